This is an optimization exercise on Yosys and OpenROAD, whose aim is small area, not a production implementation. At most, simulation tests tie the RTL to the original design; equivalence was not proved. Runs are listed by start time; runs that overlapped did not see each other's results, and the first one shown may already differ from the original design. The series may have gaps, and a smaller design here may also do less where the tests do not look. Only the layout flow was run in run 2; the RTL was not checked for function there. Power is estimated from default activity; no workload was simulated.

===== flow/config.mk =====
export PLATFORM = sky130hd
export DESIGN_NAME = conv_top
export DESIGN_NICKNAME = conv_top
export VERILOG_FILES = /design/flow/design.v
export SDC_FILE = /design/flow/constraint.sdc
export NUM_CORES = 4
export LEC_CHECK = 0
export CAP_MARGIN = 20
export CORE_MARGIN = 2
export CORE_UTILIZATION = 40
export PLACE_DENSITY = 0.6
export SLEW_MARGIN = 20

===== flow/constraint.sdc =====
create_clock -name core_clock -period 11.0 [get_ports {clk}]
set_input_delay 2.2000 -clock core_clock [delete_from_list [all_inputs] [get_ports {clk}]]
set_output_delay 2.2000 -clock core_clock [all_outputs]
set_load 0.01 [all_outputs]

===== flow/design.v =====
module convolve #(parameter KERNEL_SIZE = 9,
                  parameter DATA_WIDTH  = 8,
                  parameter KDATA_WIDTH = 8,
                  parameter ACTIVATION  = "RELU")
(
   input  logic                   clk,
   input  logic                   rst,
   input  logic                   en_convolve,
   input  logic [0:KERNEL_SIZE-1] [DATA_WIDTH-1:0] image,
   input  logic [0:KERNEL_SIZE-1][KDATA_WIDTH-1:0] kernel,  
   output logic  [DATA_WIDTH-1:0] feature_map,
   output logic                   feature_out
);
function [DATA_WIDTH-1:0] activation;
   input [DATA_WIDTH+KDATA_WIDTH+$clog2(KERNEL_SIZE)-1:0] weighted_inputs;
   begin
      case(ACTIVATION)
         "RELU": begin
            if (weighted_inputs[DATA_WIDTH+KDATA_WIDTH+$clog2(KERNEL_SIZE)-1]) activation = 0;  
            else activation = weighted_inputs[DATA_WIDTH+KDATA_WIDTH-2-1:KDATA_WIDTH-2];      
         end
         "SIGNUM": begin
            if (weighted_inputs[DATA_WIDTH+KDATA_WIDTH+$clog2(KERNEL_SIZE)-1]) activation = 0;  
            else activation = {DATA_WIDTH{1'b1}};
         end
         default: activation = 'h0;
      endcase
   end
endfunction
function [KDATA_WIDTH-1:0] twos_compl;
   input [KDATA_WIDTH-1:0] kernel;
   twos_compl = (~kernel) + 1;
endfunction
logic en_convolve_q;
logic [0:KERNEL_SIZE-1][DATA_WIDTH+KDATA_WIDTH-1:0] feat_mult_c;
logic [0:KERNEL_SIZE-1][DATA_WIDTH+KDATA_WIDTH-1:0] feat_mult_q;
logic [DATA_WIDTH+KDATA_WIDTH+$clog2(KERNEL_SIZE)-1:0] feature_map_c;
logic [0:KERNEL_SIZE-1][KDATA_WIDTH-1:0] kernel_abs;
always_comb begin
   for (int i=0;i<KERNEL_SIZE; i=i+1) begin
      kernel_abs[i] = kernel[i][KDATA_WIDTH-1] ? twos_compl(kernel[i]) : kernel[i];  
   end
end
always_comb begin
   feat_mult_c = 'h0;
   for (int i=0; i<KERNEL_SIZE; i=i+1) begin
      feat_mult_c[i][DATA_WIDTH+KDATA_WIDTH-1]     = kernel[i][KDATA_WIDTH-1];                 
      feat_mult_c[i][DATA_WIDTH+KDATA_WIDTH-2:0]   = image[i]*kernel_abs[i][KDATA_WIDTH-2:0];  
   end
end
always_comb begin
   feature_map_c = 'h0;
   for (int i=0; i<KERNEL_SIZE; i=i+1) begin
      feature_map_c = feat_mult_q[i][DATA_WIDTH+KDATA_WIDTH-1] ? feature_map_c - feat_mult_q[i][DATA_WIDTH+KDATA_WIDTH-2:0]:  
                                                                 feature_map_c + feat_mult_q[i][DATA_WIDTH+KDATA_WIDTH-2:0];   
   end
end
always_ff@(posedge clk) begin
   en_convolve_q <= en_convolve;
end
always_ff@(posedge clk, negedge rst) begin
   if (~rst) begin
      feat_mult_q <= 'h0;
      feature_map <= 'h0;
      feature_out <= 1'b0;
   end
   else begin
      if (en_convolve) begin
         feat_mult_q <= feat_mult_c;
      end
      if (en_convolve_q) begin
         feature_map <= activation(feature_map_c);  
         feature_out <= 1'b1;
      end else begin
         feature_map <= 'h0;
         feature_out <= 1'b0;
      end
   end
end
endmodule
module conv_layer # (parameter KERNEL_SIZE = 3,
                     parameter IMGCOL      = 8,
                     parameter IMGROW      = 8,
                     parameter DATA_WIDTH  = 8,
                     parameter KDATA_WIDTH = 8,
                     parameter ACTIVATION  = "RELU")
(
   input  logic                   clk,
   input  logic                   rst,
   input  logic [0:IMGROW-1][0:IMGCOL-1][DATA_WIDTH-1:0]  image,
   input  logic [0:KERNEL_SIZE-1][0:KERNEL_SIZE-1][KDATA_WIDTH-1:0] kernel,   
   output logic [0:IMGROW-KERNEL_SIZE][0:IMGCOL-KERNEL_SIZE][DATA_WIDTH-1:0]  conv_out,
   output logic                   layer_done_out
);
localparam PAD_SIZE = (KERNEL_SIZE-1)/2;
logic [0:KERNEL_SIZE*KERNEL_SIZE-1][DATA_WIDTH-1:0]  img_window;
logic [0:KERNEL_SIZE*KERNEL_SIZE-1][KDATA_WIDTH-1:0] ker_window;
logic [$clog2(IMGCOL)-1:0] col;
logic [$clog2(IMGROW+1)-1:0] row;
logic [$clog2(IMGCOL-KERNEL_SIZE):0] out_col;
logic [$clog2(IMGROW-KERNEL_SIZE):0] out_row;
logic en_convolve, layer_conv_done, feature_out;
logic [DATA_WIDTH-1:0]  activated_feature;
always_ff@(posedge clk or negedge rst) begin
   if (~rst) begin
      row <= 'h0;
      col <= 'h0;
      layer_conv_done <= 1'b0;
   end
   else begin
      if (row == IMGROW) begin
         row <= 'h0;
         col <= 'h0;
         layer_conv_done <= 1'b1;
      end else if (col==IMGCOL-1) begin
         row <= row+'h1;
         col <= 'h0;
      end else begin
         col <= col+'h1;
         layer_conv_done <= 1'b0;
      end
   end
end
assign layer_done_out = layer_conv_done;
always_comb begin
   for (int i=0; i<KERNEL_SIZE; i=i+1) begin  
      for (int j=0; j<KERNEL_SIZE; j=j+1) begin   
         ker_window[i*KERNEL_SIZE+j] = kernel[i][j];
      end
   end
end
always_ff@(posedge clk or negedge rst) begin
   if (~rst) begin
      img_window  <= 'h0;
      en_convolve <= 1'b0;
   end else begin
      if (row>PAD_SIZE-1 && row<IMGROW-PAD_SIZE &&   
          col>PAD_SIZE-1 && col<IMGCOL-PAD_SIZE)    
      begin
         en_convolve <= 1'b1;
         for (int i=0; i<KERNEL_SIZE; i=i+1) begin  
            for (int j=0; j<KERNEL_SIZE; j=j+1) begin   
               img_window[i*KERNEL_SIZE+j] <= image[row-PAD_SIZE+i][col-PAD_SIZE+j];
            end
         end
      end else begin
         en_convolve <= 1'b0;
         img_window  <= 'h0;
      end
   end
end
convolve #(
   .KERNEL_SIZE (KERNEL_SIZE*KERNEL_SIZE),
   .DATA_WIDTH  (DATA_WIDTH),
   .KDATA_WIDTH (KDATA_WIDTH),
   .ACTIVATION  (ACTIVATION)
) u_convolve (
   .clk          (clk),
   .rst          (rst),
   .en_convolve  (en_convolve),
   .image        (img_window),
   .kernel       (ker_window),
   .feature_map  (activated_feature),
   .feature_out  (feature_out)
);
always_ff@(posedge clk or negedge rst) begin
   if (~rst) begin
      out_row <= 'h0;
      out_col <= 'h0;
   end
   else if (feature_out || layer_conv_done) begin
      if (out_row == IMGROW-KERNEL_SIZE+1 || layer_conv_done) begin
         out_row <= 'h0;
         out_col <= 'h0;
      end else if (out_col==IMGCOL-KERNEL_SIZE) begin
         out_row <= out_row+'h1;
         out_col <= 'h0;
      end else begin
         out_col <= out_col+'h1;
      end
   end
end
always_ff@(posedge clk or negedge rst) begin
   if (~rst) begin
      conv_out <= 'h0;
   end else if (out_row <= IMGROW-KERNEL_SIZE && out_col <= IMGCOL-KERNEL_SIZE) begin
      conv_out[out_row][out_col] <= activated_feature;
   end
end
endmodule
module conv_top (
   input  logic         clk,
   input  logic         rst,
   input  logic [511:0] image,
   input  logic [71:0]  kernel,
   output logic [287:0] conv_out,
   output logic         layer_done_out
);
logic [0:7][0:7][7:0] image_a;
logic [0:2][0:2][7:0] kernel_a;
logic [0:5][0:5][7:0] conv_out_a;
always_comb begin
   for (int r=0; r<8; r++)
      for (int c=0; c<8; c++)
         image_a[r][c] = image[(r*8+c)*8 +: 8];
   for (int i=0; i<3; i++)
      for (int j=0; j<3; j++)
         kernel_a[i][j] = kernel[(i*3+j)*8 +: 8];
   for (int r=0; r<6; r++)
      for (int c=0; c<6; c++)
         conv_out[(r*6+c)*8 +: 8] = conv_out_a[r][c];
end
conv_layer #(
   .KERNEL_SIZE (3),
   .IMGCOL      (8),
   .IMGROW      (8),
   .DATA_WIDTH  (8),
   .KDATA_WIDTH (8),
   .ACTIVATION  ("RELU")
) u_conv_layer (
   .clk            (clk),
   .rst            (rst),
   .image          (image_a),
   .kernel         (kernel_a),
   .conv_out       (conv_out_a),
   .layer_done_out (layer_done_out)
);
endmodule

===== flow/run.sh =====
#!/bin/bash
# synth_recipe.tcl (not shown) runs the flow's synth.tcl, then flattens the netlist and writes it again
# the make line also repeats each setting of config.mk as NAME=value (left out here)
make -C /OpenROAD-flow-scripts/flow DESIGN_CONFIG=/design/flow/config.mk WORK_HOME=/design/flow/orfs CLKGATE_MAP_FILE= SYNTH_SCRIPT=/design/flow/synth_recipe.tcl finish

==> summary.md, run 1 <==
| Metric | Value |
|---|---|
| Total Routing Usage GR | 0.2805 |
| Max incr delay on CP | 0.40 ns |
| Fillcell total | 14,260 |
| Synth Area in XOR/XNOR | 0.06702 |
| RR Startpoint | u_conv_layer.u_convolve.feat_mult_q[113] |
| Commonest non-fill, non-tap cell in the layout | clkdlybuf4s50_1 |
| Status | timing/DRC/antenna clean |
| WL final | 221,700 um |
| Setup slack at placement | -0.04664 ns |
| Largest net degree at the start of global routing | 161 |
| Initial Utilization | 0.4022 |
| Slack of the critical path | 0.7493 ns |
| GPL Wtd Cong | 0.9748 |
| Crit. End Element | register |
| CP startpoint | u_conv_layer.u_convolve.feat_mult_q[113] |
| Fmax achieved | 0.09755 GHz |
| Area grow syn2layout | 22.18% |
| Max-slew violations | 0 |
| Vias/cell | 5.609 |
| H-Tree Level Count | 3 |
| CTS tree | yes |
| Least-Margin Pin Slew | 1.210 ns |
| Worst relative slew slack | 0.1700 |
| Global-route wire length before repair | 331,000 um |
| Post-synthesis mux area share | 0.2427 |
| Core box area | 0.1517 mm^2 |
| Distinct cells, synth | 78 |
| DRT iter0 DRCs | 3,602 |
| Gr ovfl total | 0 |
| Final Non-Filler Cells | 9,080 |
| Inserted Clock Buffers | 66 |
| CTS sink cnt | 531 |
| PortBufs | 874 |
| Crit path time final | 10.25 ns |
| Longest Clk Path Bufs | 3 |
| Most used DFF post-synth | dfrtp_1 |
| Synth Area in Adders | 0.2006 |
| Die Height | 394.6 um |
| Syn avg cell area | 9.808 um^2 |
| Hold Startpoint | u_conv_layer.u_convolve.en_convolve_q |
| Via count | 50,930 |
| Die area | 0.1557 mm^2 |
| Crit Path Max Fanout | 8 |
| Final ANT Viol Nets | 0 |
| Critical path type | reg -> reg |
| Worst-Skew Late Latency | 0.65 ns |
| Hold WC Path Type | reg -> reg |
| Max-Cap Viols | 0 |
| Num rows | 143 |
| Skew final | 0.03040 ns |
| Finished Cell Area | 0.07456 mm^2 |
| Flops & latches, synth | 531 |
| Fraction of layout cells with a size suffix above 1 | 0.1603 |
| RSZ-0062 raised after global routing | false |
| Placed inst area | 0.07201 mm^2 |
| Final hold slack | 0.4685 ns |
| Reg clk slew, reported paths | 0.06 ns |
| Final setup viols | 0 |
| Post-Syn Instances | 6,222 |
| Asr flop ratio synth | 0.9981 |
| Number of flops mapped to enable cells by yosys | 0 |
| Placed Instances | 8,925 |
| Critical path startpoint category | register |
| Io pins | 875 |
| Most used cell, CP | ha_1 |
| Worst EP required | 11.51 ns |
| Antenna violations before repair | 45 |
| Synth warnings | 3 |
| Final Hold Vio Count | 0 |
| Clk root buf | clkbuf_16 |
| Syn_nets | 7,618 |
| Final Cycle Share | 0.9319 |
| Pre-antenna DRT Iters | 6 |
| Hpwl dp | 182,900 um |
| Sequential fraction of the synthesis area | 0.2177 |
| Synth Area in Compound Gates | 0.09521 |
| Crit path arrival time | 10.76 ns |
| Slowest CP cell | dfrtp_1 |
| Simple-gate area share of the yosys netlist | 0.1292 |
| Die width | 394.6 um |
| # nets final | 8,371 |
| Vias in the first global route | 50,950 |
| Most frequent cells in the layout | 873 x clkdlybuf4s50_1, 705 x nand2_1, 523 x ha_1 |
| Synth Cell Area | 0.06103 mm^2 |
| Drc violations | 0 |
| Largest family of logic cells by synthesized area | multiplexers |
| Wire per inst | 24.42 um |
## synthesized netlist by cell type (25+ instances only)
cell | instances | area share
and2_1 | 224 | 0.023
a21o_1 | 66 | 0.0081
a211oi_1 | 78 | 0.0096
or3_1 | 26 | 0.0027
nand3_1 | 55 | 0.0045
mux4_2 | 302 | 0.11
inv_1 | 494 | 0.030
dfrtp_1 | 530 | 0.22
a21oi_1 | 338 | 0.028
o21a_1 | 26 | 0.0032
nor2b_1 | 35 | 0.0036
fa_1 | 281 | 0.092
nor4_1 | 27 | 0.0028
o21ai_0 | 167 | 0.014
clkbuf_1 | 196 | 0.012
nand2b_1 | 46 | 0.0047
nor2_1 | 388 | 0.024
xnor2_1 | 368 | 0.053
nand2_1 | 705 | 0.043
o31ai_1 | 30 | 0.0037
mux2i_1 | 214 | 0.035
o21bai_1 | 91 | 0.011
mux2_2 | 515 | 0.095
and3_1 | 25 | 0.0026
xor2_1 | 85 | 0.012
ha_1 | 529 | 0.11
buf_1 | 66 | 0.0041
nor3_1 | 85 | 0.0070
## worst paths after layout
path | endpoint | slack (ns) | cells after the start
worst max-delay path | u_conv_layer.u_convolve.feature_map[0] | 0.75 | 53
worst min-delay path | u_conv_layer.u_convolve.feature_out | 0.47 | 0
worst max register to register | u_conv_layer.u_convolve.feature_map[0] | 0.75 | 53
worst min register to register | u_conv_layer.u_convolve.feature_out | 0.47 | 0
max in group asynchronous | u_conv_layer.conv_out[165] | 7.53 | 3
min in group asynchronous | u_conv_layer.img_window[54] | 1.48 | 1
## worst max-delay path: cells and delay by family (launching register included)
kind,cells,cell delay (ns)
xor gates and xnor gates,9,1.68
DFF,1,0.40
and+or+nand+nor,7,0.57
muxes,1,0.30
adders and majority gates,9,2.73
AOI/OAI and AO/OA,25,4.20
buffers and inverters,2,0.18
## kinds of logic after synthesis
group / count (synthesis)
and+or+nand+nor: 1685
muxes: 1037
AOI/OAI and AO/OA: 933
adders and majority gates: 810
buffers and inverters: 767
DFF: 531
xor gates and xnor gates: 459
## stage by stage
step,util,setup TNS (ns)
after floorplan,-,0
after global placement,0.4745,0
after detailed placement,0.4746,-0.2821
after CTS,0.4889,0
after global routing,0.4913,0
final,0.4914,0
## cell type report
type | instances | area, um^2 | area share
multi-input cells | 4924 | 45240 | 0.6067
flip-flops and latches | 531 | 13300 | 0.1784
repair buffers | 953 | 9375 | 0.1257
well taps | 2030 | 2540 | 0.03406
inverters | 499 | 1878 | 0.02519
clock buffers | 89 | 1818 | 0.02438
clock inverters | 24 | 336.6 | 0.004514
diodes | 30 | 75.07 | 0.001007
## metal layers
metal / up-vias / part of all wire / global-route usage
li1: 23400 / - / -
met2: 1553 / 0.48 / 0.4701
met4: 12 / 0.053 / 0.1349
met1: 25610 / 0.41 / 0.3532
met3: 362 / 0.056 / 0.04339
met5: - / 0.00040 / 0
## sequential cells by signal (all words and copies together) (netlist names), 3 cells and up
signal,count
u_conv_layer.conv_out,288
u_conv_layer.out_col,4
u_conv_layer.u_convolve.feat_mult_q,144
u_conv_layer.u_convolve.feature_map,8
u_conv_layer.col,3
u_conv_layer.img_window,72
u_conv_layer.row,4
u_conv_layer.out_row,4
## repair_timing
| item | CTS | global route |
|---|---|---|
| endpoints found under the setup margin | 8 | 8 |
| gates resized for setup | 3 | 60 |
| pin swaps | 1 | 26 |
| hold buffers | 0 | 0 |
| buffers inserted | 0 | 12 |
Power of run 1 is not shown: default switching activity piles up to over one toggle a cycle in this logic, so the estimate is an artifact.
==> run 2: changes to the inputs <==
==> flow/design.v (replaced) <==
module conv_top (
   input  logic         clk,
   input  logic         rst,
   input  logic [511:0] image,
   input  logic [71:0]  kernel,
   output logic [287:0] conv_out,
   output logic         layer_done_out
);
logic [6:0] q;
always_ff @(posedge clk or negedge rst) begin
   if (~rst)          q <= 7'd111;
   else if (q == 7'd48) q <= 7'd112;
   else               q <= q + 7'd1;
end
assign layer_done_out = (q == 7'd48);
wire [2:0] r = q[5:3];
wire [2:0] t = q[2:0];
logic [7:0][7:0] colv;
always_comb
   for (int x = 0; x < 8; x++)
      colv[x] = image[(x*8 + t)*8 +: 8];
logic [2:0][7:0] px;
always_comb
   for (int i = 0; i < 3; i++)
      px[i] = colv[r + i];
logic [71:0] w;
always_comb
   for (int n = 0; n < 9; n++)
      w[n*8 +: 8] = {kernel[n*8+7] & (|kernel[n*8 +: 7]), kernel[n*8 +: 7]};
logic signed [19:0] a [3];
always_comb
   for (int j = 0; j < 3; j++) begin
      a[j] = 20'sd0;
      for (int i = 0; i < 3; i++)
         a[j] = a[j] + $signed({1'b0, px[i]}) * $signed(w[(i*3+j)*8 +: 8]);
   end
logic signed [19:0] s0, s1;
wire  signed [19:0] acc = a[2] + s1;
wire  [7:0] res = acc[19] ? 8'd0 : acc[13:6];
logic [45:0][7:0] chain;
always_ff @(posedge clk) begin
   s0    <= a[0];
   s1    <= a[1] + s0;
   chain <= {chain[44:0], res};
end
always_comb
   for (int rr = 0; rr < 6; rr++)
      for (int c = 0; c < 6; c++)
         conv_out[(rr*6+c)*8 +: 8] = chain[45 - 8*rr - c];
endmodule
==> summary.md, run 2 <==
| Metric | Value |
|---|---|
| Status | timing/DRC/antenna clean |
| Area leader, netlist | fa_1 |
| Final Hold Vio Count | 0 |
| Biggest regs | chain x368, s1 x20, s0 x19 |
| Initial Utilization | 0.4029 |
| DRT iter0 DRCs | 1,618 |
| Final ANT Viol Nets | 0 |
| Leading cell types by count after synthesis | 796 x inv_1, 539 x fa_1, 407 x dfxtp_1, 364 x ha_1, 310 x and2_1 |
| Synth warnings | 2 |
| Reg2Reg Depth | 27 |
| Asr flop ratio synth | 0.01691 |
| Leak | 22.32 nW |
| Clock network power share | 0.104 |
| Simple-gate area share of the yosys netlist | 0.09504 |
| Max-Cap Viols | 0 |
| Die area | 0.09963 mm^2 |
| Gr ovfl total | 0 |
| Worst-Skew Late Latency | 0.59 ns |
| Io pins | 875 |
| Most frequent cells in the layout | 874 x clkdlybuf4s50_1, 796 x inv_1, 539 x fa_1 |
| Worst EP required | 11.53 ns |
| Seq. cell area | 0.008343 mm^2 |
| Synth Area in Adders | 0.3950 |
| Hpwl dp | 118,400 um |
| Distinct cells, synth | 61 |
| RR Startpoint | q[0] |
| Area of the multi-input gates | 0.02487 mm^2 |
| Max FFs per register | 368 |
| Switch Pwr | 6.368 mW |
| Area grow syn2layout | 25.37% |
| Clk root buf | clkbuf_16 |
| Most used DFF post-synth | dfxtp_1 |
| Critical path type | in -> reg |
| Fmax achieved | 0.09896 GHz |
| PortBufs | 874 |
| GPL Wtd Cong | 0.9368 |
| Crit path arrival time | 10.63 ns |
| Largest cells by area after synthesis | fa_1 28%, dfxtp_1 21%, ha_1 12% |
| Fraction of layout cells with a size suffix above 1 | 0.08396 |
| Sequential Power Share | 0.181 |
| Max rail drop VDD | 0.0005430 V |
| Vias/cell | 4.935 |
| Comb power frac | 0.715 |
| Num rows | 114 |
| Synth Cell Area | 0.03885 mm^2 |
| CTS tree | yes |
| Worst hold path depth | 0 |
| CTS sink cnt | 414 |
| Post-synth top area share | 0.2777 |
| Number of flops mapped to enable cells by yosys | 0 |
| Highest routed layer | met5 |
| WL final | 136,800 um |
| Commonest non-fill, non-tap cell in the layout | clkdlybuf4s50_1 |
| Worst hold endpoint | chain[253] |
| Switching Fraction | 0.4542 |
| R2R setup slack | 1.47 ns |
| Syn_nets | 5,161 |
| Final Cycle Share | 0.9186 |
| Syn avg cell area | 10.58 um^2 |
| Synth Area in Compound Gates | 0.02895 |
| Core box area | 0.09642 mm^2 |
| Pre-antenna DRT Iters | 5 |
| Max-slew violations | 0 |
| Die width | 315.7 um |
| Wire per inst | 24.52 um |
| RSZ-0062 raised after global routing | false |
| Hold Startpoint | chain[245] |
| Final setup TNS | 0 ns |
| Crit Path Max Fanout | 16 |
| Reg clk slew, reported paths | 0.07 ns |
| H-Tree Level Count | 2 |
| Setup repair bufs after CTS | 0 |
| Synth Area in XOR/XNOR | 0.01127 |
| Post-Syn Instances | 3,672 |
| Largest net degree at the start of global routing | 56 |
| Crit. End Element | register |
| Inserted Clock Buffers | 43 |
| Met2 wire length | 68,470 um |
| Fillcell total | 8,922 |
| Least-Margin Pin Slew | 1.098 ns |
| Vias in the first global route | 29,360 |
| Hold buffer count at cts | 0 |
| Post-CTS sizing | 0 |
| Internal power | 7.651 mW |
| Critical path startpoint category | input pin |
| Most flops, register | chain |
| # nets final | 5,744 |
| Die Height | 315.7 um |
| Hold WC Path Type | reg -> reg |
| Largest family of logic cells by synthesized area | adder cells |
| Total Routing Usage GR | 0.2769 |
| Longest Clk Path Bufs | 3 |
| Worst relative slew slack | 0.2677 |
| Top-count cell post-synth | inv_1 |
| Met3 WL post-DR | 8884 um |
| Sequential fraction of the synthesis area | 0.2144 |
| Final setup viols | 0 |
| Antenna violations before repair | 30 |
| Post-synthesis mux area share | 0.1075 |
| M1 wire length | 51,790 um |
| Flops & latches, synth | 414 |
| Global-route wire length before repair | 198,500 um |
| Skew final | 0.02653 ns |
| Worst r2r dst | s1[19] |
| Pwr/cell area | 287.8 mW/mm^2 |
| Drc violations | 0 |
| Final hold slack | 0.3151 ns |
| Via count | 27,550 |
| Crit path time final | 10.11 ns |
==> run 2: cell count changes after synthesis, sizes merged, moves of 258 or more <==
cell   before  now
xnor2     370   35
mux2      521    5
nor2      388   74
inv       495  796
buf        72  351
a21oi     340   43
dfxtp       1  407
nand2     705  269
fa        281  539
dfrtp     530    1
==> run 2: per-stage QoR <==
step	worst slack (ns)	area (um^2)	power, mW	utilization	instances
floorplan	1.898	38850	9.741	-	3672
global placement	0.3979	47220	12.53	0.4897	5486
detailed placement	0.2590	47220	12.63	0.4897	5486
CTS	0.8892	48660	14.17	0.5047	5564
global route	0.4433	48700	15.57	0.5050	5578
finish	0.8950	48710	14.02	0.5052	5582
==> run 2: worst max-delay path: stages <==
cell	delay (ns)
clkdlybuf4s50_1	0.64
mux4_2	0.38
mux4_2	0.28
and2_1	0.15
o31a_1	0.87
nand2_1	0.18
fa_1	0.54
inv_1	0.05
fa_1	0.54
inv_1	0.06
fa_1	0.52
inv_1	0.05
fa_1	0.48
fa_1	0.55
inv_1	0.05
fa_1	0.47
inv_1	0.05
fa_1	0.43
ha_1	0.34
nor2b_1	0.17
o31ai_1	0.33
a21oi_1	0.25
o2111ai_1	0.34
nand3b_1	0.18
a311oi_1	0.36
xnor2_1	0.15
==> run 2: worst max path at each step <==
stage / from / to / slack [ns] / cells after the start
after CTS: image[108] / s0[17] / 0.89 / 26
after detailed placement: image[108] / s0[17] / 0.26 / 26
after global placement: image[108] / s0[17] / 0.40 / 26
after floorplan: kernel[65] / chain[0] / 1.90 / 22
after global routing: image[28] / s0[17] / 0.44 / 27
final: image[108] / s0[17] / 0.89 / 26
==> run 2: cell families after synthesis <==
logic type               Yosys count
AND/OR/NAND/NOR                  728
XOR/XNOR                          50
flip-flops                       414
multiplexers                     198
adder cells (fa/ha/maj)          903
AO/OA/AOI/OAI                    166
buffers and inverters           1213
==> run 2: layer usage <==
layer / GRT usage / vias to the layer above
met3: 0.04775 / 233
met1: 0.3303 / 13860
li1: - / 12310
met4: 0.1429 / 6
met5: 0 / -
met2: 0.4795 / 1145
==> run 2: power groups by stage <==
stage	Combinational [mW]	Clock (mW)	Sequential, mW
global placement	9.96	0	2.57
floorplan	7.29	0	2.45
finish	10.0	1.45	2.54
global route	11.4	1.56	2.61
CTS	10.1	1.50	2.56
detailed placement	10.0	0	2.58
==> run 2: cell type report <==
class	count	share of cell area
Clock inverter	19	0.004187
Multi-Input combinational cell	2045	0.5106
Tap cell	1276	0.03278
Timing Repair Buffer	953	0.1933
Sequential cell	414	0.1713
Clock buffer	59	0.02538
Antenna cell	18	0.0009248
Inverter	798	0.06150
--- run 3: outline of the changes from run 2 ---
flow/design.v: 50 -> 1809 lines; modules unchanged: 0
  conv_top: edited, 50 -> 1791 lines, shown in part
  cv_fa: new, 4 lines
  cv_sel: new, 4 lines
  cv_sel21: new, 3 lines
  cv_sel2: new, 3 lines
  cv_ha: new, 4 lines
==> module conv_top, changes in run 3, first 49 of 1809 lines <==
@@ -9,39 +9,1780 @@
 logic [6:0] q;
 always_ff @(posedge clk or negedge rst) begin
-   if (~rst)          q <= 7'd111;
-   else if (q == 7'd48) q <= 7'd112;
-   else               q <= q + 7'd1;
+   if (~rst)            q <= 7'd112;
+   else if (q == 7'd49) q <= 7'd113;
+   else                 q <= q + 7'd1;
 end
-assign layer_done_out = (q == 7'd48);
+assign layer_done_out = (q == 7'd49);
 wire [2:0] r = q[5:3];
 wire [2:0] t = q[2:0];
+wire [7:0] ct;
+wire [5:0] rt;
+for (genvar k = 0; k < 8; k++) begin : g_ct
+   assign ct[k] = (t == k);
+end
+for (genvar k = 0; k < 6; k++) begin : g_rt
+   assign rt[k] = (r == k);
+end
 logic [7:0][7:0] colv;
-always_comb
-   for (int x = 0; x < 8; x++)
-      colv[x] = image[(x*8 + t)*8 +: 8];
-logic [2:0][7:0] px;
-always_comb
-   for (int i = 0; i < 3; i++)
-      px[i] = colv[r + i];
-logic [71:0] w;
-always_comb
-   for (int n = 0; n < 9; n++)
-      w[n*8 +: 8] = {kernel[n*8+7] & (|kernel[n*8 +: 7]), kernel[n*8 +: 7]};
-logic signed [19:0] a [3];
-always_comb
-   for (int j = 0; j < 3; j++) begin
-      a[j] = 20'sd0;
-      for (int i = 0; i < 3; i++)
-         a[j] = a[j] + $signed({1'b0, px[i]}) * $signed(w[(i*3+j)*8 +: 8]);
+for (genvar x = 0; x < 8; x++) begin : g_colx
+   for (genvar b = 0; b < 8; b++) begin : g_colb
+      wire n0, n1, n2;
+      cv_sel u_m0 (.e0(ct[0]), .x0(image[(x*8+0)*8+b]), .e1(ct[1]), .x1(image[(x*8+1)*8+b]),
+                   .e2(ct[2]), .x2(image[(x*8+2)*8+b]), .y(n0));
+      cv_sel u_m1 (.e0(ct[3]), .x0(image[(x*8+3)*8+b]), .e1(ct[4]), .x1(image[(x*8+4)*8+b]),
+                   .e2(ct[5]), .x2(image[(x*8+5)*8+b]), .y(n1));
+      cv_sel2 u_m2 (.e0(ct[6]), .x0(image[(x*8+6)*8+b]), .e1(ct[7]), .x1(image[(x*8+7)*8+b]),
+                   .y(n2));
==> module cv_fa as of run 3 <==
module cv_fa (input logic a, input logic b, input logic c, output logic s, output logic co);
assign s  = a ^ b ^ c;
assign co = (a & b) | (a & c) | (b & c);
endmodule
==> module cv_sel as of run 3 <==
module cv_sel (input logic e0, input logic x0, input logic e1, input logic x1,
               input logic e2, input logic x2, output logic y);
assign y = ~((e0 & x0) | (e1 & x1) | (e2 & x2));
endmodule
==> module cv_sel21 as of run 3 <==
module cv_sel21 (input logic e0, input logic x0, input logic e1, input logic x1, input logic c, output logic y);
assign y = ~((e0 & x0) | (e1 & x1) | c);
endmodule
==> module cv_sel2 as of run 3 <==
module cv_sel2 (input logic e0, input logic x0, input logic e1, input logic x1, output logic y);
assign y = ~((e0 & x0) | (e1 & x1));
endmodule
==> module cv_ha as of run 3 <==
module cv_ha (input logic a, input logic b, output logic s, output logic co);
assign s  = a ^ b;
assign co = a & b;
endmodule
removed: flow/run.sh
==> flow/flow/run.sh (new file) <==
#!/bin/bash
# The standard layout (standard.sh, unchanged synthesis), except that
# the port buffers that global placement inserts use the smallest buffer cell.
export BUFFER_PORTS_ARGS="-buffer_cell sky130_fd_sc_hd__buf_1"
bash standard.sh > standard.log 2>&1
==> flow/standard.sh (new file) <==
#!/bin/bash
# synth_recipe.tcl (not shown) runs the flow's synth.tcl, then flattens the netlist and writes it again
# the make line also repeats each setting of config.mk as NAME=value (left out here)
make -C /OpenROAD-flow-scripts/flow DESIGN_CONFIG=/design/flow/config.mk WORK_HOME=/design/flow/orfs CLKGATE_MAP_FILE= SYNTH_SCRIPT=/design/flow/synth_recipe.tcl "${@:-finish}"
--- a/flow/config.mk
+++ b/flow/config.mk
@@ -8,5 +8,8 @@
 export CAP_MARGIN = 20
 export CORE_MARGIN = 2
-export CORE_UTILIZATION = 40
-export PLACE_DENSITY = 0.6
+export CORE_UTILIZATION = 60
+export CTS_BUF_LIST = sky130_fd_sc_hd__clkbuf_4 sky130_fd_sc_hd__clkbuf_8
+export PLACE_DENSITY = 0.75
 export SLEW_MARGIN = 20
+export SYNTH_HIERARCHICAL = 1
+export SYNTH_MINIMUM_KEEP_SIZE = 0
==> summary.md, run 3 <==
| Metric | Value |
|---|---|
| Post-Syn Instances | 2,274 |
| Initial Utilization | 0.6045 |
| Status | did not finish |
| Top-count cell post-synth | dfxtp_1 |
| Area leader, netlist | dfxtp_1 |
| Syn_nets | 3,310 |
| Die Height | 219.9 um |
| Leading cell types by count after synthesis | 431 x dfxtp_1, 429 x a222oi_1, 349 x fa_1, 288 x buf_4, 118 x a22oi_2 |
| Last stage reached | I/O pin placement (3_2_place_iop) |
| Synth warnings | 7 |
| Sequential fraction of the synthesis area | 0.3150 |
| Most used DFF post-synth | dfxtp_1 |
| Flops & latches, synth | 438 |
| Num rows | 79 |
| Asr flop ratio synth | 0.01598 |
| Number of flops mapped to enable cells by yosys | 0 |
| Err | [ERROR PPL-0024] Number of IO pins (875) exceeds maximum number of available positions (790). Increase the die perimeter from 879.52um to 1190.00um. |
| Die width | 219.9 um |
| Synth Cell Area | 0.02796 mm^2 |
| Distinct cells, synth | 46 |
| Post-synth top area share | 0.3086 |
| Syn avg cell area | 12.30 um^2 |
| Largest cells by area after synthesis | dfxtp_1 31%, fa_1 25%, a222oi_1 15% |
## run 3: cell count changes after synthesis, sizes merged, moves of 62 or more
cell | before | now
a222oi | 0 | 429
a22oi | 8 | 119
and2 | 310 | 39
buf | 351 | 289
fa | 539 | 349
ha | 364 | 101
inv | 796 | 116
mux4 | 175 | 0
nand2 | 269 | 61
nor2b | 13 | 76
## run 3: modules after synthesis, one instance, submodules excluded
module / flops+latches / cells inside
cv_ha: 0 / 1
cv_sel: 0 / 1
cv_fa: 0 / 1
cv_sel2: 0 / 1
conv_top: 438 / 1325
cv_sel21: 0 / 1
## run 3: cells by family after synthesis
group           after synthesis  synth area share
flops                       438            0.3150
compound gates              615            0.2240
simple gates                344           0.06654
fa+ha+maj                   451            0.2954
xor+xnor                     18          0.005638
buf+inv                     408           0.09347
==> run 4: changes to the inputs <==
--- a/flow/config.mk
+++ b/flow/config.mk
@@ -8,7 +8,6 @@
 export CAP_MARGIN = 20
 export CORE_MARGIN = 2
-export CORE_UTILIZATION = 60
-export CTS_BUF_LIST = sky130_fd_sc_hd__clkbuf_4 sky130_fd_sc_hd__clkbuf_8
-export PLACE_DENSITY = 0.75
+export CORE_UTILIZATION = 40
+export PLACE_DENSITY = 0.6
 export SLEW_MARGIN = 20
 export SYNTH_HIERARCHICAL = 1
==> summary.md, run 4 <==
| Metric | Value |
|---|---|
| Area grow syn2layout | 16.86% |
| Asr flop ratio synth | 0.01598 |
| Sequential fraction of the synthesis area | 0.3150 |
| CTS sink cnt | 438 |
| Clk root buf | clkbuf_16 |
| Via count | 24,960 |
| Inserted Clock Buffers | 45 |
| Final Cycle Share | 0.9146 |
| Synth warnings | 7 |
| Worst EP required | 11.46 ns |
| Leak | 11.16 nW |
| Largest net degree at the start of global routing | 43 |
| Slowest CP cell | fa_1 |
| Hpwl dp | 113,800 um |
| Worst-Skew Late Latency | 0.59 ns |
| Vias in the first global route | 26,280 |
| WL final | 138,900 um |
| Post-CTS sizing | 0 |
| Skew final | 0.03030 ns |
| Io pins | 875 |
| Die area | 0.07204 mm^2 |
| Global-route wire length before repair | 188,800 um |
| Worst relative slew slack | 0.1410 |
| Most flops, register | chain |
| Final ANT Viol Nets | 0 |
| Total Routing Usage GR | 0.3742 |
| Max FFs per register | 368 |
| DRT iter0 DRCs | 4,721 |
| Largest cells by area after synthesis | dfxtp_1 31%, fa_1 25%, a222oi_1 15% |
| Core box area | 0.06895 mm^2 |
| Crit path time final | 10.06 ns |
| GPL Wtd Cong | 1.134 |
| Crit path arrival time | 10.52 ns |
| Number of flops mapped to enable cells by yosys | 0 |
| Most frequent cells in the layout | 874 x buf_1, 429 x a222oi_1, 429 x dfxtp_1 |
| Flops & latches, synth | 438 |
| Final setup TNS | 0 ns |
| Final setup viols | 0 |
| Reg2Reg Depth | 30 |
| Crit Path Max Fanout | 8 |
| Die Height | 268.4 um |
| Area leader, netlist | dfxtp_1 |
| R2R setup slack | 1.39 ns |
| Max-Cap Viols | 0 |
| Initial Utilization | 0.4056 |
| Max-slew violations | 0 |
| Syn avg cell area | 12.30 um^2 |
| Distinct cells, synth | 46 |
| Top-count cell post-synth | dfxtp_1 |
| Status | timing/DRC/antenna clean |
| Worst hold path depth | 0 |
| Crit. End Element | register |
| Num rows | 96 |
| Pre-antenna DRT Iters | 11 |
| CTS tree | yes |
| Hold buffer count at cts | 0 |
| # nets final | 4,044 |
| Syn_nets | 3,310 |
| Antenna violations before repair | 19 |
| Reg clk slew, reported paths | 0.06 ns |
| Hold WC Path Type | reg -> reg |
| Die width | 268.4 um |
| Commonest non-fill, non-tap cell in the layout | buf_1 |
| Least-Margin Pin Slew | 1.286 ns |
| Gr ovfl total | 0 |
| Leading cell types by count after synthesis | 431 x dfxtp_1, 429 x a222oi_1, 349 x fa_1, 288 x buf_4, 118 x a22oi_2 |
| Pwr/cell area | 209.7 mW/mm^2 |
| Max incr delay on CP | 0.55 ns |
| RSZ-0062 raised after global routing | false |
| Fraction of layout cells with a size suffix above 1 | 0.1135 |
| Drc violations | 0 |
| PortBufs | 874 |
| H-Tree Level Count | 2 |
| Critical path startpoint category | input pin |
| Post-Syn Instances | 2,274 |
| Biggest regs | chain x368, s1 x19, s0 x18 |
| Critical path type | in -> reg |
| Synth Cell Area | 0.02796 mm^2 |
| Most used cell, CP | fa_1 |
| Power consumption | 6.853 mW |
| Final Hold Vio Count | 0 |
| Post-synth top area share | 0.3086 |
| Most used DFF post-synth | dfxtp_1 |
| Fmax achieved | 0.09940 GHz |
| Max rail drop VDD | 0.0001842 V |
| Longest Clk Path Bufs | 3 |
| Setup repair bufs after CTS | 0 |
| Vias/cell | 6.262 |
| Wire per inst | 34.84 um |
-- run 4: cell counts after synthesis --
Identical to the previous run, type by type.
-- run 4: worst paths after layout --
check / start / end
worst max-delay path: kernel[18] / chain[2]
worst min-delay path: chain[55] / chain[63]
worst max register to register: p2[1] / chain[2]
worst min register to register: chain[55] / chain[63]
max in group asynchronous: rst / q[6]
min in group asynchronous: rst / q[1]
-- run 4: Yosys stat by module, one instance, submodules excluded --
| module | flops+latches | cells |
|---|---|---|
| cv_sel21 | 0 | 1 |
| cv_sel2 | 0 | 1 |
| cv_ha | 0 | 1 |
| conv_top | 438 | 1325 |
| cv_fa | 0 | 1 |
| cv_sel | 0 | 1 |
-- run 4: stage by stage --
step | hold WS, ns | cell area [um^2] | utilization | worst slack (ns) | instances
global route | 0.3238 | 32680 | 0.4739 | 0.5443 | 3985
global placement | 0.3104 | 31150 | 0.4517 | 0.3351 | 3890
finish | 0.3078 | 32680 | 0.4740 | 0.9393 | 3986
CTS | 0.3240 | 32620 | 0.4731 | 0.9028 | 3969
floorplan | 0.3096 | 27960 | - | 1.009 | 2274
detailed placement | 0.3121 | 31150 | 0.4517 | 0.3118 | 3890
-- run 4: routing by layer --
metal / up-vias / global-route usage / wire [um]
li1: 10240 / - / -
met1: 12260 / 0.3844 / 44070
met2: 1975 / 0.6155 / 65630
met3: 481 / 0.09310 / 13680
met4: 6 / 0.3731 / 15480
met5: - / 0 / 37
-- run 4: worst max-delay path: cells and delay by family --
kind,cells,cell delay (ns)
AOI/OAI and AO/OA,1,0.43
buffers and inverters,2,0.29
and+or+nand+nor,8,1.55
xor gates and xnor gates,1,0.13
adders and majority gates,14,5.89
-- run 4: final cells by class --
| cell class | count | area [um^2] |
|---|---|---|
| Inverter | 116 | 435.4 |
| Sequential cell | 438 | 8810 |
| Fill cell | 6367 | 36270 |
| Tap cell | 931 | 1165 |
| Antenna cell | 15 | 37.54 |
| Clock inverter | 18 | 197.7 |
| Clock buffer | 61 | 1277 |
| Timing Repair Buffer | 979 | 4064 |
| Multi-Input combinational cell | 1428 | 16690 |
-- run 4: cell families after synthesis --
kind of cell             Yosys count  synth area share
AND/OR/NAND/NOR                  344           0.06654
adder cells (fa/ha/maj)          451            0.2954
buffers and inverters            408           0.09347
XOR/XNOR                          18          0.005638
AO/OA/AOI/OAI                    615            0.2240
flip-flops                       438            0.3150
-- run 4: power breakdown --
group | switching [mW] | internal (mW) | leakage (nW)
registers | 0.298 | 2.21 | 3.67
clock network | 0.647 | 0.871 | 0.728
logic | 1.64 | 1.19 | 6.77
==> run 5: changes to the inputs <==
==> flow/flow/run.sh (replaced) <==
#!/bin/bash
# The standard layout (standard.sh: the standard synthesis, unchanged),
# with three changes that only affect cell sizes:
#  - after synthesis, combinational cells that abc upsized are set back to
#    drive strength 1 (flow/downsize.tcl); later repair steps upsize again
#    where timing, slew or load need it;
#  - the port buffers that global placement inserts use buf_1;
#  - the power recovery step of global routing is on (RECOVER_POWER).
set -e
export BUFFER_PORTS_ARGS="-buffer_cell sky130_fd_sc_hd__buf_1"
export RECOVER_POWER=100
bash standard.sh synth > synth.log 2>&1
openroad -no_init -exit flow/downsize.tcl > downsize.log 2>&1
bash standard.sh > layout.log 2>&1
==> flow/flow/downsize.tcl (new file) <==
# Set combinational cells of the synthesized netlist to drive strength 1.
set odb orfs/results/sky130hd/conv_top/base/1_synth.odb
read_db $odb
set db [ord::get_db]
set block [ord::get_db_block]
set n 0
foreach inst [$block getInsts] {
   set m [$inst getMaster]
   set name [$m getName]
   if {[regexp {^(sky130_fd_sc_hd__([a-z0-9]+))_([0-9]+)$} $name -> base kind drive]} {
      if {$drive <= 1} continue
      if {[regexp {^(df|edf|sdf|dl|sdl|clk|conb|tap|fill|decap|diode|lpflow|probe)} $kind]} continue
      set new [$db findMaster ${base}_1]
      if {$new == "NULL" || $new == ""} continue
      $inst swapMaster $new
      incr n
   }
}
puts "downsized $n instances"
write_db $odb
==> summary.md, run 5 <==
| Metric | Value |
|---|---|
| Status | complete, but fails checks |
| Failed Checks | max-capacitance violations, max-slew violations |
| Post-CTS sizing | 0 |
| Gr ovfl total | 0 |
| Biggest regs | chain x368, s1 x19, s0 x18 |
| Vias in the first global route | 26,640 |
| Crit path time final | 10.27 ns |
| H-Tree Level Count | 2 |
| Final hold slack | 0.3078 ns |
| Worst EP required | 11.46 ns |
| Final setup viols | 0 |
| Final ANT Viol Nets | 0 |
| RSZ-0062 raised after global routing | false |
| Core box area | 0.06458 mm^2 |
| Hpwl dp | 117,100 um |
| Worst-Skew Late Latency | 0.63 ns |
| Pwr/cell area | 220.8 mW/mm^2 |
| Buf/Inv on CP | 2 |
| Max rail drop VDD | 0.0002184 V |
| Fmax achieved | 0.09734 GHz |
| CTS tree | yes |
| Via count | 25,870 |
| Slack of the critical path | 0.7264 ns |
| Most used cell, CP | fa_1 |
| Synth Cell Area | 0.02618 mm^2 |
| Hold WC Path Type | reg -> reg |
| Final Cycle Share | 0.9340 |
| Worst relative slew slack | -0.2716 |
| Fraction of layout cells with a size suffix above 1 | 0.06434 |
| Final Core Density | 0.4938 |
| Setup repair bufs after CTS | 0 |
| Clk root buf | clkbuf_16 |
| Power consumption | 7.041 mW |
| Crit. End Element | register |
| Antenna violations before repair | 27 |
| Max incr delay on CP | 0.60 ns |
| Skew final | 0.05344 ns |
| Comb power frac | 0.415 |
| Largest net degree at the start of global routing | 46 |
| Area grow syn2layout | 21.82% |
| GPL Wtd Cong | 1.116 |
| Clock network power share | 0.225 |
| Die width | 259.8 um |
| Internal power | 4.330 mW |
| Setup slack at placement | 0.2922 ns |
| Crit-path leading delay family | adder cells |
| Switching Fraction | 0.3851 |
| Wire per inst | 36.87 um |
| Most frequent cells in the layout | 867 x buf_1, 430 x dfxtp_1, 429 x a222oi_1 |
| Die Height | 259.8 um |
| Total Routing Usage GR | 0.4157 |
| Final Hold Vio Count | 0 |
| WL final | 144,100 um |
| Sequential Power Share | 0.359 |
| Commonest non-fill, non-tap cell in the layout | buf_1 |
| Slowest CP cell | a222oi_1 |
| PortBufs | 874 |
| Leak | 11.06 nW |
| Longest Clk Path Bufs | 3 |
| Least-Margin Pin Slew | 1.907 ns |
| Most flops, register | chain |
| Max FFs per register | 368 |
| Post-Syn Instances | 2,274 |
| # nets final | 4,033 |
| CTS sink cnt | 438 |
| Pre-antenna DRT Iters | 17 |
| Die area | 0.06751 mm^2 |
| Reg clk slew, reported paths | 0.06 ns |
| Global-route wire length before repair | 196,900 um |
| Hold buffer count at cts | 0 |
| DRT iter0 DRCs | 5,228 |
| Max-Cap Viols | 2 |
| Inserted Clock Buffers | 42 |
| Final setup TNS | 0 ns |
| Crit Path Max Fanout | 8 |
| Drc violations | 0 |
| Synth warnings | 7 |
| Crit path arrival time | 10.73 ns |
| Critical path startpoint category | input pin |
| Max-slew violations | 67 |
| Io pins | 875 |
| Syn_nets | 3,310 |
| Num rows | 93 |
| Syn avg cell area | 11.51 um^2 |
| Switch Pwr | 2.711 mW |
| Initial Utilization | 0.4053 |
| Vias/cell | 6.622 |
| Critical path type | in -> reg |
## run 5: per-stage QoR
stage	cell area, um^2	std cells
6_report	31890	3907
5_1_grt	31860	3895
4_1_cts	31830	3884
3_5_place_dp	30300	3806
3_3_place_gp	30300	3806
2_1_floorplan	26180	2274
## run 5: final timing paths
kind                            start    endpoint  slack [ns]  depth (start not counted)
max                        kernel[18]    chain[5]        0.73                         26
min                        chain[243]  chain[251]        0.31                          0
max reg2reg                     p1[1]    chain[5]        1.07                         30
min reg2reg                chain[243]  chain[251]        0.31                          0
max in group asynchronous         rst        q[5]        9.19                          1
min in group asynchronous         rst        q[1]        1.48                          1
## run 5: final cells by class
type,instances,area (um^2)
clock inverters,21,340.3
diodes,21,52.55
flip-flops and latches,438,8808
clock buffers,57,1189
repair buffers,971,4009
fillers,6003,32690
inverters,116,435.4
well taps,855,1070
multi-input cells,1428,15990
## run 5: power by group through the flow
stage	combinational [mW]	sequential [mW]	clock [mW]
6_report	2.92	2.53	1.59
5_1_grt	3.23	2.58	1.67
4_1_cts	2.90	2.54	1.61
3_5_place_dp	2.88	2.56	0
3_3_place_gp	2.82	2.53	0
2_1_floorplan	1.94	2.39	0
## run 5: routing by layer
| layer | GRT usage | up-vias | share of wire |
|---|---|---|---|
| li1 | - | 10260 | - |
| met1 | 0.4286 | 12640 | 0.32 |
| met2 | 0.6646 | 2382 | 0.46 |
| met3 | 0.1431 | 587 | 0.12 |
| met4 | 0.3841 | 12 | 0.11 |
| met5 | 0.001425 | - | 0.00048 |
## run 5: worst reg2reg max path, delay by kind of cell (launching register included)
kind,cells,cell delay (ns)
flops,1,0.41
compound gates,4,1.26
xor+xnor,1,0.13
buf+inv,3,0.66
simple gates,6,0.76
fa+ha+maj,16,6.54
==> run 6: too many edits to list; what changed since run 5 <==
flow/design.v: 1809 -> 1777 lines; modules unchanged: 5
  conv_top: edited, 1791 -> 1759 lines, shown in part
==> module conv_top, changes in run 6, first 90 of 2323 lines <==
@@ -7,13 +7,23 @@
    output logic         layer_done_out
 );
-logic [6:0] q;
+logic [2:0] rq;
+logic [3:0] tq;
 always_ff @(posedge clk or negedge rst) begin
-   if (~rst)            q <= 7'd112;
-   else if (q == 7'd49) q <= 7'd113;
-   else                 q <= q + 7'd1;
+   if (~rst) begin
+      rq <= 3'd7;
+      tq <= 4'd0;
+   end else if (rq == 3'd7) begin
+      rq <= 3'd6;
+      tq <= 4'd0;
+   end else if ((rq == 3'd6 && tq == 4'd4) || tq == 4'd9) begin
+      rq <= (rq == 3'd6) ? 3'd0 : rq + 3'd1;
+      tq <= 4'd0;
+   end else begin
+      tq <= tq + 4'd1;
+   end
 end
-assign layer_done_out = (q == 7'd49);
-wire [2:0] r = q[5:3];
-wire [2:0] t = q[2:0];
+assign layer_done_out = (rq == 3'd5) && (tq == 4'd9);
+wire [2:0] r = rq;
+wire [2:0] t = tq[2:0];
 wire [7:0] ct;
 wire [5:0] rt;
@@ -229,28 +239,29 @@
 wire k124;
 wire k125;
-wire s126, c127;
-wire s128, c129;
-wire s130, c131;
-wire s132, c133;
-wire s134, c135;
-wire s136, c137;
-wire s138, c139;
-wire s140, c141;
-wire s142, c143;
-wire s144, c145;
-wire s146, c147;
-wire s148, c149;
-wire s150, c151;
-wire s152, c153;
-wire s154, c155;
-wire k156;
-wire k157;
-wire s158, c159;
-wire s160, c161;
-wire s162, c163;
-wire s164, c165;
-wire k166;
-wire k167;
-wire k168;
+wire k126;
+wire s127, c128;
+wire k129;
+wire k130;
+wire s131, c132;
+wire k133;
+wire k134;
+wire s135, c136;
+wire s137, c138;
+wire k139;
+wire k140;
+wire s141, c142;
+wire s143, c144;
+wire s145, c146;
+wire s147, c148;
+wire s149, c150;
+wire s151, c152;
+wire s153, c154;
+wire s155, c156;
+wire s157, c158;
+wire s159, c160;
+wire s161, c162;
+wire s163, c164;
+wire s165, c166;
+wire s167, c168;
 wire s169, c170;
 wire s171, c172;
@@ -258,5 +269,6 @@
 wire s175, c176;
 wire s177, c178;
-wire s179, c180;
+wire k179;
==> flow/flow/run.sh (replaced) <==
#!/bin/bash
# The standard layout (standard.sh, with the standard synthesis unchanged),
# with changes that only affect cell sizes:
#  - after synthesis, combinational cells that abc upsized are set back to
#    drive strength 1 (flow/downsize.tcl); the repair steps of the layout
#    upsize again where timing, slew or load need it;
#  - the port buffers that global placement inserts use buf_1;
#  - clock tree synthesis uses clkbuf_4/clkbuf_8 and adds no dummy loads.
# Each step's full output is in synth.log, downsize.log and layout.log here
# (and ORFS's per-step logs under orfs/logs).
set -e
export CTS_ARGS="-sink_clustering_enable -repair_clock_nets -dont_use_dummy_load -buf_list {sky130_fd_sc_hd__clkbuf_4 sky130_fd_sc_hd__clkbuf_8}"
export BUFFER_PORTS_ARGS="-buffer_cell sky130_fd_sc_hd__buf_1"
bash standard.sh synth > synth.log 2>&1
openroad -no_init -exit flow/downsize.tcl > downsize.log 2>&1
bash standard.sh > layout.log 2>&1
==> summary.md, run 6 <==
| Metric | Value |
|---|---|
| Slowest CP cell | or4_1 |
| Biggest regs | ring x288, s1 x19, s0 x18 |
| WL final | 145,700 um |
| Crit. End Element | register |
| Least-Margin Pin Slew | 1.329 ns |
| H-Tree Level Count | 2 |
| Total Routing Usage GR | 0.4726 |
| Leak | 11.33 nW |
| Largest net degree at the start of global routing | 53 |
| Pre-antenna DRT Iters | 17 |
| Worst EP required | 11.55 ns |
| Syn_nets | 2,885 |
| Area grow syn2layout | 31.02% |
| Max incr delay on CP | 0.54 ns |
| Max-slew violations | 0 |
| Reg clk slew, reported paths | 0.06 ns |
| Synth warnings | 7 |
| Crit Path Max Fanout | 8 |
| # nets final | 4,066 |
| Commonest non-fill, non-tap cell in the layout | buf_1 |
| Crit path arrival time | 11.29 ns |
| Clk root buf | clkbuf_8 |
| Fraction of layout cells with a size suffix above 1 | 0.1178 |
| Most flops, register | ring |
| Skew final | 0.06574 ns |
| Setup repair bufs after CTS | 0 |
| Worst-Skew Late Latency | 0.68 ns |
| Vias in the first global route | 26,030 |
| Initial Utilization | 0.4032 |
| Gr ovfl total | 0 |
| Critical path startpoint category | input pin |
| Final setup viols | 0 |
| Antenna violations before repair | 41 |
| Buf/Inv on CP | 3 |
| Io pins | 875 |
| Status | timing/DRC/antenna clean |
| PortBufs | 874 |
| Final hold slack | 0.3102 ns |
| Post-Syn Instances | 1,886 |
| Setup slack at placement | -0.6965 ns |
| RSZ-0062 raised after global routing | true |
| Vias/cell | 6.750 |
| Inserted Clock Buffers | 57 |
| Die width | 244.9 um |
| Drc violations | 0 |
| Num rows | 88 |
| Final Cycle Share | 0.9760 |
| Most frequent cells in the layout | 874 x buf_1, 428 x a222oi_1, 347 x fa_1 |
| Hold WC Path Type | reg -> reg |
| Final Hold Vio Count | 0 |
| Die area | 0.05999 mm^2 |
| Via count | 26,020 |
| Fmax achieved | 0.09314 GHz |
| Crit path time final | 10.74 ns |
| Max-Cap Viols | 0 |
| Most used cell, CP | fa_1 |
| Longest Clk Path Bufs | 3 |
| Slack of the critical path | 0.2635 ns |
| CTS sink cnt | 356 |
| Synth Cell Area | 0.02322 mm^2 |
| Syn avg cell area | 12.31 um^2 |
| Worst relative slew slack | 0.1137 |
| Pwr/cell area | 320.9 mW/mm^2 |
| Global-route wire length before repair | 197,100 um |
| Max FFs per register | 288 |
| Final ANT Viol Nets | 0 |
| Hpwl dp | 121,700 um |
| Critical path type | in -> reg |
| CTS tree | yes |
| Fillcell total | 5,342 |
| GPL Wtd Cong | 1.102 |
| Hold buffer count at cts | 0 |
| Wire per inst | 37.80 um |
| Finished Cell Area | 0.03042 mm^2 |
| Die Height | 244.9 um |
| Placed inst area | 0.02952 mm^2 |
| DRT iter0 DRCs | 5,956 |
| Core box area | 0.05759 mm^2 |
| Crit-path leading delay family | adder cells |
| Max rail drop VDD | 0.0004971 V |
==> run 6: path summary, 6_finish.rpt <==
| kind | startpoint | endpoint | slack [ns] | depth (start not counted) |
|---|---|---|---|---|
| setup / recovery | kernel[18] | ring[18] | 0.26 | 27 |
| hold / removal | ring[263] | ring[271] | 0.31 | 0 |
| setup reg to reg | p0[4] | ring[18] | 0.74 | 26 |
| hold reg to reg | ring[263] | ring[271] | 0.31 | 0 |
| max in group asynchronous | rst | rq[0] | 9.18 | 1 |
| min in group asynchronous | rst | tq[2] | 1.44 | 1 |
==> run 6: repair_timing <==
item / CTS / global route
setup endpoints to repair: 5 / 25
pin swaps: 0 / 9
gates cloned: 0 / 0
gates resized for setup: 1 / 14
endpoints found under the hold margin: 0 / 0
==> run 6: power breakdown <==
part           internal, mW  switching, mW  total (mW)
Clock                 0.453          0.486       0.940
Sequential             1.80          0.263        2.06
Combinational          2.91           3.85        6.76
Total                  5.16           4.60        9.76
==> run 6: cell type report <==
type	count	area (um^2)	area share
Inverter	133	499.2	0.01641
Antenna cell	24	60.06	0.001974
Sequential cell	356	7169	0.2357
Timing Repair Buffer	1129	5187	0.1705
Tap cell	765	957.2	0.03146
Clock buffer	57	784.5	0.02579
Multi-Input combinational cell	1390	15760	0.5182
==> run 6: per-stage QoR <==
step           setup TNS (ns)    util  total power [mW]  instances
2_1_floorplan               0       -             5.733       1886
5_1_grt               -0.2848  0.5279             10.48       3844
3_5_place_dp           -16.38  0.5127             8.491       3773
4_1_cts                     0  0.5263             9.509       3830
6_report                    0  0.5283             9.763       3854
3_3_place_gp           -11.75  0.5124             8.420       3770
==> run 6: worst register-to-register path, delay by kind of cell, from the launching register on <==
kind	cells	cell delay [ns]
fa+ha+maj	19	7.72
xor+xnor	1	0.83
compound gates	4	0.82
flops	1	0.42
simple gates	1	0.21
mux	1	0.17
==> run 6: layer usage <==
layer | GRT usage | up-vias | part of all wire
met2 | 0.6698 | 2327 | 0.41
met4 | 0.3113 | 30 | 0.079
li1 | - | 10190 | -
met3 | 0.2069 | 489 | 0.15
met1 | 0.5810 | 12980 | 0.36
met5 | 0.008170 | - | 0.0017
==> run 7: changes to the inputs <==
--- a/flow/config.mk
+++ b/flow/config.mk
@@ -8,5 +8,6 @@
 export CAP_MARGIN = 20
 export CORE_MARGIN = 2
-export CORE_UTILIZATION = 40
+export CORE_UTILIZATION = 30
+export GPL_TIMING_DRIVEN = 0
 export PLACE_DENSITY = 0.6
 export SLEW_MARGIN = 20
==> summary.md, run 7 <==
| Metric | Value |
|---|---|
| Placed Instances | 3,837 |
| PortBufs | 874 |
| GPL Wtd Cong | 1.009 |
| Final Cycle Share | 0.9868 |
| Crit. End Element | register |
| Biggest regs | ring x288, s1 x19, s0 x18 |
| Clk root buf | clkbuf_8 |
| M1 wire length | 45,920 um |
| Syn_nets | 2,885 |
| Synth Cell Area | 0.02322 mm^2 |
| Vias/cell | 6.103 |
| Leak | 10.40 nW |
| Hold WC Path Type | reg -> reg |
| Slack of the critical path | 0.1448 ns |
| Final Non-Filler Cells | 3,915 |
| Setup slack at placement | -1.644 ns |
| Power consumption | 9.198 mW |
| Largest net degree at the start of global routing | 48 |
| Commonest non-fill, non-tap cell in the layout | buf_1 |
| Global-route wire length before repair | 169,800 um |
| Num rows | 102 |
| Inserted Clock Buffers | 57 |
| Core box area | 0.07708 mm^2 |
| Pwr/cell area | 310.8 mW/mm^2 |
| Gr ovfl total | 0 |
| Fmax achieved | 0.09212 GHz |
| Total Routing Usage GR | 0.2996 |
| Initial Utilization | 0.3012 |
| Area grow syn2layout | 27.46% |
| Die width | 282.2 um |
| # nets final | 3,859 |
| Fraction of layout cells with a size suffix above 1 | 0.06788 |
| Final hold slack | 0.2881 ns |
| Crit Path Max Fanout | 8 |
| Vias in the first global route | 23,450 |
| Final Core Density | 0.3839 |
| Hpwl dp | 100,900 um |
| Placed inst area | 0.02852 mm^2 |
| Die area | 0.07964 mm^2 |
| Max-slew violations | 0 |
| RSZ-0062 raised after global routing | false |
| H-Tree Level Count | 2 |
| Pre-antenna DRT Iters | 14 |
| Least-Margin Pin Slew | 1.173 ns |
| Max rail drop VDD | 0.0004571 V |
| Syn avg cell area | 12.31 um^2 |
| Worst-Skew Late Latency | 0.66 ns |
| Highest routed layer | met5 |
| WL final | 124,500 um |
| CTS sink cnt | 356 |
| Final setup viols | 0 |
| Most frequent cells in the layout | 877 x buf_1, 428 x a222oi_1, 343 x fa_1 |
| Worst relative slew slack | 0.2182 |
| DRT iter0 DRCs | 5,816 |
| Critical path startpoint category | input pin |
| Synth warnings | 7 |
| Reg clk slew, reported paths | 0.06 ns |
| Status | timing/DRC/antenna clean |
| CTS tree | yes |
| Max FFs per register | 288 |
| Met3 WL post-DR | 17,480 um |
| Die Height | 282.2 um |
| Antenna violations before repair | 34 |
| Via count | 23,890 |
| Final Hold Vio Count | 0 |
| Crit path arrival time | 11.29 ns |
| Max-Cap Viols | 0 |
| Crit path time final | 10.86 ns |
| Finished Cell Area | 0.02960 mm^2 |
| Worst EP required | 11.44 ns |
| Skew final | 0.1172 ns |
| Most flops, register | ring |
| Fillcell total | 7,830 |
| Longest Clk Path Bufs | 3 |
| Final setup TNS | 0 ns |
| Hold buffer count at cts | 0 |
| Post-Syn Instances | 1,886 |
| Drc violations | 0 |
| Final ANT Viol Nets | 0 |
| Critical path type | in -> reg |
| Wire per inst | 31.79 um |
| Met2 wire length | 55,180 um |
| Io pins | 875 |
==> run 7: power by group <==
group          leakage, nW  internal (mW)  switching (mW)
Combinational         7.02           2.76            3.42
Sequential            2.97           1.80           0.293
Clock                0.410          0.453           0.466
==> run 7: worst max-delay path, stage by stage <==
cell	delay (ns)
buf_1	0.10
or4_1	0.58
nor4_4	0.33
nand2b_1	0.23
nor2_1	0.18
a221oi_2	0.35
fa_1	0.50
fa_1	0.57
fa_1	0.44
fa_1	0.51
fa_1	0.43
fa_1	0.41
fa_1	0.38
fa_1	0.40
fa_1	0.40
fa_1	0.42
fa_1	0.41
fa_1	0.40
fa_1	0.40
fa_1	0.38
ha_1	0.20
fa_1	0.38
fa_1	0.37
ha_1	0.30
==> run 7: area by class of cell <==
| cell class | instances | area [um^2] | area share |
|---|---|---|---|
| inverters | 133 | 499.2 | 0.01687 |
| clock buffers | 57 | 784.5 | 0.02651 |
| plain buffers | 6 | 32.53 | 0.001099 |
| multi-input cells | 1390 | 15930 | 0.5382 |
| well taps | 1040 | 1301 | 0.04397 |
| flip-flops and latches | 356 | 7196 | 0.2431 |
| diodes | 17 | 42.54 | 0.001437 |
| repair buffers | 916 | 3812 | 0.1288 |
==> run 7: what timing repair did <==
action	4_1_cts	5_1_grt
buffers inserted	3	0
pin swaps	8	5
hold endpoints to repair	0	0
setup endpoints to repair	25	25
gates resized for setup	31	11
==> run 7: worst paths after layout <==
| path | start | end | slack, ns | depth (start not counted) |
|---|---|---|---|---|
| max in group asynchronous | rst | rq[0] | 9.10 | 1 |
| hold reg to reg | ring[229] | ring[237] | 0.29 | 0 |
| hold / removal | ring[229] | ring[237] | 0.29 | 0 |
| setup / recovery | kernel[34] | s1[18] | 0.14 | 24 |
| min in group asynchronous | rst | tq[2] | 1.56 | 1 |
| setup reg to reg | p2[1] | ring[39] | 0.37 | 26 |
==> run 7: per-layer routing <==
layer,GRT usage,vias to the layer above
li1,-,9757
met1,0.3771,11680
met2,0.4559,2127
met3,0.1165,297
met4,0.1247,32
met5,0.02137,-
==> run 8: changes to the inputs <==
--- a/flow/design.v
+++ b/flow/design.v
@@ -64,45 +64,48 @@
    p2 <= pn[2];
 end
-wire [7:0] w0 = {kernel[7] & (|kernel[0 +: 7]), kernel[0 +: 7]};
+logic [8:0] nz;
+always_ff @(posedge clk)
+   for (int n = 0; n < 9; n++) nz[n] <= |kernel[n*8 +: 6];
+wire [7:0] w0 = {kernel[7] & (kernel[6] | nz[0]), kernel[0 +: 7]};
 wire [2:0] e0_0 = {w0[1] & w0[0], w0[1] & ~w0[0], ~w0[1] & w0[0]};
 wire [2:0] e0_1 = {w0[3] & w0[2], w0[3] & ~w0[2], ~w0[3] & w0[2]};
 wire [2:0] e0_2 = {w0[5] & w0[4], w0[5] & ~w0[4], ~w0[5] & w0[4]};
 wire [2:0] e0_3 = {w0[7] & ~w0[6], w0[7] & w0[6], ~w0[7] & w0[6]};
-wire [7:0] w1 = {kernel[15] & (|kernel[8 +: 7]), kernel[8 +: 7]};
+wire [7:0] w1 = {kernel[15] & (kernel[14] | nz[1]), kernel[8 +: 7]};
 wire [2:0] e1_0 = {w1[1] & w1[0], w1[1] & ~w1[0], ~w1[1] & w1[0]};
 wire [2:0] e1_1 = {w1[3] & w1[2], w1[3] & ~w1[2], ~w1[3] & w1[2]};
 wire [2:0] e1_2 = {w1[5] & w1[4], w1[5] & ~w1[4], ~w1[5] & w1[4]};
 wire [2:0] e1_3 = {w1[7] & ~w1[6], w1[7] & w1[6], ~w1[7] & w1[6]};
-wire [7:0] w2 = {kernel[23] & (|kernel[16 +: 7]), kernel[16 +: 7]};
+wire [7:0] w2 = {kernel[23] & (kernel[22] | nz[2]), kernel[16 +: 7]};
 wire [2:0] e2_0 = {w2[1] & w2[0], w2[1] & ~w2[0], ~w2[1] & w2[0]};
 wire [2:0] e2_1 = {w2[3] & w2[2], w2[3] & ~w2[2], ~w2[3] & w2[2]};
 wire [2:0] e2_2 = {w2[5] & w2[4], w2[5] & ~w2[4], ~w2[5] & w2[4]};
 wire [2:0] e2_3 = {w2[7] & ~w2[6], w2[7] & w2[6], ~w2[7] & w2[6]};
-wire [7:0] w3 = {kernel[31] & (|kernel[24 +: 7]), kernel[24 +: 7]};
+wire [7:0] w3 = {kernel[31] & (kernel[30] | nz[3]), kernel[24 +: 7]};
 wire [2:0] e3_0 = {w3[1] & w3[0], w3[1] & ~w3[0], ~w3[1] & w3[0]};
 wire [2:0] e3_1 = {w3[3] & w3[2], w3[3] & ~w3[2], ~w3[3] & w3[2]};
 wire [2:0] e3_2 = {w3[5] & w3[4], w3[5] & ~w3[4], ~w3[5] & w3[4]};
 wire [2:0] e3_3 = {w3[7] & ~w3[6], w3[7] & w3[6], ~w3[7] & w3[6]};
-wire [7:0] w4 = {kernel[39] & (|kernel[32 +: 7]), kernel[32 +: 7]};
+wire [7:0] w4 = {kernel[39] & (kernel[38] | nz[4]), kernel[32 +: 7]};
 wire [2:0] e4_0 = {w4[1] & w4[0], w4[1] & ~w4[0], ~w4[1] & w4[0]};
 wire [2:0] e4_1 = {w4[3] & w4[2], w4[3] & ~w4[2], ~w4[3] & w4[2]};
 wire [2:0] e4_2 = {w4[5] & w4[4], w4[5] & ~w4[4], ~w4[5] & w4[4]};
 wire [2:0] e4_3 = {w4[7] & ~w4[6], w4[7] & w4[6], ~w4[7] & w4[6]};
-wire [7:0] w5 = {kernel[47] & (|kernel[40 +: 7]), kernel[40 +: 7]};
+wire [7:0] w5 = {kernel[47] & (kernel[46] | nz[5]), kernel[40 +: 7]};
 wire [2:0] e5_0 = {w5[1] & w5[0], w5[1] & ~w5[0], ~w5[1] & w5[0]};
 wire [2:0] e5_1 = {w5[3] & w5[2], w5[3] & ~w5[2], ~w5[3] & w5[2]};
 wire [2:0] e5_2 = {w5[5] & w5[4], w5[5] & ~w5[4], ~w5[5] & w5[4]};
 wire [2:0] e5_3 = {w5[7] & ~w5[6], w5[7] & w5[6], ~w5[7] & w5[6]};
-wire [7:0] w6 = {kernel[55] & (|kernel[48 +: 7]), kernel[48 +: 7]};
+wire [7:0] w6 = {kernel[55] & (kernel[54] | nz[6]), kernel[48 +: 7]};
 wire [2:0] e6_0 = {w6[1] & w6[0], w6[1] & ~w6[0], ~w6[1] & w6[0]};
 wire [2:0] e6_1 = {w6[3] & w6[2], w6[3] & ~w6[2], ~w6[3] & w6[2]};
 wire [2:0] e6_2 = {w6[5] & w6[4], w6[5] & ~w6[4], ~w6[5] & w6[4]};
 wire [2:0] e6_3 = {w6[7] & ~w6[6], w6[7] & w6[6], ~w6[7] & w6[6]};
-wire [7:0] w7 = {kernel[63] & (|kernel[56 +: 7]), kernel[56 +: 7]};
+wire [7:0] w7 = {kernel[63] & (kernel[62] | nz[7]), kernel[56 +: 7]};
 wire [2:0] e7_0 = {w7[1] & w7[0], w7[1] & ~w7[0], ~w7[1] & w7[0]};
 wire [2:0] e7_1 = {w7[3] & w7[2], w7[3] & ~w7[2], ~w7[3] & w7[2]};
 wire [2:0] e7_2 = {w7[5] & w7[4], w7[5] & ~w7[4], ~w7[5] & w7[4]};
 wire [2:0] e7_3 = {w7[7] & ~w7[6], w7[7] & w7[6], ~w7[7] & w7[6]};
-wire [7:0] w8 = {kernel[71] & (|kernel[64 +: 7]), kernel[64 +: 7]};
+wire [7:0] w8 = {kernel[71] & (kernel[70] | nz[8]), kernel[64 +: 7]};
 wire [2:0] e8_0 = {w8[1] & w8[0], w8[1] & ~w8[0], ~w8[1] & w8[0]};
 wire [2:0] e8_1 = {w8[3] & w8[2], w8[3] & ~w8[2], ~w8[3] & w8[2]};
==> summary.md, run 8 <==
| Metric | Value |
|---|---|
| Largest net degree at the start of global routing | 50 |
| Via count | 24,180 |
| Final Cycle Share | 0.9775 |
| Syn_nets | 2,910 |
| Longest Clk Path Bufs | 3 |
| Worst-Skew Late Latency | 0.65 ns |
| Post-CTS sizing | 20 |
| Final setup viols | 0 |
| CTS tree | yes |
| Syn avg cell area | 12.31 um^2 |
| Critical path startpoint category | register |
| Global-route wire length before repair | 175,400 um |
| WL final | 125,800 um |
| Crit path time final | 10.75 ns |
| Final hold slack | 0.3347 ns |
| Pwr/cell area | 301.4 mW/mm^2 |
| Least-Margin Pin Slew | 1.221 ns |
| Fraction of layout cells with a size suffix above 1 | 0.06531 |
| Core box area | 0.07759 mm^2 |
| Max FFs per register | 288 |
| Num rows | 102 |
| Most used cell, CP | fa_1 |
| RR Startpoint | p0[0] |
| Fillcell total | 7,920 |
| H-Tree Level Count | 2 |
| Io pins | 875 |
| Worst r2r dst | ring[0] |
| RSZ-0062 raised after global routing | false |
| Most frequent cells in the layout | 877 x buf_1, 428 x a222oi_1, 349 x fa_1 |
| PortBufs | 874 |
| Final ANT Viol Nets | 0 |
| Reg2Reg Depth | 26 |
| CP startpoint | p0[0] |
| Area grow syn2layout | 27.05% |
| Clk root buf | clkbuf_8 |
| Skew final | 0.04965 ns |
| Critical path type | reg -> reg |
| Worst relative slew slack | 0.1840 |
| Most flops, register | ring |
| Vias in the first global route | 24,160 |
| Initial Utilization | 0.3031 |
| Die width | 284.0 um |
| Post-Syn Instances | 1,911 |
| Status | timing/DRC/antenna clean |
| Total Routing Usage GR | 0.3005 |
| Sequential Power Share | 0.236 |
| Commonest non-fill, non-tap cell in the layout | buf_1 |
| Clock network power share | 0.108 |
| Pre-antenna DRT Iters | 13 |
| Internal power | 4.884 mW |
| Reg clk slew, reported paths | 0.06 ns |
| # nets final | 3,895 |
| Synth warnings | 7 |
| Hold Startpoint | ring[3] |
| DRT iter0 DRCs | 6,089 |
| Max-slew violations | 0 |
| Slack of the critical path | 0.2470 ns |
| Final Hold Vio Count | 0 |
| Inserted Clock Buffers | 60 |
| Worst hold path depth | 0 |
| Gr ovfl total | 0 |
| Setup repair bufs after CTS | 0 |
| Max incr delay on CP | 0.76 ns |
| Max rail drop VDD | 0.0003695 V |
| Crit Path Max Fanout | 32 |
| Crit path capture | ring[0] |
| Wire per inst | 31.85 um |
| Crit. End Element | register |
| Hold buffer count at cts | 0 |
| Switch Pwr | 4.124 mW |
| Setup slack at placement | -0.7880 ns |
| Die Height | 284.0 um |
| Comb power frac | 0.656 |
| Slowest CP cell | xor2_2 |
| Switching Fraction | 0.4578 |
| R2R setup slack | 0.25 ns |
| Die area | 0.08066 mm^2 |
| Synth Cell Area | 0.02352 mm^2 |
| Worst EP required | 11.56 ns |
| Max-Cap Viols | 0 |
| GPL Wtd Cong | 0.9762 |
| CTS sink cnt | 365 |
| Drc violations | 0 |
| Leak | 10.56 nW |
| Biggest regs | ring x288, s1 x19, s0 x18 |
| Vias/cell | 6.121 |
| Antenna violations before repair | 33 |
| Hold WC Path Type | reg -> reg |
| Fmax achieved | 0.09300 GHz |
| Crit path arrival time | 11.31 ns |
| Hpwl dp | 101,900 um |
==> run 8: worst max-delay path: cells and delay by family, from the launching register on <==
kind | cells | cell delay [ns]
flops | 1 | 0.54
simple gates | 1 | 0.27
compound gates | 4 | 1.00
fa+ha+maj | 19 | 7.90
mux | 1 | 0.18
xor+xnor | 1 | 0.76
==> run 8: power by group through the flow <==
stage | Combinational, mW | Clock [mW] | Sequential, mW
after global placement | 5.71 | 0 | 2.13
after floorplan | 3.57 | 0 | 2.20
after global routing | 6.71 | 1.05 | 2.17
final | 5.91 | 0.972 | 2.13
after CTS | 5.86 | 1.00 | 2.12
after detailed placement | 5.78 | 0 | 2.14
==> run 8: final cells by class <==
class	instances	area, um^2	area share
multi-input combinational	1404	15930	0.5330
sequential	365	7391	0.2473
timing repair buffer	924	3857	0.1291
tap	1040	1301	0.04354
clock buffer	60	825.8	0.02763
inverter	134	503.0	0.01683
antenna	16	40.04	0.001340
buffer	7	36.28	0.001214
==> run 8: worst min-delay path by stage <==
stage	end
floorplan	ring[100]
global placement	ring[178]
detailed placement	ring[94]
CTS	ring[140]
global route	ring[268]
finish	ring[11]
==> run 8: through the flow <==
stage,setup TNS [ns],cells,power [mW],util,cell area [um^2]
after floorplan,0,1911,5.762,-,23520
after global placement,-80.25,3825,7.847,0.3622,28100
after detailed placement,-16.44,3874,7.916,0.3726,28910
after CTS,0,3934,8.987,0.3842,29810
after global routing,0,3943,9.925,0.3849,29870
final,0,3950,9.007,0.3851,29880
==> run 8: metal layers <==
layer,up-vias,track usage,part of all wire
met4,20,0.09316,0.038
li1,9879,-,-
met2,2137,0.4803,0.45
met3,287,0.1067,0.13
met5,-,0,0.0021
met1,11850,0.3795,0.37
==> run 9: changes to the inputs <==
--- a/flow/design.v
+++ b/flow/design.v
@@ -64,48 +64,45 @@
    p2 <= pn[2];
 end
-logic [8:0] nz;
-always_ff @(posedge clk)
-   for (int n = 0; n < 9; n++) nz[n] <= |kernel[n*8 +: 6];
-wire [7:0] w0 = {kernel[7] & (kernel[6] | nz[0]), kernel[0 +: 7]};
+wire [7:0] w0 = {kernel[7] & (|kernel[0 +: 7]), kernel[0 +: 7]};
 wire [2:0] e0_0 = {w0[1] & w0[0], w0[1] & ~w0[0], ~w0[1] & w0[0]};
 wire [2:0] e0_1 = {w0[3] & w0[2], w0[3] & ~w0[2], ~w0[3] & w0[2]};
 wire [2:0] e0_2 = {w0[5] & w0[4], w0[5] & ~w0[4], ~w0[5] & w0[4]};
 wire [2:0] e0_3 = {w0[7] & ~w0[6], w0[7] & w0[6], ~w0[7] & w0[6]};
-wire [7:0] w1 = {kernel[15] & (kernel[14] | nz[1]), kernel[8 +: 7]};
+wire [7:0] w1 = {kernel[15] & (|kernel[8 +: 7]), kernel[8 +: 7]};
 wire [2:0] e1_0 = {w1[1] & w1[0], w1[1] & ~w1[0], ~w1[1] & w1[0]};
 wire [2:0] e1_1 = {w1[3] & w1[2], w1[3] & ~w1[2], ~w1[3] & w1[2]};
 wire [2:0] e1_2 = {w1[5] & w1[4], w1[5] & ~w1[4], ~w1[5] & w1[4]};
 wire [2:0] e1_3 = {w1[7] & ~w1[6], w1[7] & w1[6], ~w1[7] & w1[6]};
-wire [7:0] w2 = {kernel[23] & (kernel[22] | nz[2]), kernel[16 +: 7]};
+wire [7:0] w2 = {kernel[23] & (|kernel[16 +: 7]), kernel[16 +: 7]};
 wire [2:0] e2_0 = {w2[1] & w2[0], w2[1] & ~w2[0], ~w2[1] & w2[0]};
 wire [2:0] e2_1 = {w2[3] & w2[2], w2[3] & ~w2[2], ~w2[3] & w2[2]};
 wire [2:0] e2_2 = {w2[5] & w2[4], w2[5] & ~w2[4], ~w2[5] & w2[4]};
 wire [2:0] e2_3 = {w2[7] & ~w2[6], w2[7] & w2[6], ~w2[7] & w2[6]};
-wire [7:0] w3 = {kernel[31] & (kernel[30] | nz[3]), kernel[24 +: 7]};
+wire [7:0] w3 = {kernel[31] & (|kernel[24 +: 7]), kernel[24 +: 7]};
 wire [2:0] e3_0 = {w3[1] & w3[0], w3[1] & ~w3[0], ~w3[1] & w3[0]};
 wire [2:0] e3_1 = {w3[3] & w3[2], w3[3] & ~w3[2], ~w3[3] & w3[2]};
 wire [2:0] e3_2 = {w3[5] & w3[4], w3[5] & ~w3[4], ~w3[5] & w3[4]};
 wire [2:0] e3_3 = {w3[7] & ~w3[6], w3[7] & w3[6], ~w3[7] & w3[6]};
-wire [7:0] w4 = {kernel[39] & (kernel[38] | nz[4]), kernel[32 +: 7]};
+wire [7:0] w4 = {kernel[39] & (|kernel[32 +: 7]), kernel[32 +: 7]};
 wire [2:0] e4_0 = {w4[1] & w4[0], w4[1] & ~w4[0], ~w4[1] & w4[0]};
 wire [2:0] e4_1 = {w4[3] & w4[2], w4[3] & ~w4[2], ~w4[3] & w4[2]};
 wire [2:0] e4_2 = {w4[5] & w4[4], w4[5] & ~w4[4], ~w4[5] & w4[4]};
 wire [2:0] e4_3 = {w4[7] & ~w4[6], w4[7] & w4[6], ~w4[7] & w4[6]};
-wire [7:0] w5 = {kernel[47] & (kernel[46] | nz[5]), kernel[40 +: 7]};
+wire [7:0] w5 = {kernel[47] & (|kernel[40 +: 7]), kernel[40 +: 7]};
 wire [2:0] e5_0 = {w5[1] & w5[0], w5[1] & ~w5[0], ~w5[1] & w5[0]};
 wire [2:0] e5_1 = {w5[3] & w5[2], w5[3] & ~w5[2], ~w5[3] & w5[2]};
 wire [2:0] e5_2 = {w5[5] & w5[4], w5[5] & ~w5[4], ~w5[5] & w5[4]};
 wire [2:0] e5_3 = {w5[7] & ~w5[6], w5[7] & w5[6], ~w5[7] & w5[6]};
-wire [7:0] w6 = {kernel[55] & (kernel[54] | nz[6]), kernel[48 +: 7]};
+wire [7:0] w6 = {kernel[55] & (|kernel[48 +: 7]), kernel[48 +: 7]};
 wire [2:0] e6_0 = {w6[1] & w6[0], w6[1] & ~w6[0], ~w6[1] & w6[0]};
 wire [2:0] e6_1 = {w6[3] & w6[2], w6[3] & ~w6[2], ~w6[3] & w6[2]};
 wire [2:0] e6_2 = {w6[5] & w6[4], w6[5] & ~w6[4], ~w6[5] & w6[4]};
 wire [2:0] e6_3 = {w6[7] & ~w6[6], w6[7] & w6[6], ~w6[7] & w6[6]};
-wire [7:0] w7 = {kernel[63] & (kernel[62] | nz[7]), kernel[56 +: 7]};
+wire [7:0] w7 = {kernel[63] & (|kernel[56 +: 7]), kernel[56 +: 7]};
 wire [2:0] e7_0 = {w7[1] & w7[0], w7[1] & ~w7[0], ~w7[1] & w7[0]};
 wire [2:0] e7_1 = {w7[3] & w7[2], w7[3] & ~w7[2], ~w7[3] & w7[2]};
 wire [2:0] e7_2 = {w7[5] & w7[4], w7[5] & ~w7[4], ~w7[5] & w7[4]};
 wire [2:0] e7_3 = {w7[7] & ~w7[6], w7[7] & w7[6], ~w7[7] & w7[6]};
-wire [7:0] w8 = {kernel[71] & (kernel[70] | nz[8]), kernel[64 +: 7]};
+wire [7:0] w8 = {kernel[71] & (|kernel[64 +: 7]), kernel[64 +: 7]};
 wire [2:0] e8_0 = {w8[1] & w8[0], w8[1] & ~w8[0], ~w8[1] & w8[0]};
 wire [2:0] e8_1 = {w8[3] & w8[2], w8[3] & ~w8[2], ~w8[3] & w8[2]};
@@ -113,9 +110,39 @@
 wire [2:0] e8_3 = {w8[7] & ~w8[6], w8[7] & w8[6], ~w8[7] & w8[6]};
 wire [7:0] p0n = ~p0;
-wire [9:0] p0x3 = {2'b00, p0} + {1'b0, p0, 1'b0};
+wire [9:0] p0x3;
+wire [8:1] p0c3;
+assign p0x3[0] = p0[0];
+cv_ha u_p0h1 (.a(p0[1]), .b(p0[0]), .s(p0x3[1]), .co(p0c3[1]));
+cv_fa u_p0f2 (.a(p0[2]), .b(p0[1]), .c(p0c3[1]), .s(p0x3[2]), .co(p0c3[2]));
+cv_fa u_p0f3 (.a(p0[3]), .b(p0[2]), .c(p0c3[2]), .s(p0x3[3]), .co(p0c3[3]));
+cv_fa u_p0f4 (.a(p0[4]), .b(p0[3]), .c(p0c3[3]), .s(p0x3[4]), .co(p0c3[4]));
+cv_fa u_p0f5 (.a(p0[5]), .b(p0[4]), .c(p0c3[4]), .s(p0x3[5]), .co(p0c3[5]));
+cv_fa u_p0f6 (.a(p0[6]), .b(p0[5]), .c(p0c3[5]), .s(p0x3[6]), .co(p0c3[6]));
+cv_fa u_p0f7 (.a(p0[7]), .b(p0[6]), .c(p0c3[6]), .s(p0x3[7]), .co(p0c3[7]));
+cv_ha u_p0h8 (.a(p0[7]), .b(p0c3[7]), .s(p0x3[8]), .co(p0x3[9]));
 wire [7:0] p1n = ~p1;
-wire [9:0] p1x3 = {2'b00, p1} + {1'b0, p1, 1'b0};
+wire [9:0] p1x3;
+wire [8:1] p1c3;
+assign p1x3[0] = p1[0];
+cv_ha u_p1h1 (.a(p1[1]), .b(p1[0]), .s(p1x3[1]), .co(p1c3[1]));
+cv_fa u_p1f2 (.a(p1[2]), .b(p1[1]), .c(p1c3[1]), .s(p1x3[2]), .co(p1c3[2]));
+cv_fa u_p1f3 (.a(p1[3]), .b(p1[2]), .c(p1c3[2]), .s(p1x3[3]), .co(p1c3[3]));
+cv_fa u_p1f4 (.a(p1[4]), .b(p1[3]), .c(p1c3[3]), .s(p1x3[4]), .co(p1c3[4]));
+cv_fa u_p1f5 (.a(p1[5]), .b(p1[4]), .c(p1c3[4]), .s(p1x3[5]), .co(p1c3[5]));
+cv_fa u_p1f6 (.a(p1[6]), .b(p1[5]), .c(p1c3[5]), .s(p1x3[6]), .co(p1c3[6]));
+cv_fa u_p1f7 (.a(p1[7]), .b(p1[6]), .c(p1c3[6]), .s(p1x3[7]), .co(p1c3[7]));
+cv_ha u_p1h8 (.a(p1[7]), .b(p1c3[7]), .s(p1x3[8]), .co(p1x3[9]));
 wire [7:0] p2n = ~p2;
-wire [9:0] p2x3 = {2'b00, p2} + {1'b0, p2, 1'b0};
+wire [9:0] p2x3;
+wire [8:1] p2c3;
+assign p2x3[0] = p2[0];
+cv_ha u_p2h1 (.a(p2[1]), .b(p2[0]), .s(p2x3[1]), .co(p2c3[1]));
+cv_fa u_p2f2 (.a(p2[2]), .b(p2[1]), .c(p2c3[1]), .s(p2x3[2]), .co(p2c3[2]));
+cv_fa u_p2f3 (.a(p2[3]), .b(p2[2]), .c(p2c3[2]), .s(p2x3[3]), .co(p2c3[3]));
+cv_fa u_p2f4 (.a(p2[4]), .b(p2[3]), .c(p2c3[3]), .s(p2x3[4]), .co(p2c3[4]));
+cv_fa u_p2f5 (.a(p2[5]), .b(p2[4]), .c(p2c3[4]), .s(p2x3[5]), .co(p2c3[5]));
+cv_fa u_p2f6 (.a(p2[6]), .b(p2[5]), .c(p2c3[5]), .s(p2x3[6]), .co(p2c3[6]));
+cv_fa u_p2f7 (.a(p2[7]), .b(p2[6]), .c(p2c3[6]), .s(p2x3[7]), .co(p2c3[7]));
+cv_ha u_p2h8 (.a(p2[7]), .b(p2c3[7]), .s(p2x3[8]), .co(p2x3[9]));
 wire q1;
 wire q2;
==> summary.md, run 9 <==
| Metric | Value |
|---|---|
| Critical path startpoint category | input pin |
| Final Cycle Share | 0.9848 |
| Fraction of layout cells with a size suffix above 1 | 0.06832 |
| Crit path arrival time | 11.28 ns |
| Final Hold Vio Count | 0 |
| Leak | 10.11 nW |
| Syn_nets | 2,799 |
| Inserted Clock Buffers | 56 |
| RSZ-0062 raised after global routing | false |
| Initial Utilization | 0.3020 |
| Core box area | 0.07570 mm^2 |
| Worst-Skew Late Latency | 0.68 ns |
| Crit-path leading delay family | adder cells |
| Crit path time final | 10.83 ns |
| Total Routing Usage GR | 0.3092 |
| Status | timing/DRC/antenna clean |
| Area of the multi-input gates | 0.01546 mm^2 |
| Cell count along the critical path | 23 |
| WL final | 125,700 um |
| Worst r2r dst | s1[18] |
| Internal power | 5.118 mW |
| Final ANT Viol Nets | 0 |
| Via count | 23,620 |
| Biggest regs | ring x288, s1 x19, s0 x18 |
| Max-Cap Viols | 0 |
| RR Startpoint | p2[2] |
| Finished Cell Area | 0.02920 mm^2 |
| Seq. cell area | 0.007204 mm^2 |
| Vias/cell | 6.253 |
| Area grow syn2layout | 27.72% |
| Wire per inst | 33.27 um |
| Antenna violations before repair | 42 |
| GPL Wtd Cong | 0.9398 |
| H-Tree Level Count | 2 |
| Reg2Reg Depth | 25 |
| Placed inst area | 0.02803 mm^2 |
| Num rows | 101 |
| Max FFs per register | 288 |
| Crit-path cells | buf_1, or4_1, o41ai_2, nor2_1, a221oi_1, fa_1, fa_1, fa_1, fa_1, fa_1, fa_1, fa_1, fa_2, fa_2, fa_2, fa_2, fa_1, fa_1, fa_1, ha_1, fa_1, fa_1, ha_1 |
| Post-Syn Instances | 1,803 |
| Die width | 280.0 um |
| Critical path type | in -> reg |
| Syn avg cell area | 12.68 um^2 |
| Reg clk slew, reported paths | 0.07 ns |
| Io pins | 875 |
| Die Height | 280.0 um |
| Drc violations | 0 |
| Power consumption | 9.412 mW |
| Most frequent cells in the layout | 877 x buf_1, 428 x a222oi_1, 341 x fa_1 |
| Hpwl dp | 101,300 um |
| # nets final | 3,779 |
| Max-slew violations | 0 |
| R2R setup slack | 0.18 ns |
| Switch Pwr | 4.293 mW |
| Worst hold endpoint | ring[181] |
| Buf/Inv on CP | 1 |
| Clk root buf | clkbuf_8 |
| Pwr/cell area | 322.4 mW/mm^2 |
| Worst relative slew slack | 0.1303 |
| Least-Margin Pin Slew | 1.288 ns |
| Global-route wire length before repair | 172,300 um |
| Fillcell total | 7,592 |
| Gr ovfl total | 0 |
| Vias in the first global route | 23,360 |
| DRT iter0 DRCs | 5,701 |
| Fmax achieved | 0.09232 GHz |
| Commonest non-fill, non-tap cell in the layout | buf_1 |
| Setup slack at placement | -1.957 ns |
| Most flops, register | ring |
| Synth Cell Area | 0.02286 mm^2 |
| Longest Clk Path Bufs | 3 |
| Slowest CP cell | or4_1 |
| Skew final | 0.1266 ns |
| Worst hold path depth | 0 |
| Crit. End Element | register |
| Worst EP required | 11.45 ns |
| Max rail drop VDD | 0.0004356 V |
| PortBufs | 874 |
| Clock network power share | 0.098 |
| Largest net degree at the start of global routing | 55 |
| Hold WC Path Type | reg -> reg |
| Crit Path Max Fanout | 8 |
| Pre-antenna DRT Iters | 17 |
| Most used cell, CP | fa_1 |
| CTS sink cnt | 356 |
| Slack of the critical path | 0.1676 ns |
| Switching Fraction | 0.4562 |
| Synth warnings | 7 |
| Comb power frac | 0.681 |
| Final setup TNS | 0 ns |
| Hold Startpoint | ring[173] |
| CTS tree | yes |
| Die area | 0.07843 mm^2 |
| Max incr delay on CP | 0.58 ns |
| Final setup viols | 0 |
| Sequential Power Share | 0.221 |
run 9: layer usage:
| layer | vias up | share of wire | GRT usage |
|---|---|---|---|
| met5 | - | 0.0021 | 0 |
| met4 | 20 | 0.052 | 0.1352 |
| li1 | 9518 | - | - |
| met2 | 2145 | 0.44 | 0.4703 |
| met1 | 11610 | 0.37 | 0.3998 |
| met3 | 327 | 0.13 | 0.1028 |
run 9: cell type report:
class | count | area share
Inverter | 129 | 0.01658
Timing Repair Buffer | 923 | 0.1362
Tap cell | 978 | 0.04191
Sequential cell | 356 | 0.2468
Clock buffer | 56 | 0.02640
Buffer | 8 | 0.001028
Antenna cell | 19 | 0.001628
Multi-Input combinational cell | 1309 | 0.5295
run 9: power by group through the flow:
stage               clock, mW  combinational [mW]  sequential, mW
global route            0.999                7.11            2.12
global placement            0                5.73            2.09
CTS                     0.949                6.26            2.07
finish                  0.926                6.41            2.08
detailed placement          0                5.78            2.09
floorplan                   0                3.49            2.16
run 9: worst max path at each step:
stage,end,slack (ns),start
3_3_place_gp,ring[39],-1.94,kernel[45]
6_report,s1[18],0.17,kernel[37]
4_1_cts,s1[18],0.01,p0[1]
2_1_floorplan,ring[16],0.03,kernel[42]
3_5_place_dp,ring[39],-1.96,kernel[45]
5_1_grt,ring[39],0.009,p1[0]
run 9: through the flow:
step	util	cells	hold WS [ns]
6_report	0.3857	3778	0.3108
5_1_grt	0.3854	3768	0.3171
4_1_cts	0.3832	3752	0.2920
3_5_place_dp	0.3703	3688	0.3333
3_3_place_gp	0.3616	3655	0.3319
2_1_floorplan	-	1803	0.3817
run 9: what timing repair did:
action                     in CTS  in global routing
pin swaps                      20                 20
setup endpoints to repair      26                 26
gates resized for setup        40                 16
buffers inserted                9                  5
hold buffers                    0                  0
==> run 10: changes to the inputs <==
--- a/flow/design.v
+++ b/flow/design.v
@@ -110,39 +110,9 @@
 wire [2:0] e8_3 = {w8[7] & ~w8[6], w8[7] & w8[6], ~w8[7] & w8[6]};
 wire [7:0] p0n = ~p0;
-wire [9:0] p0x3;
-wire [8:1] p0c3;
-assign p0x3[0] = p0[0];
-cv_ha u_p0h1 (.a(p0[1]), .b(p0[0]), .s(p0x3[1]), .co(p0c3[1]));
-cv_fa u_p0f2 (.a(p0[2]), .b(p0[1]), .c(p0c3[1]), .s(p0x3[2]), .co(p0c3[2]));
-cv_fa u_p0f3 (.a(p0[3]), .b(p0[2]), .c(p0c3[2]), .s(p0x3[3]), .co(p0c3[3]));
-cv_fa u_p0f4 (.a(p0[4]), .b(p0[3]), .c(p0c3[3]), .s(p0x3[4]), .co(p0c3[4]));
-cv_fa u_p0f5 (.a(p0[5]), .b(p0[4]), .c(p0c3[4]), .s(p0x3[5]), .co(p0c3[5]));
-cv_fa u_p0f6 (.a(p0[6]), .b(p0[5]), .c(p0c3[5]), .s(p0x3[6]), .co(p0c3[6]));
-cv_fa u_p0f7 (.a(p0[7]), .b(p0[6]), .c(p0c3[6]), .s(p0x3[7]), .co(p0c3[7]));
-cv_ha u_p0h8 (.a(p0[7]), .b(p0c3[7]), .s(p0x3[8]), .co(p0x3[9]));
+wire [9:0] p0x3 = {2'b00, p0} + {1'b0, p0, 1'b0};
 wire [7:0] p1n = ~p1;
-wire [9:0] p1x3;
-wire [8:1] p1c3;
-assign p1x3[0] = p1[0];
-cv_ha u_p1h1 (.a(p1[1]), .b(p1[0]), .s(p1x3[1]), .co(p1c3[1]));
-cv_fa u_p1f2 (.a(p1[2]), .b(p1[1]), .c(p1c3[1]), .s(p1x3[2]), .co(p1c3[2]));
-cv_fa u_p1f3 (.a(p1[3]), .b(p1[2]), .c(p1c3[2]), .s(p1x3[3]), .co(p1c3[3]));
-cv_fa u_p1f4 (.a(p1[4]), .b(p1[3]), .c(p1c3[3]), .s(p1x3[4]), .co(p1c3[4]));
-cv_fa u_p1f5 (.a(p1[5]), .b(p1[4]), .c(p1c3[4]), .s(p1x3[5]), .co(p1c3[5]));
-cv_fa u_p1f6 (.a(p1[6]), .b(p1[5]), .c(p1c3[5]), .s(p1x3[6]), .co(p1c3[6]));
-cv_fa u_p1f7 (.a(p1[7]), .b(p1[6]), .c(p1c3[6]), .s(p1x3[7]), .co(p1c3[7]));
-cv_ha u_p1h8 (.a(p1[7]), .b(p1c3[7]), .s(p1x3[8]), .co(p1x3[9]));
+wire [9:0] p1x3 = {2'b00, p1} + {1'b0, p1, 1'b0};
 wire [7:0] p2n = ~p2;
-wire [9:0] p2x3;
-wire [8:1] p2c3;
-assign p2x3[0] = p2[0];
-cv_ha u_p2h1 (.a(p2[1]), .b(p2[0]), .s(p2x3[1]), .co(p2c3[1]));
-cv_fa u_p2f2 (.a(p2[2]), .b(p2[1]), .c(p2c3[1]), .s(p2x3[2]), .co(p2c3[2]));
-cv_fa u_p2f3 (.a(p2[3]), .b(p2[2]), .c(p2c3[2]), .s(p2x3[3]), .co(p2c3[3]));
-cv_fa u_p2f4 (.a(p2[4]), .b(p2[3]), .c(p2c3[3]), .s(p2x3[4]), .co(p2c3[4]));
-cv_fa u_p2f5 (.a(p2[5]), .b(p2[4]), .c(p2c3[4]), .s(p2x3[5]), .co(p2c3[5]));
-cv_fa u_p2f6 (.a(p2[6]), .b(p2[5]), .c(p2c3[5]), .s(p2x3[6]), .co(p2c3[6]));
-cv_fa u_p2f7 (.a(p2[7]), .b(p2[6]), .c(p2c3[6]), .s(p2x3[7]), .co(p2c3[7]));
-cv_ha u_p2h8 (.a(p2[7]), .b(p2c3[7]), .s(p2x3[8]), .co(p2x3[9]));
+wire [9:0] p2x3 = {2'b00, p2} + {1'b0, p2, 1'b0};
 wire q1;
 wire q2;
--- a/flow/flow/run.sh
+++ b/flow/flow/run.sh
@@ -6,9 +6,14 @@
 #    upsize again where timing, slew or load need it;
 #  - the port buffers that global placement inserts use buf_1;
-#  - clock tree synthesis uses clkbuf_4/clkbuf_8 and adds no dummy loads.
+#  - clock tree synthesis uses clkbuf_4/clkbuf_8 and adds no dummy loads;
+#  - global routing runs the power recovery step (RECOVER_POWER), which
+#    downsizes cells off the critical paths, and then (flow/post_grt.tcl)
+#    repairs slew, capacitance and timing again.
 # Each step's full output is in synth.log, downsize.log and layout.log here
 # (and ORFS's per-step logs under orfs/logs).
 set -e
 export CTS_ARGS="-sink_clustering_enable -repair_clock_nets -dont_use_dummy_load -buf_list {sky130_fd_sc_hd__clkbuf_4 sky130_fd_sc_hd__clkbuf_8}"
+export RECOVER_POWER=100
+export POST_GLOBAL_ROUTE_TCL="$PWD/flow/post_grt.tcl"
 export BUFFER_PORTS_ARGS="-buffer_cell sky130_fd_sc_hd__buf_1"
 bash standard.sh synth > synth.log 2>&1
==> flow/flow/post_grt.tcl (new file) <==
# Runs at the end of ORFS's global route step (POST_GLOBAL_ROUTE_TCL), after
# the power recovery (RECOVER_POWER) that downsizes cells off the critical
# paths: repair slew, capacitance and fanout again, legalize, reroute the
# changed nets, repair timing, and write the route guides again.
global_route -start_incremental
repair_design_helper
detailed_placement
global_route -end_incremental
estimate_parasitics -global_routing
global_route -start_incremental
repair_timing_helper
detailed_placement
global_route -end_incremental
estimate_parasitics -global_routing
report_check_types -max_slew -max_capacitance -max_fanout -violators
report_worst_slack
write_guides $::env(RESULTS_DIR)/route.guide
==> summary.md, run 10 <==
| Metric | Value |
|---|---|
| Status | timing/DRC/antenna clean |
| Final ANT Viol Nets | 0 |
| Io pins | 875 |
| Worst relative slew slack | 0.2173 |
| Max rail drop VDD | 0.0003901 V |
| Most used cell, CP | fa_1 |
| Least-Margin Pin Slew | 1.174 ns |
| Seq. cell area | 0.007196 mm^2 |
| Post-CTS sizing | 31 |
| Final setup TNS | 0 ns |
| Worst-Skew Late Latency | 0.66 ns |
| Buf/Inv on CP | 1 |
| Area grow syn2layout | 27.28% |
| Max incr delay on CP | 0.59 ns |
| Pwr/cell area | 307.6 mW/mm^2 |
| WL final | 124,500 um |
| CTS sink cnt | 356 |
| Die area | 0.07964 mm^2 |
| Setup repair bufs after CTS | 3 |
| Die Height | 282.2 um |
| Final hold slack | 0.2883 ns |
| Commonest non-fill, non-tap cell in the layout | buf_1 |
| Crit Path Max Fanout | 8 |
| Skew final | 0.1156 ns |
| Drc violations | 0 |
| Vias/cell | 6.118 |
| Crit. End Element | register |
| Hpwl dp | 100,900 um |
| Wire per inst | 31.79 um |
| Reg clk slew, reported paths | 0.06 ns |
| CTS tree | yes |
| Syn_nets | 2,885 |
| Syn avg cell area | 12.31 um^2 |
| Critical path type | in -> reg |
| Fmax achieved | 0.09214 GHz |
| Post-Syn Instances | 1,886 |
| Crit-path leading delay family | adder cells |
| Final Non-Filler Cells | 3,915 |
| GPL Wtd Cong | 1.009 |
| Antenna violations before repair | 34 |
| Initial Utilization | 0.3012 |
| Slowest CP cell | or4_1 |
| DRT iter0 DRCs | 5,800 |
| Area of the multi-input gates | 0.01591 mm^2 |
| Longest Clk Path Bufs | 3 |
| Crit-path cells | buf_1, or4_1, nor4_4, nand2b_1, nor2_1, a221oi_2, fa_1, fa_1, fa_1, fa_1, fa_1, fa_1, fa_1, fa_1, fa_1, fa_1, fa_1, fa_1, fa_1, fa_1, ha_1, fa_1, fa_1, ha_1 |
| Total Routing Usage GR | 0.2996 |
| Max FFs per register | 288 |
| Most flops, register | ring |
| Final Hold Vio Count | 0 |
| Gr ovfl total | 0 |
| PortBufs | 874 |
| Max-Cap Viols | 0 |
| # nets final | 3,859 |
| Crit path time final | 10.85 ns |
| Via count | 23,950 |
| H-Tree Level Count | 2 |
| Num rows | 102 |
| Fillcell total | 7,831 |
| Max-slew violations | 0 |
| Hold buffer count at cts | 0 |
| Worst EP required | 11.44 ns |
| Synth Cell Area | 0.02322 mm^2 |
| Placed Instances | 3,837 |
| Clk root buf | clkbuf_8 |
| Final setup viols | 0 |
| Core box area | 0.07708 mm^2 |
| Fraction of layout cells with a size suffix above 1 | 0.06613 |
| Crit path arrival time | 11.29 ns |
| Biggest regs | ring x288, s1 x19, s0 x18 |
| Inserted Clock Buffers | 57 |
| Critical path startpoint category | input pin |
| Largest net degree at the start of global routing | 48 |
| Synth warnings | 7 |
| Most frequent cells in the layout | 869 x buf_1, 428 x a222oi_1, 343 x fa_1 |
| Final Cycle Share | 0.9866 |
| Hold WC Path Type | reg -> reg |
| Leak | 10.38 nW |
| Vias in the first global route | 23,450 |
| Die width | 282.2 um |
| Pre-antenna DRT Iters | 15 |
| Global-route wire length before repair | 169,800 um |
-- run 10: cell type report --
cell class / instances / area share
clock buffer: 57 / 0.02654
multi-input combinational: 1390 / 0.5383
timing repair buffer: 916 / 0.1282
tap: 1040 / 0.04403
antenna: 17 / 0.001439
inverter: 133 / 0.01689
buffer: 6 / 0.001101
sequential: 356 / 0.2435
-- run 10: where the power goes --
| part | leakage [nW] | internal (mW) | total, mW | switching (mW) |
|---|---|---|---|---|
| sequential | 2.97 | 1.80 | 2.09 | 0.294 |
| combinational | 6.99 | 2.70 | 6.08 | 3.38 |
| clock | 0.410 | 0.453 | 0.919 | 0.466 |
-- run 10: final timing paths --
path / startpoint / end / slack, ns / cells past startpoint
worst max-delay path: kernel[13] / s1[18] / 0.15 / 24
worst min-delay path: ring[229] / ring[237] / 0.29 / 0
worst max register to register: p1[1] / ring[39] / 0.43 / 27
worst min register to register: ring[229] / ring[237] / 0.29 / 0
max in group asynchronous: rst / rq[0] / 9.11 / 1
min in group asynchronous: rst / tq[2] / 1.55 / 1
-- run 10: stage by stage --
step	setup slack, ns	total power [mW]	instance area (um^2)	utilization
after floorplan	0.08533	5.733	23220	-
after global placement	-1.572	7.776	27800	0.3607
after detailed placement	-1.644	7.858	28520	0.3700
after CTS	0.04520	9.297	29470	0.3824
final	0.1474	9.092	29550	0.3834
-- run 10: per-layer routing --
metal  up-vias  global-route usage  wire length, um
li1       9756                   -                -
met1     11730              0.3771            46040
met2      2140              0.4559            55240
met3       297              0.1165            17440
met4        30              0.1247             5372
met5         -             0.02137              372
-- run 10: worst reg2reg max path, delay by kind of cell (launching register included) --
| family | cells | cell delay (ns) |
|---|---|---|
| AO/OA/AOI/OAI | 3 | 0.60 |
| XOR/XNOR | 1 | 0.84 |
| adder cells (fa/ha/maj) | 20 | 7.72 |
| buffers and inverters | 1 | 0.16 |
| flip-flops | 1 | 0.85 |
| multiplexers | 1 | 0.18 |
| AND/OR/NAND/NOR | 1 | 0.17 |
==> run 11: changes to the inputs <==
--- a/flow/design.v
+++ b/flow/design.v
@@ -110,9 +110,39 @@
 wire [2:0] e8_3 = {w8[7] & ~w8[6], w8[7] & w8[6], ~w8[7] & w8[6]};
 wire [7:0] p0n = ~p0;
-wire [9:0] p0x3 = {2'b00, p0} + {1'b0, p0, 1'b0};
+wire [9:0] p0x3;
+wire [8:1] p0c3;
+assign p0x3[0] = p0[0];
+cv_ha u_p0h1 (.a(p0[1]), .b(p0[0]), .s(p0x3[1]), .co(p0c3[1]));
+cv_fa u_p0f2 (.a(p0[2]), .b(p0[1]), .c(p0c3[1]), .s(p0x3[2]), .co(p0c3[2]));
+cv_fa u_p0f3 (.a(p0[3]), .b(p0[2]), .c(p0c3[2]), .s(p0x3[3]), .co(p0c3[3]));
+cv_fa u_p0f4 (.a(p0[4]), .b(p0[3]), .c(p0c3[3]), .s(p0x3[4]), .co(p0c3[4]));
+cv_fa u_p0f5 (.a(p0[5]), .b(p0[4]), .c(p0c3[4]), .s(p0x3[5]), .co(p0c3[5]));
+cv_fa u_p0f6 (.a(p0[6]), .b(p0[5]), .c(p0c3[5]), .s(p0x3[6]), .co(p0c3[6]));
+cv_fa u_p0f7 (.a(p0[7]), .b(p0[6]), .c(p0c3[6]), .s(p0x3[7]), .co(p0c3[7]));
+cv_ha u_p0h8 (.a(p0[7]), .b(p0c3[7]), .s(p0x3[8]), .co(p0x3[9]));
 wire [7:0] p1n = ~p1;
-wire [9:0] p1x3 = {2'b00, p1} + {1'b0, p1, 1'b0};
+wire [9:0] p1x3;
+wire [8:1] p1c3;
+assign p1x3[0] = p1[0];
+cv_ha u_p1h1 (.a(p1[1]), .b(p1[0]), .s(p1x3[1]), .co(p1c3[1]));
+cv_fa u_p1f2 (.a(p1[2]), .b(p1[1]), .c(p1c3[1]), .s(p1x3[2]), .co(p1c3[2]));
+cv_fa u_p1f3 (.a(p1[3]), .b(p1[2]), .c(p1c3[2]), .s(p1x3[3]), .co(p1c3[3]));
+cv_fa u_p1f4 (.a(p1[4]), .b(p1[3]), .c(p1c3[3]), .s(p1x3[4]), .co(p1c3[4]));
+cv_fa u_p1f5 (.a(p1[5]), .b(p1[4]), .c(p1c3[4]), .s(p1x3[5]), .co(p1c3[5]));
+cv_fa u_p1f6 (.a(p1[6]), .b(p1[5]), .c(p1c3[5]), .s(p1x3[6]), .co(p1c3[6]));
+cv_fa u_p1f7 (.a(p1[7]), .b(p1[6]), .c(p1c3[6]), .s(p1x3[7]), .co(p1c3[7]));
+cv_ha u_p1h8 (.a(p1[7]), .b(p1c3[7]), .s(p1x3[8]), .co(p1x3[9]));
 wire [7:0] p2n = ~p2;
-wire [9:0] p2x3 = {2'b00, p2} + {1'b0, p2, 1'b0};
+wire [9:0] p2x3;
+wire [8:1] p2c3;
+assign p2x3[0] = p2[0];
+cv_ha u_p2h1 (.a(p2[1]), .b(p2[0]), .s(p2x3[1]), .co(p2c3[1]));
+cv_fa u_p2f2 (.a(p2[2]), .b(p2[1]), .c(p2c3[1]), .s(p2x3[2]), .co(p2c3[2]));
+cv_fa u_p2f3 (.a(p2[3]), .b(p2[2]), .c(p2c3[2]), .s(p2x3[3]), .co(p2c3[3]));
+cv_fa u_p2f4 (.a(p2[4]), .b(p2[3]), .c(p2c3[3]), .s(p2x3[4]), .co(p2c3[4]));
+cv_fa u_p2f5 (.a(p2[5]), .b(p2[4]), .c(p2c3[4]), .s(p2x3[5]), .co(p2c3[5]));
+cv_fa u_p2f6 (.a(p2[6]), .b(p2[5]), .c(p2c3[5]), .s(p2x3[6]), .co(p2c3[6]));
+cv_fa u_p2f7 (.a(p2[7]), .b(p2[6]), .c(p2c3[6]), .s(p2x3[7]), .co(p2c3[7]));
+cv_ha u_p2h8 (.a(p2[7]), .b(p2c3[7]), .s(p2x3[8]), .co(p2x3[9]));
 wire q1;
 wire q2;
@@ -896,5 +926,5 @@
 wire r1131;
 wire r1132;
-cv_sel2 u_q1 (.e0(e0_0[0]), .x0(p0[0]), .e1(e0_0[2]), .x1(p0x3[0]), .y(q1));
+assign q1 = ~(w0[0] & p0[0]);
 cv_sel u_q2 (.e0(e0_0[0]), .x0(p0[1]), .e1(e0_0[1]), .x1(p0[0]), .e2(e0_0[2]), .x2(p0x3[1]), .y(q2));
 cv_sel u_q3 (.e0(e0_0[0]), .x0(p0[2]), .e1(e0_0[1]), .x1(p0[1]), .e2(e0_0[2]), .x2(p0x3[2]), .y(q3));
@@ -906,5 +936,5 @@
 cv_sel2 u_q9 (.e0(e0_0[1]), .x0(p0[7]), .e1(e0_0[2]), .x1(p0x3[8]), .y(q9));
 assign q10 = ~((e0_0[2] & p0x3[9]));
-cv_sel2 u_q11 (.e0(e0_1[0]), .x0(p0[0]), .e1(e0_1[2]), .x1(p0x3[0]), .y(q11));
+assign q11 = ~(w0[2] & p0[0]);
 cv_sel u_q12 (.e0(e0_1[0]), .x0(p0[1]), .e1(e0_1[1]), .x1(p0[0]), .e2(e0_1[2]), .x2(p0x3[1]), .y(q12));
 cv_sel u_q13 (.e0(e0_1[0]), .x0(p0[2]), .e1(e0_1[1]), .x1(p0[1]), .e2(e0_1[2]), .x2(p0x3[2]), .y(q13));
@@ -916,5 +946,5 @@
 cv_sel2 u_q19 (.e0(e0_1[1]), .x0(p0[7]), .e1(e0_1[2]), .x1(p0x3[8]), .y(q19));
 assign q20 = ~((e0_1[2] & p0x3[9]));
-cv_sel2 u_q21 (.e0(e0_2[0]), .x0(p0[0]), .e1(e0_2[2]), .x1(p0x3[0]), .y(q21));
+assign q21 = ~(w0[4] & p0[0]);
 cv_sel u_q22 (.e0(e0_2[0]), .x0(p0[1]), .e1(e0_2[1]), .x1(p0[0]), .e2(e0_2[2]), .x2(p0x3[1]), .y(q22));
 cv_sel u_q23 (.e0(e0_2[0]), .x0(p0[2]), .e1(e0_2[1]), .x1(p0[1]), .e2(e0_2[2]), .x2(p0x3[2]), .y(q23));
@@ -936,5 +966,5 @@
 assign q39 = ~(e0_3[1] | (e0_3[2] & p0n[7]));
 assign q40 = (e0_3[1] | e0_3[2]);
-cv_sel2 u_q41 (.e0(e3_0[0]), .x0(p1[0]), .e1(e3_0[2]), .x1(p1x3[0]), .y(q41));
+assign q41 = ~(w3[0] & p1[0]);
 cv_sel u_q42 (.e0(e3_0[0]), .x0(p1[1]), .e1(e3_0[1]), .x1(p1[0]), .e2(e3_0[2]), .x2(p1x3[1]), .y(q42));
 cv_sel u_q43 (.e0(e3_0[0]), .x0(p1[2]), .e1(e3_0[1]), .x1(p1[1]), .e2(e3_0[2]), .x2(p1x3[2]), .y(q43));
@@ -946,5 +976,5 @@
 cv_sel2 u_q49 (.e0(e3_0[1]), .x0(p1[7]), .e1(e3_0[2]), .x1(p1x3[8]), .y(q49));
 assign q50 = ~((e3_0[2] & p1x3[9]));
-cv_sel2 u_q51 (.e0(e3_1[0]), .x0(p1[0]), .e1(e3_1[2]), .x1(p1x3[0]), .y(q51));
+assign q51 = ~(w3[2] & p1[0]);
 cv_sel u_q52 (.e0(e3_1[0]), .x0(p1[1]), .e1(e3_1[1]), .x1(p1[0]), .e2(e3_1[2]), .x2(p1x3[1]), .y(q52));
 cv_sel u_q53 (.e0(e3_1[0]), .x0(p1[2]), .e1(e3_1[1]), .x1(p1[1]), .e2(e3_1[2]), .x2(p1x3[2]), .y(q53));
@@ -956,5 +986,5 @@
 cv_sel2 u_q59 (.e0(e3_1[1]), .x0(p1[7]), .e1(e3_1[2]), .x1(p1x3[8]), .y(q59));
 assign q60 = ~((e3_1[2] & p1x3[9]));
-cv_sel2 u_q61 (.e0(e3_2[0]), .x0(p1[0]), .e1(e3_2[2]), .x1(p1x3[0]), .y(q61));
+assign q61 = ~(w3[4] & p1[0]);
 cv_sel u_q62 (.e0(e3_2[0]), .x0(p1[1]), .e1(e3_2[1]), .x1(p1[0]), .e2(e3_2[2]), .x2(p1x3[1]), .y(q62));
 cv_sel u_q63 (.e0(e3_2[0]), .x0(p1[2]), .e1(e3_2[1]), .x1(p1[1]), .e2(e3_2[2]), .x2(p1x3[2]), .y(q63));
@@ -976,5 +1006,5 @@
 assign q79 = ~(e3_3[1] | (e3_3[2] & p1n[7]));
 assign q80 = (e3_3[1] | e3_3[2]);
-cv_sel2 u_q81 (.e0(e6_0[0]), .x0(p2[0]), .e1(e6_0[2]), .x1(p2x3[0]), .y(q81));
+assign q81 = ~(w6[0] & p2[0]);
 cv_sel u_q82 (.e0(e6_0[0]), .x0(p2[1]), .e1(e6_0[1]), .x1(p2[0]), .e2(e6_0[2]), .x2(p2x3[1]), .y(q82));
 cv_sel u_q83 (.e0(e6_0[0]), .x0(p2[2]), .e1(e6_0[1]), .x1(p2[1]), .e2(e6_0[2]), .x2(p2x3[2]), .y(q83));
@@ -986,5 +1016,5 @@
 cv_sel2 u_q89 (.e0(e6_0[1]), .x0(p2[7]), .e1(e6_0[2]), .x1(p2x3[8]), .y(q89));
 assign q90 = ~((e6_0[2] & p2x3[9]));
-cv_sel2 u_q91 (.e0(e6_1[0]), .x0(p2[0]), .e1(e6_1[2]), .x1(p2x3[0]), .y(q91));
+assign q91 = ~(w6[2] & p2[0]);
 cv_sel u_q92 (.e0(e6_1[0]), .x0(p2[1]), .e1(e6_1[1]), .x1(p2[0]), .e2(e6_1[2]), .x2(p2x3[1]), .y(q92));
 cv_sel u_q93 (.e0(e6_1[0]), .x0(p2[2]), .e1(e6_1[1]), .x1(p2[1]), .e2(e6_1[2]), .x2(p2x3[2]), .y(q93));
@@ -996,5 +1026,5 @@
 cv_sel2 u_q99 (.e0(e6_1[1]), .x0(p2[7]), .e1(e6_1[2]), .x1(p2x3[8]), .y(q99));
 assign q100 = ~((e6_1[2] & p2x3[9]));
-cv_sel2 u_q101 (.e0(e6_2[0]), .x0(p2[0]), .e1(e6_2[2]), .x1(p2x3[0]), .y(q101));
+assign q101 = ~(w6[4] & p2[0]);
 cv_sel u_q102 (.e0(e6_2[0]), .x0(p2[1]), .e1(e6_2[1]), .x1(p2[0]), .e2(e6_2[2]), .x2(p2x3[1]), .y(q102));
 cv_sel u_q103 (.e0(e6_2[0]), .x0(p2[2]), .e1(e6_2[1]), .x1(p2[1]), .e2(e6_2[2]), .x2(p2x3[2]), .y(q103));
@@ -1141,5 +1171,5 @@
 assign k350 = ~c348;
 always_ff @(posedge clk) s0 <= {s347, s345, s343, s341, s339, s337, s335, s333, s331, s329, s327, s325, s323, s305, s285, s251, s203, s121};
-cv_sel2 u_q351 (.e0(e1_0[0]), .x0(p0[0]), .e1(e1_0[2]), .x1(p0x3[0]), .y(q351));
+assign q351 = ~(w1[0] & p0[0]);
 cv_sel u_q352 (.e0(e1_0[0]), .x0(p0[1]), .e1(e1_0[1]), .x1(p0[0]), .e2(e1_0[2]), .x2(p0x3[1]), .y(q352));
 cv_sel u_q353 (.e0(e1_0[0]), .x0(p0[2]), .e1(e1_0[1]), .x1(p0[1]), .e2(e1_0[2]), .x2(p0x3[2]), .y(q353));
@@ -1151,5 +1181,5 @@
 cv_sel2 u_q359 (.e0(e1_0[1]), .x0(p0[7]), .e1(e1_0[2]), .x1(p0x3[8]), .y(q359));
 assign q360 = ~((e1_0[2] & p0x3[9]));
-cv_sel2 u_q361 (.e0(e1_1[0]), .x0(p0[0]), .e1(e1_1[2]), .x1(p0x3[0]), .y(q361));
+assign q361 = ~(w1[2] & p0[0]);
 cv_sel u_q362 (.e0(e1_1[0]), .x0(p0[1]), .e1(e1_1[1]), .x1(p0[0]), .e2(e1_1[2]), .x2(p0x3[1]), .y(q362));
 cv_sel u_q363 (.e0(e1_1[0]), .x0(p0[2]), .e1(e1_1[1]), .x1(p0[1]), .e2(e1_1[2]), .x2(p0x3[2]), .y(q363));
@@ -1161,5 +1191,5 @@
 cv_sel2 u_q369 (.e0(e1_1[1]), .x0(p0[7]), .e1(e1_1[2]), .x1(p0x3[8]), .y(q369));
 assign q370 = ~((e1_1[2] & p0x3[9]));
-cv_sel2 u_q371 (.e0(e1_2[0]), .x0(p0[0]), .e1(e1_2[2]), .x1(p0x3[0]), .y(q371));
+assign q371 = ~(w1[4] & p0[0]);
 cv_sel u_q372 (.e0(e1_2[0]), .x0(p0[1]), .e1(e1_2[1]), .x1(p0[0]), .e2(e1_2[2]), .x2(p0x3[1]), .y(q372));
 cv_sel u_q373 (.e0(e1_2[0]), .x0(p0[2]), .e1(e1_2[1]), .x1(p0[1]), .e2(e1_2[2]), .x2(p0x3[2]), .y(q373));
@@ -1181,5 +1211,5 @@
 assign q389 = ~(e1_3[1] | (e1_3[2] & p0n[7]));
 assign q390 = (e1_3[1] | e1_3[2]);
-cv_sel2 u_q391 (.e0(e4_0[0]), .x0(p1[0]), .e1(e4_0[2]), .x1(p1x3[0]), .y(q391));
+assign q391 = ~(w4[0] & p1[0]);
 cv_sel u_q392 (.e0(e4_0[0]), .x0(p1[1]), .e1(e4_0[1]), .x1(p1[0]), .e2(e4_0[2]), .x2(p1x3[1]), .y(q392));
 cv_sel u_q393 (.e0(e4_0[0]), .x0(p1[2]), .e1(e4_0[1]), .x1(p1[1]), .e2(e4_0[2]), .x2(p1x3[2]), .y(q393));
@@ -1191,5 +1221,5 @@
 cv_sel2 u_q399 (.e0(e4_0[1]), .x0(p1[7]), .e1(e4_0[2]), .x1(p1x3[8]), .y(q399));
 assign q400 = ~((e4_0[2] & p1x3[9]));
-cv_sel2 u_q401 (.e0(e4_1[0]), .x0(p1[0]), .e1(e4_1[2]), .x1(p1x3[0]), .y(q401));
+assign q401 = ~(w4[2] & p1[0]);
 cv_sel u_q402 (.e0(e4_1[0]), .x0(p1[1]), .e1(e4_1[1]), .x1(p1[0]), .e2(e4_1[2]), .x2(p1x3[1]), .y(q402));
 cv_sel u_q403 (.e0(e4_1[0]), .x0(p1[2]), .e1(e4_1[1]), .x1(p1[1]), .e2(e4_1[2]), .x2(p1x3[2]), .y(q403));
@@ -1201,5 +1231,5 @@
 cv_sel2 u_q409 (.e0(e4_1[1]), .x0(p1[7]), .e1(e4_1[2]), .x1(p1x3[8]), .y(q409));
 assign q410 = ~((e4_1[2] & p1x3[9]));
-cv_sel2 u_q411 (.e0(e4_2[0]), .x0(p1[0]), .e1(e4_2[2]), .x1(p1x3[0]), .y(q411));
+assign q411 = ~(w4[4] & p1[0]);
 cv_sel u_q412 (.e0(e4_2[0]), .x0(p1[1]), .e1(e4_2[1]), .x1(p1[0]), .e2(e4_2[2]), .x2(p1x3[1]), .y(q412));
 cv_sel u_q413 (.e0(e4_2[0]), .x0(p1[2]), .e1(e4_2[1]), .x1(p1[1]), .e2(e4_2[2]), .x2(p1x3[2]), .y(q413));
@@ -1221,5 +1251,5 @@
 assign q429 = ~(e4_3[1] | (e4_3[2] & p1n[7]));
 assign q430 = (e4_3[1] | e4_3[2]);
-cv_sel2 u_q431 (.e0(e7_0[0]), .x0(p2[0]), .e1(e7_0[2]), .x1(p2x3[0]), .y(q431));
+assign q431 = ~(w7[0] & p2[0]);
 cv_sel u_q432 (.e0(e7_0[0]), .x0(p2[1]), .e1(e7_0[1]), .x1(p2[0]), .e2(e7_0[2]), .x2(p2x3[1]), .y(q432));
 cv_sel u_q433 (.e0(e7_0[0]), .x0(p2[2]), .e1(e7_0[1]), .x1(p2[1]), .e2(e7_0[2]), .x2(p2x3[2]), .y(q433));
@@ -1231,5 +1261,5 @@
 cv_sel2 u_q439 (.e0(e7_0[1]), .x0(p2[7]), .e1(e7_0[2]), .x1(p2x3[8]), .y(q439));
 assign q440 = ~((e7_0[2] & p2x3[9]));
-cv_sel2 u_q441 (.e0(e7_1[0]), .x0(p2[0]), .e1(e7_1[2]), .x1(p2x3[0]), .y(q441));
+assign q441 = ~(w7[2] & p2[0]);
 cv_sel u_q442 (.e0(e7_1[0]), .x0(p2[1]), .e1(e7_1[1]), .x1(p2[0]), .e2(e7_1[2]), .x2(p2x3[1]), .y(q442));
 cv_sel u_q443 (.e0(e7_1[0]), .x0(p2[2]), .e1(e7_1[1]), .x1(p2[1]), .e2(e7_1[2]), .x2(p2x3[2]), .y(q443));
@@ -1241,5 +1271,5 @@
 cv_sel2 u_q449 (.e0(e7_1[1]), .x0(p2[7]), .e1(e7_1[2]), .x1(p2x3[8]), .y(q449));
 assign q450 = ~((e7_1[2] & p2x3[9]));
-cv_sel2 u_q451 (.e0(e7_2[0]), .x0(p2[0]), .e1(e7_2[2]), .x1(p2x3[0]), .y(q451));
+assign q451 = ~(w7[4] & p2[0]);
 cv_sel u_q452 (.e0(e7_2[0]), .x0(p2[1]), .e1(e7_2[1]), .x1(p2[0]), .e2(e7_2[2]), .x2(p2x3[1]), .y(q452));
 cv_sel u_q453 (.e0(e7_2[0]), .x0(p2[2]), .e1(e7_2[1]), .x1(p2[1]), .e2(e7_2[2]), .x2(p2x3[2]), .y(q453));
@@ -1406,5 +1436,5 @@
 assign k737 = ~c736;
 always_ff @(posedge clk) s1 <= {s735, s733, s731, s729, s727, s725, s723, s721, s719, s717, s715, s713, s711, s709, s705, s685, s661, s617, s553};
-cv_sel2 u_q738 (.e0(e2_0[0]), .x0(p0[0]), .e1(e2_0[2]), .x1(p0x3[0]), .y(q738));
+assign q738 = ~(w2[0] & p0[0]);
 cv_sel u_q739 (.e0(e2_0[0]), .x0(p0[1]), .e1(e2_0[1]), .x1(p0[0]), .e2(e2_0[2]), .x2(p0x3[1]), .y(q739));
 cv_sel u_q740 (.e0(e2_0[0]), .x0(p0[2]), .e1(e2_0[1]), .x1(p0[1]), .e2(e2_0[2]), .x2(p0x3[2]), .y(q740));
@@ -1416,5 +1446,5 @@
 cv_sel2 u_q746 (.e0(e2_0[1]), .x0(p0[7]), .e1(e2_0[2]), .x1(p0x3[8]), .y(q746));
 assign q747 = ~((e2_0[2] & p0x3[9]));
-cv_sel2 u_q748 (.e0(e2_1[0]), .x0(p0[0]), .e1(e2_1[2]), .x1(p0x3[0]), .y(q748));
+assign q748 = ~(w2[2] & p0[0]);
 cv_sel u_q749 (.e0(e2_1[0]), .x0(p0[1]), .e1(e2_1[1]), .x1(p0[0]), .e2(e2_1[2]), .x2(p0x3[1]), .y(q749));
 cv_sel u_q750 (.e0(e2_1[0]), .x0(p0[2]), .e1(e2_1[1]), .x1(p0[1]), .e2(e2_1[2]), .x2(p0x3[2]), .y(q750));
@@ -1426,5 +1456,5 @@
 cv_sel2 u_q756 (.e0(e2_1[1]), .x0(p0[7]), .e1(e2_1[2]), .x1(p0x3[8]), .y(q756));
 assign q757 = ~((e2_1[2] & p0x3[9]));
-cv_sel2 u_q758 (.e0(e2_2[0]), .x0(p0[0]), .e1(e2_2[2]), .x1(p0x3[0]), .y(q758));
+assign q758 = ~(w2[4] & p0[0]);
 cv_sel u_q759 (.e0(e2_2[0]), .x0(p0[1]), .e1(e2_2[1]), .x1(p0[0]), .e2(e2_2[2]), .x2(p0x3[1]), .y(q759));
 cv_sel u_q760 (.e0(e2_2[0]), .x0(p0[2]), .e1(e2_2[1]), .x1(p0[1]), .e2(e2_2[2]), .x2(p0x3[2]), .y(q760));
@@ -1446,5 +1476,5 @@
 assign q776 = ~(e2_3[1] | (e2_3[2] & p0n[7]));
 assign q777 = (e2_3[1] | e2_3[2]);
-cv_sel2 u_q778 (.e0(e5_0[0]), .x0(p1[0]), .e1(e5_0[2]), .x1(p1x3[0]), .y(q778));
+assign q778 = ~(w5[0] & p1[0]);
 cv_sel u_q779 (.e0(e5_0[0]), .x0(p1[1]), .e1(e5_0[1]), .x1(p1[0]), .e2(e5_0[2]), .x2(p1x3[1]), .y(q779));
 cv_sel u_q780 (.e0(e5_0[0]), .x0(p1[2]), .e1(e5_0[1]), .x1(p1[1]), .e2(e5_0[2]), .x2(p1x3[2]), .y(q780));
@@ -1456,5 +1486,5 @@
 cv_sel2 u_q786 (.e0(e5_0[1]), .x0(p1[7]), .e1(e5_0[2]), .x1(p1x3[8]), .y(q786));
 assign q787 = ~((e5_0[2] & p1x3[9]));
-cv_sel2 u_q788 (.e0(e5_1[0]), .x0(p1[0]), .e1(e5_1[2]), .x1(p1x3[0]), .y(q788));
+assign q788 = ~(w5[2] & p1[0]);
 cv_sel u_q789 (.e0(e5_1[0]), .x0(p1[1]), .e1(e5_1[1]), .x1(p1[0]), .e2(e5_1[2]), .x2(p1x3[1]), .y(q789));
 cv_sel u_q790 (.e0(e5_1[0]), .x0(p1[2]), .e1(e5_1[1]), .x1(p1[1]), .e2(e5_1[2]), .x2(p1x3[2]), .y(q790));
@@ -1466,5 +1496,5 @@
 cv_sel2 u_q796 (.e0(e5_1[1]), .x0(p1[7]), .e1(e5_1[2]), .x1(p1x3[8]), .y(q796));
 assign q797 = ~((e5_1[2] & p1x3[9]));
-cv_sel2 u_q798 (.e0(e5_2[0]), .x0(p1[0]), .e1(e5_2[2]), .x1(p1x3[0]), .y(q798));
+assign q798 = ~(w5[4] & p1[0]);
 cv_sel u_q799 (.e0(e5_2[0]), .x0(p1[1]), .e1(e5_2[1]), .x1(p1[0]), .e2(e5_2[2]), .x2(p1x3[1]), .y(q799));
 cv_sel u_q800 (.e0(e5_2[0]), .x0(p1[2]), .e1(e5_2[1]), .x1(p1[1]), .e2(e5_2[2]), .x2(p1x3[2]), .y(q800));
@@ -1486,5 +1516,5 @@
 assign q816 = ~(e5_3[1] | (e5_3[2] & p1n[7]));
 assign q817 = (e5_3[1] | e5_3[2]);
-cv_sel2 u_q818 (.e0(e8_0[0]), .x0(p2[0]), .e1(e8_0[2]), .x1(p2x3[0]), .y(q818));
+assign q818 = ~(w8[0] & p2[0]);
 cv_sel u_q819 (.e0(e8_0[0]), .x0(p2[1]), .e1(e8_0[1]), .x1(p2[0]), .e2(e8_0[2]), .x2(p2x3[1]), .y(q819));
 cv_sel u_q820 (.e0(e8_0[0]), .x0(p2[2]), .e1(e8_0[1]), .x1(p2[1]), .e2(e8_0[2]), .x2(p2x3[2]), .y(q820));
@@ -1496,5 +1526,5 @@
 cv_sel2 u_q826 (.e0(e8_0[1]), .x0(p2[7]), .e1(e8_0[2]), .x1(p2x3[8]), .y(q826));
 assign q827 = ~((e8_0[2] & p2x3[9]));
-cv_sel2 u_q828 (.e0(e8_1[0]), .x0(p2[0]), .e1(e8_1[2]), .x1(p2x3[0]), .y(q828));
+assign q828 = ~(w8[2] & p2[0]);
 cv_sel u_q829 (.e0(e8_1[0]), .x0(p2[1]), .e1(e8_1[1]), .x1(p2[0]), .e2(e8_1[2]), .x2(p2x3[1]), .y(q829));
 cv_sel u_q830 (.e0(e8_1[0]), .x0(p2[2]), .e1(e8_1[1]), .x1(p2[1]), .e2(e8_1[2]), .x2(p2x3[2]), .y(q830));
@@ -1506,5 +1536,5 @@
 cv_sel2 u_q836 (.e0(e8_1[1]), .x0(p2[7]), .e1(e8_1[2]), .x1(p2x3[8]), .y(q836));
 assign q837 = ~((e8_1[2] & p2x3[9]));
-cv_sel2 u_q838 (.e0(e8_2[0]), .x0(p2[0]), .e1(e8_2[2]), .x1(p2x3[0]), .y(q838));
+assign q838 = ~(w8[4] & p2[0]);
 cv_sel u_q839 (.e0(e8_2[0]), .x0(p2[1]), .e1(e8_2[1]), .x1(p2[0]), .e2(e8_2[2]), .x2(p2x3[1]), .y(q839));
 cv_sel u_q840 (.e0(e8_2[0]), .x0(p2[2]), .e1(e8_2[1]), .x1(p2[1]), .e2(e8_2[2]), .x2(p2x3[2]), .y(q840));
@@ -1575,5 +1605,5 @@
 assign k938 = ~(q777 ^ q817);
 assign k939 = q777 | q817;
-cv_fa u_s940 (.a(q818), .b(s1[0]), .c(k858), .s(s940), .co(c941));
+assign c941 = (q818 & s1[0]) | (q818 & k858) | (s1[0] & k858);
 cv_fa u_s942 (.a(q819), .b(s1[1]), .c(k860), .s(s942), .co(c943));
 cv_fa u_s944 (.a(q828), .b(s1[2]), .c(k862), .s(s944), .co(c945));
@@ -1608,5 +1638,5 @@
 assign k1002 = ~(s1[16] ^ k939);
 assign k1003 = s1[16] | k939;
-cv_fa u_s1004 (.a(k859), .b(s942), .c(c941), .s(s1004), .co(c1005));
+assign c1005 = (k859 & s942) | (k859 & c941) | (s942 & c941);
 cv_fa u_s1006 (.a(s864), .b(k861), .c(s944), .s(s1006), .co(c1007));
 cv_fa u_s1008 (.a(s946), .b(s948), .c(c945), .s(s1008), .co(c1009));
@@ -1629,5 +1659,5 @@
 cv_fa u_s1042 (.a(c935), .b(s998), .c(c997), .s(s1042), .co(c1043));
 cv_fa u_s1044 (.a(c937), .b(s1000), .c(c999), .s(s1044), .co(c1045));
-cv_fa u_s1046 (.a(c943), .b(s1006), .c(c1005), .s(s1046), .co(c1047));
+assign c1047 = (c943 & s1006) | (c943 & c1005) | (s1006 & c1005);
 cv_fa u_s1048 (.a(c947), .b(c949), .c(s1010), .s(s1048), .co(c1049));
 cv_fa u_s1050 (.a(s1012), .b(s1014), .c(c1011), .s(s1050), .co(c1051));
@@ -1641,5 +1671,5 @@
 cv_fa u_s1066 (.a(c993), .b(c995), .c(s1040), .s(s1066), .co(c1067));
 cv_fa u_s1068 (.a(k1002), .b(c1001), .c(c1045), .s(s1068), .co(c1069));
-cv_fa u_s1070 (.a(s1008), .b(c1007), .c(c1047), .s(s1070), .co(c1071));
+assign c1071 = (s1008 & c1007) | (s1008 & c1047) | (c1007 & c1047);
 cv_fa u_s1072 (.a(c1013), .b(c1015), .c(s1052), .s(s1072), .co(c1073));
 cv_fa u_s1074 (.a(c1017), .b(s1054), .c(c1053), .s(s1074), .co(c1075));
@@ -1652,7 +1682,7 @@
 cv_fa u_s1088 (.a(s1042), .b(c1041), .c(c1067), .s(s1088), .co(c1089));
 cv_fa u_s1090 (.a(s1[17]), .b(k1003), .c(c1069), .s(s1090), .co(c1091));
-cv_fa u_s1092 (.a(c1009), .b(s1048), .c(c1071), .s(s1092), .co(c1093));
+assign c1093 = (c1009 & s1048) | (c1009 & c1071) | (s1048 & c1071);
 cv_fa u_s1094 (.a(s1044), .b(c1043), .c(c1089), .s(s1094), .co(c1095));
-cv_fa u_s1096 (.a(s1050), .b(c1049), .c(c1093), .s(s1096), .co(c1097));
+assign c1097 = (s1050 & c1049) | (s1050 & c1093) | (c1049 & c1093);
 cv_fa u_s1098 (.a(c1051), .b(s1072), .c(c1097), .s(s1098), .co(c1099));
 cv_fa u_s1100 (.a(s1074), .b(c1073), .c(c1099), .s(s1100), .co(c1101));
@@ -1663,9 +1693,9 @@
 cv_fa u_s1110 (.a(s1084), .b(c1083), .c(c1109), .s(s1110), .co(c1111));
 cv_fa u_s1112 (.a(s1086), .b(c1085), .c(c1111), .s(s1112), .co(c1113));
-cv_fa u_s1114 (.a(s1088), .b(c1087), .c(c1113), .s(s1114), .co(c1115));
-cv_ha u_s1116 (.a(s1094), .b(c1115), .s(s1116), .co(c1117));
-cv_fa u_s1118 (.a(s1068), .b(c1095), .c(c1117), .s(s1118), .co(c1119));
-cv_ha u_s1120 (.a(s1090), .b(c1119), .s(s1120), .co(c1121));
-cv_fa u_s1122 (.a(~s1[18]), .b(c1091), .c(c1121), .s(s1122), .co(c1123));
+assign c1115 = (s1088 & c1087) | (s1088 & c1113) | (c1087 & c1113);
+assign c1117 = s1094 & c1115;
+assign c1119 = (s1068 & c1095) | (s1068 & c1117) | (c1095 & c1117);
+assign c1121 = s1090 & c1119;
+assign c1123 = (~s1[18] & c1091) | (~s1[18] & c1121) | (c1091 & c1121);
 assign k1124 = ~c1123;
 assign r1125 = k1124 & ~s1098;
==> flow/flow/run.sh (replaced) <==
#!/bin/bash
# The standard layout (standard.sh, with the standard synthesis unchanged),
# with changes that only affect cell sizes:
#  - after synthesis, combinational cells that abc upsized are set back to
#    drive strength 1 (flow/downsize.tcl); the repair steps of the layout
#    upsize again where timing, slew or load need it;
#  - the port buffers that global placement inserts use buf_1;
#  - clock tree synthesis uses clkbuf_4/clkbuf_8 and adds no dummy loads.
# Each step's full output is in synth.log, downsize.log and layout.log here
# (and ORFS's per-step logs under orfs/logs).
set -e
export CTS_ARGS="-sink_clustering_enable -repair_clock_nets -dont_use_dummy_load -buf_list {sky130_fd_sc_hd__clkbuf_4 sky130_fd_sc_hd__clkbuf_8}"
export BUFFER_PORTS_ARGS="-buffer_cell sky130_fd_sc_hd__buf_1"
bash standard.sh synth > synth.log 2>&1
openroad -no_init -exit flow/downsize.tcl > downsize.log 2>&1
bash standard.sh > layout.log 2>&1
--- a/flow/config.mk
+++ b/flow/config.mk
@@ -11,4 +11,5 @@
 export GPL_TIMING_DRIVEN = 0
 export PLACE_DENSITY = 0.6
+export SETUP_SLACK_MARGIN = 0.2
 export SLEW_MARGIN = 20
 export SYNTH_HIERARCHICAL = 1
removed: flow/flow/post_grt.tcl
==> summary.md, run 11 <==
| Metric | Value |
|---|---|
| Setup slack at placement | -1.059 ns |
| DRT iter0 DRCs | 5,656 |
| Crit path arrival time | 11.28 ns |
| Clk root buf | clkbuf_8 |
| Crit Path Max Fanout | 8 |
| Highest routed layer | met5 |
| GPL Wtd Cong | 1.004 |
| Biggest regs | ring x288, s1 x19, s0 x18 |
| Met2 wire length | 56,160 um |
| Longest Clk Path Bufs | 3 |
| Via count | 23,960 |
| # nets final | 3,795 |
| Max FFs per register | 288 |
| M1 wire length | 48,910 um |
| Fraction of layout cells with a size suffix above 1 | 0.07123 |
| Power consumption | 9.965 mW |
| Syn_nets | 2,789 |
| Global-route wire length before repair | 175,700 um |
| Final Cycle Share | 0.9781 |
| Leak | 10.12 nW |
| Max-slew violations | 0 |
| Syn avg cell area | 12.53 um^2 |
| Initial Utilization | 0.3031 |
| Final setup viols | 0 |
| Largest net degree at the start of global routing | 46 |
| Drc violations | 0 |
| Pwr/cell area | 343.2 mW/mm^2 |
| Reg clk slew, reported paths | 0.05 ns |
| Skew final | 0.09717 ns |
| CTS tree | yes |
| Critical path startpoint category | input pin |
| Post-Syn Instances | 1,804 |
| Wire per inst | 34.68 um |
| Io pins | 875 |
| Area grow syn2layout | 28.50% |
| Worst relative slew slack | 0.2136 |
| Worst-Skew Late Latency | 0.65 ns |
| Antenna violations before repair | 48 |
| Critical path type | in -> reg |
| Inserted Clock Buffers | 56 |
| Final ANT Viol Nets | 0 |
| WL final | 131,600 um |
| Die area | 0.07754 mm^2 |
| Worst EP required | 11.52 ns |
| Vias in the first global route | 23,310 |
| Gr ovfl total | 0 |
| Die width | 278.5 um |
| Total Routing Usage GR | 0.3225 |
| H-Tree Level Count | 2 |
| Fmax achieved | 0.09295 GHz |
| Status | timing/DRC/antenna clean |
| Max-Cap Viols | 0 |
| Most flops, register | ring |
| RSZ-0062 raised after global routing | false |
| Hold WC Path Type | reg -> reg |
| Die Height | 278.5 um |
| Hpwl dp | 106,100 um |
| Num rows | 100 |
| CTS sink cnt | 356 |
| Synth Cell Area | 0.02260 mm^2 |
| Final Hold Vio Count | 0 |
| Pre-antenna DRT Iters | 17 |
| Placed Instances | 3,686 |
| Vias/cell | 6.312 |
| Least-Margin Pin Slew | 1.180 ns |
| Fillcell total | 7,557 |
| Met3 WL post-DR | 19,290 um |
| Core box area | 0.07457 mm^2 |
| Crit path time final | 10.76 ns |
| Crit. End Element | register |
| Hold buffer count at cts | 0 |
| PortBufs | 874 |
| Synth warnings | 7 |
| Final setup TNS | 0 ns |
| Commonest non-fill, non-tap cell in the layout | buf_1 |
| Max rail drop VDD | 0.0007671 V |
| Most frequent cells in the layout | 877 x buf_1, 428 x a222oi_1, 345 x fa_1 |
| Slack of the critical path | 0.2413 ns |
| Final Non-Filler Cells | 3,796 |
## run 11: area by class of cell
| type | instances | area (um^2) | share of cell area |
|---|---|---|---|
| flip-flops and latches | 356 | 7218 | 0.2486 |
| clock buffers | 56 | 770.7 | 0.02654 |
| diodes | 19 | 47.55 | 0.001637 |
| inverters | 119 | 446.7 | 0.01538 |
| repair buffers | 948 | 4061 | 0.1399 |
| well taps | 969 | 1212 | 0.04175 |
| plain buffers | 11 | 42.54 | 0.001465 |
| multi-input cells | 1318 | 15240 | 0.5248 |
## run 11: worst paths after layout
path / from / slack, ns / cells past startpoint / endpoint
worst max-delay path: kernel[68] / 0.24 / 22 / ring[36]
worst min-delay path: ring[122] / 0.32 / 0 / ring[130]
worst max register to register: p0[1] / 0.34 / 25 / s0[17]
worst min register to register: ring[122] / 0.32 / 0 / ring[130]
max in group asynchronous: rst / 9.13 / 1 / asynchronous set/reset pin
min in group asynchronous: rst / 1.54 / 1 / tq[0]
## run 11: where the power goes
| group | leakage, nW | total [mW] | internal, mW | switching [mW] |
|---|---|---|---|---|
| registers | 2.98 | 2.10 | 1.79 | 0.305 |
| clock network | 0.403 | 0.924 | 0.446 | 0.478 |
| logic | 6.74 | 6.94 | 2.88 | 4.06 |
## run 11: what timing repair did
action                                  CTS  global route
pin swaps                                 9            19
buffers inserted                          7            26
endpoints found under the setup margin   29            18
hold endpoints to repair                  0             0
gates resized for setup                  24            20
## run 11: metal layers
metal | track usage | vias up
met5 | 0.02126 | -
met4 | 0.1352 | 36
met3 | 0.1415 | 390
met2 | 0.4809 | 2216
met1 | 0.4041 | 11770
li1 | - | 9551
## run 11: worst max-delay path, stage by stage
cell and delay [ns]:
buf_1 0.21, or4_1 0.62, o41ai_4 0.52, nor2_1 0.34, a221oi_1 0.40, fa_1 0.51
fa_1 0.55, fa_1 0.44, fa_1 0.51, fa_1 0.43, fa_1 0.43, fa_1 0.39
fa_1 0.38, fa_1 0.42, fa_1 0.40, fa_1 0.39, fa_1 0.39, fa_1 0.43
a21oi_1 0.15, or4_1 0.22, nand4_1 0.58, o2bb2ai_1 0.36
## run 11: stage by stage
step           cell area (um^2)  utilization  hold slack (ns)
2_1_floorplan             22610            -           0.3817
3_3_place_gp              27110       0.3635           0.3314
3_5_place_dp              27730       0.3719           0.3329
4_1_cts                   28660       0.3843           0.2992
5_1_grt                   29020       0.3892           0.3316
6_report                  29040       0.3894           0.3189
==> run 12: changes to the inputs <==
--- a/flow/design.v
+++ b/flow/design.v
@@ -64,45 +64,48 @@
    p2 <= pn[2];
 end
-wire [7:0] w0 = {kernel[7] & (|kernel[0 +: 7]), kernel[0 +: 7]};
+logic [8:0] nz;
+always_ff @(posedge clk)
+   for (int n = 0; n < 9; n++) nz[n] <= |kernel[n*8 +: 6];
+wire [7:0] w0 = {kernel[7] & (kernel[6] | nz[0]), kernel[0 +: 7]};
 wire [2:0] e0_0 = {w0[1] & w0[0], w0[1] & ~w0[0], ~w0[1] & w0[0]};
 wire [2:0] e0_1 = {w0[3] & w0[2], w0[3] & ~w0[2], ~w0[3] & w0[2]};
 wire [2:0] e0_2 = {w0[5] & w0[4], w0[5] & ~w0[4], ~w0[5] & w0[4]};
 wire [2:0] e0_3 = {w0[7] & ~w0[6], w0[7] & w0[6], ~w0[7] & w0[6]};
-wire [7:0] w1 = {kernel[15] & (|kernel[8 +: 7]), kernel[8 +: 7]};
+wire [7:0] w1 = {kernel[15] & (kernel[14] | nz[1]), kernel[8 +: 7]};
 wire [2:0] e1_0 = {w1[1] & w1[0], w1[1] & ~w1[0], ~w1[1] & w1[0]};
 wire [2:0] e1_1 = {w1[3] & w1[2], w1[3] & ~w1[2], ~w1[3] & w1[2]};
 wire [2:0] e1_2 = {w1[5] & w1[4], w1[5] & ~w1[4], ~w1[5] & w1[4]};
 wire [2:0] e1_3 = {w1[7] & ~w1[6], w1[7] & w1[6], ~w1[7] & w1[6]};
-wire [7:0] w2 = {kernel[23] & (|kernel[16 +: 7]), kernel[16 +: 7]};
+wire [7:0] w2 = {kernel[23] & (kernel[22] | nz[2]), kernel[16 +: 7]};
 wire [2:0] e2_0 = {w2[1] & w2[0], w2[1] & ~w2[0], ~w2[1] & w2[0]};
 wire [2:0] e2_1 = {w2[3] & w2[2], w2[3] & ~w2[2], ~w2[3] & w2[2]};
 wire [2:0] e2_2 = {w2[5] & w2[4], w2[5] & ~w2[4], ~w2[5] & w2[4]};
 wire [2:0] e2_3 = {w2[7] & ~w2[6], w2[7] & w2[6], ~w2[7] & w2[6]};
-wire [7:0] w3 = {kernel[31] & (|kernel[24 +: 7]), kernel[24 +: 7]};
+wire [7:0] w3 = {kernel[31] & (kernel[30] | nz[3]), kernel[24 +: 7]};
 wire [2:0] e3_0 = {w3[1] & w3[0], w3[1] & ~w3[0], ~w3[1] & w3[0]};
 wire [2:0] e3_1 = {w3[3] & w3[2], w3[3] & ~w3[2], ~w3[3] & w3[2]};
 wire [2:0] e3_2 = {w3[5] & w3[4], w3[5] & ~w3[4], ~w3[5] & w3[4]};
 wire [2:0] e3_3 = {w3[7] & ~w3[6], w3[7] & w3[6], ~w3[7] & w3[6]};
-wire [7:0] w4 = {kernel[39] & (|kernel[32 +: 7]), kernel[32 +: 7]};
+wire [7:0] w4 = {kernel[39] & (kernel[38] | nz[4]), kernel[32 +: 7]};
 wire [2:0] e4_0 = {w4[1] & w4[0], w4[1] & ~w4[0], ~w4[1] & w4[0]};
 wire [2:0] e4_1 = {w4[3] & w4[2], w4[3] & ~w4[2], ~w4[3] & w4[2]};
 wire [2:0] e4_2 = {w4[5] & w4[4], w4[5] & ~w4[4], ~w4[5] & w4[4]};
 wire [2:0] e4_3 = {w4[7] & ~w4[6], w4[7] & w4[6], ~w4[7] & w4[6]};
-wire [7:0] w5 = {kernel[47] & (|kernel[40 +: 7]), kernel[40 +: 7]};
+wire [7:0] w5 = {kernel[47] & (kernel[46] | nz[5]), kernel[40 +: 7]};
 wire [2:0] e5_0 = {w5[1] & w5[0], w5[1] & ~w5[0], ~w5[1] & w5[0]};
 wire [2:0] e5_1 = {w5[3] & w5[2], w5[3] & ~w5[2], ~w5[3] & w5[2]};
 wire [2:0] e5_2 = {w5[5] & w5[4], w5[5] & ~w5[4], ~w5[5] & w5[4]};
 wire [2:0] e5_3 = {w5[7] & ~w5[6], w5[7] & w5[6], ~w5[7] & w5[6]};
-wire [7:0] w6 = {kernel[55] & (|kernel[48 +: 7]), kernel[48 +: 7]};
+wire [7:0] w6 = {kernel[55] & (kernel[54] | nz[6]), kernel[48 +: 7]};
 wire [2:0] e6_0 = {w6[1] & w6[0], w6[1] & ~w6[0], ~w6[1] & w6[0]};
 wire [2:0] e6_1 = {w6[3] & w6[2], w6[3] & ~w6[2], ~w6[3] & w6[2]};
 wire [2:0] e6_2 = {w6[5] & w6[4], w6[5] & ~w6[4], ~w6[5] & w6[4]};
 wire [2:0] e6_3 = {w6[7] & ~w6[6], w6[7] & w6[6], ~w6[7] & w6[6]};
-wire [7:0] w7 = {kernel[63] & (|kernel[56 +: 7]), kernel[56 +: 7]};
+wire [7:0] w7 = {kernel[63] & (kernel[62] | nz[7]), kernel[56 +: 7]};
 wire [2:0] e7_0 = {w7[1] & w7[0], w7[1] & ~w7[0], ~w7[1] & w7[0]};
 wire [2:0] e7_1 = {w7[3] & w7[2], w7[3] & ~w7[2], ~w7[3] & w7[2]};
 wire [2:0] e7_2 = {w7[5] & w7[4], w7[5] & ~w7[4], ~w7[5] & w7[4]};
 wire [2:0] e7_3 = {w7[7] & ~w7[6], w7[7] & w7[6], ~w7[7] & w7[6]};
-wire [7:0] w8 = {kernel[71] & (|kernel[64 +: 7]), kernel[64 +: 7]};
+wire [7:0] w8 = {kernel[71] & (kernel[70] | nz[8]), kernel[64 +: 7]};
 wire [2:0] e8_0 = {w8[1] & w8[0], w8[1] & ~w8[0], ~w8[1] & w8[0]};
 wire [2:0] e8_1 = {w8[3] & w8[2], w8[3] & ~w8[2], ~w8[3] & w8[2]};
--- a/flow/config.mk
+++ b/flow/config.mk
@@ -11,5 +11,4 @@
 export GPL_TIMING_DRIVEN = 0
 export PLACE_DENSITY = 0.6
-export SETUP_SLACK_MARGIN = 0.2
 export SLEW_MARGIN = 20
 export SYNTH_HIERARCHICAL = 1
==> summary.md, run 12 <==
| Metric | Value |
|---|---|
| Power consumption | 9.713 mW |
| Crit. End Element | register |
| Max rail drop VDD | 0.0004684 V |
| Pre-antenna DRT Iters | 15 |
| H-Tree Level Count | 2 |
| Hpwl dp | 107,700 um |
| Most flops, register | ring |
| Status | timing/DRC/antenna clean |
| Biggest regs | ring x288, s1 x19, s0 x18 |
| Skew final | 0.1937 ns |
| Least-Margin Pin Slew | 1.139 ns |
| Crit Path Max Fanout | 13 |
| Max FFs per register | 288 |
| Final Hold Vio Count | 0 |
| Crit path arrival time | 11.33 ns |
| Syn avg cell area | 12.48 um^2 |
| Most frequent cells in the layout | 880 x buf_1, 428 x a222oi_1, 348 x fa_1 |
| Final ANT Viol Nets | 0 |
| Slack of the critical path | 0.1313 ns |
| Die Height | 279.8 um |
| Clk root buf | clkbuf_8 |
| Antenna violations before repair | 38 |
| Reg clk slew, reported paths | 0.06 ns |
| Total Routing Usage GR | 0.3262 |
| Max-slew violations | 0 |
| Final hold slack | 0.2134 ns |
| DRT iter0 DRCs | 5,271 |
| Final setup viols | 0 |
| Crit path time final | 10.87 ns |
| Critical path type | reg -> reg |
| Die width | 279.8 um |
| PortBufs | 874 |
| Num rows | 101 |
| Longest Clk Path Bufs | 3 |
| Io pins | 875 |
| Gr ovfl total | 0 |
| Hold WC Path Type | reg -> reg |
| Die area | 0.07831 mm^2 |
| Via count | 23,980 |
| Synth warnings | 7 |
| Commonest non-fill, non-tap cell in the layout | buf_1 |
| Placed Instances | 3,715 |
| Final Non-Filler Cells | 3,829 |
| Pwr/cell area | 334.3 mW/mm^2 |
| Fraction of layout cells with a size suffix above 1 | 0.06016 |
| Worst relative slew slack | 0.2409 |
| Critical path startpoint category | register |
| Leak | 10.13 nW |
| Vias/cell | 6.261 |
| Largest net degree at the start of global routing | 46 |
| Worst EP required | 11.46 ns |
| Fmax achieved | 0.09201 GHz |
| Max-Cap Viols | 0 |
| Global-route wire length before repair | 177,300 um |
| # nets final | 3,813 |
| Final setup TNS | 0 ns |
| CTS sink cnt | 365 |
| GPL Wtd Cong | 1.006 |
| Syn_nets | 2,814 |
| Initial Utilization | 0.3020 |
| Worst-Skew Late Latency | 0.75 ns |
| Core box area | 0.07557 mm^2 |
| Post-Syn Instances | 1,829 |
| Synth Cell Area | 0.02283 mm^2 |
| Vias in the first global route | 22,890 |
| Area grow syn2layout | 27.29% |
| CTS tree | yes |
| Wire per inst | 35.01 um |
| Final Cycle Share | 0.9881 |
| Inserted Clock Buffers | 60 |
| Drc violations | 0 |
| WL final | 134,100 um |
| Setup slack at placement | -0.4214 ns |
-- run 12: layer usage --
metal  routed length, um  global-route usage
met1               50970              0.4189
met2               56740              0.4748
met3               18540              0.1282
met4                7524              0.1637
met5                 281                   0
-- run 12: power breakdown --
part / total [mW] / internal, mW / leakage [nW] / switching, mW
Clock: 0.974 / 0.476 / 0.432 / 0.498
Sequential: 2.10 / 1.80 / 3.04 / 0.298
Combinational: 6.64 / 2.79 / 6.65 / 3.85
Total: 9.71 / 5.07 / 10.1 / 4.64
-- run 12: critical path: stages (launching register included) --
cell	delay, ns
dfxtp_4	0.44
ha_1	0.25
fa_1	0.38
fa_1	0.39
fa_1	0.42
fa_1	0.42
fa_2	0.42
fa_2	0.38
ha_1	0.66
a22oi_1	0.18
fa_1	0.58
fa_1	0.44
fa_1	0.53
fa_1	0.58
fa_1	0.45
fa_1	0.47
fa_1	0.41
fa_1	0.42
fa_1	0.41
fa_1	0.41
fa_1	0.41
fa_1	0.37
ha_1	0.20
fa_1	0.38
fa_1	0.38
ha_1	0.32
-- run 12: final cells by class --
cell class                      count  area (um^2)
Tap cell                          978         1224
Buffer                             11        41.29
Sequential cell                   365         7398
Multi-Input combinational cell   1331        15070
Fill cell                        7686        46520
Clock buffer                       60        825.8
Antenna cell                       25        62.56
Timing Repair Buffer              937         3976
Inverter                          122        457.9
-- run 12: final timing paths --
kind	from	end	slack [ns]	depth (start not counted)
min	ring[267]	ring[275]	0.21	0
max in group asynchronous	rst	rq[0]	9.17	1
min reg2reg	ring[267]	ring[275]	0.21	0
min in group asynchronous	rst	tq[0]	1.50	1
max reg2reg	p1[1]	s1[18]	0.13	25
max	p1[1]	s1[18]	0.13	25
-- run 12: timing repair --
item                       in CTS  in global routing
gates resized for setup        12                  9
gates cloned                    0                  0
hold buffers                    0                  0
setup endpoints to repair       2                  4
pin swaps                       2                 14
setup buffers                   1                 27
hold endpoints to repair        0                  0
-- run 12: per-stage QoR --
stage                       util  instance area (um^2)
after CTS                 0.3801                 28730
final                     0.3845                 29050
after global routing      0.3844                 29050
after floorplan                -                 22830
after global placement    0.3617                 27330
after detailed placement  0.3687                 27870
==> run 13: changes to the inputs <==
--- a/flow/config.mk
+++ b/flow/config.mk
@@ -8,5 +8,5 @@
 export CAP_MARGIN = 20
 export CORE_MARGIN = 2
-export CORE_UTILIZATION = 30
+export CORE_UTILIZATION = 35
 export GPL_TIMING_DRIVEN = 0
 export PLACE_DENSITY = 0.6
==> summary.md, run 13 <==
| Metric | Value |
|---|---|
| CTS sink cnt | 365 |
| PortBufs | 874 |
| Core box area | 0.06446 mm^2 |
| Syn avg cell area | 12.48 um^2 |
| Hold WC Path Type | reg -> reg |
| Least-Margin Pin Slew | 1.083 ns |
| Reg clk slew, reported paths | 0.06 ns |
| Hpwl dp | 107,300 um |
| Crit Path Max Fanout | 24 |
| Most frequent cells in the layout | 880 x buf_1, 428 x a222oi_1, 348 x fa_1 |
| Vias/cell | 6.564 |
| Die width | 259.4 um |
| Fillcell total | 6,271 |
| Vias in the first global route | 23,720 |
| Die Height | 259.4 um |
| Wire per inst | 36.34 um |
| Post-Syn Instances | 1,829 |
| Pwr/cell area | 327.8 mW/mm^2 |
| Final Cycle Share | 0.9863 |
| Num rows | 93 |
| Fmax achieved | 0.09217 GHz |
| Most used cell, CP | fa_1 |
| Synth Cell Area | 0.02283 mm^2 |
| Critical path type | reg -> reg |
| DRT iter0 DRCs | 6,068 |
| Final setup TNS | 0 ns |
| Critical path startpoint category | register |
| Commonest non-fill, non-tap cell in the layout | buf_1 |
| Final setup viols | 0 |
| Longest Clk Path Bufs | 3 |
| Fraction of layout cells with a size suffix above 1 | 0.05415 |
| Max-Cap Viols | 0 |
| Biggest regs | ring x288, s1 x19, s0 x18 |
| Worst relative slew slack | 0.2783 |
| Crit-path cells | fa_1, fa_1, fa_1, fa_1, fa_2, fa_2, ha_1, a22oi_1, fa_1, fa_1, fa_1, fa_1, fa_1, fa_1, fa_1, fa_1, fa_1, fa_1, fa_1, fa_1, ha_1, fa_1, fa_1, ha_1 |
| Gr ovfl total | 0 |
| Die area | 0.06728 mm^2 |
| RSZ-0062 raised after global routing | false |
| Largest net degree at the start of global routing | 48 |
| Final Hold Vio Count | 0 |
| GPL Wtd Cong | 1.020 |
| Leak | 10.04 nW |
| Io pins | 875 |
| Crit path arrival time | 11.35 ns |
| Via count | 24,210 |
| Final hold slack | 0.2699 ns |
| CTS tree | yes |
| Setup slack at placement | -0.4617 ns |
| Drc violations | 0 |
| Antenna violations before repair | 38 |
| Max-slew violations | 0 |
| Worst EP required | 11.50 ns |
| Slowest CP cell | ha_1 |
| Most flops, register | ring |
| Skew final | 0.08721 ns |
| Worst-Skew Late Latency | 0.68 ns |
| Crit. End Element | register |
| Syn_nets | 2,814 |
| Area grow syn2layout | 26.02% |
| Max FFs per register | 288 |
| Final ANT Viol Nets | 0 |
| Global-route wire length before repair | 176,800 um |
| Power consumption | 9.428 mW |
| Synth warnings | 7 |
| Slack of the critical path | 0.1510 ns |
| Total Routing Usage GR | 0.3771 |
| # nets final | 3,794 |
| R2R setup slack | 0.15 ns |
| Placed inst area | 0.02761 mm^2 |
| Finished Cell Area | 0.02876 mm^2 |
| Clk root buf | clkbuf_8 |
| Pre-antenna DRT Iters | 13 |
| Status | timing/DRC/antenna clean |
| Crit path time final | 10.85 ns |
| Hold buffer count at cts | 0 |
| Inserted Clock Buffers | 59 |
| Max rail drop VDD | 0.0005113 V |
| H-Tree Level Count | 2 |
| WL final | 134,000 um |
| Initial Utilization | 0.3541 |
| Max incr delay on CP | 0.68 ns |
## run 13: changes by cell type in the layout (fill, tap and decap cells not counted), sizes merged
cell,delta
buf,-16
clkbuf,-3
diode,+1
## run 13: path summary, 6_finish.rpt
path | start | to | cells after the start
worst max register to register | p1[2] | s1[18] | 24
worst min-delay path | ring[232] | ring[240] | 0
max in group asynchronous | rst | rq[1] | 1
worst max-delay path | p1[2] | s1[18] | 24
min in group asynchronous | rst | tq[3] | 1
worst min register to register | ring[232] | ring[240] | 0
## run 13: worst max-delay path: cells and delay by family (launching register included)
family | cells | cell delay, ns
AO/OA/AOI/OAI | 1 | 0.19
adder cells (fa/ha/maj) | 23 | 9.96
flip-flops | 1 | 0.54
## run 13: per-layer routing
| metal | part of all wire | GRT usage | up-vias |
|---|---|---|---|
| met3 | 0.13 | 0.1379 | 394 |
| met1 | 0.35 | 0.4435 | 12060 |
| met4 | 0.068 | 0.2229 | 8 |
| met2 | 0.45 | 0.5904 | 2199 |
| met5 | 0.00037 | 0 | - |
| li1 | - | - | 9551 |
## run 13: where the power goes
group / leakage, nW / total (mW) / switching [mW] / internal, mW
sequential: 3.04 / 2.10 / 0.296 / 1.80
clock: 0.424 / 0.964 / 0.495 / 0.469
combinational: 6.57 / 6.37 / 3.62 / 2.74
## run 13: per-stage QoR
stage / utilization / instances
after floorplan: - / 1829
after global placement: 0.4216 / 3558
after detailed placement: 0.4283 / 3578
after CTS: 0.4412 / 3637
after global routing: 0.4461 / 3685
final: 0.4462 / 3688
## run 13: layout make-up
type / instances / area (um^2) / area share
Clock buffer: 59 / 812.0 / 0.02823
Buffer: 11 / 41.29 / 0.001435
Multi-Input combinational cell: 1331 / 15070 / 0.5241
Antenna cell: 26 / 65.06 / 0.002262
Inverter: 122 / 457.9 / 0.01592
Timing Repair Buffer: 919 / 3847 / 0.1338
Tap cell: 855 / 1070 / 0.03719
Sequential cell: 365 / 7396 / 0.2571
## run 13: timing repair
item                                    in CTS  in global routing
gates resized for setup                     11                 10
endpoints found under the setup margin       4                  3
pin swaps                                    1                 13
setup buffers                                0                 25
==> run 14: changes to the inputs <==
--- a/flow/config.mk
+++ b/flow/config.mk
@@ -11,4 +11,5 @@
 export GPL_TIMING_DRIVEN = 0
 export PLACE_DENSITY = 0.6
+export SETUP_SLACK_MARGIN = 0.15
 export SLEW_MARGIN = 20
 export SYNTH_HIERARCHICAL = 1
==> summary.md, run 14 <==
| Metric | Value |
|---|---|
| Status | timing/DRC/antenna clean |
| Final setup viols | 0 |
| Syn_nets | 2,814 |
| GR Layer Usage met3 | 0.1415 |
| Fmax achieved | 0.09308 GHz |
| Core box area | 0.06446 mm^2 |
| Skew final | 0.08979 ns |
| Max rail drop VDD | 0.0005015 V |
| Final Cycle Share | 0.9766 |
| Max-Cap Viols | 0 |
| Gr ovfl total | 0 |
| Area grow syn2layout | 26.02% |
| Antenna violations before repair | 37 |
| Final setup TNS | 0 ns |
| Hpwl dp | 107,300 um |
| Max FFs per register | 288 |
| Max-slew violations | 0 |
| Global-route wire length before repair | 177,300 um |
| Crit Path Max Fanout | 13 |
| Worst relative slew slack | 0.2838 |
| Hold WC Path Type | reg -> reg |
| Leak | 10.03 nW |
| Worst EP required | 11.51 ns |
| Final Non-Filler Cells | 3,689 |
| Total Routing Usage GR | 0.3783 |
| Grt met1 use | 0.4416 |
| Internal power | 5.030 mW |
| RSZ-0062 raised after global routing | true |
| Inserted Clock Buffers | 59 |
| R2R setup slack | 0.26 ns |
| Final ANT Viol Nets | 0 |
| DRT iter0 DRCs | 6,032 |
| Crit. End Element | register |
| Sequential Power Share | 0.222 |
| Commonest non-fill, non-tap cell in the layout | buf_1 |
| Most frequent cells in the layout | 880 x buf_1, 428 x a222oi_1, 347 x fa_1 |
| PortBufs | 874 |
| CTS sink cnt | 365 |
| Clock network power share | 0.102 |
| Comb power frac | 0.676 |
| Wire per inst | 36.32 um |
| Placed Instances | 3,578 |
| WL final | 134,000 um |
| Slack of the critical path | 0.2571 ns |
| Initial Utilization | 0.3541 |
| Largest net degree at the start of global routing | 48 |
| Switching Fraction | 0.4674 |
| M2 GR Usage | 0.5907 |
| Power consumption | 9.445 mW |
| Die area | 0.06728 mm^2 |
| Critical path startpoint category | register |
| H-Tree Level Count | 2 |
| Die width | 259.4 um |
| Io pins | 875 |
| Pre-antenna DRT Iters | 13 |
| Critical path type | reg -> reg |
| Drc violations | 0 |
| Fraction of layout cells with a size suffix above 1 | 0.05488 |
| Vias in the first global route | 23,790 |
| Synth warnings | 7 |
| GPL Wtd Cong | 1.020 |
| Switch Pwr | 4.415 mW |
| Clk root buf | clkbuf_8 |
| Longest Clk Path Bufs | 3 |
| Synth Cell Area | 0.02283 mm^2 |
| Post-Syn Instances | 1,829 |
| Crit path time final | 10.74 ns |
| Crit path arrival time | 11.25 ns |
| Final Hold Vio Count | 0 |
| Worst-Skew Late Latency | 0.68 ns |
| Pwr/cell area | 328.3 mW/mm^2 |
| # nets final | 3,793 |
| Biggest regs | ring x288, s1 x19, s0 x18 |
| Num rows | 93 |
| Least-Margin Pin Slew | 1.074 ns |
| Die Height | 259.4 um |
| CTS tree | yes |
| Vias/cell | 6.540 |
| Most flops, register | ring |
| Setup slack at placement | -0.4617 ns |
| Syn avg cell area | 12.48 um^2 |
| Final hold slack | 0.2704 ns |
| Via count | 24,130 |
| Reg clk slew, reported paths | 0.06 ns |
| GRT busiest layer | met2 |
[run 14: final cells by class]
type | instances | area (um^2)
Antenna cell | 28 | 70.07
Buffer | 11 | 41.29
Clock buffer | 59 | 812.0
Fill cell | 6281 | 35700
Inverter | 122 | 457.9
Multi-Input combinational cell | 1331 | 15080
Sequential cell | 365 | 7396
Tap cell | 855 | 1070
Timing Repair Buffer | 918 | 3836
[run 14: timing repair]
item	4_1_cts	5_1_grt
setup endpoints to repair	10	4
buffers inserted	7	17
gates resized for setup	15	9
pin swaps	9	8
hold buffers	0	0
[run 14: final timing paths]
path,cells after the start,endpoint,startpoint
setup / recovery,25,s1[18],p1[1]
hold / removal,0,ring[240],ring[232]
setup reg to reg,25,s1[18],p1[1]
hold reg to reg,0,ring[240],ring[232]
max in group asynchronous,1,rq[1],rst
min in group asynchronous,1,tq[3],rst
[run 14: per-layer routing]
| metal | part of all wire | vias up |
|---|---|---|
| met1 | 0.35 | 12010 |
| met5 | 0.00037 | - |
| met3 | 0.13 | 391 |
| met4 | 0.072 | 8 |
| li1 | - | 9557 |
| met2 | 0.45 | 2165 |
[run 14: power by group through the flow]
stage                     combinational (mW)  clock, mW  sequential [mW]
after floorplan                         3.65          0             2.14
after global placement                  6.27          0             2.11
after detailed placement                6.28          0             2.11
after CTS                               6.37      0.981             2.09
after global routing                    6.94       1.03             2.13
final                                   6.38      0.963             2.10
[run 14: per-stage QoR]
stage | instance area [um^2] | util
floorplan | 22830 | -
global placement | 27180 | 0.4216
detailed placement | 27610 | 0.4283
CTS | 28510 | 0.4423
global route | 28750 | 0.4460
finish | 28770 | 0.4462
[run 14: critical path: stages (launching register included)]
cell      delay, ns
dfxtp_4        0.44
ha_1           0.25
fa_1           0.38
fa_1           0.39
fa_1           0.39
fa_1           0.42
fa_2           0.41
fa_2           0.49
a222oi_1       0.45
fa_1           0.53
fa_1           0.52
fa_1           0.45
fa_1           0.54
fa_1           0.44
fa_1           0.46
fa_1           0.40
fa_1           0.40
fa_1           0.41
fa_2           0.37
fa_1           0.40
fa_1           0.39
fa_1           0.38
ha_1           0.21
fa_1           0.38
fa_1           0.37
ha_1           0.33
==> run 15: changes to the inputs <==
--- a/flow/config.mk
+++ b/flow/config.mk
@@ -8,8 +8,7 @@
 export CAP_MARGIN = 20
 export CORE_MARGIN = 2
-export CORE_UTILIZATION = 35
+export CORE_UTILIZATION = 40
 export GPL_TIMING_DRIVEN = 0
 export PLACE_DENSITY = 0.6
-export SETUP_SLACK_MARGIN = 0.15
 export SLEW_MARGIN = 20
 export SYNTH_HIERARCHICAL = 1
==> summary.md, run 15 <==
| Metric | Value |
|---|---|
| Err | [ERROR PPL-0024] Number of IO pins (875) exceeds maximum number of available positions (874). Increase the die perimeter from 971.52um to 1190.00um. |
| Num rows | 87 |
| Status | did not finish |
| Synth Cell Area | 0.02283 mm^2 |
| Post-Syn Instances | 1,829 |
| Syn_nets | 2,814 |
| Die width | 242.9 um |
| Die Height | 242.9 um |
| Syn avg cell area | 12.48 um^2 |
| Synth warnings | 7 |
| Last stage reached | I/O pin placement (3_2_place_iop) |
| Initial Utilization | 0.4048 |

==> static timing again, ports no longer ideal <==
How much do the figures lean on ideal ports? The routed layouts below were timed once more, with nothing changed but the port constraints.
Step 1, drivers: a clkbuf_16 drives clk and a buf_2 each remaining input, both assumed.
Step 2 also shifts input and output timing later by t, the mid clock arrival at the registers, as if the neighbouring blocks saw the same clock.
a / b / c = ideal ports / drivers / drivers and shift; a / b = the first two.
run	t, ns	slack for setup (ns)	worst hold slack (ns)	worst register clock-pin slew, ns
run 1	0.713	0.749 / 0.749 / 0.749	0.468 / 0.468 / 0.468	0.06 / 0.06
run 2	0.639	0.895 / 0.899 / 0.260	0.315 / 0.315 / 0.315	0.07 / 0.07
run 4	0.639	0.939 / 0.930 / 0.292	0.308 / 0.308 / 0.308	0.07 / 0.07
run 5	0.666	0.726 / 0.764 / 0.098	0.308 / 0.308 / 0.308	0.07 / 0.07
run 6	0.695	0.264 / 0.291 / -0.404	0.310 / 0.310 / 0.310	0.07 / 0.07
run 7	0.650	0.145 / 0.169 / -0.481	0.288 / 0.288 / 0.288	0.07 / 0.07
run 8	0.685	0.247 / 0.247 / -0.352	0.335 / 0.335 / 0.335	0.06 / 0.06
run 9	0.663	0.168 / 0.176 / -0.475	0.311 / 0.311 / 0.311	0.07 / 0.07
run 10	0.649	0.147 / 0.170 / -0.479	0.288 / 0.288 / 0.288	0.07 / 0.07
run 11	0.653	0.241 / 0.273 / -0.380	0.319 / 0.319 / 0.319	0.07 / 0.07
run 12	0.721	0.131 / 0.131 / -0.328	0.213 / 0.213 / 0.213	0.06 / 0.06
run 13	0.693	0.151 / 0.151 / -0.321	0.270 / 0.270 / 0.270	0.07 / 0.07
run 14	0.697	0.257 / 0.257 / -0.284	0.270 / 0.270 / 0.270	0.07 / 0.07
With both steps, setup timing fails in 9 of these runs, where it was met with ideal ports. For run 6, which loses most, drivers alone change the setup slack by +0.027 ns; drivers and shift together by -0.668 ns.
